What follows belongs to an exercise in optimizing a design on an open flow for a short achievable clock period and few clock cycles; a production flow would make more cautious choices. At most, simulation tests tie the RTL to the original design; equivalence was not proved. The runs stand in the order in which they began. Some may have run side by side, so a run need not build on the results above it, and the first need not be the original design. The series may have gaps, and a smaller design here may also do less where the tests do not look. For runs 2 and 3, only the layout was checked, not whether the RTL still works. Power and IR drop assume default switching activity.

`flow/design.v`:
```
`timescale 1ns/100ps
module alu (clk, rst_f, alu_en, rsa, rsb, imm, alu_op, alu_result, stat, stat_en);
  input   clk;
  input   rst_f;
  input   alu_en;
  input   [31:0] rsa;
  input   [31:0] rsb;
  input   [15:0] imm;
  input   [1:0]  alu_op;
  output  [31:0] alu_result;
  output  [3:0]  stat;
  output         stat_en;
  wire [3:0]  stat;
  reg  [32:0] add_out;
  reg  [31:0] log_out;
  reg  [31:0] shf_out;
  reg  [31:0] alu_out;
  reg  [63:0] reg_rot;
  reg  [31:0] imm_ext;
  reg  [31:0] alu_result;
  wire [3:0]  funct;
  wire        stat_en, fsb;
  parameter add = 1, sub = 2, lnot = 4, lor = 5, land = 6, lxor = 7;
  parameter shf_r = 10, shf_l = 11, rot_r = 8, rot_l = 9;
  assign funct = imm[3:0];
  always @ (imm)
  begin
    if (imm[15] == 1'b0)
      imm_ext[31:16] = 16'h0000;
    else
      imm_ext[31:16] = 16'hFFFF;
    imm_ext[15:0] = imm;
  end
  always @ (rsa, rsb, funct, imm_ext, alu_op)
    if (alu_op[0] == 1'b0)
      if (funct == sub)
        add_out = rsa - rsb;
      else
        add_out = rsa + rsb;
    else
      add_out = rsa + imm_ext;  
  always @ (rsa, rsb, funct)
    case (funct[1:0])
      2'b00:    log_out = ~rsa;
      2'b01:    log_out = rsa | rsb;
      2'b10:    log_out = rsa & rsb;
      2'b11:    log_out = rsa ^ rsb;
    endcase
  always @ (rsa, rsb, funct)
  begin
    reg_rot = 64'h0;
    case (funct[1:0])
      2'b10: begin                    
        shf_out = rsa >> rsb;
      end
      2'b11: begin                    
        shf_out = rsa << rsb;
      end
      2'b00: begin                    
        reg_rot = {rsa, rsa} >> rsb[4:0];
        shf_out = reg_rot[31:0];
      end
      default: begin                  
        reg_rot = {rsa, rsa} << rsb[4:0];
        shf_out = reg_rot[63:32];
      end
    endcase
  end
  always @ (add_out, log_out, shf_out, funct, alu_op)
  begin
    if (alu_op[0] == 1'b1)
      alu_out = add_out[31:0];
    else
    begin
      case (funct[3:2])
        2'b00: alu_out = add_out[31:0];
        2'b01: alu_out = log_out;
        2'b10: alu_out = shf_out;
        2'b11: alu_out = 32'H00000000;
      endcase
    end
  end
  always @(posedge clk or negedge rst_f)
    if (!rst_f)
      alu_result <= 32'H00000000;
    else if (alu_en == 1'b1)
      alu_result <= alu_out;
  assign fsb = (funct == sub) ? 1'b1 : 1'b0;
  assign stat[3] = add_out[32];
  assign stat[2] = (~(fsb ^ rsa[31] ^ rsb[31])) & (fsb ^ rsb[31] ^ add_out[31]);
  assign stat[1] = alu_out[31];
  assign stat[0] = ~|alu_out[31:0];
  assign stat_en = ((funct == add) || (funct == sub)) && (alu_op[1] == 1'b0) ? 1'b1 : 1'b0;
endmodule
`timescale 1ns/100ps
module rf (clk, read_rega, read_regb, rd_en, write_reg, write_data, rf_we, rsa, rsb);
  input  clk;
  input  [3:0]  read_rega;
  input  [3:0]  read_regb;
  input  rd_en;
  input  [3:0]  write_reg;
  input  [31:0] write_data;
  input  rf_we;
  output [31:0] rsa;
  output [31:0] rsb;
  reg    [31:0] ram_array [15:0];
  reg    [31:0] rsa;
  reg    [31:0] rsb;
  always @(posedge clk)
  begin
    if (rd_en == 1'b1)
    begin
      if (read_rega == 4'H0)
        rsa <= 32'H00000000;
      else
        rsa <= ram_array[read_rega];
    end
  end
  always @(posedge clk)
  begin
    if (rd_en == 1'b1)
    begin
      if (read_regb == 4'H0)
        rsb <= 32'H00000000;
      else
        rsb <= ram_array[read_regb];
    end
  end
  always @(posedge clk)
  begin
    if (rf_we == 1'b1)
      ram_array[write_reg] <= write_data;
  end
endmodule
`timescale 1ns/100ps
module statreg (clk, rst_f, in, enable, out);
  input        clk;
  input        rst_f;
  input  [3:0] in;
  input        enable;
  output [3:0] out;
  reg   [3:0] outreg;
  always @ (posedge clk or negedge rst_f)
    if (!rst_f)
      outreg <= 4'b0000;
    else if (enable == 1'b1)
      outreg <= in;
  assign out = outreg;
endmodule
`timescale 1ns/100ps
module ir (clk, rst_f, ir_load, read_data, instr);
  input         clk;
  input         rst_f;
  input         ir_load;
  input  [31:0] read_data;
  output [31:0] instr;
  wire          clk;
  wire          ir_load;
  wire   [31:0] read_data;
  reg    [31:0] instr;
  always @(posedge clk or negedge rst_f)
    if (!rst_f)
      instr <= 32'h00000000;
    else if (ir_load == 1'b1)
      instr <= read_data;
endmodule
`timescale 1ns/100ps
module pc (clk, br_addr, pc_sel, pc_write, pc_rst, pc_out, pc_inc);
  input         clk;
  input  [15:0] br_addr;
  input         pc_sel;
  input         pc_write;
  input         pc_rst;
  output [15:0] pc_out;
  output [15:0] pc_inc;
  reg    [15:0] pc_in;
  reg    [15:0] pc_out;
  wire   [15:0] pc_inc;
  always @(posedge clk or posedge pc_rst)
  begin
    if (pc_rst == 1'b1)
      pc_out <= 16'h0000;
    else
      if (pc_write == 1'b1)
        pc_out <= pc_in;
  end
  always @(br_addr, pc_inc, pc_sel)
  begin
    if (pc_sel == 1'b0)
      pc_in = pc_inc;
    else
      pc_in = br_addr;
  end
  assign pc_inc = pc_out + 1;
endmodule
`timescale 1ns/100ps
module br (pc_inc, imm, br_sel, br_addr);
  input  [15:0] pc_inc;
  input  [15:0] imm;
  input         br_sel;
  output [15:0] br_addr;
  reg   [15:0] br_in;
  always @ (pc_inc, br_sel)
  begin
    if (br_sel == 1'b1)
      br_in = 16'h0000;
    else
      br_in = pc_inc;
  end
  assign br_addr = br_in + imm;
endmodule
`timescale 1ns/100ps
module mux4 (in_a, in_b, in_swap, sel, out);
  input  [3:0] in_a;
  input  [3:0] in_b;
  input  [3:0] in_swap;
  input  [1:0] sel;
  output [3:0] out;
  reg   [3:0] out;
  always @ (in_a, in_b, in_swap, sel)
  begin
    if (sel == 0)
      out = in_a;
    else if(sel == 1)
      out = in_b;
    else
      out = in_swap;
  end
endmodule
`timescale 1ns/100ps
module mux16 (in_a, in_b, sel, out);
  input  [15:0] in_a;
  input  [15:0] in_b;
  input         sel;
  output [15:0] out;
  reg   [15:0] out;
  always @ (in_a, in_b, sel)
  begin
    if (sel == 1'b0)
      out = in_a;
    else
      out = in_b;
  end
endmodule 
`timescale 1ns/100ps
module mux32 (in_a, in_b, sel, out);
  input  [31:0] in_a;
  input  [31:0] in_b;
  input         sel;
  output [31:0] out;
  reg   [31:0] outreg;
  always @ (in_a, in_b, sel)
  begin
    if (sel == 1'b0)
      outreg = in_a;
    else
      outreg = in_b;
  end
  assign out = outreg;
endmodule
`timescale 1ns/100ps
module register_swap(in_a, in_b, sel, data_out);
input [3:0] in_a;
input [3:0] in_b;
input sel;
output [3:0] data_out;
reg [3:0] data_out;
always @ (in_a, in_b, sel)
begin
	if(sel == 1'b1)
		data_out = in_a;
	else
		data_out = in_b;
end
endmodule
`timescale 1ns/100ps
module ctrl (clk, rst_f, opcode, mm, stat, rf_we, alu_op, wb_sel, rd_sel, br_sel, pc_rst, pc_write, pc_sel,
             mm_sel, dm_we, ir_load, rd_en, stat_we, reg_swap, data_swap, mux_swap, halted);
  input clk, rst_f;
  input [3:0] stat, opcode, mm;
  output reg rf_we, wb_sel, mm_sel, dm_we, ir_load, rd_en, stat_we;
  output reg br_sel, pc_write, pc_sel;
  output pc_rst;
  output reg [1:0] alu_op;
  output reg [1:0] rd_sel;
  output reg reg_swap, data_swap, mux_swap;
  output halted;
  parameter start0 = 0, start1 = 1, fetch = 2, decode = 3, execute = 4, mem = 5, writeback = 6, halt = 7;
  parameter NOOP = 0, LOD = 1, STR = 2, SWAP = 3, ALU_OP = 8, BRA = 4, BRR = 5, BNE = 6, HLT = 15;
  parameter am_imm = 8;
  reg [2:0]  present_state, next_state;
  reg        taken;
  assign pc_rst = ~rst_f;
  assign halted = (present_state == halt);
  always @(posedge clk or negedge rst_f)
  begin
    if (!rst_f)
      present_state <= start0;
    else
      present_state <= next_state;
  end
  always @(opcode, mm, stat)
  begin
    case (opcode)
      BRA, BRR: taken = ((mm & stat) != 4'b0000);
      BNE:      taken = ((mm & stat) == 4'b0000);
      default:  taken = 1'b0;
    endcase
  end
  always @(present_state, opcode, taken)
  begin
    case (present_state)
      start0:    next_state = start1;
      start1:    next_state = fetch;
      fetch:     next_state = decode;
      decode:    next_state = (opcode == HLT) ? halt : execute;
      execute:   next_state = taken ? fetch : mem;
      mem:       next_state = writeback;
      writeback: next_state = fetch;
      default:   next_state = halt;
    endcase
  end
  always @(present_state, opcode, mm, taken)
  begin
    rf_we     = 1'b0;
    wb_sel    = 1'b0;
    dm_we     = 1'b0;
    ir_load   = 1'b0;
    rd_en     = 1'b0;
    stat_we   = 1'b0;
    pc_write  = 1'b0;
    pc_sel    = 1'b0;
    rd_sel    = 2'b00;
    reg_swap  = 1'b0;
    data_swap = 1'b0;
    mux_swap  = 1'b0;
    if (opcode == ALU_OP)
      alu_op = (mm == am_imm) ? 2'b01 : 2'b00;
    else if ((opcode == LOD) || (opcode == STR))
      alu_op = 2'b11;
    else
      alu_op = 2'b10;
    mm_sel = (mm == am_imm);
    br_sel = (opcode != BRR);
    case (present_state)
      fetch:   ir_load = 1'b1;
      decode:  rd_en = 1'b1;
      execute:
        begin
          stat_we  = 1'b1;
          pc_write = 1'b1;
          pc_sel   = taken;
        end
      mem:
        begin
          if (opcode == STR)
            dm_we = 1'b1;
          if (opcode == SWAP)
            begin
              rf_we     = 1'b1;
              rd_sel    = 2'b10;
              reg_swap  = 1'b0;
              data_swap = 1'b0;
              mux_swap  = 1'b1;
            end
        end
      writeback:
        begin
          if (opcode == ALU_OP)
            begin
              rf_we  = 1'b1;
              rd_sel = (mm == am_imm) ? 2'b01 : 2'b00;
            end
          if (opcode == LOD)
            begin
              rf_we  = 1'b1;
              rd_sel = 2'b01;
              wb_sel = 1'b1;
            end
          if (opcode == SWAP)
            begin
              rf_we     = 1'b1;
              rd_sel    = 2'b10;
              reg_swap  = 1'b1;
              data_swap = 1'b1;
              mux_swap  = 1'b1;
            end
        end
      default: ;
    endcase
  end
endmodule
`timescale 1ns/100ps
module sisc (clk, rst_f, imem_addr, imem_rdata, dmem_addr, dmem_wdata, dmem_we, dmem_rdata, halted);
  input         clk, rst_f;
  output [15:0] imem_addr;
  input  [31:0] imem_rdata;
  output [15:0] dmem_addr;
  output [31:0] dmem_wdata;
  output        dmem_we;
  input  [31:0] dmem_rdata;
  output        halted;
  wire [3:0] mux4_result;
  wire [31:0] wb_data;
  wire [31:0] rsa;
  wire [31:0] rsb;
  wire rf_we;
  wire rd_en;
  wire cc_en;
  wire stat_we;
  wire [3:0] cc;
  wire [31:0] alu_result;
  wire wb_sel;
  wire [1:0] alu_op;
  wire [3:0] stat_out;
  wire [1:0] rd_sel;
  wire [15:0] pc_out;
  wire [15:0] pc_inc;
  wire [15:0] branch_address;
  wire [31:0] IR;
  wire pc_write;
  wire pc_sel;
  wire pc_rst;
  wire br_sel;
  wire ir_load;
  wire [15:0] mux16_result;
  wire mm_sel;
  wire dm_we;
  wire [31:0] data_swapped;
  wire [31:0] swap_mux_data;
  wire [3:0] swap_reg;
  wire swapmux;
  wire swap_data_sel;
  wire swap_reg_sel;
  assign imem_addr  = pc_out;
  assign dmem_addr  = mux16_result;
  assign dmem_wdata = rsb;
  assign dmem_we    = dm_we;
  mux32 swapmuxer (.in_a (wb_data),
                   .in_b (data_swapped),
                   .sel  (swapmux),
                   .out  (swap_mux_data));
  mux32 sd (.in_a (rsa),
            .in_b (rsb),
            .sel  (swap_data_sel),
            .out  (data_swapped));
  register_swap sr (.in_a     (IR[23:20]),
                    .in_b     (IR[19:16]),
                    .sel      (swap_reg_sel),
                    .data_out (swap_reg));
  mux16 amux16 (.in_a (alu_result[15:0]),
                .in_b (IR[15:0]),
                .sel  (mm_sel),
                .out  (mux16_result));
  mux4 amux4 (.in_a    (IR[15:12]),
              .in_b    (IR[19:16]),
              .in_swap (swap_reg),
              .sel     (rd_sel),
              .out     (mux4_result));
  rf my_rf (.clk        (clk),
            .read_rega  (IR[23:20]),
            .read_regb  (IR[19:16]),
            .rd_en      (rd_en),
            .write_reg  (mux4_result[3:0]),
            .write_data (swap_mux_data[31:0]),
            .rf_we      (rf_we),
            .rsa        (rsa),
            .rsb        (rsb));
  alu my_alu (.clk        (clk),
              .rst_f      (rst_f),
              .alu_en     (stat_we),
              .rsa        (rsa[31:0]),
              .rsb        (rsb[31:0]),
              .imm        (IR[15:0]),
              .alu_op     (alu_op[1:0]),
              .alu_result (alu_result),
              .stat       (cc),
              .stat_en    (cc_en));
  mux32 amux32 (.in_a (alu_result[31:0]),
                .in_b (dmem_rdata[31:0]),
                .sel  (wb_sel),
                .out  (wb_data));
  statreg my_s (.clk    (clk),
                .rst_f  (rst_f),
                .in     (cc[3:0]),
                .enable (cc_en & stat_we),
                .out    (stat_out));
  ctrl my_ctrl (.clk       (clk),
                .rst_f     (rst_f),
                .opcode    (IR[31:28]),
                .mm        (IR[27:24]),
                .stat      (stat_out),
                .rf_we     (rf_we),
                .alu_op    (alu_op),
                .wb_sel    (wb_sel),
                .rd_sel    (rd_sel),
                .br_sel    (br_sel),
                .pc_rst    (pc_rst),
                .pc_write  (pc_write),
                .pc_sel    (pc_sel),
                .mm_sel    (mm_sel),
                .dm_we     (dm_we),
                .ir_load   (ir_load),
                .rd_en     (rd_en),
                .stat_we   (stat_we),
                .reg_swap  (swap_reg_sel),
                .data_swap (swap_data_sel),
                .mux_swap  (swapmux),
                .halted    (halted));
  pc progcounter (.clk      (clk),
                  .br_addr  (branch_address[15:0]),
                  .pc_sel   (pc_sel),
                  .pc_write (pc_write),
                  .pc_rst   (pc_rst),
                  .pc_out   (pc_out[15:0]),
                  .pc_inc   (pc_inc[15:0]));
  ir instr_reg (.clk       (clk),
                .rst_f     (rst_f),
                .ir_load   (ir_load),
                .read_data (imem_rdata),
                .instr     (IR));
  br branch (.pc_inc  (pc_inc[15:0]),
             .imm     (IR[15:0]),
             .br_sel  (br_sel),
             .br_addr (branch_address));
endmodule
```
`flow/run.sh`:
```
#!/bin/bash
# synth_recipe.tcl (not shown) runs the flow's synth.tcl, then flattens the netlist and writes it again
# the make line also repeats each setting of config.mk as NAME=value (left out here)
make -C /OpenROAD-flow-scripts/flow DESIGN_CONFIG=/design/flow/config.mk WORK_HOME=/design/flow/orfs CLKGATE_MAP_FILE= SYNTH_SCRIPT=/design/flow/synth_recipe.tcl finish
```
`flow/config.mk`:
```
export PLATFORM = sky130hd
export DESIGN_NAME = sisc
export DESIGN_NICKNAME = sisc
export VERILOG_FILES = /design/flow/design.v
export SDC_FILE = /design/flow/constraint.sdc
export NUM_CORES = 4
export LEC_CHECK = 0
export CAP_MARGIN = 20
export CORE_MARGIN = 2
export CORE_UTILIZATION = 40
export SLEW_MARGIN = 20
```
`flow/constraint.sdc`:
```
create_clock -name core_clock -period 7.0 [get_ports {clk}]
set_input_delay 1.4000 -clock core_clock [delete_from_list [all_inputs] [get_ports {clk}]]
set_output_delay 1.4000 -clock core_clock [all_outputs]
set_load 0.01 [all_outputs]
```
==> results.sh, run 1 <==
export IMPL_antenna_left=0
export IMPL_ctsResizeCount=0
export IMPL_die_w_um=331.9
export IMPL_slew_viol_final=0
export IMPL_cp_arrival_ns=7.05
export IMPL_p_clk_share_pct=14.7
export IMPL_slew_headroom_pct=22.53
export IMPL_pre_cts_ws_ns=0.1581
export IMPL_rsz0062_at_grt="false"
export IMPL_hold_depth=2
export IMPL_synth_top_area_share_pct=40.22
export IMPL_p_leak_uw=0.01687
export IMPL_cp_end_kind="flop"
export IMPL_ctsLongestPathBuffers=3
export IMPL_fin_tns_setup_ns=0
export IMPL_required_ns=7.56
export IMPL_netlist_top_cells_area="edfxtp_1 (40%), mux4_2 (22%), dfrtp_1 (5.1%)"
export IMPL_ff_latch_area_mm2=0.01950
export IMPL_cts_tree="done"
export IMPL_hp_class="flop to flop"
export IMPL_clk_latency_ns=0.63
export IMPL_setup_violations_final=0
export IMPL_synthFlopType="edfxtp_1"
export IMPL_skew_ns=0.02325
export IMPL_antenna_found_initial=5
export IMPL_cp_start_kind="flop"
export IMPL_die_area_mm2=0.1102
export IMPL_synth_edf_count=576
export IMPL_hold_end="my_alu.alu_result[30]"
export IMPL_worst_pin_slew_ns=1.153
export IMPL_postSynthCellCount=3298
export IMPL_n_antenna_cell=0
export IMPL_place_congestion=1.017
export IMPL_via_count=31689
export IMPL_nFillCells=9601
export IMPL_grt_max_degree=67
export IMPL_grt_use_total_pct=27.36
export IMPL_syn_area_per_cell_um2=13.04
export IMPL_path_class="flop to flop"
export IMPL_first_iter_violations=4248
export IMPL_drt_wl_total_um=153200
export IMPL_stdcell_count=4847
export IMPL_multi_input_area_mm2=0.02225
export IMPL_hold_viol=0
export IMPL_clk_pin_slew_ns=0.07
export IMPL_grt_pass1_wl_um=221500
export IMPL_placementRows=120
export IMPL_r2r_setup_slack_ns=0.50
export IMPL_max_flop_register="my_rf.ram_array"
export IMPL_post_cts_buffers=0
export IMPL_overflow=0
export IMPL_final_layout_size_suffix_gt1_share_pct=24.68
export IMPL_dp_cells=4716
export IMPL_yosysWarnings=11
export IMPL_cts_num_sinks=663
export IMPL_fmax_mhz=153.9
export IMPL_p_sw_uw=12130
export IMPL_synth_seq_cells=663
export IMPL_worstHoldStart="my_alu.alu_result[30]"
export IMPL_p_comb_share_pct=60.4
export IMPL_via_per_inst=6.538
export IMPL_p_sw_share_pct=45.44
export IMPL_p_int_uw=14560
export IMPL_dr_pass1_iters=5
export IMPL_maxCapViolCount=0
export IMPL_path_max_fanout=9
export IMPL_pin_count=132
export IMPL_wl_per_cell_um=31.60
export IMPL_io_buffer_count=131
export IMPL_ctsHoldBuffers=0
export IMPL_hpwl_um=105800
export IMPL_h_tree_depth=3
export IMPL_drc=0
export IMPL_final_setup_worst_slack_ns=0.5033
export IMPL_period_needed_ns=6.497
export IMPL_reg2reg_to="my_s.outreg[0]"
export IMPL_critPathLaunch="my_rf.rsb[0]"
export IMPL_rr_worst_depth=26
export IMPL_synth_common_cells="edfxtp_1 (576), mux4_2 (426), nand2_1 (267), nor2_1 (199), clkbuf_1 (176)"
export IMPL_largest_reg_flops=512
export IMPL_die_y_um=331.9
export IMPL_core_area_mm2=0.1069
export IMPL_period_share_pct=92.81
export IMPL_power_density_mw_per_mm2=546.4
export IMPL_yosysUniqueCellTypes=92
export IMPL_max_vdd_ir_drop_mv=0.4294
export IMPL_outcome="finished clean"
export IMPL_cts_buffers=71
export IMPL_seq_power_share_pct=24.9
export IMPL_post_synth_top_count_cell="edfxtp_1"
export IMPL_synth_top_area_cell="edfxtp_1"
export IMPL_synth_area_mm2=0.04301
export IMPL_syn_to_final_growth_pct=13.57
export IMPL_async_reset_ff_share_pct=13.12
export IMPL_layout_nets=3573
export IMPL_root_buffer="clkbuf_16"
export IMPL_grt_pass1_vias=30541
export IMPL_synth_seq_area_share_pct=45.28
export IMPL_r2r_start="my_rf.rsb[0]"
export IMPL_start_util_pct=40.23
layer usage:
layer	up-vias	share of wire, %	routed length [um]	global-route usage (%)
met2	1804	46	70410	42.77
met5	-	0.017	26	0
met4	4	4.5	6818	11.07
met1	16296	41	62080	38.05
met3	318	9.0	13820	4.653
li1	13267	-	-	-
layout make-up:
cell class                      instances  share of cell area [%]
Tap cell                             1403                   3.594
Clock inverter                         40                  0.9222
Clock buffer                           90                   3.955
Inverter                              118                  0.9068
Timing Repair Buffer                  281                   5.162
Sequential cell                       663                   39.92
Multi-Input combinational cell       2252                   45.54
cell families (layout without fill, tap and decap cells):
logic type / count (synthesis) / after routing / synth area share [%]
buffers and inverters: 383 / 529 / 3.584
muxes: 602 / 602 / 27.09
and+or+nand+nor: 839 / 839 / 9.397
DFF: 663 / 663 / 45.28
adders and majority gates: 120 / 120 / 3.526
AOI/OAI and AO/OA: 585 / 585 / 8.969
xor gates and xnor gates: 106 / 106 / 2.159
worst max-delay path, cell delays in order (launching register included):
cell and delay [ns]:
edfxtp_1 0.43, inv_1 0.14, ha_1 0.24, nor2b_2 0.36
a31oi_1 0.15, or4_1 0.44, a21oi_1 0.30, nand3_1 0.19
nor2_1 0.19, nand2_1 0.10, o21ai_0 0.22, a21oi_1 0.12
xnor2_1 0.19, a21oi_1 0.09, ha_1 0.41, nand3_1 0.17
nor3_1 0.07, a2111oi_2 0.45, o31ai_1 0.16, nor4_1 0.33
or2_2 0.19, o211ai_1 0.12, or4_1 0.53, or4_1 0.43
nor4_2 0.15, nand4_1 0.13, o21ai_1 0.13
per-stage QoR:
stage	instance area (um^2)	util (%)	hold slack (ns)	power, uW
after global placement	46400	43.40	0.4648	22380
final	48850	45.69	0.4815	26690
after floorplan	43010	-	0.4455	16850
after detailed placement	46400	43.41	0.4715	22400
after global routing	48850	45.69	0.5228	27830
after CTS	48780	45.63	0.4860	26350
cell usage in the layout, fill, tap and decap left out, drive strengths merged, types with 15 or more instances in the layout:
cell type and n:
edfxtp 576, a21o 22, and2 16, nand2b 19, ha 118, clkbuf 90, nor4 32, a31oi 21
nor3 56, clkdlybuf4s50 130, nand3 69, xor2 22, mux2i 84, o221ai 31, or3 15, mux2 81
mux4 437, and3 32, dfrtp 87, buf 151, nor2 199, o21a 16, inv 121, xnor2 84
clkinv 25, a21oi 148, o21ai 148, nor2b 86, nand2 267, o211ai 16, a211oi 17, o22ai 20
power by group through the flow:
stage | sequential (uW) | combinational, uW | clock (uW)
after floorplan | 5990 | 10900 | 0
after global placement | 6680 | 15700 | 0
after detailed placement | 6690 | 15700 | 0
after CTS | 6610 | 15800 | 3970
after global routing | 6710 | 17000 | 4120
final | 6640 | 16100 | 3920
worst max path at each step:
stage	end	slack, ns	cells past startpoint
floorplan	my_s.outreg[0]	0.37	34
global placement	my_s.outreg[0]	0.24	26
detailed placement	my_s.outreg[0]	0.16	26
CTS	my_s.outreg[0]	0.14	26
global route	my_s.outreg[0]	0.02	26
finish	my_s.outreg[0]	0.50	26
==> run 2: changes to the inputs <==
==> flow/design.v (replaced) <==
`timescale 1ns/100ps
module pfx_add #(parameter W = 32) (a, b, cin, sum, cout);
  input  [W-1:0] a, b;
  input          cin;
  output [W-1:0] sum;
  output         cout;
  localparam L = $clog2(W);
  wire [W-1:0] p0 = a ^ b;
  wire [W-1:0] g0 = a & b;
  wire [W-1:0] G [0:L];
  wire [W-1:0] P [0:L];
  assign G[0] = {g0[W-1:1], g0[0] | (p0[0] & cin)};
  assign P[0] = p0;
  genvar l, i;
  generate
    for (l = 0; l < L; l = l + 1) begin : lv
      for (i = 0; i < W; i = i + 1) begin : bt
        if (i >= (1 << l)) begin : c
          assign G[l+1][i] = G[l][i] | (P[l][i] & G[l][i-(1<<l)]);
          assign P[l+1][i] = P[l][i] & P[l][i-(1<<l)];
        end else begin : n
          assign G[l+1][i] = G[l][i];
          assign P[l+1][i] = P[l][i];
        end
      end
    end
  endgenerate
  assign sum  = p0 ^ {G[L][W-2:0], cin};
  assign cout = G[L][W-1];
endmodule
module alu (a, b, y, cin, funct, sum, log_out, shf_out, stat);
  input  [31:0] a;
  input  [31:0] b;
  input  [31:0] y;
  input         cin;
  input  [3:0]  funct;
  output [31:0] sum;
  output [31:0] log_out;
  output [31:0] shf_out;
  output [3:0]  stat;     
  wire cout;
  pfx_add #(32) add (.a (a), .b (y), .cin (cin), .sum (sum), .cout (cout));
  wire [31:0] zt = (a ^ y) ^ {a[30:0] | y[30:0], cin};
  wire fsb = (funct == 4'd2);
  assign stat[3] = cin ? ~cout : cout;
  assign stat[2] = (~(fsb ^ a[31] ^ b[31])) & (fsb ^ b[31] ^ sum[31]);
  assign stat[1] = sum[31];
  assign stat[0] = ~|zt;
  reg [31:0] lo;
  always @(*)
    case (funct[1:0])
      2'b00: lo = ~a;
      2'b01: lo = a | b;
      2'b10: lo = a & b;
      default: lo = a ^ b;
    endcase
  assign log_out = lo;
  reg [31:0] so;
  reg [63:0] rot;
  always @(*) begin
    rot = 64'h0;
    case (funct[1:0])
      2'b10: so = a >> b;
      2'b11: so = a << b;
      2'b00: begin
        rot = {a, a} >> b[4:0];
        so = rot[31:0];
      end
      default: begin
        rot = {a, a} << b[4:0];
        so = rot[63:32];
      end
    endcase
  end
  assign shf_out = so;
endmodule
`timescale 1ns/100ps
module rf (clk, sa, sb, rdata_a, rdata_b, we1, d1, we2, d2);
  input         clk;
  input  [15:0] sa, sb;
  output [31:0] rdata_a, rdata_b;
  input  [15:0] we1, we2;
  input  [31:0] d1, d2;
  wire [31:0] oa [0:15];
  wire [31:0] ob [0:15];
  assign oa[0] = 32'h00000000;
  assign ob[0] = 32'h00000000;
  genvar i;
  generate
    for (i = 1; i < 16; i = i + 1) begin : r
      reg [31:0] q;
      always @(posedge clk)
        if (we1[i])
          q <= d1;
        else if (we2[i])
          q <= d2;
      assign oa[i] = oa[i-1] | ({32{sa[i]}} & q);
      assign ob[i] = ob[i-1] | ({32{sb[i]}} & q);
    end
  endgenerate
  assign rdata_a = oa[15];
  assign rdata_b = ob[15];
endmodule
`timescale 1ns/100ps
module sisc (clk, rst_f, imem_addr, imem_rdata, dmem_addr, dmem_wdata, dmem_we, dmem_rdata, halted);
  input         clk, rst_f;
  output [15:0] imem_addr;
  input  [31:0] imem_rdata;
  output [15:0] dmem_addr;
  output [31:0] dmem_wdata;
  output        dmem_we;
  input  [31:0] dmem_rdata;
  output        halted;
  localparam LOD = 4'd1, STR = 4'd2, SWAP = 4'd3, BRA = 4'd4, BRR = 4'd5, BNE = 4'd6,
             ALU = 4'd8, HLT = 4'd15;
  reg  [15:0] pc;
  reg  [3:0]  stat;           
  reg         halt_q;
  reg         d_valid;
  reg  [3:0]  d_mm;
  reg  [3:0]  d_rs;
  reg  [15:0] d_imm;
  reg  [15:0] d_sa, d_sb;     
  reg  [15:0] d_alt;          
  reg         d_br;           
  reg         d_inv;          
  reg         d_hlt;
  reg         d_ldst_reg;     
  reg         d_lod, d_str, d_swp, d_alu, d_immf, d_sub, d_wfl;
  reg  [15:0] d_w1;           
  reg  [15:0] d_w2;           
  reg         d_sel_add, d_sel_log, d_sel_shf;
  reg         fa1, fa2, fb1, fb2;    
  reg  [31:0] e_a, e_b, e_y;
  reg         e_cin;
  reg  [3:0]  e_funct;
  reg         e_fl;           
  reg         e_str;          
  reg  [15:0] e_addr;
  reg  [15:0] e_we1, e_we2;   
  reg         e_sel_add, e_sel_log, e_sel_shf, e_sel_mem, e_sel_swp;
  wire [31:0] sum, log_out, shf_out;
  wire [3:0]  e_stat;
  alu my_alu (.a (e_a), .b (e_b), .y (e_y), .cin (e_cin), .funct (e_funct),
              .sum (sum), .log_out (log_out), .shf_out (shf_out), .stat (e_stat));
  wire [31:0] e_d1 = ({32{e_sel_add}} & sum)
                   | ({32{e_sel_log}} & log_out)
                   | ({32{e_sel_shf}} & shf_out)
                   | ({32{e_sel_mem}} & dmem_rdata)
                   | ({32{e_sel_swp}} & e_a);
  wire [31:0] e_d2 = e_b;
  assign dmem_addr  = e_addr;
  assign dmem_wdata = e_b;
  assign dmem_we    = e_str;
  assign imem_addr  = pc;
  assign halted     = halt_q;
  wire [31:0] rf_a, rf_b;
  rf my_rf (.clk (clk), .sa (d_sa), .sb (d_sb), .rdata_a (rf_a), .rdata_b (rf_b),
            .we1 (e_we1), .d1 (e_d1), .we2 (e_we2), .d2 (e_d2));
  wire [31:0] d_a = fa1 ? e_d1 : fa2 ? e_d2 : rf_a;
  wire        fb0 = ~fb1 & ~fb2;
  wire        y_imm = d_immf;
  wire        y_p1 = ~d_immf & ~d_sub & fb1;
  wire        y_n1 = ~d_immf &  d_sub & fb1;
  wire        y_p2 = ~d_immf & ~d_sub & ~fb1 & fb2;
  wire        y_n2 = ~d_immf &  d_sub & ~fb1 & fb2;
  wire        y_pr = ~d_immf & ~d_sub & fb0;
  wire        y_nr = ~d_immf &  d_sub & fb0;
  wire [31:0] d_b = fb1 ? e_d1 : fb2 ? e_d2 : rf_b;
  wire [31:0] d_y = ({32{y_imm}} & {{16{d_imm[15]}}, d_imm})
                  | ({32{y_p1}} & e_d1) | ({32{y_n1}} & ~e_d1)
                  | ({32{y_p2}} & e_d2) | ({32{y_n2}} & ~e_d2)
                  | ({32{y_pr}} & rf_b) | ({32{y_nr}} & ~rf_b);
  wire d_hazard = d_valid & d_ldst_reg & (fa1 | fa2);
  wire [15:0] d_addr;
  wire        d_addr_co;
  pfx_add #(16) aadd (.a (rf_a[15:0]), .b (d_imm), .cin (1'b0), .sum (d_addr), .cout (d_addr_co));
  wire [3:0] s_fwd = e_fl ? e_stat : stat;
  wire       d_cond = |(d_mm & s_fwd);
  wire       d_redirect = d_br & (d_cond ^ d_inv);
  wire       d_halt = d_valid & d_hlt;
  wire       d_go = d_valid & ~d_hlt & ~d_hazard & ~halt_q;    
  wire [31:0] f_ir = imem_rdata;
  wire [3:0]  f_op = f_ir[31:28];
  wire [3:0]  f_mm = f_ir[27:24];
  wire [3:0]  f_rs = f_ir[23:20];
  wire [3:0]  f_rt = f_ir[19:16];
  wire [3:0]  f_rd = f_ir[15:12];
  wire [15:0] f_imm = f_ir[15:0];
  wire [3:0]  f_fn = f_ir[3:0];
  wire        f_immm = (f_mm == 4'd8);
  wire        f_lod = (f_op == LOD);
  wire        f_str = (f_op == STR);
  wire        f_swp = (f_op == SWAP);
  wire        f_alu = (f_op == ALU);
  wire        f_bne = (f_op == BNE);
  wire        f_brr = (f_op == BRR);
  wire        f_is_br = (f_op == BRA) | f_brr | f_bne;
  wire        f_hlt = (f_op == HLT);
  wire        f_stable = ~(d_valid & d_wfl) & ~e_fl;
  wire        f_cond = |(f_mm & stat);
  wire        f_exact = f_bne ? ~f_cond : f_cond;
  wire [15:0] pc_inc, f_rel, f_dif_unused;
  wire        pc_inc_co, f_rel_co, f_ge;
  pfx_add #(16) inc  (.a (pc), .b (16'h0000), .cin (1'b1), .sum (pc_inc), .cout (pc_inc_co));
  pfx_add #(16) radd (.a (pc), .b (f_imm), .cin (1'b1), .sum (f_rel), .cout (f_rel_co));
  pfx_add #(16) cmp  (.a (pc), .b (~f_imm), .cin (1'b1), .sum (f_dif_unused), .cout (f_ge));
  wire        f_back = f_brr ? f_imm[15] : f_ge;
  wire        f_pred = f_is_br & (f_stable ? f_exact : f_back);
  wire [15:0] f_target = f_brr ? f_rel : f_imm;
  wire [15:0] f_next = f_pred ? f_target : pc_inc;
  wire [15:0] f_alt = ~f_is_br ? pc : f_pred ? pc_inc : f_target;
  wire [3:0]  f_dst = (f_alu & ~f_immm) ? f_rd : f_rt;
  wire        f_w1 = (f_alu | f_lod | f_swp) & (f_dst != 4'd0);
  wire        f_w2 = f_swp & (f_rs != 4'd0);
  wire        f_uses_a = ~((f_lod | f_str) & f_immm);
  function [15:0] onehot (input [3:0] x);
    onehot = 16'h0001 << x;
  endfunction
  wire [15:0] f_rs_oh = onehot(f_rs);
  wire [15:0] f_rt_oh = onehot(f_rt);
  always @(posedge clk or negedge rst_f)
    if (!rst_f) begin
      pc      <= 16'h0000;
      d_valid <= 1'b0;
      halt_q  <= 1'b0;
      stat    <= 4'b0000;
      e_str   <= 1'b0;
      e_fl    <= 1'b0;
      e_we1   <= 16'h0000;
      e_we2   <= 16'h0000;
    end else begin
      if (e_fl)
        stat <= e_stat;
      if (d_halt)
        halt_q <= 1'b1;
      if (d_valid & (d_redirect | d_hazard))
        pc <= d_alt;
      else
        pc <= f_next;
      d_valid <= ~halt_q & ~d_halt & ~(d_valid & (d_redirect | d_hazard));
      e_str   <= d_go & d_str;
      e_fl    <= d_go & d_wfl;
      e_we1   <= d_go ? d_w1 : 16'h0000;
      e_we2   <= d_go ? d_w2 : 16'h0000;
    end
  always @(posedge clk) begin
    d_mm       <= f_mm;
    d_rs       <= f_rs;
    d_imm      <= f_imm;
    d_sa       <= f_uses_a ? (f_rs_oh & 16'hFFFE) : 16'h0000;
    d_sb       <= f_rt_oh & 16'hFFFE;
    d_alt      <= f_alt;
    d_br       <= f_is_br;
    d_inv      <= f_bne ^ f_pred;
    d_hlt      <= f_hlt;
    d_ldst_reg <= (f_lod | f_str) & ~f_immm;
    d_lod      <= f_lod;
    d_str      <= f_str;
    d_swp      <= f_swp;
    d_alu      <= f_alu;
    d_immf     <= f_alu & f_immm;
    d_sub      <= f_alu & ~f_immm & (f_fn == 4'd2);
    d_wfl      <= f_alu & ((f_fn == 4'd1) | (f_fn == 4'd2));
    d_w1       <= f_w1 ? onehot(f_dst) : 16'h0000;
    d_w2       <= f_w2 ? f_rs_oh : 16'h0000;
    d_sel_add  <= f_alu & (f_immm | (f_fn[3:2] == 2'b00));
    d_sel_log  <= f_alu & ~f_immm & (f_fn[3:2] == 2'b01);
    d_sel_shf  <= f_alu & ~f_immm & (f_fn[3:2] == 2'b10);
    fa1 <= d_valid & |(d_w1 & f_rs_oh);
    fa2 <= d_valid & |(d_w2 & f_rs_oh);
    fb1 <= d_valid & |(d_w1 & f_rt_oh);
    fb2 <= d_valid & |(d_w2 & f_rt_oh);
    e_a       <= d_a;
    e_b       <= d_b;
    e_y       <= d_y;
    e_cin     <= d_sub;
    e_funct   <= d_imm[3:0];
    e_addr    <= d_addr;
    e_sel_add <= d_sel_add;
    e_sel_log <= d_sel_log;
    e_sel_shf <= d_sel_shf;
    e_sel_mem <= d_lod;
    e_sel_swp <= d_swp;
  end
endmodule
--- a/flow/config.mk
+++ b/flow/config.mk
@@ -6,6 +6,8 @@
 export NUM_CORES = 4
 export LEC_CHECK = 0
+export ABC_CLOCK_PERIOD_IN_PS = 2500
 export CAP_MARGIN = 20
 export CORE_MARGIN = 2
-export CORE_UTILIZATION = 40
+export CORE_UTILIZATION = 35
+export SETUP_SLACK_MARGIN = 4.5
 export SLEW_MARGIN = 20
==> run 2 against run 1 <==
  * Still clean
  * Register-to-register slack gained 2.7 ns
  * Fmax grew 70%
  * Synthesized cell count grew 54%
  * Area after synthesis grew 13%
  * Via count grew 56%
  * Largest cell class unchanged
  * Largest power group unchanged
==> results.sh, run 2 <==
export IMPL_cp_start_kind="flop"
export IMPL_slew_headroom_pct=15.51
export IMPL_fin_tns_setup_ns=0
export IMPL_cp_arrival_ns=4.36
export IMPL_synthFlopType="edfxtp_1"
export IMPL_syn_to_final_growth_pct=34.51
export IMPL_placementRows=136
export IMPL_cts_num_sinks=771
export IMPL_grt_pass1_vias=46373
export IMPL_start_util_pct=35.39
export IMPL_synth_top_area_share_pct=31.52
export IMPL_final_layout_size_suffix_gt1_share_pct=36.57
export IMPL_synth_edf_count=512
export IMPL_worst_pin_slew_ns=1.266
export IMPL_syn_area_per_cell_um2=9.605
export IMPL_period_share_pct=54.50
export IMPL_die_w_um=377.3
export IMPL_die_area_mm2=0.1424
export IMPL_place_congestion=0.9894
export IMPL_period_needed_ns=3.815
export IMPL_dp_cells=6640
export IMPL_hold_depth=0
export IMPL_cts_buffers=84
export IMPL_grt_max_degree=70
export IMPL_cp_end_kind="flop"
export IMPL_antenna_left=0
export IMPL_path_class="flop to flop"
export IMPL_slew_viol_final=0
export IMPL_post_synth_top_count_cell="nor2_1"
export IMPL_p_leak_uw=0.02396
export IMPL_yosysWarnings=5
export IMPL_synth_top_area_cell="edfxtp_1"
export IMPL_antenna_found_initial=4
export IMPL_async_reset_ff_share_pct=7.004
export IMPL_stdcell_count=7317
export IMPL_max_vdd_ir_drop_mv=0.1808
export IMPL_synth_area_mm2=0.04878
export IMPL_via_per_inst=6.736
export IMPL_outcome="finished clean"
export IMPL_maxCapViolCount=0
export IMPL_wl_per_cell_um=33.58
export IMPL_fmax_mhz=262.1
export IMPL_via_count=49287
export IMPL_path_max_fanout=9
export IMPL_core_area_mm2=0.1378
export IMPL_rr_worst_depth=12
export IMPL_skew_ns=0.03722
export IMPL_layout_nets=5689
export IMPL_die_y_um=377.3
export IMPL_hp_class="flop to flop"
export IMPL_largest_reg_flops=480
export IMPL_synth_seq_area_share_pct=42.70
export IMPL_drt_wl_total_um=245700
export IMPL_required_ns=7.55
export IMPL_drc=0
export IMPL_hpwl_um=137100
export IMPL_grt_pass1_wl_um=340600
export IMPL_synth_common_cells="nor2_1 (780), a21oi_1 (721), edfxtp_1 (512), clkbuf_1 (353), a22oi_1 (295)"
export IMPL_ctsLongestPathBuffers=3
export IMPL_postSynthCellCount=5079
export IMPL_clk_pin_slew_ns=0.07
export IMPL_pin_count=132
export IMPL_power_density_mw_per_mm2=289.8
export IMPL_root_buffer="clkbuf_16"
export IMPL_grt_use_total_pct=33.09
export IMPL_io_buffer_count=131
export IMPL_setup_violations_final=0
export IMPL_most_common_layout_cells="nor2_1 (762), edfxtp_1 (512), a21oi_2 (476), buf_4 (342), a22oi_1 (294)"
export IMPL_rsz0062_at_grt="true"
export IMPL_max_flop_register="my_rf.r.q"
export IMPL_h_tree_depth=3
export IMPL_overflow=0
export IMPL_synth_seq_cells=771
export IMPL_yosysUniqueCellTypes=98
export IMPL_hold_viol=0
export IMPL_clk_latency_ns=0.72
export IMPL_netlist_top_cells_area="edfxtp_1 (32%), dfxtp_1 (8.4%), a21oi_1 (7.4%)"
export IMPL_ctsHoldBuffers=0
export IMPL_first_iter_violations=9406
export IMPL_cts_tree="done"
export IMPL_dr_pass1_iters=10
export IMPL_layout_commonest_cell="nor2_1"
## run 2: changes by cell type in the layout (fill, tap and decap cells not counted), moves of 98 or more
| cell | change |
|---|---|
| nor2_1 | +579 |
| a21oi_2 | +470 |
| mux4_2 | -302 |
| a22oi_1 | +287 |
| buf_4 | +199 |
| buf_6 | +158 |
| nand2_1 | -142 |
| dfxtp_1 | +124 |
| buf_12 | +115 |
| clkdlybuf4s50_1 | -98 |
## run 2: final timing paths
| check | from | slack [ns] | to |
|---|---|---|---|
| max reg2reg | e_b[0] | 3.19 | e_y[15] |
| min in group asynchronous | rst_f | 0.82 | pc[13] |
| min | d_sel_add | 0.33 | e_sel_add |
| max in group asynchronous | rst_f | 5.48 | e_we1[1] |
| max | e_b[0] | 3.19 | e_y[15] |
| min reg2reg | d_sel_add | 0.33 | e_sel_add |
## run 2: cell families (layout without fill, tap and decap cells)
family                   after synthesis  in the layout  synth area share, %
flip-flops                           771            771                42.70
AND/OR/NAND/NOR                     1365           1365                12.67
XOR/XNOR                             112            112                2.011
adder cells (fa/ha/maj)              177            177                4.601
multiplexers                         330            330                10.29
AO/OA/AOI/OAI                       1629           1635                21.99
other                                  1              7             0.007687
buffers and inverters                694           1126                5.727
## run 2: through the flow
step	total power, uW	hold slack (ns)	worst slack [ns]	util [%]	instance area, um^2
floorplan	10030	0.3096	3.259	-	51580
global placement	11860	0.3111	1.583	38.86	53570
detailed placement	11940	0.3143	1.500	38.87	53570
CTS	18100	0.3270	3.336	46.21	63700
global route	19530	0.3352	3.124	47.60	65610
finish	19010	0.3260	3.185	47.61	65620
## run 2: area by class of cell
type | count | area [um^2]
inverter | 198 | 792.0
fill | 12370 | 72220
tap | 1794 | 2245
sequential | 771 | 21130
multi-input combinational | 3621 | 29380
antenna | 5 | 12.51
clock inverter | 42 | 332.8
clock buffer | 116 | 2462
timing repair buffer | 770 | 9258
## run 2: metal layers
metal | part of all wire [%] | track usage (%) | up-vias | routed length (um)
met3 | 16 | 12.86 | 1272 | 39630
li1 | - | - | 19810 | -
met5 | 0 | 0.1029 | - | 0
met1 | 36 | 42.75 | 23613 | 87970
met2 | 40 | 46.66 | 4592 | 98400
met4 | 8.0 | 19.24 | 0 | 19730
## run 2: timing repair
| action | CTS | global route |
|---|---|---|
| setup buffers | 365 | 88 |
| pin swaps | 137 | 111 |
| hold endpoints to repair | 0 | 0 |
| gates resized for setup | 1074 | 205 |
| gates cloned | 49 | 12 |
| endpoints found under the setup margin | 748 | 696 |
## run 2: report_power, final
part	switching, uW	internal (uW)	leakage [uW]
clock	2050	2590	0.00137
sequential	347	5290	0.00710
combinational	4790	3950	0.0155
total	7190	11800	0.0240
## run 2: worst max-delay path: stages, from the launching register on
cell and delay (ns):
edfxtp_1 0.42, buf_6 0.15, buf_12 0.15, mux4_2 0.58, mux4_2 0.58, mux4_2 0.54, a32oi_4 0.36, o221a_1 0.32
buf_12 0.13, nand2_4 0.05, o21ai_2 0.10, xor2_1 0.15, o21ai_1 0.07
==> run 3: changes to the inputs <==
==> flow/design.v (replaced) <==
`timescale 1ns/100ps
module pfx_add #(parameter W = 32) (a, b, cin, sum, cout);
  input  [W-1:0] a, b;
  input          cin;
  output [W-1:0] sum;
  output         cout;
  localparam L = $clog2(W);
  wire [W-1:0] p0 = a ^ b;
  wire [W-1:0] g0 = a & b;
  wire [W-1:0] G [0:L];
  wire [W-1:0] P [0:L];
  assign G[0] = {g0[W-1:1], g0[0] | (p0[0] & cin)};
  assign P[0] = p0;
  genvar l, i;
  generate
    for (l = 0; l < L; l = l + 1) begin : lv
      for (i = 0; i < W; i = i + 1) begin : bt
        if (i >= (1 << l)) begin : c
          assign G[l+1][i] = G[l][i] | (P[l][i] & G[l][i-(1<<l)]);
          assign P[l+1][i] = P[l][i] & P[l][i-(1<<l)];
        end else begin : n
          assign G[l+1][i] = G[l][i];
          assign P[l+1][i] = P[l][i];
        end
      end
    end
  endgenerate
  assign sum  = p0 ^ {G[L][W-2:0], cin};
  assign cout = G[L][W-1];
endmodule
module alu (a, b, y, cin, funct, sum, log_out, stat);
  input  [31:0] a;
  input  [31:0] b;
  input  [31:0] y;
  input         cin;
  input  [3:0]  funct;
  output [31:0] sum;
  output [31:0] log_out;
  output [3:0]  stat;     
  wire cout;
  pfx_add #(32) add (.a (a), .b (y), .cin (cin), .sum (sum), .cout (cout));
  wire [31:0] zt = (a ^ y) ^ {a[30:0] | y[30:0], cin};
  wire fsb = (funct == 4'd2);
  assign stat[3] = cin ? ~cout : cout;
  assign stat[2] = (~(fsb ^ a[31] ^ b[31])) & (fsb ^ b[31] ^ sum[31]);
  assign stat[1] = sum[31];
  assign stat[0] = ~|zt;
  reg [31:0] lo;
  always @(*)
    case (funct[1:0])
      2'b00: lo = ~a;
      2'b01: lo = a | b;
      2'b10: lo = a & b;
      default: lo = a ^ b;
    endcase
  assign log_out = lo;
endmodule
module shf (a, b, funct, shf_out);
  input  [31:0] a;
  input  [31:0] b;
  input  [3:0]  funct;
  output [31:0] shf_out;
  reg [31:0] so;
  reg [63:0] rot;
  always @(*) begin
    rot = 64'h0;
    case (funct[1:0])
      2'b10: so = a >> b;
      2'b11: so = a << b;
      2'b00: begin
        rot = {a, a} >> b[4:0];
        so = rot[31:0];
      end
      default: begin
        rot = {a, a} << b[4:0];
        so = rot[63:32];
      end
    endcase
  end
  assign shf_out = so;
endmodule
`timescale 1ns/100ps
module rf (clk, sa, sb, xa, xb, m1, m2, rdata_a, rdata_b, we1, d1, we2, d2);
  input         clk;
  input  [15:0] sa, sb;
  input  [3:0]  xa, xb;
  input  [31:0] m1, m2;
  output [31:0] rdata_a, rdata_b;
  input  [15:0] we1, we2;
  input  [31:0] d1, d2;
  wire [31:0] oa [0:15];
  wire [31:0] ob [0:15];
  assign oa[0] = ({32{xa[0]}} & m1) | ({32{xa[1]}} & m2) | ({32{xa[2]}} & d1) | ({32{xa[3]}} & d2);
  assign ob[0] = ({32{xb[0]}} & m1) | ({32{xb[1]}} & m2) | ({32{xb[2]}} & d1) | ({32{xb[3]}} & d2);
  genvar i;
  generate
    for (i = 1; i < 16; i = i + 1) begin : r
      reg [31:0] q;
      always @(posedge clk)
        if (we1[i])
          q <= d1;
        else if (we2[i])
          q <= d2;
      assign oa[i] = oa[i-1] | ({32{sa[i]}} & q);
      assign ob[i] = ob[i-1] | ({32{sb[i]}} & q);
    end
  endgenerate
  assign rdata_a = oa[15];
  assign rdata_b = ob[15];
endmodule
`timescale 1ns/100ps
module sisc (clk, rst_f, imem_addr, imem_rdata, dmem_addr, dmem_wdata, dmem_we, dmem_rdata, halted);
  input         clk, rst_f;
  output [15:0] imem_addr;
  input  [31:0] imem_rdata;
  output [15:0] dmem_addr;
  output [31:0] dmem_wdata;
  output        dmem_we;
  input  [31:0] dmem_rdata;
  output        halted;
  localparam LOD = 4'd1, STR = 4'd2, SWAP = 4'd3, BRA = 4'd4, BRR = 4'd5, BNE = 4'd6,
             ALU = 4'd8, HLT = 4'd15;
  reg  [15:0] pc;
  reg  [3:0]  stat;           
  reg         halt_q;
  reg         d_valid;
  reg  [3:0]  d_mm;
  reg  [15:0] d_imm;
  reg  [15:0] d_rsoh, d_rtoh;  
  reg         d_rda, d_rdb;   
  reg  [15:0] d_sa, d_sb;     
  reg  [3:0]  d_xa, d_xb;     
  reg         d_ha, d_hb;     
  reg  [15:0] d_pc;           
  reg         d_br;           
  reg         d_brr;          
  reg         d_pred;         
  reg         d_inv;          
  reg         d_hlt;
  reg         d_lod, d_str, d_swp, d_immf, d_sub, d_wfl;
  reg  [15:0] d_w1;           
  reg  [15:0] d_w2;           
  reg         d_sel_add, d_sel_log, d_sel_shf;
  reg  [31:0] e_a, e_b, e_y;
  reg         e_cin;
  reg  [3:0]  e_funct;
  reg         e_fl;           
  reg         e_lod, e_str;   
  reg         e_hlt;          
  reg  [15:0] e_we1, e_we2;   
  reg         e_sel_add, e_sel_log, e_sel_shf, e_sel_swp;
  reg         e_chk;          
  reg  [3:0]  e_mm;
  reg         e_inv;
  reg  [15:0] e_alt;
  reg  [31:0] m_res, m_b;
  reg         m_lod, m_str;
  reg  [15:0] m_we1, m_we2;
  reg  [15:0] w_we1, w_we2;
  reg  [31:0] w_d1, w_d2;
  assign dmem_addr  = m_res[15:0];
  assign dmem_wdata = m_b;
  assign dmem_we    = m_str;
  assign imem_addr  = pc;
  assign halted     = halt_q;
  wire [31:0] m_d1 = m_lod ? dmem_rdata : m_res;
  wire [31:0] sum, log_out, sh_out;
  wire [3:0]  e_stat;
  alu my_alu (.a (e_a), .b (e_b), .y (e_y), .cin (e_cin), .funct (e_funct),
              .sum (sum), .log_out (log_out), .stat (e_stat));
  shf my_shf (.a (e_a), .b (e_b), .funct (e_funct), .shf_out (sh_out));
  wire [31:0] e_res = ({32{e_sel_add}} & sum)
                    | ({32{e_sel_log}} & log_out)
                    | ({32{e_sel_shf}} & sh_out)
                    | ({32{e_sel_swp}} & e_a);
  wire       e_redirect = e_chk & (|(e_mm & stat) ^ e_inv);
  wire [31:0] rf_a, rf_b;
  rf my_rf (.clk (clk), .sa (d_sa), .sb (d_sb), .xa (d_xa), .xb (d_xb),
            .m1 (m_d1), .m2 (m_b), .rdata_a (rf_a), .rdata_b (rf_b),
            .we1 (w_we1), .d1 (w_d1), .we2 (w_we2), .d2 (w_d2));
  wire [31:0] d_y = (d_immf | d_lod | d_str) ? {{16{d_imm[15]}}, d_imm} : d_sub ? ~rf_b : rf_b;
  wire        d_stall = d_valid & ((d_ha & d_rda) | (d_hb & d_rdb));
  wire [15:0] d_pc1, d_rel;
  wire        d_pc1_co, d_rel_co;
  pfx_add #(16) inc1 (.a (d_pc), .b (16'h0000), .cin (1'b1), .sum (d_pc1), .cout (d_pc1_co));
  pfx_add #(16) radd (.a (d_pc), .b (d_imm), .cin (1'b1), .sum (d_rel), .cout (d_rel_co));
  wire [15:0] d_alt = d_pred ? d_pc1 : d_brr ? d_rel : d_imm;
  wire       d_fast = ~e_fl | (d_mm[3:1] == 3'b000);
  wire       d_cond = e_fl ? (d_mm[0] & e_stat[0]) : |(d_mm & stat);
  wire       d_redirect = d_valid & d_br & d_fast & (d_cond ^ d_inv);
  wire       d_halt = d_valid & d_hlt & ~e_redirect;
  wire       d_go = d_valid & ~d_hlt & ~d_stall & ~halt_q & ~e_redirect;    
  wire [31:0] f_ir = imem_rdata;
  wire [3:0]  f_op = f_ir[31:28];
  wire [3:0]  f_mm = f_ir[27:24];
  wire [3:0]  f_rs = f_ir[23:20];
  wire [3:0]  f_rt = f_ir[19:16];
  wire [3:0]  f_rd = f_ir[15:12];
  wire [15:0] f_imm = f_ir[15:0];
  wire [3:0]  f_fn = f_ir[3:0];
  wire        f_immm = (f_mm == 4'd8);
  wire        f_lod = (f_op == LOD);
  wire        f_str = (f_op == STR);
  wire        f_swp = (f_op == SWAP);
  wire        f_alu = (f_op == ALU);
  wire        f_bne = (f_op == BNE);
  wire        f_brr = (f_op == BRR);
  wire        f_is_br = (f_op == BRA) | f_brr | f_bne;
  wire        f_hlt = (f_op == HLT);
  wire        f_flw = f_alu & ((f_fn == 4'd1) | (f_fn == 4'd2));
  wire        f_stable = ~(d_valid & d_wfl) & ~e_fl;
  wire        f_cond = |(f_mm & stat);
  wire        f_exact = f_bne ? ~f_cond : f_cond;
  wire [15:0] pc_inc;
  wire        pc_inc_co;
  pfx_add #(16) inc  (.a (pc), .b (16'h0000), .cin (1'b1), .sum (pc_inc), .cout (pc_inc_co));
  wire        f_pred = f_is_br & ~f_brr & (f_stable ? f_exact : f_bne);
  wire [15:0] f_next = f_pred ? f_imm : pc_inc;
  wire [3:0]  f_dst = (f_alu & ~f_immm) ? f_rd : f_rt;
  wire        f_w1 = (f_alu | f_lod | f_swp) & (f_dst != 4'd0);
  wire        f_w2 = f_swp & (f_rs != 4'd0);
  wire        f_absa = (f_lod | f_str) & f_immm;      
  wire        f_rda = f_alu | f_swp | ((f_lod | f_str) & ~f_immm);
  wire        f_rdb = (f_alu & (~f_immm | f_flw)) | f_swp | f_str;
  function [15:0] onehot (input [3:0] x);
    onehot = 16'h0001 << x;
  endfunction
  wire [15:0] f_rsoh = f_absa ? 16'h0000 : (onehot(f_rs) & 16'hFFFE);
  wire [15:0] f_rtoh = onehot(f_rt) & 16'hFFFE;
  wire [15:0] n_rsoh = d_stall ? d_rsoh : f_rsoh;
  wire [15:0] n_rtoh = d_stall ? d_rtoh : f_rtoh;
  wire        n_am1 = |(e_we1 & n_rsoh);
  wire        n_am2 = |(e_we2 & n_rsoh);
  wire        n_aw1 = |(m_we1 & n_rsoh);
  wire        n_aw2 = |(m_we2 & n_rsoh);
  wire        n_bm1 = |(e_we1 & n_rtoh);
  wire        n_bm2 = |(e_we2 & n_rtoh);
  wire        n_bw1 = |(m_we1 & n_rtoh);
  wire        n_bw2 = |(m_we2 & n_rtoh);
  wire [3:0]  n_xa = {~n_am1 & ~n_am2 & ~n_aw1 & n_aw2, ~n_am1 & ~n_am2 & n_aw1, ~n_am1 & n_am2, n_am1};
  wire [3:0]  n_xb = {~n_bm1 & ~n_bm2 & ~n_bw1 & n_bw2, ~n_bm1 & ~n_bm2 & n_bw1, ~n_bm1 & n_bm2, n_bm1};
  wire [15:0] d_wr = d_w1 | d_w2;
  always @(posedge clk or negedge rst_f)
    if (!rst_f) begin
      pc      <= 16'h0000;
      d_valid <= 1'b0;
      halt_q  <= 1'b0;
      stat    <= 4'b0000;
      e_lod   <= 1'b0;
      e_str   <= 1'b0;
      e_hlt   <= 1'b0;
      e_chk   <= 1'b0;
      e_fl    <= 1'b0;
      e_we1   <= 16'h0000;
      e_we2   <= 16'h0000;
      m_lod   <= 1'b0;
      m_str   <= 1'b0;
      m_we1   <= 16'h0000;
      m_we2   <= 16'h0000;
      w_we1   <= 16'h0000;
      w_we2   <= 16'h0000;
    end else begin
      if (e_fl)
        stat <= e_stat;
      if (e_hlt)
        halt_q <= 1'b1;
      if (e_redirect)
        pc <= e_alt;
      else if (d_redirect)
        pc <= d_alt;
      else if (!d_stall)
        pc <= f_next;
      d_valid <= ~halt_q & ~e_hlt & ~d_halt & ~e_redirect & ~d_redirect;
      e_chk   <= d_go & d_br & ~d_fast;
      e_lod   <= d_go & d_lod;
      e_str   <= d_go & d_str;
      e_hlt   <= d_halt;
      e_fl    <= d_go & d_wfl;
      e_we1   <= d_go ? d_w1 : 16'h0000;
      e_we2   <= d_go ? d_w2 : 16'h0000;
      m_lod   <= e_lod;
      m_str   <= e_str;
      m_we1   <= e_we1;
      m_we2   <= e_we2;
      w_we1   <= m_we1;
      w_we2   <= m_we2;
    end
  always @(posedge clk) begin
    if (!d_stall) begin
      d_mm       <= f_mm;
      d_imm      <= f_imm;
      d_rsoh     <= f_rsoh;
      d_rtoh     <= f_rtoh;
      d_rda      <= f_rda;
      d_rdb      <= f_rdb;
      d_pc       <= pc;
      d_br       <= f_is_br;
      d_brr      <= f_brr;
      d_pred     <= f_pred;
      d_inv      <= f_bne ^ f_pred;
      d_hlt      <= f_hlt;
      d_lod      <= f_lod;
      d_str      <= f_str;
      d_swp      <= f_swp;
      d_immf     <= f_alu & f_immm;
      d_sub      <= f_alu & ~f_immm & (f_fn == 4'd2);
      d_wfl      <= f_flw;
      d_w1       <= f_w1 ? onehot(f_dst) : 16'h0000;
      d_w2       <= f_w2 ? onehot(f_rs) : 16'h0000;
      d_sel_add  <= (f_alu & (f_immm | (f_fn[3:2] == 2'b00))) | f_lod | f_str;
      d_sel_log  <= f_alu & ~f_immm & (f_fn[3:2] == 2'b01);
      d_sel_shf  <= f_alu & ~f_immm & (f_fn[3:2] == 2'b10);
    end
    d_xa <= n_xa;
    d_xb <= n_xb;
    d_sa <= (n_am1 | n_am2 | n_aw1 | n_aw2) ? 16'h0000 : n_rsoh;
    d_sb <= (n_bm1 | n_bm2 | n_bw1 | n_bw2) ? 16'h0000 : n_rtoh;
    d_ha <= ~d_stall & d_valid & |(d_wr & f_rsoh);
    d_hb <= ~d_stall & d_valid & |(d_wr & f_rtoh);
    e_a       <= rf_a;
    e_b       <= rf_b;
    e_y       <= d_y;
    e_cin     <= d_sub;
    e_funct   <= d_imm[3:0];
    e_sel_add <= d_sel_add;
    e_sel_log <= d_sel_log;
    e_sel_shf <= d_sel_shf;
    e_sel_swp <= d_swp;
    e_mm      <= d_mm;
    e_inv     <= d_inv;
    e_alt     <= d_alt;
    m_res     <= e_res;
    m_b       <= e_b;
    w_d1      <= m_d1;
    w_d2      <= m_b;
  end
endmodule
--- a/flow/config.mk
+++ b/flow/config.mk
@@ -10,4 +10,5 @@
 export CORE_MARGIN = 2
 export CORE_UTILIZATION = 35
+export PLACE_DENSITY = 0.5
 export SETUP_SLACK_MARGIN = 4.5
 export SLEW_MARGIN = 20
==> run 3 against run 2 <==
  * Clock-buffer cell count rose by 52
  * Still clean
  * Power rose by 13%
  * Final cell count fell by 1.0%
==> results.sh, run 3 <==
export IMPL_outcome="finished clean"
export IMPL_clk_pin_slew_ns=0.06
export IMPL_synth_top_area_cell="edfxtp_1"
export IMPL_grt_use_total_pct=31.96
export IMPL_netlist_top_cells_area="edfxtp_1 (31%), dfxtp_1 (12%), mux2_2 (12%)"
export IMPL_crit_cells=11
export IMPL_post_synth_top_count_cell="a22oi_1"
export IMPL_top_layer_used="met5"
export IMPL_power_density_mw_per_mm2=312.5
export IMPL_dr_pass1_iters=9
export IMPL_ff_latch_area_mm2=0.02697
export IMPL_period_needed_ns=3.144
export IMPL_multi_input_area_mm2=0.02962
export IMPL_synth_edf_count=564
export IMPL_p_comb_share_pct=33.8
export IMPL_met1_length_um=103700
export IMPL_cts_tree="done"
export IMPL_io_buffer_count=131
export IMPL_slew_viol_final=0
export IMPL_antenna_left=0
export IMPL_via_count=47753
export IMPL_cts_num_sinks=1013
export IMPL_overflow=0
export IMPL_yosysUniqueCellTypes=93
export IMPL_via_per_inst=6.592
export IMPL_max_flop_register="my_rf.r.q"
export IMPL_period_share_pct=44.92
export IMPL_die_area_mm2=0.1614
export IMPL_postSynthCellCount=4884
export IMPL_most_common_layout_cells="a22oi_1 (633), edfxtp_1 (564), mux2_2 (540), buf_4 (265), nand2_1 (209)"
export IMPL_antenna_found_initial=13
export IMPL_p_leak_uw=0.02508
export IMPL_hp_class="flop to flop"
export IMPL_maxCapViolCount=0
export IMPL_setup_violations_final=0
export IMPL_p_clk_share_pct=28.9
export IMPL_syn_area_per_cell_um2=11.34
export IMPL_die_w_um=401.7
export IMPL_cp_end_kind="flop"
export IMPL_crit_top_cell="fa_2"
export IMPL_grt_pass1_wl_um=368000
export IMPL_h_tree_depth=3
export IMPL_nFillCells=14433
export IMPL_reg2reg_to="stat[3]"
export IMPL_hold_end="e_sel_log"
export IMPL_layout_nets=5289
export IMPL_path_class="flop to flop"
export IMPL_grt_max_degree=80
export IMPL_die_y_um=401.7
export IMPL_layout_commonest_cell="a22oi_1"
export IMPL_required_ns=7.63
export IMPL_first_iter_violations=7145
export IMPL_hold_depth=0
export IMPL_grt_pass1_vias=46265
export IMPL_core_area_mm2=0.1566
export IMPL_hpwl_um=154000
export IMPL_syn_to_final_growth_pct=24.07
export IMPL_path_cells="fa_2 > inv_2 > fa_2 > nor2b_4 > o31ai_4 > a311o_2 > a21oi_4 > o2111ai_4 > a211oi_2 > or4_4 > a31o_4"
export IMPL_rr_worst_depth=11
export IMPL_r2r_start="e_y[0]"
export IMPL_fin_tns_setup_ns=0
export IMPL_start_util_pct=35.36
export IMPL_skew_ns=0.07741
export IMPL_dr_wl_met3_um=31080
export IMPL_rsz0062_at_grt="true"
export IMPL_critical_path_top_delay_family="compound AO/OA/AOI/OAI gates"
export IMPL_place_area_mm2=0.05878
export IMPL_largest_reg_flops=480
export IMPL_max_vdd_ir_drop_mv=0.2478
export IMPL_p_sw_uw=7595
export IMPL_synth_seq_cells=1013
export IMPL_r2r_setup_slack_ns=3.86
export IMPL_yosysWarnings=6
export IMPL_cp_start_kind="flop"
export IMPL_slew_headroom_pct=28.44
export IMPL_synth_common_cells="a22oi_1 (637), mux2_2 (571), edfxtp_1 (564), clkbuf_1 (339), dfxtp_1 (326)"
export IMPL_place_congestion=0.9677
export IMPL_cpPeakStageDelay_ns=0.50
export IMPL_ctsLongestPathBuffers=3
export IMPL_wl_per_cell_um=36.88
export IMPL_wl_met2_um=115800
export IMPL_pin_count=132
export IMPL_design_area_mm2=0.06869
export IMPL_synth_area_mm2=0.05536
export IMPL_synth_top_area_share_pct=30.59
export IMPL_path_max_fanout=3
export IMPL_seq_power_share_pct=37.3
export IMPL_placementRows=145
export IMPL_worst_pin_slew_ns=1.073
export IMPL_clk_latency_ns=0.78
export IMPL_p_sw_share_pct=35.38
export IMPL_cp_num_buf_inv=1
export IMPL_async_reset_ff_share_pct=12.14
export IMPL_synth_seq_area_share_pct=47.94
export IMPL_synthFlopType="edfxtp_1"
export IMPL_fmax_mhz=318.1
export IMPL_final_layout_size_suffix_gt1_share_pct=36.93
export IMPL_hold_viol=0
export IMPL_cp_arrival_ns=3.77
export IMPL_p_int_uw=13870
export IMPL_ctsHoldBuffers=0
export IMPL_root_buffer="clkbuf_16"
export IMPL_crit_slowest_cell="or4_4"
export IMPL_drt_wl_total_um=267200
export IMPL_worstHoldStart="d_sel_log"
export IMPL_drc=0
export IMPL_cts_buffers=113
[run 3: cell type report]
type | instances | share of cell area [%]
Antenna cell | 8 | 0.02914
Clock buffer | 168 | 4.814
Clock inverter | 48 | 0.7687
Inverter | 172 | 0.9745
Multi-Input combinational cell | 3286 | 43.13
Sequential cell | 1013 | 39.26
Tap cell | 2058 | 3.749
Timing Repair Buffer | 491 | 7.275
[run 3: what timing repair did]
item,4_1_cts,5_1_grt
endpoints found under the setup margin,388,183
gates resized for setup,1064,200
gates cloned,14,3
pin swaps,149,115
buffers inserted,199,50
[run 3: how the worst max path moves through the flow]
stage | start | end | slack (ns)
after floorplan | imem_rdata[26] | d_sa[12] | 3.64
after global placement | imem_rdata[26] | d_sa[2] | 1.96
after detailed placement | imem_rdata[26] | d_sa[5] | 1.89
after CTS | e_cin | m_res[20] | 3.87
after global routing | e_y[0] | m_res[18] | 3.79
final | e_y[0] | stat[3] | 3.86
[run 3: kinds of logic after synthesis]
logic type      synth area share, %
compound gates                16.46
xor+xnor                      1.865
fa+ha+maj                     3.340
buf+inv                       4.337
flops                         47.94
mux                           16.95
other cells                0.006773
simple gates                  9.096
[run 3: per-stage QoR]
step	setup slack [ns]	hold WS, ns	util, %	power, uW	std cells
2_1_floorplan	3.644	0.3233	-	11310	4885
3_3_place_gp	1.964	0.3290	37.54	13400	6753
3_5_place_dp	1.894	0.3288	37.54	13420	6753
4_1_cts	3.872	0.3491	42.96	20850	7182
5_1_grt	3.788	0.3543	43.86	22170	7237
6_report	3.856	0.3460	43.87	21470	7244
[run 3: metal layers]
metal,vias up,GRT usage (%)
li1,19233,-
met1,24075,42.14
met2,3471,47.93
met3,970,8.783
met4,4,16.36
met5,-,0.05947
[run 3: power by group through the flow]
stage	clock, uW	sequential (uW)	combinational, uW
after floorplan	0	7500	3820
after global placement	0	8170	5230
after detailed placement	0	8150	5270
after CTS	6250	7980	6630
after global routing	6460	8060	7640
final	6200	8010	7260
==> run 4: changes to the inputs <==
--- a/flow/design.v
+++ b/flow/design.v
@@ -1,9 +1,8 @@
 `timescale 1ns/100ps
-module pfx_add #(parameter W = 32) (a, b, cin, sum, cout);
+module pfx_add #(parameter W = 32, parameter L = 5) (a, b, cin, sum, cout);
   input  [W-1:0] a, b;
   input          cin;
   output [W-1:0] sum;
   output         cout;
-  localparam L = $clog2(W);
   wire [W-1:0] p0 = a ^ b;
   wire [W-1:0] g0 = a & b;
@@ -29,21 +28,48 @@
   assign cout = G[L][W-1];
 endmodule
-module alu (a, b, y, cin, funct, sum, log_out, stat);
-  input  [31:0] a;
-  input  [31:0] b;
-  input  [31:0] y;
+module pfx_pg #(parameter W = 32, parameter L = 5) (p, g, cin, sum, cout);
+  input  [W-1:0] p, g;
+  input          cin;
+  output [W-1:0] sum;
+  output         cout;
+  wire [W-1:0] G [0:L];
+  wire [W-1:0] P [0:L];
+  assign G[0] = g;
+  assign P[0] = p;
+  genvar l, i;
+  generate
+    for (l = 0; l < L; l = l + 1) begin : lv
+      for (i = 0; i < W; i = i + 1) begin : bt
+        if (i >= (1 << l)) begin : c
+          assign G[l+1][i] = G[l][i] | (P[l][i] & G[l][i-(1<<l)]);
+          assign P[l+1][i] = P[l][i] & P[l][i-(1<<l)];
+        end else begin : n
+          assign G[l+1][i] = G[l][i];
+          assign P[l+1][i] = P[l][i];
+        end
+      end
+    end
+  endgenerate
+  assign sum  = p ^ {G[L][W-2:0], cin};
+  assign cout = G[L][W-1];
+endmodule
+module alu (p, g, cin, a31, b31, fsb, sum, stat);
+  input  [31:0] p, g;
   input         cin;
-  input  [3:0]  funct;
+  input         a31, b31, fsb;
   output [31:0] sum;
-  output [31:0] log_out;
   output [3:0]  stat;     
   wire cout;
-  pfx_add #(32) add (.a (a), .b (y), .cin (cin), .sum (sum), .cout (cout));
-  wire [31:0] zt = (a ^ y) ^ {a[30:0] | y[30:0], cin};
-  wire fsb = (funct == 4'd2);
+  pfx_pg #(32, 5) add (.p (p), .g (g), .cin (cin), .sum (sum), .cout (cout));
+  wire [31:0] zt = p ^ {p[30:0] | g[30:0], cin};
   assign stat[3] = cin ? ~cout : cout;
-  assign stat[2] = (~(fsb ^ a[31] ^ b[31])) & (fsb ^ b[31] ^ sum[31]);
+  assign stat[2] = (~(fsb ^ a31 ^ b31)) & (fsb ^ b31 ^ sum[31]);
   assign stat[1] = sum[31];
   assign stat[0] = ~|zt;
+endmodule
+module alu_log (a, b, funct, log_out);
+  input  [31:0] a, b;
+  input  [3:0]  funct;
+  output [31:0] log_out;
   reg [31:0] lo;
   always @(*)
@@ -142,6 +168,8 @@
   reg  [15:0] d_w2;           
   reg         d_sel_add, d_sel_log, d_sel_shf;
-  reg  [31:0] e_a, e_b, e_y;
-  reg         e_cin;
+  reg  [31:0] e_a, e_b;
+  reg  [31:0] e_p, e_g;       
+  reg  [31:0] e_pre;          
+  reg         e_cin, e_fsb;
   reg  [3:0]  e_funct;
   reg         e_fl;           
@@ -149,5 +177,5 @@
   reg         e_hlt;          
   reg  [15:0] e_we1, e_we2;   
-  reg         e_sel_add, e_sel_log, e_sel_shf, e_sel_swp;
+  reg         e_sel_add, e_sel_pre, e_sel_shf;
   reg         e_chk;          
   reg  [3:0]  e_mm;
@@ -165,13 +193,12 @@
   assign halted     = halt_q;
   wire [31:0] m_d1 = m_lod ? dmem_rdata : m_res;
-  wire [31:0] sum, log_out, sh_out;
+  wire [31:0] sum, sh_out;
   wire [3:0]  e_stat;
-  alu my_alu (.a (e_a), .b (e_b), .y (e_y), .cin (e_cin), .funct (e_funct),
-              .sum (sum), .log_out (log_out), .stat (e_stat));
+  alu my_alu (.p (e_p), .g (e_g), .cin (e_cin), .a31 (e_a[31]), .b31 (e_b[31]), .fsb (e_fsb),
+              .sum (sum), .stat (e_stat));
   shf my_shf (.a (e_a), .b (e_b), .funct (e_funct), .shf_out (sh_out));
   wire [31:0] e_res = ({32{e_sel_add}} & sum)
-                    | ({32{e_sel_log}} & log_out)
                     | ({32{e_sel_shf}} & sh_out)
-                    | ({32{e_sel_swp}} & e_a);
+                    | ({32{e_sel_pre}} & e_pre);
   wire       e_redirect = e_chk & (|(e_mm & stat) ^ e_inv);
   wire [31:0] rf_a, rf_b;
@@ -180,9 +207,13 @@
             .we1 (w_we1), .d1 (w_d1), .we2 (w_we2), .d2 (w_d2));
   wire [31:0] d_y = (d_immf | d_lod | d_str) ? {{16{d_imm[15]}}, d_imm} : d_sub ? ~rf_b : rf_b;
+  wire [31:0] d_p = rf_a ^ d_y;
+  wire [31:0] d_g = rf_a & d_y;
+  wire [31:0] d_log;
+  alu_log my_log (.a (rf_a), .b (rf_b), .funct (d_imm[3:0]), .log_out (d_log));
   wire        d_stall = d_valid & ((d_ha & d_rda) | (d_hb & d_rdb));
   wire [15:0] d_pc1, d_rel;
   wire        d_pc1_co, d_rel_co;
-  pfx_add #(16) inc1 (.a (d_pc), .b (16'h0000), .cin (1'b1), .sum (d_pc1), .cout (d_pc1_co));
-  pfx_add #(16) radd (.a (d_pc), .b (d_imm), .cin (1'b1), .sum (d_rel), .cout (d_rel_co));
+  pfx_add #(16, 4) inc1 (.a (d_pc), .b (16'h0000), .cin (1'b1), .sum (d_pc1), .cout (d_pc1_co));
+  pfx_add #(16, 4) radd (.a (d_pc), .b (d_imm), .cin (1'b1), .sum (d_rel), .cout (d_rel_co));
   wire [15:0] d_alt = d_pred ? d_pc1 : d_brr ? d_rel : d_imm;
   wire       d_fast = ~e_fl | (d_mm[3:1] == 3'b000);
@@ -214,5 +245,5 @@
   wire [15:0] pc_inc;
   wire        pc_inc_co;
-  pfx_add #(16) inc  (.a (pc), .b (16'h0000), .cin (1'b1), .sum (pc_inc), .cout (pc_inc_co));
+  pfx_add #(16, 4) inc  (.a (pc), .b (16'h0000), .cin (1'b1), .sum (pc_inc), .cout (pc_inc_co));
   wire        f_pred = f_is_br & ~f_brr & (f_stable ? f_exact : f_bne);
   wire [15:0] f_next = f_pred ? f_imm : pc_inc;
@@ -230,14 +261,10 @@
   wire [15:0] n_rsoh = d_stall ? d_rsoh : f_rsoh;
   wire [15:0] n_rtoh = d_stall ? d_rtoh : f_rtoh;
-  wire        n_am1 = |(e_we1 & n_rsoh);
-  wire        n_am2 = |(e_we2 & n_rsoh);
-  wire        n_aw1 = |(m_we1 & n_rsoh);
-  wire        n_aw2 = |(m_we2 & n_rsoh);
-  wire        n_bm1 = |(e_we1 & n_rtoh);
-  wire        n_bm2 = |(e_we2 & n_rtoh);
-  wire        n_bw1 = |(m_we1 & n_rtoh);
-  wire        n_bw2 = |(m_we2 & n_rtoh);
-  wire [3:0]  n_xa = {~n_am1 & ~n_am2 & ~n_aw1 & n_aw2, ~n_am1 & ~n_am2 & n_aw1, ~n_am1 & n_am2, n_am1};
-  wire [3:0]  n_xb = {~n_bm1 & ~n_bm2 & ~n_bw1 & n_bw2, ~n_bm1 & ~n_bm2 & n_bw1, ~n_bm1 & n_bm2, n_bm1};
+  wire [15:0] e_pend = e_we1 | e_we2;
+  wire [15:0] wv1 = m_we1 & ~e_pend;
+  wire [15:0] wv2 = m_we2 & ~e_pend;
+  wire [15:0] pend = e_pend | m_we1 | m_we2;
+  wire [3:0]  n_xa = {|(wv2 & n_rsoh), |(wv1 & n_rsoh), |(e_we2 & n_rsoh), |(e_we1 & n_rsoh)};
+  wire [3:0]  n_xb = {|(wv2 & n_rtoh), |(wv1 & n_rtoh), |(e_we2 & n_rtoh), |(e_we1 & n_rtoh)};
   wire [15:0] d_wr = d_w1 | d_w2;
   always @(posedge clk or negedge rst_f)
@@ -314,17 +341,19 @@
     d_xa <= n_xa;
     d_xb <= n_xb;
-    d_sa <= (n_am1 | n_am2 | n_aw1 | n_aw2) ? 16'h0000 : n_rsoh;
-    d_sb <= (n_bm1 | n_bm2 | n_bw1 | n_bw2) ? 16'h0000 : n_rtoh;
+    d_sa <= n_rsoh & ~pend;
+    d_sb <= n_rtoh & ~pend;
     d_ha <= ~d_stall & d_valid & |(d_wr & f_rsoh);
     d_hb <= ~d_stall & d_valid & |(d_wr & f_rtoh);
     e_a       <= rf_a;
     e_b       <= rf_b;
-    e_y       <= d_y;
+    e_p       <= d_p;
+    e_g       <= {d_g[31:1], d_g[0] | (d_p[0] & d_sub)};
+    e_pre     <= d_swp ? rf_a : d_log;
     e_cin     <= d_sub;
+    e_fsb     <= d_imm[3:0] == 4'd2;
     e_funct   <= d_imm[3:0];
     e_sel_add <= d_sel_add;
-    e_sel_log <= d_sel_log;
+    e_sel_pre <= d_sel_log | d_swp;
     e_sel_shf <= d_sel_shf;
-    e_sel_swp <= d_swp;
     e_mm      <= d_mm;
     e_inv     <= d_inv;
==> run 4 against run 3 <==
  * Wire length is 4.1% higher
  * Clock power is 11% higher
  * Critical path depth is 3 lower
  * Die area is 1.5% higher
  * Via count is 5.3% higher
  * Area after synthesis is 1.5% higher
==> results.sh, run 4 <==
export IMPL_cts_tree="done"
export IMPL_ctsHoldBuffers=0
export IMPL_ctsLongestPathBuffers=3
export IMPL_drt_wl_total_um=278200
export IMPL_dr_pass1_iters=7
export IMPL_hp_class="flop to flop"
export IMPL_grt_pass1_vias=47556
export IMPL_crit_slowest_cell="mux2i_4"
export IMPL_most_common_layout_cells="a22oi_1 (594), edfxtp_1 (564), mux2_2 (493), nor2_1 (308), buf_4 (304)"
export IMPL_netlist_top_cells_area="edfxtp_1 (30%), dfxtp_1 (14%), mux2_2 (11%)"
export IMPL_cp_arrival_ns=3.54
export IMPL_fin_tns_setup_ns=0
export IMPL_hpwl_um=157100
export IMPL_maxCapViolCount=0
export IMPL_start_util_pct=35.13
export IMPL_synth_top_area_share_pct=30.13
export IMPL_grt_pass1_wl_um=376800
export IMPL_period_needed_ns=2.893
export IMPL_io_buffer_count=131
export IMPL_period_share_pct=41.33
export IMPL_overflow=0
export IMPL_synth_seq_cells=1075
export IMPL_worst_pin_slew_ns=1.201
export IMPL_critPathLaunch="e_g[5]"
export IMPL_die_w_um=404.7
export IMPL_yosysWarnings=6
export IMPL_setup_violations_final=0
export IMPL_clk_pin_slew_ns=0.06
export IMPL_power_density_mw_per_mm2=321.3
export IMPL_place_congestion=0.9769
export IMPL_antenna_found_initial=5
export IMPL_cp_start_kind="flop"
export IMPL_p_leak_uw=0.02580
export IMPL_layout_commonest_cell="a22oi_1"
export IMPL_hold_depth=0
export IMPL_syn_to_final_growth_pct=26.57
export IMPL_cpPeakStageDelay_ns=0.44
export IMPL_max_flop_register="my_rf.r.q"
export IMPL_synth_top_area_cell="edfxtp_1"
export IMPL_outcome="finished clean"
export IMPL_cts_num_sinks=1075
export IMPL_required_ns=7.64
export IMPL_crit_cells=8
export IMPL_first_iter_violations=7532
export IMPL_antenna_left=0
export IMPL_postSynthCellCount=5091
export IMPL_critical_path_top_delay_family="compound AO/OA/AOI/OAI gates"
export IMPL_clk_latency_ns=0.79
export IMPL_post_synth_top_count_cell="a22oi_1"
export IMPL_synth_area_mm2=0.05621
export IMPL_fmax_mhz=345.6
export IMPL_slew_viol_final=0
export IMPL_r2r_setup_slack_ns=4.11
export IMPL_reg2reg_to="stat[1]"
export IMPL_layout_nets=5520
export IMPL_pin_count=132
export IMPL_grt_use_total_pct=32.43
export IMPL_nFillCells=14949
export IMPL_total_power_uw=22860
export IMPL_synth_seq_area_share_pct=49.43
export IMPL_synth_common_cells="a22oi_1 (599), edfxtp_1 (564), mux2_2 (541), dfxtp_1 (388), clkbuf_1 (380)"
export IMPL_skew_ns=0.03653
export IMPL_synthFlopType="edfxtp_1"
export IMPL_path_cells="or3_4 > a211o_1 > o2111ai_4 > nand3_4 > o31ai_4 > mux2i_4 > nand2_2 > mux2_4"
export IMPL_cp_end_kind="flop"
export IMPL_via_count=50296
export IMPL_slew_headroom_pct=19.90
export IMPL_root_buffer="clkbuf_16"
export IMPL_die_y_um=404.7
export IMPL_via_per_inst=6.640
export IMPL_yosysUniqueCellTypes=90
export IMPL_whs_ns=0.3477
export IMPL_cp_num_buf_inv=0
export IMPL_hold_viol=0
export IMPL_rsz0062_at_grt="true"
export IMPL_r2r_start="e_g[5]"
export IMPL_grt_max_degree=68
export IMPL_final_layout_size_suffix_gt1_share_pct=36.69
export IMPL_path_class="flop to flop"
export IMPL_syn_area_per_cell_um2=11.04
export IMPL_max_vdd_ir_drop_mv=0.2421
export IMPL_h_tree_depth=4
export IMPL_largest_reg_flops=480
export IMPL_path_max_fanout=3
export IMPL_rr_worst_depth=8
export IMPL_placementRows=147
export IMPL_cp_endpoint="stat[1]"
export IMPL_die_area_mm2=0.1638
export IMPL_worstHoldStart="e_lod"
export IMPL_core_area_mm2=0.1600
export IMPL_synth_edf_count=564
export IMPL_drc=0
export IMPL_cts_buffers=130
export IMPL_wl_per_cell_um=36.73
export IMPL_async_reset_ff_share_pct=11.44
run 4: cell count changes after synthesis, moves of 50 or more:
cell / change
a211oi_1: +60
dfxtp_1: +62
ha_1: -61
inv_1: -109
nand2_1: +77
nor2_1: +109
o31ai_1: +50
run 4: worst min-delay path by stage:
| stage | endpoint | slack, ns |
|---|---|---|
| after floorplan | e_sel_add | 0.32 |
| after global placement | e_sel_shf | 0.33 |
| after detailed placement | m_lod | 0.34 |
| after CTS | m_b[28] | 0.35 |
| after global routing | m_b[28] | 0.35 |
| final | m_lod | 0.35 |
run 4: power breakdown:
group | total (uW) | internal (uW) | leakage [uW] | switching (uW)
logic | 7100 | 3230 | 0.0135 | 3870
registers | 8840 | 7490 | 0.0102 | 1360
clock network | 6910 | 3990 | 0.00206 | 2920
run 4: routing by layer:
| layer | share of wire [%] | up-vias | global-route usage (%) |
|---|---|---|---|
| met2 | 42 | 3829 | 47.49 |
| met4 | 6.5 | 8 | 16.59 |
| li1 | - | 20342 | - |
| met5 | 0.020 | - | 0 |
| met1 | 39 | 25223 | 44.25 |
| met3 | 12 | 894 | 8.041 |
run 4: cell type report:
cell class / instances / area [um^2] / share of cell area [%]
Multi-Input combinational cell: 3510 / 29660 / 41.69
Sequential cell: 1075 / 28170 / 39.60
Timing Repair Buffer: 589 / 6103 / 8.579
Clock buffer: 194 / 3645 / 5.123
Tap cell: 2086 / 2610 / 3.669
Clock inverter: 48 / 650.6 / 0.9145
Inverter: 65 / 282.8 / 0.3975
Antenna cell: 8 / 20.02 / 0.02814
run 4: kinds of logic (layout without fill, tap and decap cells):
kind of cell	count (synthesis)	after routing	synth area share (%)
compound gates	1372	1372	17.25
mux	694	694	15.30
fa+ha+maj	83	83	1.861
other cells	1	10	0.006672
buf+inv	509	896	3.648
flops	1075	1075	49.43
xor+xnor	100	100	1.558
simple gates	1257	1259	10.95
run 4: metrics by stage:
stage | util [%] | cell area (um^2) | setup slack (ns) | std cells
finish | 44.46 | 71140 | 4.107 | 7575
global route | 44.45 | 71120 | 4.104 | 7568
CTS | 43.00 | 68810 | 4.145 | 7466
floorplan | - | 57110 | 3.834 | 5092
detailed placement | 37.48 | 59970 | 2.562 | 6952
global placement | 37.47 | 59960 | 2.531 | 6951
run 4: worst reg2reg max path, stage by stage (launching register included):
cell       delay, ns
dfxtp_4         0.34
or3_4           0.38
a211o_1         0.28
o2111ai_4       0.33
nand3_4         0.18
o31ai_4         0.35
mux2i_4         0.44
nand2_2         0.16
mux2_4          0.32
run 4: repair_timing:
action / CTS / global route
resized for setup: 974 / 313
gates cloned: 17 / 2
pin swaps: 221 / 232
endpoints found under the setup margin: 432 / 257
buffers inserted: 255 / 99
Testbench counts for the RTL of run 4, summed over its fixed seeds: cycles 34,887.
==> run 5: changes to the inputs <==
--- a/flow/config.mk
+++ b/flow/config.mk
@@ -9,6 +9,6 @@
 export CAP_MARGIN = 20
 export CORE_MARGIN = 2
-export CORE_UTILIZATION = 35
-export PLACE_DENSITY = 0.5
+export CORE_UTILIZATION = 30
+export PLACE_DENSITY = 0.4
 export SETUP_SLACK_MARGIN = 4.5
 export SLEW_MARGIN = 20
==> run 5 against run 4 <==
  * Sequential share of layout area is 0.37 points lower
  * Register-to-register slack got worse by 0.13 ns
  * Still clean on timing, DRC and antenna
  * Power grew 0.45%
  * Worst hold slack lost 0.010 ns
  * Largest power group unchanged
  * Global-route usage decreased by 2.7 points
==> results.sh, run 5 <==
export IMPL_outcome="finished clean"
export IMPL_maxCapViolCount=0
export IMPL_path_class="flop to flop"
export IMPL_slew_headroom_pct=20.58
export IMPL_p_sw_share_pct=35.74
export IMPL_layout_nets=5539
export IMPL_setup_violations_final=0
export IMPL_clk_pin_slew_ns=0.06
export IMPL_cts_tree="done"
export IMPL_postSynthCellCount=5091
export IMPL_wl_per_cell_um=37.32
export IMPL_start_util_pct=30.25
export IMPL_root_buffer="clkbuf_16"
export IMPL_path_cells="buf_4 > buf_8 > mux4_2 > buf_4 > mux4_2 > nor2_4 > o21ai_1 > a211oi_4 > o21ai_2"
export IMPL_synth_edf_count=564
export IMPL_pre_cts_ws_ns=1.997
export IMPL_netlist_top_cells_area="edfxtp_1 (30%), dfxtp_1 (14%), mux2_2 (11%)"
export IMPL_antenna_left=0
export IMPL_die_w_um=436.9
export IMPL_slew_viol_final=0
export IMPL_die_y_um=436.9
export IMPL_dr_pass1_iters=8
export IMPL_skew_ns=0.03224
export IMPL_synth_seq_area_share_pct=49.43
export IMPL_fmax_mhz=331.0
export IMPL_overflow=0
export IMPL_most_common_layout_cells="a22oi_1 (594), edfxtp_1 (564), mux2_2 (497), buf_4 (326), nor2_1 (302)"
export IMPL_synth_top_area_cell="edfxtp_1"
export IMPL_async_reset_ff_share_pct=11.44
export IMPL_max_vdd_ir_drop_mv=0.2061
export IMPL_grt_pass1_vias=47451
export IMPL_cp_start_kind="flop"
export IMPL_antenna_found_initial=6
export IMPL_r2r_setup_slack_ns=3.98
export IMPL_ctsLongestPathBuffers=3
export IMPL_max_flop_register="my_rf.r.q"
export IMPL_largest_reg_flops=480
export IMPL_period_share_pct=43.16
export IMPL_hp_class="flop to flop"
export IMPL_worstHoldStart="d_sel_shf"
export IMPL_first_iter_violations=6201
export IMPL_rsz0062_at_grt="true"
export IMPL_grt_pass1_wl_um=398500
export IMPL_syn_to_final_growth_pct=27.89
export IMPL_synthFlopType="edfxtp_1"
export IMPL_p_sw_uw=8206
export IMPL_p_clk_share_pct=30.4
export IMPL_layout_commonest_cell="a22oi_1"
export IMPL_io_buffer_count=131
export IMPL_rr_worst_depth=9
export IMPL_hpwl_um=174100
export IMPL_p_comb_share_pct=30.7
export IMPL_core_area_mm2=0.1858
export IMPL_power_density_mw_per_mm2=319.4
export IMPL_r2r_start="e_b[0]"
export IMPL_reg2reg_to="m_res[6]"
export IMPL_cpPeakStageDelay_ns=0.63
export IMPL_cts_num_sinks=1075
export IMPL_final_setup_worst_slack_ns=3.979
export IMPL_h_tree_depth=4
export IMPL_synth_common_cells="a22oi_1 (599), edfxtp_1 (564), mux2_2 (541), dfxtp_1 (388), clkbuf_1 (380)"
export IMPL_drt_wl_total_um=298000
export IMPL_cp_end_kind="flop"
export IMPL_fin_tns_setup_ns=0
export IMPL_placementRows=158
export IMPL_via_per_inst=6.189
export IMPL_final_layout_size_suffix_gt1_share_pct=37.39
export IMPL_p_leak_uw=0.02600
export IMPL_syn_area_per_cell_um2=11.04
export IMPL_via_count=49411
export IMPL_synth_area_mm2=0.05621
export IMPL_cts_buffers=132
export IMPL_post_synth_top_count_cell="a22oi_1"
export IMPL_hold_end="e_sel_shf"
export IMPL_path_max_fanout=6
export IMPL_hold_viol=0
export IMPL_synth_top_area_share_pct=30.13
export IMPL_p_int_uw=14750
export IMPL_drc=0
export IMPL_worst_pin_slew_ns=1.191
export IMPL_grt_max_degree=73
export IMPL_clk_latency_ns=0.80
export IMPL_period_needed_ns=3.021
export IMPL_pin_count=132
export IMPL_synth_seq_cells=1075
export IMPL_yosysUniqueCellTypes=90
export IMPL_hold_depth=0
export IMPL_grt_use_total_pct=29.70
export IMPL_seq_power_share_pct=38.9
export IMPL_place_congestion=0.9285
export IMPL_yosysWarnings=6
export IMPL_ctsHoldBuffers=0
export IMPL_cp_arrival_ns=3.68
export IMPL_crit_slowest_cell="mux4_2"
export IMPL_die_area_mm2=0.1908
export IMPL_required_ns=7.66
[run 5: changes by cell type in the layout (fill, tap and decap cells not counted), moves of 10 or more]
cell	before	now
buf_4	304	326
dfxtp_1	272	260
mux2i_1	48	59
dfxtp_4	71	85
o21ai_1	71	56
clkbuf_1	50	36
clkbuf_8	13	26
o21ai_2	20	32
buf_12	42	32
[run 5: power by group through the flow]
stage | registers (uW) | logic [uW] | clock network, uW
2_1_floorplan | 8040 | 3830 | 0
3_3_place_gp | 9040 | 5280 | 0
3_5_place_dp | 9020 | 5270 | 0
4_1_cts | 8890 | 6530 | 7100
5_1_grt | 9000 | 7430 | 7360
6_report | 8930 | 7040 | 6990
[run 5: what timing repair did]
action                                  in CTS  in global routing
setup buffers                              280                 77
gates resized for setup                   1065                220
endpoints found under the setup margin     452                208
pin swaps                                  294                211
cloned                                      18                  1
[run 5: layout make-up]
| class | instances | area (um^2) |
|---|---|---|
| sequential | 1075 | 28200 |
| clock inverter | 47 | 451.7 |
| multi-input combinational | 3511 | 29740 |
| timing repair buffer | 605 | 6210 |
| fill | 18167 | 113900 |
| antenna | 3 | 7.507 |
| clock buffer | 198 | 3908 |
| inverter | 65 | 270.3 |
| tap | 2480 | 3103 |
[run 5: worst max path at each step]
stage	startpoint	endpoint	depth (start not counted)
2_1_floorplan	imem_rdata[24]	pc[13]	10
3_3_place_gp	imem_rdata[24]	pc[12]	10
3_5_place_dp	imem_rdata[26]	pc[12]	10
4_1_cts	m_b[19]	dmem_wdata[19]	1
5_1_grt	e_b[0]	m_res[2]	10
6_report	e_b[0]	m_res[6]	9
[run 5: through the flow]
stage | total power [uW] | utilization (%) | hold slack, ns | std cells | cell area, um^2
final | 22960 | 38.68 | 0.3374 | 7984 | 71890
after global routing | 23790 | 38.68 | 0.3528 | 7981 | 71880
after CTS | 22520 | 37.70 | 0.3415 | 7903 | 70050
after detailed placement | 14290 | 32.60 | 0.3329 | 7360 | 60570
after global placement | 14320 | 32.59 | 0.3293 | 7360 | 60560
after floorplan | 11870 | - | 0.3233 | 5092 | 57110
[run 5: kinds of logic (layout without fill, tap and decap cells)]
kind of cell               after synthesis  after routing  synth area share (%)
AOI/OAI and AO/OA                     1372           1372                 17.25
and+or+nand+nor                       1257           1260                 10.95
DFF                                   1075           1075                 49.43
muxes                                  694            694                 15.30
buffers and inverters                  509            915                 3.648
xor gates and xnor gates               100            100                 1.558
adders and majority gates               83             83                 1.861
other                                    1              5              0.006672
[run 5: worst max-delay path: cells and delay by family, from the launching register on]
kind / cells / cell delay, ns
AOI/OAI and AO/OA: 3 / 0.70
buffers and inverters: 3 / 0.45
DFF: 1 / 0.48
muxes: 2 / 1.13
and+or+nand+nor: 1 / 0.11
[run 5: layer usage]
layer	track usage, %	part of all wire, %	up-vias
li1	-	-	20363
met1	39.25	40	25325
met2	45.16	44	3024
met3	6.691	9.5	691
met4	15.62	6.4	8
met5	0	0.035	-
==> run 6: changes to the inputs <==
--- a/flow/config.mk
+++ b/flow/config.mk
@@ -9,6 +9,6 @@
 export CAP_MARGIN = 20
 export CORE_MARGIN = 2
-export CORE_UTILIZATION = 30
-export PLACE_DENSITY = 0.4
-export SETUP_SLACK_MARGIN = 4.5
+export CORE_UTILIZATION = 35
+export PLACE_DENSITY = 0.5
+export SETUP_SLACK_MARGIN = 4.8
 export SLEW_MARGIN = 20
==> run 6 against run 5 <==
  * Still clean on timing, DRC and antenna
  * Synthesized cell count did not move
  * Wire length decreased by 2.9%
  * Clock-buffer cell count down 37
  * Sequential power fell by 0.7%
  * Area after synthesis stayed put
  * Critical path type unchanged
==> results.sh, run 6 <==
export IMPL_outcome="finished clean"
export IMPL_worstHoldStart="d_sel_shf"
export IMPL_first_iter_violations=7985
export IMPL_whs_ns=0.3403
export IMPL_cp_arrival_ns=3.55
export IMPL_synth_top_area_cell="edfxtp_1"
export IMPL_yosysWarnings=6
export IMPL_largest_reg_flops=480
export IMPL_hpwl_um=156400
export IMPL_most_common_layout_cells="a22oi_1 (594), edfxtp_1 (564), mux2_2 (497), nor2_1 (306), buf_4 (294)"
export IMPL_synth_edf_count=564
export IMPL_start_util_pct=35.13
export IMPL_postSynthCellCount=5091
export IMPL_layout_commonest_cell="a22oi_1"
export IMPL_crit_slowest_cell="mux4_2"
export IMPL_hold_end="e_sel_shf"
export IMPL_cts_tree="done"
export IMPL_grt_pass1_wl_um=389200
export IMPL_total_power_uw=22490
export IMPL_io_buffer_count=131
export IMPL_power_density_mw_per_mm2=309.0
export IMPL_period_needed_ns=2.952
export IMPL_cp_end_kind="flop"
export IMPL_path_cells="buf_12 > buf_12 > mux4_2 > mux2_4 > mux2i_4 > mux2i_1 > a21oi_1 > o211ai_1 > a221o_1"
export IMPL_layout_nets=5585
export IMPL_netlist_top_cells_area="edfxtp_1 (30%), dfxtp_1 (14%), mux2_2 (11%)"
export IMPL_placementRows=147
export IMPL_dr_pass1_iters=7
export IMPL_pin_count=132
export IMPL_grt_max_degree=69
export IMPL_clk_pin_slew_ns=0.06
export IMPL_place_congestion=0.9832
export IMPL_rsz0062_at_grt="true"
export IMPL_ctsLongestPathBuffers=3
export IMPL_yosysUniqueCellTypes=90
export IMPL_antenna_left=0
export IMPL_cts_buffers=117
export IMPL_hold_depth=0
export IMPL_setup_violations_final=0
export IMPL_via_count=51107
export IMPL_grt_use_total_pct=33.86
export IMPL_die_w_um=404.7
export IMPL_r2r_start="e_b[0]"
export IMPL_slew_headroom_pct=4.416
export IMPL_hold_viol=0
export IMPL_cts_num_sinks=1075
export IMPL_antenna_found_initial=6
export IMPL_period_share_pct=42.16
export IMPL_syn_area_per_cell_um2=11.04
export IMPL_cpPeakStageDelay_ns=0.63
export IMPL_r2r_setup_slack_ns=4.05
export IMPL_p_leak_uw=0.02661
export IMPL_final_core_util_pct=45.48
export IMPL_reg2reg_to="m_res[2]"
export IMPL_hp_class="flop to flop"
export IMPL_crit_top_cell="buf_12"
export IMPL_async_reset_ff_share_pct=11.44
export IMPL_clk_latency_ns=0.78
export IMPL_rr_worst_depth=9
export IMPL_root_buffer="clkbuf_16"
export IMPL_synth_top_area_share_pct=30.13
export IMPL_required_ns=7.60
export IMPL_core_area_mm2=0.1600
export IMPL_final_setup_worst_slack_ns=4.048
export IMPL_synth_seq_cells=1075
export IMPL_skew_ns=0.07503
export IMPL_pre_cts_ws_ns=2.100
export IMPL_synth_seq_area_share_pct=49.43
export IMPL_grt_pass1_vias=47874
export IMPL_maxCapViolCount=0
export IMPL_overflow=0
export IMPL_synth_area_mm2=0.05621
export IMPL_slew_viol_final=0
export IMPL_fmax_mhz=338.8
export IMPL_path_max_fanout=8
export IMPL_post_synth_top_count_cell="a22oi_1"
export IMPL_drc=0
export IMPL_drt_wl_total_um=289500
export IMPL_ctsHoldBuffers=0
export IMPL_die_y_um=404.7
export IMPL_cp_start_kind="flop"
export IMPL_path_class="flop to flop"
export IMPL_max_vdd_ir_drop_mv=0.2308
export IMPL_h_tree_depth=3
export IMPL_worst_pin_slew_ns=1.434
export IMPL_max_flop_register="my_rf.r.q"
export IMPL_synthFlopType="edfxtp_1"
export IMPL_fin_tns_setup_ns=0
export IMPL_wl_per_cell_um=37.90
export IMPL_die_area_mm2=0.1638
export IMPL_synth_common_cells="a22oi_1 (599), edfxtp_1 (564), mux2_2 (541), dfxtp_1 (388), clkbuf_1 (380)"
export IMPL_final_layout_size_suffix_gt1_share_pct=39.13
export IMPL_via_per_inst=6.692
export IMPL_syn_to_final_growth_pct=29.47
==> run 6: cells by family (layout without fill, tap and decap cells) <==
group | after synthesis | after routing | share of synthesized area, %
xor+xnor | 100 | 100 | 1.558
compound gates | 1372 | 1372 | 17.25
simple gates | 1257 | 1263 | 10.95
flops | 1075 | 1075 | 49.43
other cells | 1 | 12 | 0.006672
mux | 694 | 694 | 15.30
buf+inv | 509 | 952 | 3.648
fa+ha+maj | 83 | 83 | 1.861
==> run 6: critical path: cells and delay by family, from the launching register on <==
family	cells	cell delay [ns]
mux	4	1.22
compound gates	3	0.90
flops	1	0.37
buf+inv	2	0.28
==> run 6: power breakdown <==
group,switching (uW),total [uW],internal (uW)
combinational,3900,7190,3290
clock,2860,6430,3570
sequential,1380,8870,7490
==> run 6: layout make-up <==
type | count | area (um^2)
fill | 14792 | 87240
multi-input combinational | 3514 | 30220
inverter | 65 | 325.3
sequential | 1075 | 28210
tap | 2086 | 2610
clock inverter | 63 | 688.2
timing repair inverter | 2 | 25.02
timing repair buffer | 661 | 7412
antenna | 10 | 25.02
clock buffer | 161 | 3248
==> run 6: metal layers <==
layer / vias up / GRT usage (%) / wire [um]
li1: 20440 / - / -
met1: 25771 / 45.17 / 110500
met2: 3904 / 49.01 / 120700
met4: 8 / 19.36 / 21660
met3: 984 / 9.501 / 36590
met5: - / 0 / 49
==> run 6: through the flow <==
stage,cells,instance area (um^2)
2_1_floorplan,5092,57700
3_3_place_gp,6937,60280
3_5_place_dp,6937,60280
4_1_cts,7517,70340
5_1_grt,7627,72750
6_report,7637,72770
==> run 6: timing repair <==
item                       4_1_cts  5_1_grt
pin swaps                      298      264
cloned                          25        8
gates resized for setup       1115      307
setup endpoints to repair      907      309
setup buffers                  331      102
==> run 6: how the worst max path moves through the flow <==
stage                         from       end  slack [ns]  depth (start not counted)
floorplan           imem_rdata[24]    pc[13]        3.85                         10
global placement    imem_rdata[24]    pc[12]        2.02                         10
detailed placement  imem_rdata[26]    pc[12]        2.10                         10
CTS                         e_g[5]   stat[1]        4.09                          8
global route                e_b[0]  m_res[2]        4.02                          9
finish                      e_b[0]  m_res[2]        4.05                          9
==> run 7: changes to the inputs <==
--- a/flow/design.v
+++ b/flow/design.v
@@ -54,6 +54,6 @@
   assign cout = G[L][W-1];
 endmodule
-module alu (p, g, cin, a31, b31, fsb, sum, stat);
-  input  [31:0] p, g;
+module alu (p, g, zt, cin, a31, b31, fsb, sum, stat);
+  input  [31:0] p, g, zt;
   input         cin;
   input         a31, b31, fsb;
@@ -62,5 +62,4 @@
   wire cout;
   pfx_pg #(32, 5) add (.p (p), .g (g), .cin (cin), .sum (sum), .cout (cout));
-  wire [31:0] zt = p ^ {p[30:0] | g[30:0], cin};
   assign stat[3] = cin ? ~cout : cout;
   assign stat[2] = (~(fsb ^ a31 ^ b31)) & (fsb ^ b31 ^ sum[31]);
@@ -82,27 +81,32 @@
   assign log_out = lo;
 endmodule
-module shf (a, b, funct, shf_out);
-  input  [31:0] a;
+module zero_test (p, g, cin, zt);
+  input  [31:0] p, g;
+  input         cin;
+  output [31:0] zt;
+  assign zt = p ^ {p[30:0] | g[30:0], cin};
+endmodule
+module shf_ctl (b, funct, amt, big);
   input  [31:0] b;
   input  [3:0]  funct;
+  output [4:0]  amt;
+  output        big;
+  wire [4:0] nb = 5'd0 - b[4:0];
+  assign amt = funct[0] ? nb : b[4:0];
+  assign big = |b[31:5];
+endmodule
+module shf_rot (a, b, funct, amt, big, shf_out);
+  input  [31:0] a;
+  input  [4:0]  b;
+  input  [3:0]  funct;
+  input  [4:0]  amt;
+  input         big;
   output [31:0] shf_out;
-  reg [31:0] so;
-  reg [63:0] rot;
-  always @(*) begin
-    rot = 64'h0;
-    case (funct[1:0])
-      2'b10: so = a >> b;
-      2'b11: so = a << b;
-      2'b00: begin
-        rot = {a, a} >> b[4:0];
-        so = rot[31:0];
-      end
-      default: begin
-        rot = {a, a} << b[4:0];
-        so = rot[63:32];
-      end
-    endcase
-  end
-  assign shf_out = so;
+  wire [31:0] ones = 32'hFFFFFFFF;
+  wire [31:0] mr = ones >> b;
+  wire [31:0] ml = ones << b;
+  wire [31:0] mask = ~funct[1] ? ones : big ? 32'h00000000 : funct[0] ? ml : mr;
+  wire [63:0] rot = {a, a} >> amt;
+  assign shf_out = rot[31:0] & mask;
 endmodule
 `timescale 1ns/100ps
@@ -148,5 +152,5 @@
              ALU = 4'd8, HLT = 4'd15;
   reg  [15:0] pc;
-  reg  [3:0]  stat;           
+  reg  [3:0]  stat_q;         
   reg         halt_q;
   reg         d_valid;
@@ -158,5 +162,9 @@
   reg  [3:0]  d_xa, d_xb;     
   reg         d_ha, d_hb;     
-  reg  [15:0] d_pc;           
+  reg  [15:0] d_pc1;          
+  reg  [7:0]  d_rel_lo;       
+  reg         d_rel_c;        
+  reg  [7:0]  d_rel_h0, d_rel_h1;
+  reg         d_absa;         
   reg         d_br;           
   reg         d_brr;          
@@ -170,4 +178,7 @@
   reg  [31:0] e_a, e_b;
   reg  [31:0] e_p, e_g;       
+  reg  [31:0] e_zt;           
+  reg  [4:0]  e_amt;          
+  reg         e_big;          
   reg  [31:0] e_pre;          
   reg         e_cin, e_fsb;
@@ -184,4 +195,6 @@
   reg  [31:0] m_res, m_b;
   reg         m_lod, m_str;
+  reg         m_fl;           
+  reg  [3:0]  m_stat;
   reg  [15:0] m_we1, m_we2;
   reg  [15:0] w_we1, w_we2;
@@ -193,9 +206,11 @@
   assign halted     = halt_q;
   wire [31:0] m_d1 = m_lod ? dmem_rdata : m_res;
+  wire [3:0]  stat = m_fl ? m_stat : stat_q;
   wire [31:0] sum, sh_out;
   wire [3:0]  e_stat;
-  alu my_alu (.p (e_p), .g (e_g), .cin (e_cin), .a31 (e_a[31]), .b31 (e_b[31]), .fsb (e_fsb),
-              .sum (sum), .stat (e_stat));
-  shf my_shf (.a (e_a), .b (e_b), .funct (e_funct), .shf_out (sh_out));
+  alu my_alu (.p (e_p), .g (e_g), .zt (e_zt), .cin (e_cin), .a31 (e_a[31]), .b31 (e_b[31]),
+              .fsb (e_fsb), .sum (sum), .stat (e_stat));
+  shf_rot my_rot (.a (e_a), .b (e_b[4:0]), .funct (e_funct), .amt (e_amt), .big (e_big),
+                  .shf_out (sh_out));
   wire [31:0] e_res = ({32{e_sel_add}} & sum)
                     | ({32{e_sel_shf}} & sh_out)
@@ -204,5 +219,5 @@
   wire [31:0] rf_a, rf_b;
   rf my_rf (.clk (clk), .sa (d_sa), .sb (d_sb), .xa (d_xa), .xb (d_xb),
-            .m1 (m_d1), .m2 (m_b), .rdata_a (rf_a), .rdata_b (rf_b),
+            .m1 (m_res), .m2 (m_b), .rdata_a (rf_a), .rdata_b (rf_b),
             .we1 (w_we1), .d1 (w_d1), .we2 (w_we2), .d2 (w_d2));
   wire [31:0] d_y = (d_immf | d_lod | d_str) ? {{16{d_imm[15]}}, d_imm} : d_sub ? ~rf_b : rf_b;
@@ -211,9 +226,11 @@
   wire [31:0] d_log;
   alu_log my_log (.a (rf_a), .b (rf_b), .funct (d_imm[3:0]), .log_out (d_log));
+  wire [31:0] d_zt;
+  zero_test my_zt (.p (d_p), .g (d_g), .cin (d_sub), .zt (d_zt));
+  wire [4:0]  d_amt;
+  wire        d_big;
+  shf_ctl my_shc (.b (rf_b), .funct (d_imm[3:0]), .amt (d_amt), .big (d_big));
   wire        d_stall = d_valid & ((d_ha & d_rda) | (d_hb & d_rdb));
-  wire [15:0] d_pc1, d_rel;
-  wire        d_pc1_co, d_rel_co;
-  pfx_add #(16, 4) inc1 (.a (d_pc), .b (16'h0000), .cin (1'b1), .sum (d_pc1), .cout (d_pc1_co));
-  pfx_add #(16, 4) radd (.a (d_pc), .b (d_imm), .cin (1'b1), .sum (d_rel), .cout (d_rel_co));
+  wire [15:0] d_rel = {d_rel_c ? d_rel_h1 : d_rel_h0, d_rel_lo};
   wire [15:0] d_alt = d_pred ? d_pc1 : d_brr ? d_rel : d_imm;
   wire       d_fast = ~e_fl | (d_mm[3:1] == 3'b000);
@@ -246,4 +263,9 @@
   wire        pc_inc_co;
   pfx_add #(16, 4) inc  (.a (pc), .b (16'h0000), .cin (1'b1), .sum (pc_inc), .cout (pc_inc_co));
+  wire [7:0]  f_rel_lo, f_rel_h0, f_rel_h1;
+  wire        f_rel_c, f_rel_c0, f_rel_c1;
+  pfx_add #(8, 3) radl (.a (pc_inc[7:0]), .b (f_imm[7:0]), .cin (1'b0), .sum (f_rel_lo), .cout (f_rel_c));
+  pfx_add #(8, 3) rad0 (.a (pc_inc[15:8]), .b (f_imm[15:8]), .cin (1'b0), .sum (f_rel_h0), .cout (f_rel_c0));
+  pfx_add #(8, 3) rad1 (.a (pc_inc[15:8]), .b (f_imm[15:8]), .cin (1'b1), .sum (f_rel_h1), .cout (f_rel_c1));
   wire        f_pred = f_is_br & ~f_brr & (f_stable ? f_exact : f_bne);
   wire [15:0] f_next = f_pred ? f_imm : pc_inc;
@@ -257,5 +279,5 @@
     onehot = 16'h0001 << x;
   endfunction
-  wire [15:0] f_rsoh = f_absa ? 16'h0000 : (onehot(f_rs) & 16'hFFFE);
+  wire [15:0] f_rsoh = onehot(f_rs) & 16'hFFFE;
   wire [15:0] f_rtoh = onehot(f_rt) & 16'hFFFE;
   wire [15:0] n_rsoh = d_stall ? d_rsoh : f_rsoh;
@@ -265,6 +287,8 @@
   wire [15:0] wv2 = m_we2 & ~e_pend;
   wire [15:0] pend = e_pend | m_we1 | m_we2;
-  wire [3:0]  n_xa = {|(wv2 & n_rsoh), |(wv1 & n_rsoh), |(e_we2 & n_rsoh), |(e_we1 & n_rsoh)};
-  wire [3:0]  n_xb = {|(wv2 & n_rtoh), |(wv1 & n_rtoh), |(e_we2 & n_rtoh), |(e_we1 & n_rtoh)};
+  wire        n_am1 = |(e_we1 & n_rsoh);
+  wire        n_bm1 = |(e_we1 & n_rtoh);
+  wire [3:0]  n_xa = {|(wv2 & n_rsoh), |(wv1 & n_rsoh), |(e_we2 & n_rsoh), n_am1};
+  wire [3:0]  n_xb = {|(wv2 & n_rtoh), |(wv1 & n_rtoh), |(e_we2 & n_rtoh), n_bm1};
   wire [15:0] d_wr = d_w1 | d_w2;
   always @(posedge clk or negedge rst_f)
@@ -273,5 +297,6 @@
       d_valid <= 1'b0;
       halt_q  <= 1'b0;
-      stat    <= 4'b0000;
+      stat_q  <= 4'b0000;
+      m_fl    <= 1'b0;
       e_lod   <= 1'b0;
       e_str   <= 1'b0;
@@ -288,6 +313,6 @@
       w_we2   <= 16'h0000;
     end else begin
-      if (e_fl)
-        stat <= e_stat;
+      stat_q  <= stat;
+      m_fl    <= e_fl;
       if (e_hlt)
         halt_q <= 1'b1;
@@ -321,5 +346,10 @@
       d_rda      <= f_rda;
       d_rdb      <= f_rdb;
-      d_pc       <= pc;
+      d_pc1      <= pc_inc;
+      d_rel_lo   <= f_rel_lo;
+      d_rel_c    <= f_rel_c;
+      d_rel_h0   <= f_rel_h0;
+      d_rel_h1   <= f_rel_h1;
+      d_absa     <= f_absa;
       d_br       <= f_is_br;
       d_brr      <= f_brr;
@@ -335,5 +365,5 @@
       d_w1       <= f_w1 ? onehot(f_dst) : 16'h0000;
       d_w2       <= f_w2 ? onehot(f_rs) : 16'h0000;
-      d_sel_add  <= (f_alu & (f_immm | (f_fn[3:2] == 2'b00))) | f_lod | f_str;
+      d_sel_add  <= (f_alu & (f_immm | (f_fn[3:2] == 2'b00))) | ((f_lod | f_str) & ~f_immm);
       d_sel_log  <= f_alu & ~f_immm & (f_fn[3:2] == 2'b01);
       d_sel_shf  <= f_alu & ~f_immm & (f_fn[3:2] == 2'b10);
@@ -343,16 +373,19 @@
     d_sa <= n_rsoh & ~pend;
     d_sb <= n_rtoh & ~pend;
-    d_ha <= ~d_stall & d_valid & |(d_wr & f_rsoh);
-    d_hb <= ~d_stall & d_valid & |(d_wr & f_rtoh);
+    d_ha <= (~d_stall & d_valid & |(d_wr & f_rsoh)) | (e_lod & n_am1);
+    d_hb <= (~d_stall & d_valid & |(d_wr & f_rtoh)) | (e_lod & n_bm1);
     e_a       <= rf_a;
     e_b       <= rf_b;
     e_p       <= d_p;
+    e_zt      <= d_zt;
+    e_amt     <= d_amt;
+    e_big     <= d_big;
     e_g       <= {d_g[31:1], d_g[0] | (d_p[0] & d_sub)};
-    e_pre     <= d_swp ? rf_a : d_log;
+    e_pre     <= d_swp ? rf_a : d_absa ? {16'h0000, d_imm} : d_log;
     e_cin     <= d_sub;
     e_fsb     <= d_imm[3:0] == 4'd2;
     e_funct   <= d_imm[3:0];
     e_sel_add <= d_sel_add;
-    e_sel_pre <= d_sel_log | d_swp;
+    e_sel_pre <= d_sel_log | d_swp | d_absa;
     e_sel_shf <= d_sel_shf;
     e_mm      <= d_mm;
@@ -360,4 +393,5 @@
     e_alt     <= d_alt;
     m_res     <= e_res;
+    m_stat    <= e_stat;
     m_b       <= e_b;
     w_d1      <= m_d1;
--- a/flow/config.mk
+++ b/flow/config.mk
@@ -11,4 +11,4 @@
 export CORE_UTILIZATION = 35
 export PLACE_DENSITY = 0.5
-export SETUP_SLACK_MARGIN = 4.8
+export SETUP_SLACK_MARGIN = 4.5
 export SLEW_MARGIN = 20
==> run 7 against run 6 <==
  * Clock-buffer cell count rose by 22
  * Worst setup slack improved by 0.19 ns
  * Critical endpoint is now m_res[30]
  * Via count fell by 7.2%
  * Clock power rose by 12%
  * Power rose by 1.7%
  * Register-to-register slack improved by 0.19 ns
  * Wire length fell by 7.3%
  * Still clean on timing, DRC and antenna
  * Highest routed layer unchanged
  * Critical path type unchanged
  * Cell area rose by 0.48%
  * Clock skew fell by 0.040 ns
  * Utilization rose by 0.74 points
  * Die area fell by 0.82%
  * Sequential cell count rose by 68
==> results.sh, run 7 <==
export IMPL_grt_use_total_pct=31.44
export IMPL_ctsHoldBuffers=0
export IMPL_clk_latency_ns=0.80
export IMPL_synth_edf_count=590
export IMPL_period_needed_ns=2.761
export IMPL_power_density_mw_per_mm2=312.6
export IMPL_layout_commonest_cell="edfxtp_1"
export IMPL_synth_top_area_cell="edfxtp_1"
export IMPL_largest_reg_flops=480
export IMPL_layout_nets=5370
export IMPL_r2r_setup_slack_ns=4.24
export IMPL_max_vdd_ir_drop_mv=0.2480
export IMPL_h_tree_depth=4
export IMPL_final_core_util_pct=46.22
export IMPL_hold_viol=0
export IMPL_crit_top_cell="mux4_2"
export IMPL_synth_top_area_share_pct=31.78
export IMPL_max_flop_register="my_rf.r.q"
export IMPL_die_y_um=403.1
export IMPL_place_area_mm2=0.05913
export IMPL_cpPeakStageDelay_ns=0.57
export IMPL_r2r_start="e_amt[0]"
export IMPL_synth_area_mm2=0.05575
export IMPL_worst_pin_slew_ns=1.313
export IMPL_most_common_layout_cells="edfxtp_1 (590), mux2_2 (527), a22oi_1 (387), buf_4 (347), dfxtp_1 (319)"
export IMPL_clk_pin_slew_ns=0.06
export IMPL_root_buffer="clkbuf_16"
export IMPL_overflow=0
export IMPL_drt_wl_total_um=268300
export IMPL_hold_end="m_b[21]"
export IMPL_netlist_top_cells_area="edfxtp_1 (32%), dfxtp_1 (15%), mux2_2 (11%)"
export IMPL_syn_area_per_cell_um2=11.67
export IMPL_via_per_inst=6.442
export IMPL_cp_end_kind="flop"
export IMPL_placementRows=146
export IMPL_setup_violations_final=0
export IMPL_core_area_mm2=0.1582
export IMPL_worstHoldStart="e_b[21]"
export IMPL_grt_max_degree=80
export IMPL_antenna_left=0
export IMPL_path_max_fanout=5
export IMPL_rr_worst_depth=7
export IMPL_crit_slowest_cell="mux4_2"
export IMPL_hp_class="flop to flop"
export IMPL_outcome="finished clean"
export IMPL_cp_start_kind="flop"
export IMPL_cp_arrival_ns=3.31
export IMPL_hold_depth=0
export IMPL_postSynthCellCount=4778
export IMPL_die_w_um=403.1
export IMPL_die_area_mm2=0.1625
export IMPL_fin_tns_setup_ns=0
export IMPL_first_iter_violations=7601
export IMPL_place_congestion=0.9386
export IMPL_reg2reg_to="m_res[30]"
export IMPL_io_buffer_count=131
export IMPL_hpwl_um=140300
export IMPL_start_util_pct=35.24
export IMPL_via_count=47442
export IMPL_synth_seq_area_share_pct=52.75
export IMPL_maxCapViolCount=0
export IMPL_grt_pass1_vias=44440
export IMPL_drc=0
export IMPL_p_leak_uw=0.02747
export IMPL_path_cells="buf_12 > buf_16 > mux4_2 > mux4_2 > buf_4 > o2111ai_2 > o211ai_1"
export IMPL_cts_buffers=131
export IMPL_cts_tree="done"
export IMPL_period_share_pct=39.44
export IMPL_antenna_found_initial=12
export IMPL_slew_headroom_pct=12.49
export IMPL_yosysWarnings=6
export IMPL_synth_seq_cells=1143
export IMPL_wl_per_cell_um=36.43
export IMPL_grt_pass1_wl_um=358700
export IMPL_design_area_mm2=0.07312
export IMPL_rsz0062_at_grt="true"
export IMPL_required_ns=7.55
export IMPL_syn_to_final_growth_pct=31.17
export IMPL_pin_count=132
export IMPL_yosysUniqueCellTypes=79
export IMPL_path_class="flop to flop"
export IMPL_dr_pass1_iters=7
export IMPL_post_synth_top_count_cell="edfxtp_1"
export IMPL_synth_common_cells="edfxtp_1 (590), mux2_2 (548), dfxtp_1 (429), a22oi_1 (427), clkbuf_1 (330)"
export IMPL_skew_ns=0.03502
export IMPL_async_reset_ff_share_pct=10.85
export IMPL_final_layout_size_suffix_gt1_share_pct=40.84
export IMPL_fmax_mhz=362.2
export IMPL_cts_num_sinks=1143
export IMPL_slew_viol_final=0
export IMPL_synthFlopType="edfxtp_1"
export IMPL_ctsLongestPathBuffers=3
-- run 7: cell type report --
type / count / area, um^2
antenna: 10 / 25.02
clock buffer: 183 / 3836
clock inverter: 60 / 590.6
fill: 14376 / 85070
inverter: 135 / 556.8
multi-input combinational: 3099 / 28190
sequential: 1143 / 29800
tap: 2072 / 2592
timing repair buffer: 660 / 7517
timing repair inverter: 2 / 13.76
-- run 7: stage by stage --
stage	instances	setup WS, ns	hold WS [ns]	power [uW]
6_report	7364	4.239	0.3123	22860
5_1_grt	7354	4.193	0.3246	23610
4_1_cts	7212	4.203	0.3215	21960
3_5_place_dp	6660	2.766	0.3121	13700
3_3_place_gp	6660	2.620	0.3101	13680
2_1_floorplan	4779	3.543	0.3096	11860
-- run 7: how the worst max path moves through the flow --
stage / from / end / slack [ns] / depth (start not counted)
2_1_floorplan: d_valid / pc[15] / 3.54 / 9
4_1_cts: pc[10] / imem_addr[10] / 4.20 / 1
6_report: e_amt[0] / m_res[30] / 4.24 / 7
3_5_place_dp: imem_rdata[17] / d_hb / 2.77 / 8
5_1_grt: pc[2] / d_rel_h0[7] / 4.19 / 10
3_3_place_gp: imem_rdata[16] / d_hb / 2.62 / 8
-- run 7: cells by family after synthesis --
group	Yosys count	synth area share [%]
fa+ha+maj	132	3.017
xor+xnor	127	1.995
compound gates	1132	14.81
simple gates	1015	8.857
other cells	1	0.006727
buf+inv	539	3.804
mux	689	14.76
flops	1143	52.75
-- run 7: repair_timing --
item | CTS | global route
endpoints found under the hold margin | 0 | 0
pin swaps | 148 | 228
cloned | 35 | 14
setup buffers | 274 | 128
setup endpoints to repair | 439 | 293
resized for setup | 1056 | 423
-- run 7: layer usage --
metal	routed length [um]	up-vias	GRT usage (%)
li1	-	19113	-
met1	103200	23788	41.87
met2	111600	3644	45.33
met3	34480	883	9.467
met4	18860	14	17.75
met5	117	-	0
-- run 7: worst max-delay path: cells and delay by family, from the launching register on --
| family | cells | cell delay [ns] |
|---|---|---|
| muxes | 2 | 1.08 |
| DFF | 1 | 0.43 |
| buffers and inverters | 3 | 0.42 |
| AOI/OAI and AO/OA | 2 | 0.61 |
-- run 7: where the power goes --
| part | switching, uW | leakage [uW] | internal (uW) | total (uW) |
|---|---|---|---|---|
| registers | 1180 | 0.0109 | 8060 | 9240 |
| clock network | 3010 | 0.00218 | 4150 | 7170 |
| logic | 3270 | 0.0144 | 3180 | 6450 |
| total | 7470 | 0.0275 | 15400 | 22900 |
Testbench counts for the RTL of run 7, summed over its fixed seeds: cycles 35,075.
==> run 8: changes to the inputs <==
--- a/flow/design.v
+++ b/flow/design.v
@@ -265,7 +265,7 @@
   wire [7:0]  f_rel_lo, f_rel_h0, f_rel_h1;
   wire        f_rel_c, f_rel_c0, f_rel_c1;
-  pfx_add #(8, 3) radl (.a (pc_inc[7:0]), .b (f_imm[7:0]), .cin (1'b0), .sum (f_rel_lo), .cout (f_rel_c));
-  pfx_add #(8, 3) rad0 (.a (pc_inc[15:8]), .b (f_imm[15:8]), .cin (1'b0), .sum (f_rel_h0), .cout (f_rel_c0));
-  pfx_add #(8, 3) rad1 (.a (pc_inc[15:8]), .b (f_imm[15:8]), .cin (1'b1), .sum (f_rel_h1), .cout (f_rel_c1));
+  pfx_add #(8, 3) radl (.a (pc[7:0]), .b (f_imm[7:0]), .cin (1'b1), .sum (f_rel_lo), .cout (f_rel_c));
+  pfx_add #(8, 3) rad0 (.a (pc[15:8]), .b (f_imm[15:8]), .cin (1'b0), .sum (f_rel_h0), .cout (f_rel_c0));
+  pfx_add #(8, 3) rad1 (.a (pc[15:8]), .b (f_imm[15:8]), .cin (1'b1), .sum (f_rel_h1), .cout (f_rel_c1));
   wire        f_pred = f_is_br & ~f_brr & (f_stable ? f_exact : f_bne);
   wire [15:0] f_next = f_pred ? f_imm : pc_inc;
@@ -315,5 +315,5 @@
       stat_q  <= stat;
       m_fl    <= e_fl;
-      if (e_hlt)
+      if (e_hlt | (d_halt & ~e_str))
         halt_q <= 1'b1;
       if (e_redirect)
==> run 8 against run 7 <==
  * Clock-buffer cell count is 11 higher
  * Synthesized cell count is 0.25% lower
  * Sequential power is 0.6% higher
  * Non-clock buffer count is 19 lower
  * First-iteration DRC count is 12% lower
  * Fmax is 0.44% lower
  * Critical path depth is 6 lower
  * Die area hardly changed
  * Clock skew is 0.0090 ns higher
  * Largest cell class unchanged
==> results.sh, run 8 <==
export IMPL_setup_violations_final=0
export IMPL_pin_count=132
export IMPL_synth_common_cells="edfxtp_1 (590), mux2_2 (544), a22oi_1 (441), dfxtp_1 (429), nand2_1 (333)"
export IMPL_placementRows=146
export IMPL_wl_per_cell_um=36.10
export IMPL_antenna_left=0
export IMPL_cp_end_kind="output pin"
export IMPL_syn_to_final_growth_pct=29.95
export IMPL_hold_depth=0
export IMPL_drc=0
export IMPL_yosysUniqueCellTypes=99
export IMPL_critical_path_top_delay_family="flip-flops"
export IMPL_layout_commonest_cell="edfxtp_1"
export IMPL_root_buffer="clkbuf_16"
export IMPL_skew_ns=0.04403
export IMPL_via_per_inst=6.366
export IMPL_r2r_setup_slack_ns=4.24
export IMPL_cp_start_kind="flop"
export IMPL_grt_max_degree=76
export IMPL_max_flop_register="my_rf.r.q"
export IMPL_die_w_um=403.1
export IMPL_clk_latency_ns=0.79
export IMPL_final_core_util_pct=45.79
export IMPL_first_iter_violations=6676
export IMPL_post_synth_top_count_cell="edfxtp_1"
export IMPL_drt_wl_total_um=265100
export IMPL_reg2reg_to="m_stat[2]"
export IMPL_die_y_um=403.1
export IMPL_slew_headroom_pct=25.76
export IMPL_whs_ns=0.3162
export IMPL_synth_edf_count=590
export IMPL_worst_pin_slew_ns=1.114
export IMPL_syn_area_per_cell_um2=11.70
export IMPL_fin_tns_setup_ns=0
export IMPL_final_layout_size_suffix_gt1_share_pct=39.34
export IMPL_path_max_fanout=3
export IMPL_hold_end="m_b[11]"
export IMPL_ctsHoldBuffers=0
export IMPL_path_cells="buf_6"
export IMPL_rsz0062_at_grt="true"
export IMPL_p_leak_uw=0.02724
export IMPL_place_area_mm2=0.05940
export IMPL_maxCapViolCount=0
export IMPL_largest_reg_flops=480
export IMPL_fmax_mhz=360.6
export IMPL_grt_use_total_pct=31.54
export IMPL_postSynthCellCount=4766
export IMPL_layout_nets=5354
export IMPL_die_area_mm2=0.1625
export IMPL_via_count=46749
export IMPL_required_ns=5.60
export IMPL_grt_pass1_wl_um=359600
export IMPL_pre_cts_ws_ns=2.989
export IMPL_netlist_top_cells_area="edfxtp_1 (32%), dfxtp_1 (15%), mux2_2 (11%)"
export IMPL_clk_pin_slew_ns=0.06
export IMPL_design_area_mm2=0.07244
export IMPL_io_buffer_count=131
export IMPL_crit_slowest_cell="dfxtp_4"
export IMPL_synth_area_mm2=0.05574
export IMPL_slew_viol_final=0
export IMPL_h_tree_depth=4
export IMPL_nFillCells=14398
export IMPL_rr_worst_depth=10
export IMPL_hp_class="flop to flop"
export IMPL_max_vdd_ir_drop_mv=0.2475
export IMPL_r2r_start="e_p[1]"
export IMPL_synth_top_area_share_pct=31.78
export IMPL_cts_tree="done"
export IMPL_hpwl_um=144000
export IMPL_path_class="flop to output pin"
export IMPL_period_share_pct=39.62
export IMPL_final_setup_worst_slack_ns=4.227
export IMPL_cts_buffers=133
export IMPL_ctsLongestPathBuffers=3
export IMPL_cts_num_sinks=1143
export IMPL_cp_num_buf_inv=1
export IMPL_start_util_pct=35.24
export IMPL_outcome="finished clean"
export IMPL_most_common_layout_cells="edfxtp_1 (590), mux2_2 (529), a22oi_1 (408), buf_4 (346), dfxtp_1 (318)"
export IMPL_grt_pass1_vias=44462
export IMPL_dr_pass1_iters=8
export IMPL_antenna_found_initial=7
export IMPL_cpPeakStageDelay_ns=0.47
export IMPL_worstHoldStart="e_b[11]"
export IMPL_yosysWarnings=6
export IMPL_core_area_mm2=0.1582
export IMPL_cp_arrival_ns=1.37
export IMPL_synthFlopType="edfxtp_1"
export IMPL_power_density_mw_per_mm2=312.7
export IMPL_async_reset_ff_share_pct=10.85
export IMPL_synth_seq_cells=1143
export IMPL_period_needed_ns=2.773
export IMPL_hold_viol=0
export IMPL_synth_top_area_cell="edfxtp_1"
export IMPL_synth_seq_area_share_pct=52.76
export IMPL_place_congestion=0.9088
export IMPL_overflow=0
[run 8: cell types whose count changed in the layout (fill, tap and decap cells not counted), moves of 11 or more]
cell and delta:
o21ai_2 -18, a22oi_1 +21, a21o_1 -11, or2_4 -13
mux2i_1 +18, and2_1 +16, nor2_1 +18
[run 8: logic make-up after synthesis]
logic type / share of synthesized area (%)
AO/OA/AOI/OAI: 14.45
XOR/XNOR: 1.964
adder cells (fa/ha/maj): 3.017
buffers and inverters: 3.773
flip-flops: 52.76
multiplexers: 14.91
other: 0.006728
AND/OR/NAND/NOR: 9.120
[run 8: layout make-up]
cell class,instances,area (um^2),share of cell area (%)
Sequential cell,1143,29810,41.15
Multi-Input combinational cell,3091,27680,38.21
Timing Repair Buffer,641,7129,9.842
Clock buffer,194,4003,5.526
Tap cell,2072,2592,3.579
Inverter,145,631.9,0.8723
Clock inverter,52,574.3,0.7928
Antenna cell,5,12.51,0.01727
Timing Repair inverter,1,7.507,0.01036
[run 8: how the worst max path moves through the flow]
stage / start / to / cells after the start
after global placement: imem_rdata[18] / d_hb / 7
final: m_b[1] / dmem_wdata[1] / 1
after floorplan: imem_rdata[25] / pc[11] / 10
after detailed placement: imem_rdata[18] / d_hb / 7
after global routing: e_p[1] / m_stat[2] / 10
after CTS: halt_q / halted / 1
[run 8: what timing repair did]
action,CTS,global route
gates cloned,26,5
gates resized for setup,979,387
setup endpoints to repair,475,255
setup buffers,288,104
pin swaps,146,223
[run 8: per-stage QoR]
step	instances	total power [uW]
final	7344	22650
after global routing	7339	23430
after CTS	7229	22030
after detailed placement	6669	13780
after global placement	6669	13760
after floorplan	4767	11870
[run 8: where the power goes]
part	internal [uW]	total, uW	leakage (uW)	switching, uW
clock network	4360	7320	0.00225	2970
registers	8080	9300	0.0109	1220
logic	2900	6030	0.0141	3130
total	15300	22600	0.0272	7320
[run 8: per-layer routing]
layer  vias to the layer above  part of all wire (%)  global-route usage (%)  wire length [um]
met5                         -                 0.026                       0                68
met4                        10                   6.8                   17.32             18010
met3                       830                    12                   8.585             31860
met2                      3391                    42                   46.17            111800
met1                     23505                    39                   42.18            103500
li1                      19013                     -                       -                 -
Testbench counts for the RTL of run 8, summed over its fixed seeds: cycles 35,069.
==> run 9: changes to the inputs <==
--- a/flow/design.v
+++ b/flow/design.v
@@ -151,7 +151,7 @@
   localparam LOD = 4'd1, STR = 4'd2, SWAP = 4'd3, BRA = 4'd4, BRR = 4'd5, BNE = 4'd6,
              ALU = 4'd8, HLT = 4'd15;
-  reg  [15:0] pc;
+  reg  [15:0] pc, pc_n;
   reg  [3:0]  stat_q;         
-  reg         halt_q;
+  reg         halt_q, halt_n;
   reg         d_valid;
   reg  [3:0]  d_mm;
@@ -193,5 +193,9 @@
   reg         e_inv;
   reg  [15:0] e_alt;
-  reg  [31:0] m_res, m_b;
+  reg  [15:0] m_ao;
+  reg  [31:0] m_bo;
+  reg  [31:0] m_res_n, m_b_n;
+  wire [31:0] m_res = ~m_res_n;
+  wire [31:0] m_b = ~m_b_n;
   reg         m_lod, m_str;
   reg         m_fl;           
@@ -200,9 +204,11 @@
   reg  [15:0] w_we1, w_we2;
   reg  [31:0] w_d1, w_d2;
-  assign dmem_addr  = m_res[15:0];
-  assign dmem_wdata = m_b;
+  assign dmem_addr  = m_ao;
+  assign dmem_wdata = m_bo;
   assign dmem_we    = m_str;
   assign imem_addr  = pc;
   assign halted     = halt_q;
+  wire [15:0] pc_i = ~pc_n;
+  wire        halt_i = ~halt_n;
   wire [31:0] m_d1 = m_lod ? dmem_rdata : m_res;
   wire [3:0]  stat = m_fl ? m_stat : stat_q;
@@ -238,5 +244,5 @@
   wire       d_redirect = d_valid & d_br & d_fast & (d_cond ^ d_inv);
   wire       d_halt = d_valid & d_hlt & ~e_redirect;
-  wire       d_go = d_valid & ~d_hlt & ~d_stall & ~halt_q & ~e_redirect;    
+  wire       d_go = d_valid & ~d_hlt & ~d_stall & ~halt_i & ~e_redirect;    
   wire [31:0] f_ir = imem_rdata;
   wire [3:0]  f_op = f_ir[31:28];
@@ -262,10 +268,10 @@
   wire [15:0] pc_inc;
   wire        pc_inc_co;
-  pfx_add #(16, 4) inc  (.a (pc), .b (16'h0000), .cin (1'b1), .sum (pc_inc), .cout (pc_inc_co));
+  pfx_add #(16, 4) inc  (.a (pc_i), .b (16'h0000), .cin (1'b1), .sum (pc_inc), .cout (pc_inc_co));
   wire [7:0]  f_rel_lo, f_rel_h0, f_rel_h1;
   wire        f_rel_c, f_rel_c0, f_rel_c1;
-  pfx_add #(8, 3) radl (.a (pc[7:0]), .b (f_imm[7:0]), .cin (1'b1), .sum (f_rel_lo), .cout (f_rel_c));
-  pfx_add #(8, 3) rad0 (.a (pc[15:8]), .b (f_imm[15:8]), .cin (1'b0), .sum (f_rel_h0), .cout (f_rel_c0));
-  pfx_add #(8, 3) rad1 (.a (pc[15:8]), .b (f_imm[15:8]), .cin (1'b1), .sum (f_rel_h1), .cout (f_rel_c1));
+  pfx_add #(8, 3) radl (.a (pc_i[7:0]), .b (f_imm[7:0]), .cin (1'b1), .sum (f_rel_lo), .cout (f_rel_c));
+  pfx_add #(8, 3) rad0 (.a (pc_i[15:8]), .b (f_imm[15:8]), .cin (1'b0), .sum (f_rel_h0), .cout (f_rel_c0));
+  pfx_add #(8, 3) rad1 (.a (pc_i[15:8]), .b (f_imm[15:8]), .cin (1'b1), .sum (f_rel_h1), .cout (f_rel_c1));
   wire        f_pred = f_is_br & ~f_brr & (f_stable ? f_exact : f_bne);
   wire [15:0] f_next = f_pred ? f_imm : pc_inc;
@@ -292,7 +298,10 @@
   wire [3:0]  n_xb = {|(wv2 & n_rtoh), |(wv1 & n_rtoh), |(e_we2 & n_rtoh), n_bm1};
   wire [15:0] d_wr = d_w1 | d_w2;
+  wire [15:0] pc_next = e_redirect ? e_alt : d_redirect ? d_alt : d_stall ? pc_i : f_next;
   always @(posedge clk or negedge rst_f)
     if (!rst_f) begin
       pc      <= 16'h0000;
+      pc_n    <= 16'hFFFF;
+      halt_n  <= 1'b1;
       d_valid <= 1'b0;
       halt_q  <= 1'b0;
@@ -316,12 +325,11 @@
       m_fl    <= e_fl;
       if (e_hlt | (d_halt & ~e_str))
-        halt_q <= 1'b1;
-      if (e_redirect)
-        pc <= e_alt;
-      else if (d_redirect)
-        pc <= d_alt;
-      else if (!d_stall)
-        pc <= f_next;
-      d_valid <= ~halt_q & ~e_hlt & ~d_halt & ~e_redirect & ~d_redirect;
+        begin
+          halt_q <= 1'b1;
+          halt_n <= 1'b0;
+        end
+      pc      <= pc_next;
+      pc_n    <= ~pc_next;
+      d_valid <= ~halt_i & ~e_hlt & ~d_halt & ~e_redirect & ~d_redirect;
       e_chk   <= d_go & d_br & ~d_fast;
       e_lod   <= d_go & d_lod;
@@ -392,7 +400,9 @@
     e_inv     <= d_inv;
     e_alt     <= d_alt;
-    m_res     <= e_res;
+    m_res_n   <= ~e_res;
+    m_ao      <= e_res[15:0];
     m_stat    <= e_stat;
-    m_b       <= e_b;
+    m_b_n     <= ~e_b;
+    m_bo      <= e_b;
     w_d1      <= m_d1;
     w_d2      <= m_b;
==> run 9 against run 8 <==
  * Clock skew fell by 0.0070 ns
  * Non-clock buffer count fell by 56
  * Global-route usage fell by 1.1 points
  * Register-to-register slack got worse by 0.09 ns
  * Critical path type is now flop to flop
  * Largest cell class unchanged
  * Highest routed layer unchanged
==> results.sh, run 9 <==
export IMPL_synth_edf_count=590
export IMPL_place_congestion=0.9078
export IMPL_synth_common_cells="edfxtp_1 (590), mux2_2 (531), dfxtp_1 (477), nand2_1 (351), clkbuf_1 (333)"
export IMPL_max_flop_register="my_rf.r.q"
export IMPL_hp_class="flop to flop"
export IMPL_post_synth_top_count_cell="edfxtp_1"
export IMPL_cp_start_kind="flop"
export IMPL_pin_count=132
export IMPL_ctsLongestPathBuffers=3
export IMPL_worst_pin_slew_ns=1.121
export IMPL_via_count=47791
export IMPL_synth_seq_cells=1208
export IMPL_p_clk_share_pct=36.6
export IMPL_drt_wl_total_um=266400
export IMPL_first_iter_violations=6720
export IMPL_final_setup_worst_slack_ns=4.150
export IMPL_synth_top_area_share_pct=30.89
export IMPL_synth_area_mm2=0.05736
export IMPL_p_sw_uw=6085
export IMPL_grt_pass1_wl_um=360800
export IMPL_synth_top_area_cell="edfxtp_1"
export IMPL_path_class="flop to flop"
export IMPL_final_layout_size_suffix_gt1_share_pct=39.83
export IMPL_period_share_pct=40.72
export IMPL_max_vdd_ir_drop_mv=0.2528
export IMPL_p_comb_share_pct=20.1
export IMPL_cts_tree="done"
export IMPL_p_sw_share_pct=29.32
export IMPL_skew_ns=0.03705
export IMPL_syn_to_final_growth_pct=30.94
export IMPL_via_per_inst=6.268
export IMPL_antenna_left=0
export IMPL_postSynthCellCount=4981
export IMPL_p_leak_uw=0.02816
export IMPL_die_area_mm2=0.1671
export IMPL_fin_tns_setup_ns=0
export IMPL_grt_pass1_vias=46042
export IMPL_outcome="finished clean"
export IMPL_root_buffer="clkbuf_16"
export IMPL_met1_length_um=100500
export IMPL_r2r_start="e_zt[21]"
export IMPL_cp_arrival_ns=3.51
export IMPL_layout_commonest_cell="edfxtp_1"
export IMPL_place_area_mm2=0.06132
export IMPL_synth_seq_area_share_pct=53.73
export IMPL_placementRows=148
export IMPL_total_power_uw=20750
export IMPL_crit_slowest_cell="nand4_1"
export IMPL_setup_violations_final=0
export IMPL_worstHoldStart="d_sel_add"
export IMPL_drc=0
export IMPL_path_cells="nor4_4 > nand4_1 > nor2_4 > buf_12 > a31oi_4 > xnor2_2 > nand2_2 > buf_6 > buf_6 > mux2_4 > mux2_4"
export IMPL_period_needed_ns=2.850
export IMPL_slew_headroom_pct=25.25
export IMPL_start_util_pct=35.24
export IMPL_overflow=0
export IMPL_antenna_found_initial=7
export IMPL_p_int_uw=14670
export IMPL_netlist_top_cells_area="edfxtp_1 (31%), dfxtp_1 (17%), mux2_2 (10%)"
export IMPL_wl_met2_um=115200
export IMPL_rsz0062_at_grt="true"
export IMPL_grt_max_degree=63
export IMPL_cpPeakStageDelay_ns=0.46
export IMPL_syn_area_per_cell_um2=11.52
export IMPL_seq_power_share_pct=43.4
export IMPL_dp_cells=6971
export IMPL_fmax_mhz=350.8
export IMPL_pre_cts_ws_ns=2.263
export IMPL_maxCapViolCount=0
export IMPL_largest_reg_flops=480
export IMPL_die_y_um=408.8
export IMPL_top_layer_used="met5"
export IMPL_io_buffer_count=131
export IMPL_wl_per_cell_um=34.94
export IMPL_cp_end_kind="flop"
export IMPL_cts_num_sinks=1208
export IMPL_clk_latency_ns=0.80
export IMPL_path_max_fanout=2
export IMPL_yosysWarnings=6
export IMPL_core_area_mm2=0.1628
export IMPL_synthFlopType="edfxtp_1"
export IMPL_dr_pass1_iters=10
export IMPL_stdcell_count=7624
export IMPL_required_ns=7.66
export IMPL_yosysUniqueCellTypes=83
export IMPL_layout_nets=5524
export IMPL_design_area_mm2=0.07510
export IMPL_async_reset_ff_share_pct=11.67
export IMPL_power_density_mw_per_mm2=276.3
export IMPL_dr_wl_met3_um=30550
export IMPL_most_common_layout_cells="edfxtp_1 (590), mux2_2 (496), dfxtp_1 (378), a22oi_1 (289), nand2_1 (283)"
export IMPL_die_w_um=408.8
export IMPL_hpwl_um=140100
export IMPL_grt_use_total_pct=30.42
export IMPL_h_tree_depth=4
export IMPL_critPathLaunch="e_zt[21]"
export IMPL_clk_pin_slew_ns=0.06
export IMPL_hold_viol=0
export IMPL_cts_buffers=138
export IMPL_slew_viol_final=0
## run 9: worst max-delay path: cells and delay by family, from the launching register on
kind,cells,cell delay [ns]
flip-flops,1,0.33
buffers and inverters,3,0.38
multiplexers,2,0.56
AND/OR/NAND/NOR,4,1.16
AO/OA/AOI/OAI,1,0.09
XOR/XNOR,1,0.20
## run 9: layout make-up
| cell class | count | area (um^2) |
|---|---|---|
| flip-flops and latches | 1208 | 31060 |
| fillers | 14786 | 87670 |
| multi-input cells | 3173 | 29080 |
| well taps | 2175 | 2721 |
| inverters | 219 | 940.9 |
| diodes | 6 | 15.01 |
| repair buffers | 585 | 6581 |
| clock inverters | 50 | 573.1 |
| repair inverters | 3 | 17.52 |
| clock buffers | 205 | 4108 |
## run 9: power by group through the flow
| stage | clock network (uW) | registers, uW | logic [uW] |
|---|---|---|---|
| after floorplan | 0 | 8650 | 2230 |
| after global placement | 0 | 9060 | 3030 |
| after detailed placement | 0 | 9050 | 3060 |
| after CTS | 7660 | 8950 | 3660 |
| after global routing | 7940 | 9070 | 4410 |
| final | 7590 | 9000 | 4160 |
## run 9: through the flow
stage                     util, %  hold WS (ns)
after floorplan                 -        0.3233
after global routing        46.13        0.3508
after detailed placement    37.67        0.3313
after global placement      37.67        0.3294
final                       46.14        0.3418
after CTS                   43.77        0.3433
## run 9: worst paths after layout
path,cells past startpoint,slack (ns),end
max,11,4.15,pc[0]
max reg2reg,11,4.15,pc[0]
max in group asynchronous,2,5.16,w_we1[9]
min,0,0.34,e_sel_add
min in group asynchronous,1,0.57,pc[10]
min reg2reg,0,0.34,e_sel_add
## run 9: per-layer routing
| layer | up-vias | global-route usage (%) |
|---|---|---|
| met5 | - | 0.1724 |
| met3 | 935 | 7.843 |
| met2 | 3421 | 45.81 |
| met4 | 6 | 17.90 |
| met1 | 23817 | 39.32 |
| li1 | 19612 | - |
## run 9: kinds of logic (layout without fill, tap and decap cells)
logic type | Yosys count | after routing | share of synthesized area [%]
and+or+nand+nor | 1026 | 1030 | 8.704
muxes | 662 | 662 | 13.54
xor gates and xnor gates | 130 | 130 | 1.985
DFF | 1208 | 1208 | 53.73
buffers and inverters | 605 | 1062 | 4.003
adders and majority gates | 130 | 130 | 2.888
AOI/OAI and AO/OA | 1219 | 1219 | 15.15
other | 1 | 8 | 0.006538
## run 9: timing repair
action / CTS / global route
gates resized for setup: 1039 / 566
gates cloned: 22 / 11
setup endpoints to repair: 411 / 287
pin swaps: 172 / 274
buffers inserted: 236 / 123
hold buffers: 0 / 0
Testbench counts for the RTL of run 9, summed over its fixed seeds: cycles 35,069.
==> run 10: changes to the inputs <==
==> flow/design.v: back to that of run 8 <==
--- a/flow/config.mk
+++ b/flow/config.mk
@@ -11,4 +11,4 @@
 export CORE_UTILIZATION = 35
 export PLACE_DENSITY = 0.5
-export SETUP_SLACK_MARGIN = 4.5
+export SETUP_SLACK_MARGIN = 4.3
 export SLEW_MARGIN = 20
==> run 10 against run 9 <==
  * Still clean
  * Area after synthesis down 2.8%
  * Synthesized cell count down 4.3%
  * Final cell count down 6.4%
  * Wire length down 5.3%
  * Sequential cell count down 65
  * First-iteration DRC count up 4.7%
  * Power up 4.4%
  * Critical path type is now input port to flop
==> results.sh, run 10 <==
export IMPL_synth_seq_cells=1143
export IMPL_rr_worst_depth=12
export IMPL_fmax_mhz=357.2
export IMPL_maxCapViolCount=0
export IMPL_drc=0
export IMPL_cp_arrival_ns=3.46
export IMPL_die_area_mm2=0.1625
export IMPL_grt_pass1_wl_um=343300
export IMPL_r2r_start="e_zt[17]"
export IMPL_max_vdd_ir_drop_mv=0.2404
export IMPL_largest_reg_flops=480
export IMPL_worst_pin_slew_ns=1.058
export IMPL_dp_cells=6667
export IMPL_antenna_left=0
export IMPL_ctsLongestPathBuffers=3
export IMPL_fin_tns_setup_ns=0
export IMPL_period_share_pct=40.00
export IMPL_root_buffer="clkbuf_16"
export IMPL_power_density_mw_per_mm2=320.2
export IMPL_yosysWarnings=6
export IMPL_slew_viol_final=0
export IMPL_synth_top_area_share_pct=31.78
export IMPL_cp_start_kind="input port"
export IMPL_hpwl_um=143900
export IMPL_p_comb_share_pct=23.8
export IMPL_clk_pin_slew_ns=0.06
export IMPL_p_sw_share_pct=32.03
export IMPL_syn_area_per_cell_um2=11.70
export IMPL_io_buffer_count=131
export IMPL_path_max_fanout=8
export IMPL_first_iter_violations=7034
export IMPL_yosysUniqueCellTypes=99
export IMPL_slew_headroom_pct=29.47
export IMPL_dr_pass1_iters=10
export IMPL_netlist_top_cells_area="edfxtp_1 (32%), dfxtp_1 (15%), mux2_2 (11%)"
export IMPL_p_int_uw=14720
export IMPL_overflow=0
export IMPL_period_needed_ns=2.800
export IMPL_p_leak_uw=0.02547
export IMPL_via_per_inst=6.311
export IMPL_most_common_layout_cells="edfxtp_1 (590), mux2_2 (544), a22oi_1 (440), dfxtp_1 (330), nand2_1 (292)"
export IMPL_postSynthCellCount=4766
export IMPL_pin_count=132
export IMPL_place_congestion=0.9173
export IMPL_cts_num_sinks=1143
export IMPL_stdcell_count=7137
export IMPL_path_class="input port to flop"
export IMPL_setup_violations_final=0
export IMPL_drt_wl_total_um=252400
export IMPL_max_flop_register="my_rf.r.q"
export IMPL_wl_per_cell_um=35.36
export IMPL_h_tree_depth=4
export IMPL_async_reset_ff_share_pct=10.85
export IMPL_syn_to_final_growth_pct=21.34
export IMPL_synth_top_area_cell="edfxtp_1"
export IMPL_p_sw_uw=6935
export IMPL_synthFlopType="edfxtp_1"
export IMPL_synth_common_cells="edfxtp_1 (590), mux2_2 (544), a22oi_1 (441), dfxtp_1 (429), nand2_1 (333)"
export IMPL_die_y_um=403.1
export IMPL_synth_area_mm2=0.05574
export IMPL_critPathLaunch="imem_rdata[27]"
export IMPL_die_w_um=403.1
export IMPL_r2r_setup_slack_ns=4.22
export IMPL_reg2reg_to="pc[13]"
export IMPL_cts_tree="done"
export IMPL_skew_ns=0.03176
export IMPL_p_clk_share_pct=33.5
export IMPL_synth_seq_area_share_pct=52.76
export IMPL_whs_ns=0.3182
export IMPL_synth_edf_count=590
export IMPL_core_area_mm2=0.1582
export IMPL_via_count=45039
export IMPL_layout_commonest_cell="edfxtp_1"
export IMPL_cp_endpoint="pc[1]"
export IMPL_rsz0062_at_grt="true"
export IMPL_grt_pass1_vias=43700
export IMPL_required_ns=7.66
export IMPL_start_util_pct=35.24
export IMPL_final_layout_size_suffix_gt1_share_pct=31.08
export IMPL_cts_buffers=133
export IMPL_layout_nets=5146
export IMPL_outcome="finished clean"
export IMPL_hp_class="flop to flop"
export IMPL_seq_power_share_pct=42.6
export IMPL_grt_max_degree=75
export IMPL_final_core_util_pct=42.76
export IMPL_antenna_found_initial=9
export IMPL_placementRows=146
export IMPL_hold_viol=0
export IMPL_ctsHoldBuffers=0
export IMPL_clk_latency_ns=0.79
export IMPL_post_synth_top_count_cell="edfxtp_1"
export IMPL_cp_end_kind="flop"
export IMPL_grt_use_total_pct=29.86
run 10: cell count changes in the layout (fill, tap and decap cells not counted), sizes merged, moves of 48 or more:
cell	delta
o21ai	-68
a22oi	+138
dfxtp	-48
a21oi	-62
buf	-164
a221oi	-51
inv	-70
run 10: what timing repair did:
action	in CTS	in global routing
cloned	3	10
endpoints found under the setup margin	320	156
setup buffers	141	63
pin swaps	32	60
gates resized for setup	701	168
run 10: kinds of logic (layout without fill, tap and decap cells):
kind of cell    count (synthesis)  count (layout)  synth area share, %
fa+ha+maj                     132             132                3.017
buf+inv                       533             824                3.773
xor+xnor                      125             125                1.964
compound gates               1098            1098                14.45
flops                        1143            1143                52.76
other cells                     1               9             0.006728
mux                           695             695                14.91
simple gates                 1039            1039                9.120
run 10: how the worst min path moves through the flow:
stage	cells past startpoint	endpoint	start	slack, ns
2_1_floorplan	0	m_b[10]	e_b[10]	0.31
3_3_place_gp	0	m_b[14]	e_b[14]	0.31
3_5_place_dp	0	m_b[10]	e_b[10]	0.31
4_1_cts	0	m_b[7]	e_b[7]	0.32
5_1_grt	0	m_b[8]	e_b[8]	0.33
6_report	0	m_b[6]	e_b[6]	0.32
run 10: layout make-up:
cell class	instances	area, um^2
Clock inverter	47	454.2
Sequential cell	1143	29770
Clock buffer	198	4083
Antenna cell	7	17.52
Timing Repair inverter	2	11.26
Tap cell	2072	2592
Multi-Input combinational cell	3091	25590
Inverter	145	601.8
Fill cell	14876	90560
Timing Repair Buffer	432	4516
run 10: layer usage:
| layer | vias to the layer above | global-route usage [%] | routed length (um) |
|---|---|---|---|
| met2 | 3123 | 44.01 | 107100 |
| met4 | 12 | 17.07 | 16750 |
| met5 | - | 0 | 92 |
| met3 | 768 | 7.224 | 29070 |
| met1 | 22554 | 40.01 | 99380 |
| li1 | 18582 | - | - |
run 10: critical path, stage by stage:
cell             delay, ns
clkdlybuf4s50_1       0.52
a22oi_2               0.08
a221oi_2              0.29
xnor2_1               0.12
or3_4                 0.35
buf_12                0.16
inv_12                0.09
mux2_4                0.29
nor2_1                0.10
a211oi_1              0.05
run 10: power by group through the flow:
stage / Sequential [uW] / Combinational [uW] / Clock [uW]
floorplan: 8680 / 3150 / 0
global placement: 9440 / 4260 / 0
detailed placement: 9420 / 4300 / 0
CTS: 9190 / 4910 / 7350
global route: 9330 / 5520 / 7610
finish: 9230 / 5160 / 7260
run 10: through the flow:
stage	area, um^2	setup slack [ns]	power [uW]
after floorplan	55950	4.080	11830
after global placement	59020	2.950	13700
after detailed placement	59050	2.877	13720
after CTS	66200	4.189	21440
after global routing	67620	4.042	22460
final	67640	4.200	21660
Testbench counts for the RTL of run 10, summed over its fixed seeds: cycles 35,069.
==> run 11: changes to the inputs <==
--- a/flow/config.mk
+++ b/flow/config.mk
@@ -9,6 +9,6 @@
 export CAP_MARGIN = 20
 export CORE_MARGIN = 2
-export CORE_UTILIZATION = 35
-export PLACE_DENSITY = 0.5
-export SETUP_SLACK_MARGIN = 4.3
+export CORE_UTILIZATION = 45
+export PLACE_DENSITY = 0.6
+export SETUP_SLACK_MARGIN = 4.5
 export SLEW_MARGIN = 20
==> run 11 against run 10 <==
  * Die area shrank 22%
  * Cell area grew 3.8%
  * Fmax grew 0.72%
  * Worst hold slack gained 0.0064 ns
  * Still clean on timing, DRC and antenna
==> results.sh, run 11 <==
export IMPL_via_count=46509
export IMPL_p_clk_share_pct=30.0
export IMPL_skew_ns=0.04831
export IMPL_via_per_inst=6.823
export IMPL_die_w_um=356.0
export IMPL_core_area_mm2=0.1233
export IMPL_fin_tns_setup_ns=0
export IMPL_overflow=0
export IMPL_p_sw_uw=6973
export IMPL_antenna_found_initial=9
export IMPL_required_ns=7.61
export IMPL_path_class="flop to flop"
export IMPL_seq_power_share_pct=43.2
export IMPL_p_int_uw=14470
export IMPL_async_reset_ff_share_pct=10.85
export IMPL_place_congestion=0.9649
export IMPL_synth_top_area_share_pct=31.78
export IMPL_netlist_top_cells_area="edfxtp_1 (32%), dfxtp_1 (15%), mux2_2 (11%)"
export IMPL_maxCapViolCount=0
export IMPL_grt_pass1_wl_um=333100
export IMPL_cp_start_kind="flop"
export IMPL_yosysWarnings=6
export IMPL_synth_seq_cells=1143
export IMPL_cts_num_sinks=1143
export IMPL_grt_max_degree=71
export IMPL_clk_pin_slew_ns=0.06
export IMPL_synth_edf_count=590
export IMPL_grt_use_total_pct=36.98
export IMPL_syn_to_final_growth_pct=25.90
export IMPL_whs_ns=0.3246
export IMPL_pin_count=132
export IMPL_ctsLongestPathBuffers=3
export IMPL_max_flop_register="my_rf.r.q"
export IMPL_period_share_pct=39.71
export IMPL_root_buffer="clkbuf_16"
export IMPL_h_tree_depth=3
export IMPL_dp_cells=6232
export IMPL_cp_end_kind="flop"
export IMPL_post_synth_top_count_cell="edfxtp_1"
export IMPL_place_area_mm2=0.05883
export IMPL_drt_wl_total_um=245300
export IMPL_yosysUniqueCellTypes=99
export IMPL_power_density_mw_per_mm2=305.5
export IMPL_dr_pass1_iters=10
export IMPL_design_area_mm2=0.07018
export IMPL_grt_pass1_vias=44279
export IMPL_clk_latency_ns=0.77
export IMPL_hold_viol=0
export IMPL_ctsHoldBuffers=0
export IMPL_final_layout_size_suffix_gt1_share_pct=37.43
export IMPL_max_vdd_ir_drop_mv=0.2182
export IMPL_placementRows=129
export IMPL_slew_headroom_pct=25.55
export IMPL_p_sw_share_pct=32.52
export IMPL_total_power_uw=21440
export IMPL_path_max_fanout=3
export IMPL_synth_area_mm2=0.05574
export IMPL_synth_seq_area_share_pct=52.76
export IMPL_p_leak_uw=0.02645
export IMPL_fmax_mhz=359.7
export IMPL_largest_reg_flops=480
export IMPL_cp_arrival_ns=3.39
export IMPL_layout_commonest_cell="edfxtp_1"
export IMPL_cts_buffers=120
export IMPL_postSynthCellCount=4766
export IMPL_synth_top_area_cell="edfxtp_1"
export IMPL_slew_viol_final=0
export IMPL_worst_pin_slew_ns=1.117
export IMPL_outcome="finished clean"
export IMPL_drc=0
export IMPL_wl_per_cell_um=35.98
export IMPL_nFillCells=10120
export IMPL_synthFlopType="edfxtp_1"
export IMPL_start_util_pct=45.20
export IMPL_hp_class="flop to flop"
export IMPL_io_buffer_count=131
export IMPL_layout_nets=5261
export IMPL_first_iter_violations=7395
export IMPL_hpwl_um=130300
export IMPL_p_comb_share_pct=26.8
export IMPL_setup_violations_final=0
export IMPL_stdcell_count=6817
export IMPL_synth_common_cells="edfxtp_1 (590), mux2_2 (544), a22oi_1 (441), dfxtp_1 (429), nand2_1 (333)"
export IMPL_cts_tree="done"
export IMPL_rsz0062_at_grt="true"
export IMPL_period_needed_ns=2.780
export IMPL_syn_area_per_cell_um2=11.70
export IMPL_die_area_mm2=0.1267
export IMPL_die_y_um=356.0
export IMPL_antenna_left=0
export IMPL_most_common_layout_cells="edfxtp_1 (590), mux2_2 (532), a22oi_1 (415), dfxtp_1 (320), buf_4 (290)"
-- run 11: cell counts after synthesis --
Identical to the previous run, type by type.
-- run 11: path summary, 6_finish.rpt --
path	endpoint	slack (ns)	cells after the start	startpoint
worst min-delay path	m_b[12]	0.32	0	e_b[12]
min in group asynchronous	pc[11]	0.54	1	rst_f
max in group asynchronous	w_we1[2]	5.21	2	rst_f
worst max-delay path	m_stat[2]	4.22	9	e_p[7]
worst min register to register	m_b[12]	0.32	0	e_b[12]
worst max register to register	m_stat[2]	4.22	9	e_p[7]
-- run 11: power by group through the flow --
stage                     sequential (uW)  clock, uW  combinational (uW)
after CTS                            9180       6440                5140
after floorplan                      8680          0                3190
after detailed placement             9360          0                4270
final                                9260       6440                5740
after global routing                 9340       6730                6060
after global placement               9360          0                4210
-- run 11: worst max-delay path, stage by stage, from the launching register on --
cell	delay, ns
dfxtp_4	0.34
a21o_1	0.19
a221oi_4	0.35
o211ai_4	0.16
or4_4	0.60
and3_4	0.18
o21ba_4	0.19
nor3_4	0.20
inv_2	0.08
mux2_4	0.35
-- run 11: metrics by stage --
stage,worst slack [ns],utilization [%]
after detailed placement,2.997,47.70
final,4.220,56.91
after global placement,3.045,47.69
after global routing,4.177,56.89
after CTS,4.249,54.82
after floorplan,4.081,-
-- run 11: cell families (layout without fill, tap and decap cells) --
logic type	Yosys count	count (layout)	synth area share [%]
AO/OA/AOI/OAI	1098	1098	14.45
XOR/XNOR	125	125	1.964
adder cells (fa/ha/maj)	132	132	3.017
buffers and inverters	533	933	3.773
flip-flops	1143	1143	52.76
multiplexers	695	695	14.91
other	1	15	0.006728
AND/OR/NAND/NOR	1039	1039	9.120
-- run 11: timing repair --
action,4_1_cts,5_1_grt
hold endpoints to repair,0,0
buffers inserted,212,96
resized for setup,937,335
setup endpoints to repair,363,251
pin swaps,113,186
gates cloned,27,11
-- run 11: final cells by class --
type / count / area (um^2) / share of cell area, %
Sequential cell: 1143 / 29760 / 42.40
Multi-Input combinational cell: 3091 / 27440 / 39.10
Timing Repair Buffer: 560 / 6352 / 9.052
Clock buffer: 185 / 3611 / 5.145
Tap cell: 1637 / 2048 / 2.919
Inverter: 145 / 610.6 / 0.8701
Clock inverter: 41 / 310.3 / 0.4422
Antenna cell: 13 / 32.53 / 0.04636
Timing Repair inverter: 2 / 16.27 / 0.02318
-- run 11: layer usage --
layer | GRT usage [%] | vias to the layer above | wire length, um
li1 | - | 18827 | -
met1 | 47.03 | 22679 | 87660
met2 | 53.84 | 3856 | 101700
met3 | 12.15 | 1139 | 34560
met4 | 24.09 | 8 | 21350
met5 | 0 | - | 49

==> what the ideal ports hide <==
Ports are ideal in the flow. The routed layouts listed here were re-timed in OpenROAD.
Step 1: set_driving_cell puts a clkbuf_16 on clk and a buf_2 on each other input, an assumption about the parent block.
Step 2, shift: input delay + t, output delay - t, t = (earliest + latest rising clock arrival at the registers) / 2. This alone moves slack from input paths to output paths.
Slacks: ideal ports / drivers / drivers and shift; pairs: ideal ports / drivers.
| run | t, ns | slack for setup (ns) | cell pins on the clock port's net |
|---|---|---|---|
| run 1 | 0.677 | 0.503 / 0.503 / 0.503 | 1 |
| run 2 | 0.780 | 3.185 / 3.185 / 2.866 | 1 |
| run 3 | 0.826 | 3.856 / 3.856 / 3.152 | 1 |
| run 4 | 0.853 | 4.107 / 4.107 / 3.431 | 1 |
| run 5 | 0.863 | 3.979 / 3.979 / 3.306 | 1 |
| run 6 | 0.827 | 4.048 / 4.048 / 3.479 | 1 |
| run 7 | 0.858 | 4.239 / 4.162 / 3.599 | 1 |
| run 8 | 0.849 | 4.227 / 4.149 / 3.629 | 1 |
| run 9 | 0.865 | 4.150 / 4.150 / 3.515 | 1 |
| run 10 | 0.857 | 4.200 / 4.162 / 3.397 | 1 |
| run 11 | 0.823 | 4.220 / 4.195 / 3.748 | 1 |
After both steps every run listed still meets setup and hold. The setup slack of run 10, which loses most, moves by -0.038 ns with the drivers and by -0.803 ns with both steps.
